From an optimization exercise on the open Yosys and OpenROAD flow, aimed at small area and few clock cycles; shortcuts taken in it are not production practice.
Only simulation tests tie the RTL to the original design; equivalence was not proved.
Order is by start time. A run may have started before the one above it ended, and the first run may already hold edits.
The series may have gaps, and a smaller design here may also do less where the tests do not look.

==> design/flow/design.v <==
module merlin_fifo
    #(
        parameter C_FIFO_PASSTHROUGH = 0,
        parameter C_FIFO_WIDTH       = 1,
        parameter C_FIFO_DEPTH_X     = 1,
        parameter C_FIFO_DEPTH       = 2**C_FIFO_DEPTH_X
    )
    (
        input  wire                     clk_i,
        input  wire                     reset_i,
        input  wire                     flush_i,
        output wire                     empty_o,
        output reg                      full_o,
        input  wire                     wr_i,
        input  wire  [C_FIFO_WIDTH-1:0] din_i,
        input  wire                     rd_i,
        output wire  [C_FIFO_WIDTH-1:0] dout_o
    );
    reg                    empty_int;
    reg [C_FIFO_DEPTH_X:0] rd_ptr_q;
    reg [C_FIFO_DEPTH_X:0] wr_ptr_q;
    reg [C_FIFO_WIDTH-1:0] mem[C_FIFO_DEPTH-1:0];
    generate if (C_FIFO_PASSTHROUGH) begin
        assign empty_o = (empty_int == 1'b1 ? ~wr_i : empty_int);
        assign dout_o  = (empty_int == 1'b1 ? din_i : mem[rd_ptr_q[C_FIFO_DEPTH_X-1:0]]);
    end else begin
        assign empty_o = empty_int;
        assign dout_o  = mem[rd_ptr_q[C_FIFO_DEPTH_X-1:0]];
    end endgenerate
    always @ (*) begin
        empty_int = 1'b0;
        full_o    = 1'b0;
        if (rd_ptr_q[C_FIFO_DEPTH_X-1:0] == wr_ptr_q[C_FIFO_DEPTH_X-1:0]) begin
            if (rd_ptr_q[C_FIFO_DEPTH_X] == wr_ptr_q[C_FIFO_DEPTH_X]) begin
                empty_int = 1'b1;
            end else begin
                full_o = 1'b1;
            end
        end
    end
    always @ (posedge clk_i or posedge reset_i) begin
        if (reset_i) begin
            rd_ptr_q <= { C_FIFO_DEPTH_X+1 {1'b0} };
            wr_ptr_q <= { C_FIFO_DEPTH_X+1 {1'b0} };
        end else begin
            if (flush_i) begin
                rd_ptr_q <= { C_FIFO_DEPTH_X+1 {1'b0} };
                wr_ptr_q <= { C_FIFO_DEPTH_X+1 {1'b0} };
            end else begin
                if (rd_i) begin
                    rd_ptr_q <= rd_ptr_q + { { C_FIFO_DEPTH_X {1'b0} }, 1'b1 };
                end
                if (wr_i) begin
                    wr_ptr_q <= wr_ptr_q + { { C_FIFO_DEPTH_X {1'b0} }, 1'b1 };
                end
            end
        end
    end
    always @ (posedge clk_i) begin
        if (wr_i) begin
            mem[wr_ptr_q[C_FIFO_DEPTH_X-1:0]] <= din_i;
        end
    end
endmodule
module merlin_pfu32ic
    #(
        parameter C_FIFO_PASSTHROUGH  = 0,
        parameter C_FIFO_DEPTH_X      = 2,     
        parameter C_WORD_RESET_VECTOR = 30'b0
    )
    (
        input  wire                   clk_i,
        input  wire                   reset_i,
        input  wire                   ireqready_i,
        output wire                   ireqvalid_o,
        output wire             [1:0] ireqhpl_o,
        output wire            [31:0] ireqaddr_o,  
        output wire                   irspready_o,
        input  wire                   irspvalid_i,
        input  wire                   irsprerr_i,
        input  wire            [31:0] irspdata_i,
        output wire                   ids_dav_o,       
        input  wire                   ids_ack_i,       
        input  wire             [1:0] ids_ack_size_i,  
        output reg  [2-1:0] ids_sofid_o,     
        output reg             [31:0] ids_ins_o,       
        output wire                   ids_ferr_o,      
        output wire            [31:0] ids_pc_o,        
        input  wire                   exs_pc_wr_i,
        input  wire            [31:0] exs_pc_din_i,
        input  wire             [1:0] exs_hpl_i
    );
    reg                          request_gate;
    reg                          ibus_debt;
    wire                         request;
    wire                         response;
    reg       [C_FIFO_DEPTH_X:0] fifo_level_q;
    reg                          fifo_accepting;
    reg                   [31:0] pc_q;
    reg                   [31:0] request_addr_q;
    reg                          vectoring_q;
    reg                          sofid_q;
    parameter C_FIFO_LINE_WIDTH = 1 + 30;
    parameter C_FERR_LSB        = 30;
    parameter C_FIFO_PC_LSB     =  0;
    wire                         fifo_line_rd;
    wire [C_FIFO_LINE_WIDTH-1:0] fifo_line_din;
    wire [C_FIFO_LINE_WIDTH-1:0] fifo_line_dout;
    genvar                       genvar_i;
    wire                   [1:0] fifo_atom_empty;
    wire                   [1:0] fifo_atom_wr_mask;
    wire                   [1:0] fifo_atom_rd_mask;
    wire                   [1:0] fifo_atom_din_sof;
    wire                  [16:0] fifo_atom_dout[1:0];
    wire                  [15:0] fifo_atom_dout_ins[1:0];
    wire                   [1:0] fifo_atom_dout_sof;
    reg                          atom_base_q;
    reg                          atom_base;
    assign ireqhpl_o   = exs_hpl_i;
    assign ireqvalid_o = fifo_accepting & ~exs_pc_wr_i & (~ibus_debt | response) & request_gate;
    assign ireqaddr_o  = { pc_q[31:2], 2'b0 };
    assign irspready_o = 1'b1;  
    assign ids_dav_o = ~(|fifo_atom_empty);
    always @ (posedge clk_i or posedge reset_i) begin
        if (reset_i) begin
            request_gate <= 1'b0;
        end else begin
            request_gate <= 1'b1;
        end
    end
    assign request  = ireqvalid_o & ireqready_i;
    assign response = irspvalid_i & irspready_o;
    always @ (posedge clk_i or posedge reset_i) begin
        if (reset_i) begin
            ibus_debt <= 1'b0;
        end else begin
            if (request & ~response) begin
                ibus_debt <= 1'b1;
            end else if (~request & response) begin
                ibus_debt <= 1'b0;
            end
        end
    end
    always @ (posedge clk_i or posedge reset_i) begin
        if (reset_i) begin
            fifo_level_q <= { 1'b1, { C_FIFO_DEPTH_X {1'b0} } };
        end else begin
            if (exs_pc_wr_i) begin
                fifo_level_q <= { 1'b1, { C_FIFO_DEPTH_X {1'b0} } };
            end else if (request & ~fifo_line_rd) begin
                fifo_level_q <= fifo_level_q - { { C_FIFO_DEPTH_X {1'b0} }, 1'b1 };
            end else if (~request & fifo_line_rd) begin
                fifo_level_q <= fifo_level_q + { { C_FIFO_DEPTH_X {1'b0} }, 1'b1 };
            end
        end
    end
    always @ (*) begin
        if (|fifo_level_q) begin
            fifo_accepting = 1'b1;
        end else begin
            fifo_accepting = 1'b0;
        end
    end
    always @ (posedge clk_i or posedge reset_i) begin
        if (reset_i) begin
            pc_q <= { C_WORD_RESET_VECTOR, 2'b0 };
        end else begin
            if (exs_pc_wr_i) begin
                pc_q <= exs_pc_din_i;
            end else if (request) begin
                pc_q <= pc_q + 32'd4;
            end
        end
    end
    always @ (posedge clk_i) begin
        if (request) begin
            request_addr_q <= pc_q;
        end
    end
    always @ (posedge clk_i or posedge reset_i) begin
        if (reset_i) begin
            vectoring_q <= 1'b0;
        end else begin
            if (exs_pc_wr_i) begin
                vectoring_q <= 1'b1;
            end else if (request) begin
                vectoring_q <= 1'b0;
            end
        end
    end
    always @ (posedge clk_i or posedge reset_i) begin
        if (reset_i) begin
            sofid_q <= 1'b0;
        end else begin
            if (vectoring_q & request) begin
                sofid_q <= 1'b1;
            end else if (response) begin
                sofid_q <= 1'b0;
            end
        end
    end
    assign fifo_line_rd = ids_ack_i & (atom_base | ids_ack_size_i[1]);
    assign fifo_line_din[   C_FERR_LSB +:  1] = irsprerr_i;
    assign fifo_line_din[C_FIFO_PC_LSB +: 30] = request_addr_q[31:2];
    assign ids_ferr_o    = fifo_line_dout[C_FERR_LSB +: 1];
    assign ids_pc_o      = { fifo_line_dout[C_FIFO_PC_LSB +: 30], atom_base, 1'b0 };
    merlin_fifo
        #(
            .C_FIFO_PASSTHROUGH (C_FIFO_PASSTHROUGH),
            .C_FIFO_WIDTH       (C_FIFO_LINE_WIDTH),
            .C_FIFO_DEPTH_X     (C_FIFO_DEPTH_X)
        ) i_line_merlin_fifo (
            .clk_i              (clk_i),
            .reset_i            (reset_i),
            .flush_i            (exs_pc_wr_i | vectoring_q),
            .empty_o            (),
            .full_o             (),
            .wr_i               (response),
            .din_i              (fifo_line_din),
            .rd_i               (fifo_line_rd),
            .dout_o             (fifo_line_dout)
        );
    assign fifo_atom_wr_mask = { 1'b1, ~sofid_q | (sofid_q & ~request_addr_q[1]) };
    assign fifo_atom_rd_mask = { atom_base | ids_ack_size_i[1], ~atom_base | ids_ack_size_i[1] };
    assign fifo_atom_din_sof = { (sofid_q & request_addr_q[1]), (sofid_q & ~request_addr_q[1]) };
    generate
    for (genvar_i = 0; genvar_i < 2; genvar_i = genvar_i + 1) begin : atom_fifo
        assign fifo_atom_dout_ins[genvar_i] = fifo_atom_dout[genvar_i][15:0];
        assign fifo_atom_dout_sof[genvar_i] = fifo_atom_dout[genvar_i][16];
        merlin_fifo
            #(
                .C_FIFO_PASSTHROUGH (C_FIFO_PASSTHROUGH),
                .C_FIFO_WIDTH       (17),  
                .C_FIFO_DEPTH_X     (C_FIFO_DEPTH_X)
            ) i_atom_merlin_fifo (
                .clk_i              (clk_i),
                .reset_i            (reset_i),
                .flush_i            (exs_pc_wr_i | vectoring_q),
                .empty_o            (fifo_atom_empty[genvar_i]),
                .full_o             (),
                .wr_i               (response & fifo_atom_wr_mask[genvar_i]),
                .din_i              ({ fifo_atom_din_sof[genvar_i], irspdata_i[16*genvar_i +: 16] }),
                .rd_i               (ids_ack_i & fifo_atom_rd_mask[genvar_i]),
                .dout_o             (fifo_atom_dout[genvar_i])
            );
    end
    endgenerate
    always @ (posedge clk_i or posedge reset_i) begin
        if (reset_i) begin
            atom_base_q <= 1'b0;  
        end else if (ids_ack_i) begin
            if (|fifo_atom_dout_sof) begin
                if (~ids_ack_size_i[1]) begin  
                    atom_base_q <= ~fifo_atom_dout_sof[1];
                end else begin  
                    atom_base_q <= fifo_atom_dout_sof[1];
                end
            end else begin
                if (~ids_ack_size_i[1]) begin  
                    atom_base_q <= ~atom_base_q;
                end
            end
        end
    end
    always @ (*) begin
        if (|fifo_atom_dout_sof) begin
            atom_base = fifo_atom_dout_sof[1];
        end else begin
            atom_base = atom_base_q;
        end
    end
    always @ (*) begin
        if (atom_base == 1'b0) begin
            ids_ins_o = { fifo_atom_dout_ins[1], fifo_atom_dout_ins[0] };
        end else begin
            ids_ins_o = { fifo_atom_dout_ins[0], fifo_atom_dout_ins[1] };
        end
        if (|fifo_atom_dout_sof) begin
            ids_sofid_o = 2'b01;
        end else begin
            ids_sofid_o = 2'b00;
        end
    end
endmodule
module merlin_rv32ic_expander
    (
        input  wire [15:0] ins_i,
        output reg         ins_rvc_o,
        output reg         ins_err_o,
        output reg  [31:0] ins_o
    );
    wire [1:0] op;
    wire [2:0] funct3;
    assign op     = ins_i[1:0];
    assign funct3 = ins_i[15:13];
    always @ (*) begin
        ins_rvc_o = 1'b1;
        ins_err_o = 1'b0;
        ins_o     = 32'b0;  
        case (op)
            2'b00 : begin
                case (funct3)
                    3'b000 : begin  
                        if (ins_i[12:2] == 11'b0) begin  
                            ins_err_o = 1'b1;
                        end else if (ins_i[12:5] != 8'b0) begin  
                            ins_o = { 2'b0, ins_i[10:7], ins_i[12:11], ins_i[5], ins_i[6], 2'b0, 5'd2, 3'b000, 2'b01, ins_i[4:2], 7'b0010011 };
                        end else begin
                            ins_err_o = 1'b1;
                        end
                    end
                    3'b010 : begin  
                        ins_o = { 5'b0, ins_i[5], ins_i[12:10], ins_i[6], 2'b0, 2'b01, ins_i[9:7], 3'b010, 2'b01, ins_i[4:2], 7'b0000011 };
                    end
                    3'b110 : begin  
                        ins_o = { 5'b0, ins_i[5], ins_i[12], 2'b01, ins_i[4:2], 2'b01, ins_i[9:7], 3'b010, ins_i[11:10], ins_i[6], 2'b0, 7'b0100011 };
                    end
                    default : begin
                        ins_err_o = 1'b1;
                    end
                endcase
            end
            2'b01 : begin
                case (funct3)
                    3'b000 : begin  
                        if (ins_i[12:2] == 11'b0) begin  
                            ins_o = { 25'b0, 7'b0010011 };  
                        end else if (!(ins_i[12] == 1'b0 && ins_i[6:2] == 5'b0) ) begin  
                            ins_o = { { 7 {ins_i[12]} }, ins_i[6:2], ins_i[11:7], 3'b000, ins_i[11:7], 7'b0010011 };
                        end else begin
                            ins_err_o = 1'b1;
                        end
                    end
                    3'b001 : begin  
                        ins_o = { ins_i[12], ins_i[8], ins_i[10:9], ins_i[6], ins_i[7], ins_i[2], ins_i[11], ins_i[5:3], ins_i[12], { 8 {ins_i[12]} }, 5'd1, 7'b1101111 };
                    end
                    3'b010 : begin  
                        if (ins_i[11:7] != 5'd0) begin
                            ins_o = { { 7 {ins_i[12]} }, ins_i[6:2], 5'd0, 3'b000, ins_i[11:7], 7'b0010011 };
                        end else begin
                            ins_err_o = 1'b1;
                        end
                    end
                    3'b011 : begin  
                        if (!(ins_i[12] == 1'b0 && ins_i[6:2] == 5'b0)) begin
                            if (ins_i[11:7] != 5'd0) begin
                                if (ins_i[11:7] == 5'd2) begin  
                                    ins_o = { { 3 {ins_i[12]} }, ins_i[4], ins_i[3], ins_i[5], ins_i[2], ins_i[6], 4'b0, 5'd2, 3'b000, 5'd2, 7'b0010011 };
                                end else begin  
                                    ins_o = { { 15 {ins_i[12]} }, ins_i[6:2], ins_i[11:7], 7'b0110111 };
                                end
                            end else begin
                                ins_err_o = 1'b1;
                            end
                        end else begin
                            ins_err_o = 1'b1;
                        end
                    end
                    3'b100 : begin  
                        if (ins_i[12:10] == 3'b011) begin  
                            if (ins_i[6:5] == 2'b00) begin  
                                ins_o = { 7'b0100000, 2'b01, ins_i[4:2], 2'b01, ins_i[9:7], 3'b000, 2'b01, ins_i[9:7], 7'b0110011 };
                            end else if (ins_i[6:5] == 2'b01) begin  
                                ins_o = { 7'b0000000, 2'b01, ins_i[4:2], 2'b01, ins_i[9:7], 3'b100, 2'b01, ins_i[9:7], 7'b0110011 };
                            end else if (ins_i[6:5] == 2'b10) begin  
                                ins_o = { 7'b0000000, 2'b01, ins_i[4:2], 2'b01, ins_i[9:7], 3'b110, 2'b01, ins_i[9:7], 7'b0110011 };
                            end else begin  
                                ins_o = { 7'b0000000, 2'b01, ins_i[4:2], 2'b01, ins_i[9:7], 3'b111, 2'b01, ins_i[9:7], 7'b0110011 };
                            end
                        end else begin
                            if (ins_i[11:10] == 2'b10) begin  
                                    ins_o = { { 7 {ins_i[12]} }, ins_i[6:2], 2'b01, ins_i[9:7], 3'b111, 2'b01, ins_i[9:7], 7'b0010011 };
                            end else begin
                                if (ins_i[12] == 1'b0 && ins_i[6:2] == 5'b0) begin
                                    ins_err_o = 1'b1;
                                end else begin
                                    if (ins_i[11:10] == 2'b00) begin  
                                        ins_o = { 7'b0000000, ins_i[6:2], 2'b01, ins_i[9:7], 3'b101, 2'b01, ins_i[9:7], 7'b0010011 };
                                    end else if (ins_i[11:10] == 2'b01) begin  
                                        ins_o = { 7'b0100000, ins_i[6:2], 2'b01, ins_i[9:7], 3'b101, 2'b01, ins_i[9:7], 7'b0010011 };
                                    end else begin
                                        ins_err_o = 1'b1;
                                    end
                                end
                            end
                        end
                    end
                    3'b101 : begin  
                        ins_o = { ins_i[12], ins_i[8], ins_i[10:9], ins_i[6], ins_i[7], ins_i[2], ins_i[11], ins_i[5:3], ins_i[12], { 8 {ins_i[12]} }, 5'd0, 7'b1101111 };
                    end
                    3'b110 : begin  
                        ins_o = { { 4 {ins_i[12]} }, ins_i[6], ins_i[5], ins_i[2], 5'd0, 2'b01, ins_i[9:7], 3'b000, ins_i[11], ins_i[10], ins_i[4], ins_i[3], ins_i[12], 7'b1100011 };
                    end
                    3'b111 : begin  
                        ins_o = { { 4 {ins_i[12]} }, ins_i[6], ins_i[5], ins_i[2], 5'd0, 2'b01, ins_i[9:7], 3'b001, ins_i[11], ins_i[10], ins_i[4], ins_i[3], ins_i[12], 7'b1100011 };
                    end
                    default : begin
                        ins_err_o = 1'b1;
                    end
                endcase
            end
            2'b10 : begin
                case (funct3)
                    3'b000 : begin  
                        if (ins_i[12] == 1'b0 && ins_i[6:2] != 5'b0 && ins_i[11:7] != 5'b0) begin
                            ins_o = { 7'b0, ins_i[6:2], ins_i[11:7], 3'b001, ins_i[11:7], 7'b0010011 };
                        end else begin
                            ins_err_o = 1'b1;
                        end
                    end
                    3'b010 : begin  
                        if (ins_i[11:7] != 5'b0) begin
                            ins_o = { 4'b0, ins_i[3:2], ins_i[12], ins_i[6:4], 2'b0, 5'd2, 3'b010, ins_i[11:7], 7'b0000011 };
                        end else begin
                            ins_err_o = 1'b1;
                        end
                    end
                    3'b110 : begin  
                        ins_o = { 4'b0, ins_i[8:7], ins_i[12], ins_i[6:2], 5'd2, 3'b010, ins_i[11:9], 2'b0, 7'b0100011 };
                    end
                    3'b100 : begin  
                        if (ins_i[6:2] == 5'd0) begin  
                            if (ins_i[11:7] == 5'd0) begin
                                if (ins_i[12] == 1'b1) begin  
                                    ins_o = { 11'b0, 1'b1, 13'b0, 7'b1110011 };
                                end else begin
                                    ins_err_o = 1'b1;
                                end
                            end else begin  
                                if (ins_i[12] == 1'b0) begin  
                                    ins_o = { 12'b0, ins_i[11:7], 3'b000, 5'd0, 7'b1100111 };
                                end else begin  
                                    ins_o = { 12'b0, ins_i[11:7], 3'b000, 5'd1, 7'b1100111 };
                                end
                            end
                        end else begin  
                            if (ins_i[11:7] != 5'd0) begin  
                                if (ins_i[12] == 1'b0) begin  
                                    ins_o = { 7'b0, ins_i[6:2], 5'd0, 3'b000, ins_i[11:7], 7'b0110011 };
                                end else begin  
                                    ins_o = { 7'b0, ins_i[6:2], ins_i[11:7], 3'b000, ins_i[11:7], 7'b0110011 };
                                end
                            end else begin
                                ins_err_o = 1'b1;
                            end
                        end
                    end
                    default : begin
                        ins_err_o = 1'b1;
                    end
                endcase
            end
            default : begin
                ins_rvc_o = 1'b0;
            end
        endcase
    end
endmodule
module merlin_rv32i_decoder
    (
        input  wire              [31:0] ins_i,
        output reg                      ins_err_o,
        output reg                      fencei_o,
        output reg                      wfi_o,
        output reg                      jump_o,
        output reg                      ecall_o,
        output reg                      trap_rtn_o,
        output wire               [1:0] trap_rtn_mode_o,
        output reg     [2-1:0] zone_o,
        output reg                      regd_tgt_o,
        output wire               [4:0] regd_addr_o,
        output reg                      regs1_rd_o,
        output wire               [4:0] regs1_addr_o,
        output reg                      regs2_rd_o,
        output wire               [4:0] regs2_addr_o,
        output reg       [(2**5)-1:0] imm_o,
        output reg                      link_o,
        output reg                      sels1_pc_o,
        output reg                      sel_csr_wr_data_imm_o,
        output reg                      sels2_imm_o,
        output reg                      selcmps2_imm_o,
        output reg    [4-1:0] aluop_o,
        output wire               [2:0] funct3_o,
        output reg                      csr_rd_o,
        output reg                      csr_wr_o,
        output wire              [11:0] csr_addr_o,
        output reg                      conditional_o
    );
    parameter C_IMM_TYPE_UDEF     = 3'd0;  
    parameter C_IMM_TYPE_R        = 3'd0;
    parameter C_IMM_TYPE_I        = 3'd1;
    parameter C_IMM_TYPE_I_ZIMM   = 3'd2;
    parameter C_IMM_TYPE_S        = 3'd3;
    parameter C_IMM_TYPE_SB       = 3'd4;
    parameter C_IMM_TYPE_U        = 3'd5;
    parameter C_IMM_TYPE_UJ       = 3'd6;
    parameter C_IMM_TYPE_MISC_MEM = 3'd7;
    wire [6:0] opcode;
    wire [2:0] funct3;
    wire [6:0] funct7;
    wire [4:0] regd_addr;
    wire [4:0] regs1_addr;
    reg  [2:0] ins_type;
    reg [(2**5)-1:0] sign_imm;
    assign trap_rtn_mode_o = ins_i[29:28];
    assign regd_addr_o     = regd_addr;
    assign regs1_addr_o    = regs1_addr;
    assign regs2_addr_o    = ins_i[24:20];
    assign funct3_o        = funct3;
    assign csr_addr_o      = ins_i[31:20];
    assign opcode     = ins_i[ 6: 0];
    assign funct3     = ins_i[14:12];
    assign funct7     = ins_i[31:25];
    assign regd_addr  = ins_i[11: 7];
    assign regs1_addr = ins_i[19:15];
    always @ (*) begin
        ins_err_o             = 1'b0;
        fencei_o              = 1'b0;
        wfi_o                 = 1'b0;
        jump_o                = 1'b0;
        ecall_o               = 1'b0;
        trap_rtn_o            = 1'b0;
        zone_o                = 2'b00;
        regd_tgt_o            = 1'b0;
        regs1_rd_o            = 1'b0;
        regs2_rd_o            = 1'b0;
        aluop_o               = { 1'b0, 3'b000 };  
        link_o                = 1'b0;
        sels1_pc_o            = 1'b0;
        sels2_imm_o           = 1'b0;
        selcmps2_imm_o        = 1'b0;
        sel_csr_wr_data_imm_o = 1'b0;
        csr_rd_o              = 1'b0;
        csr_wr_o              = 1'b0;
        conditional_o         = 1'b0;
        ins_type              = C_IMM_TYPE_UDEF;
        case (opcode)
            7'b0110111 : begin  
                ins_type    = C_IMM_TYPE_U;
                zone_o      = 2'b01;
                regd_tgt_o  = 1'b1;
                aluop_o     = { 1'b1, 3'b111    };
                sels2_imm_o = 1'b1;
            end
            7'b0010111 : begin  
                ins_type    = C_IMM_TYPE_U;
                zone_o      = 2'b01;
                regd_tgt_o  = 1'b1;
                aluop_o     = { 1'b0, 3'b000 };
                sels1_pc_o  = 1'b1;
                sels2_imm_o = 1'b1;
            end
            7'b1101111 : begin  
                ins_type    = C_IMM_TYPE_UJ;
                jump_o      = 1'b1;
                zone_o      = 2'b01;
                regd_tgt_o  = 1'b1;
                aluop_o     = { 1'b0, 3'b000 };
                link_o      = 1'b1;
                sels1_pc_o  = 1'b1;
                sels2_imm_o = 1'b1;
            end
            7'b1100111 : begin  
                ins_type    = C_IMM_TYPE_I;
                jump_o      = 1'b1;
                zone_o      = 2'b01;
                regd_tgt_o  = 1'b1;
                regs1_rd_o  = 1'b1;
                aluop_o     = { 1'b0, 3'b000 };
                link_o      = 1'b1;
                sels2_imm_o = 1'b1;
                if (funct3 != 3'b0) begin
                    ins_err_o = 1'b1;
                end
            end
            7'b1100011 : begin  
                ins_type      = C_IMM_TYPE_SB;
                jump_o        = 1'b1;
                regs1_rd_o    = 1'b1;
                regs2_rd_o    = 1'b1;
                aluop_o       = { 1'b0, 3'b000 };
                sels1_pc_o    = 1'b1;
                sels2_imm_o   = 1'b1;
                conditional_o = 1'b1;
                if (funct3 != 3'b000 &&
                    funct3 != 3'b001 &&
                    funct3 != 3'b100 &&
                    funct3 != 3'b101 &&
                    funct3 != 3'b110 &&
                    funct3 != 3'b111) begin
                    ins_err_o = 1'b1;
                end
            end
            7'b0000011 : begin  
                ins_type    = C_IMM_TYPE_I;
                zone_o      = 2'b11;
                regd_tgt_o  = 1'b1;
                regs1_rd_o  = 1'b1;
                aluop_o     = { 1'b0, 3'b000 };
                sels2_imm_o = 1'b1;
                if (funct3 != 3'b000 &&
                    funct3 != 3'b001 &&
                    funct3 != 3'b010 &&
                    funct3 != 3'b100 &&
                    funct3 != 3'b101) begin
                    ins_err_o = 1'b1;
                end
            end
            7'b0100011 : begin  
                ins_type    = C_IMM_TYPE_S;
                regs1_rd_o  = 1'b1;
                regs2_rd_o  = 1'b1;
                zone_o      = 2'b10;
                aluop_o     = { 1'b0, 3'b000 };
                sels2_imm_o = 1'b1;
                if (funct3 != 3'b000 &&
                    funct3 != 3'b001 &&
                    funct3 != 3'b010) begin
                    ins_err_o = 1'b1;
                end
            end
            7'b0010011 : begin  
                ins_type    = C_IMM_TYPE_I;
                zone_o      = 2'b01;
                regd_tgt_o  = 1'b1;
                regs1_rd_o  = 1'b1;
                sels2_imm_o = 1'b1;
                case (funct3)
                    3'b000 : begin
                        aluop_o = { 1'b0, 3'b000 };
                    end
                    3'b001 : begin
                        aluop_o = { 1'b0, 3'b001    };
                        if (funct7 != 7'b0000000) begin
                            ins_err_o = 1'b1;
                        end
                    end
                    3'b010 : begin
                        aluop_o        = { 1'b0, 3'b010    };
                        selcmps2_imm_o = 1'b1;
                    end
                    3'b011 : begin
                        aluop_o        = { 1'b0, 3'b011   };
                        selcmps2_imm_o = 1'b1;
                    end
                    3'b100 : begin
                        aluop_o = { 1'b0, 3'b100    };
                    end
                    3'b101 : begin
                        if (funct7 == 7'b0000000) begin
                            aluop_o = { 1'b0, 3'b101 };
                        end else if (funct7 == 7'b0100000) begin
                            aluop_o = { 1'b1, 3'b101 };
                        end else begin
                            ins_err_o = 1'b1;
                        end
                    end
                    3'b110 : begin
                        aluop_o = { 1'b0, 3'b110     };
                    end
                    3'b111 : begin
                        aluop_o = { 1'b0, 3'b111    };
                    end
                    default : begin
                        ins_err_o = 1'b1;
                    end
                endcase
            end
            7'b0110011 : begin  
                ins_type   = C_IMM_TYPE_R;
                zone_o     = 2'b01;
                regd_tgt_o = 1'b1;
                regs1_rd_o = 1'b1;
                regs2_rd_o = 1'b1;
                case (funct3)
                    3'b000 : begin
                        if (funct7 == 7'b0000000) begin
                            aluop_o = { 1'b0, 3'b000 };
                        end else if (funct7 == 7'b0100000) begin
                            aluop_o = { 1'b1, 3'b000 };
                        end else begin
                            ins_err_o = 1'b1;
                        end
                    end
                    3'b001 : begin
                        aluop_o = { 1'b0, 3'b001    };
                        if (funct7 != 7'b0000000) begin
                            ins_err_o = 1'b1;
                        end
                    end
                    3'b010 : begin
                        aluop_o = { 1'b0, 3'b010    };
                        if (funct7 != 7'b0000000) begin
                            ins_err_o = 1'b1;
                        end
                    end
                    3'b011 : begin
                        aluop_o = { 1'b0, 3'b011   };
                        if (funct7 != 7'b0000000) begin
                            ins_err_o = 1'b1;
                        end
                    end
                    3'b100 : begin
                        aluop_o = { 1'b0, 3'b100    };
                        if (funct7 != 7'b0000000) begin
                            ins_err_o = 1'b1;
                        end
                    end
                    3'b101 : begin
                        if (funct7 == 7'b0000000) begin
                            aluop_o = { 1'b0, 3'b101 };
                        end else if (funct7 == 7'b0100000) begin
                            aluop_o = { 1'b1, 3'b101 };
                        end else begin
                            ins_err_o = 1'b1;
                        end
                    end
                    3'b110 : begin
                        aluop_o = { 1'b0, 3'b110     };
                        if (funct7 != 7'b0000000) begin
                            ins_err_o = 1'b1;
                        end
                    end
                    3'b111 : begin
                        aluop_o = { 1'b0, 3'b111    };
                        if (funct7 != 7'b0000000) begin
                            ins_err_o = 1'b1;
                        end
                    end
                    default : begin
                        ins_err_o = 1'b1;
                    end
                endcase
            end
            7'b0001111 : begin  
                ins_type = C_IMM_TYPE_MISC_MEM;
                if (funct3 == 3'b000 && ins_i[31:28] == 4'b0 && regs1_addr == 5'b0 && regd_addr == 5'b0) begin  
                    fencei_o = 1'b1;
                end else if (funct3 == 3'b001 && ins_i[31:15] == 17'b0 && regd_addr == 5'b0) begin  
                    fencei_o = 1'b1;
                end else begin
                    ins_err_o = 1'b1;
                end
            end
            7'b1110011 : begin  
                if (funct3 == 3'b000) begin
                    if (regd_addr == 5'b0) begin
                        if (funct7 == 7'b0001001) begin  
                            ins_err_o = 1'b1;
                        end else if (regs1_addr == 5'b0) begin
                            if (ins_i[31:20] == 12'h000) begin  
                                ecall_o = 1'b1;
                            end else if (ins_i[31:20] == 12'h001) begin  
                            end else if (ins_i[31:30] == 2'b0 && ins_i[27:20] == 8'h02) begin  
                                trap_rtn_o = 1'b1;
                            end else if (ins_i[31:20] == 12'h105) begin
                                wfi_o = 1'b1;
                            end else begin
                                ins_err_o = 1'b1;
                            end
                        end else begin
                            ins_err_o = 1'b1;
                        end
                    end else begin
                        ins_err_o = 1'b1;
                    end
                end else if (funct3 == 3'b001 ||
                             funct3 == 3'b010 ||
                             funct3 == 3'b011) begin  
                    zone_o     = 2'b01;
                    regd_tgt_o = 1'b1;
                    regs1_rd_o = 1'b1;
                    if (regd_addr != 5'b0) begin
                        csr_rd_o = 1'b1;
                    end
                    if (regs1_addr != 5'b0 || funct3 == 3'b001) begin
                        csr_wr_o = 1'b1;
                    end
                end else if (funct3 == 3'b101 ||
                             funct3 == 3'b110 ||
                             funct3 == 3'b111) begin  
                    ins_type              = C_IMM_TYPE_I_ZIMM;
                    zone_o                = 2'b01;
                    regd_tgt_o            = 1'b1;
                    sel_csr_wr_data_imm_o = 1'b1;
                    if (regd_addr != 5'b0) begin
                        csr_rd_o = 1'b1;
                    end
                    if (regs1_addr != 5'b0 || funct3 == 3'b101) begin
                        csr_wr_o = 1'b1;
                    end
                end else begin
                    ins_err_o = 1'b1;
                end
            end
            default : begin
                ins_err_o = 1'b1;
            end
        endcase
    end
    always @ (*) begin
        if (ins_i[31]) begin
            sign_imm = { (2**5) {1'b1} };
        end else begin
            sign_imm = { (2**5) {1'b0} };
        end
        case (ins_type)
            C_IMM_TYPE_I      : imm_o = { sign_imm[(2**5)-1:11], ins_i[30:20] };
            C_IMM_TYPE_I_ZIMM : imm_o = {   { (2**5)-5 {1'b0} }, ins_i[19:15] };
            C_IMM_TYPE_S      : imm_o = { sign_imm[(2**5)-1:11], ins_i[30:25], ins_i[11:7] };
            C_IMM_TYPE_SB     : imm_o = { sign_imm[(2**5)-1:12], ins_i[7],     ins_i[30:25], ins_i[11:8],  1'b0 };
            C_IMM_TYPE_U      : imm_o = { sign_imm[(2**5)-1:31], ins_i[30:12], 12'b0 };
            C_IMM_TYPE_UJ     : imm_o = { sign_imm[(2**5)-1:20], ins_i[19:12], ins_i[20],    ins_i[30:21], 1'b0 };
            default           : imm_o = { (2**5) {1'b0} };  
        endcase
    end
endmodule
module merlin_int_regs
    (
        input  wire                clk_i,
        input  wire                reset_i,
        input  wire                wreg_a_wr_i,
        input  wire          [4:0] wreg_a_addr_i,
        input  wire [(2**5)-1:0] wreg_a_data_i,
        input  wire                wreg_b_wr_i,
        input  wire          [4:0] wreg_b_addr_i,
        input  wire [(2**5)-1:0] wreg_b_data_i,
        input  wire                rreg_a_rd_i,
        input  wire          [4:0] rreg_a_addr_i,
        output reg  [(2**5)-1:0] rreg_a_data_o,
        input  wire                rreg_b_rd_i,
        input  wire          [4:0] rreg_b_addr_i,
        output reg  [(2**5)-1:0] rreg_b_data_o
    );
    reg [(2**5)-1:0] mem[1:31];
    always @ (posedge clk_i) begin
        if (wreg_a_wr_i) begin
            mem[wreg_a_addr_i] <= wreg_a_data_i;
        end
        if (wreg_b_wr_i) begin
            mem[wreg_b_addr_i] <= wreg_b_data_i;
        end
    end
    always @ (*) begin
        if (rreg_a_rd_i && rreg_a_addr_i != 5'b0) begin
            rreg_a_data_o = mem[rreg_a_addr_i];
        end else begin
            rreg_a_data_o = { (2**5) {1'b0} };
        end
        if (rreg_b_rd_i && rreg_b_addr_i != 5'b0) begin
            rreg_b_data_o = mem[rreg_b_addr_i];
        end else begin
            rreg_b_data_o = { (2**5) {1'b0} };
        end
    end
endmodule
module merlin_id_stage
    (
        input  wire                      clk_i,
        input  wire                      reset_i,
        input  wire                      pfu_dav_i,    
        output wire                      pfu_ack_o,    
        output reg                 [1:0] pfu_ack_size_o,  
        input  wire    [2-1:0] pfu_sofid_i,  
        input  wire               [31:0] pfu_ins_i,    
        input  wire                      pfu_ferr_i,   
        input  wire       [(2**5)-1:0] pfu_pc_i,     
        output reg        [(2**5)-1:0] exs_ins_o,
        output reg                       exs_valid_o,
        input  wire                      exs_stall_i,
        output reg     [2-1:0] exs_sofid_o,
        output reg                 [1:0] exs_ins_size_o,
        output reg                       exs_ins_uerr_o,
        output reg                       exs_ins_ferr_o,
        output reg                       exs_fencei_o,
        output reg                       exs_wfi_o,
        output reg                       exs_jump_o,
        output reg                       exs_ecall_o,
        output reg                       exs_trap_rtn_o,
        output reg                 [1:0] exs_trap_rtn_mode_o,
        output reg                       exs_cond_o,
        output reg      [2-1:0] exs_zone_o,
        output reg                       exs_link_o,
        output wire       [(2**5)-1:0] exs_pc_o,
        output reg     [4-1:0] exs_alu_op_o,
        output reg        [(2**5)-1:0] exs_operand_left_o,
        output reg        [(2**5)-1:0] exs_operand_right_o,
        output reg        [(2**5)-1:0] exs_cmp_right_o,
        output wire       [(2**5)-1:0] exs_regs1_data_o,
        output wire       [(2**5)-1:0] exs_regs2_data_o,
        output reg                 [4:0] exs_regd_addr_o,
        output reg                 [2:0] exs_funct3_o,
        output reg                       exs_csr_rd_o,
        output reg                       exs_csr_wr_o,
        output reg                [11:0] exs_csr_addr_o,
        output reg        [(2**5)-1:0] exs_csr_wr_data_o,
        input  wire                      exs_regd_cncl_load_i,
        input  wire                      exs_regd_wr_i,
        input  wire                [4:0] exs_regd_addr_i,
        input  wire       [(2**5)-1:0] exs_regd_data_i,
        input  wire                      lsq_reg_wr_i,
        input  wire                [4:0] lsq_reg_addr_i,
        input  wire       [(2**5)-1:0] lsq_reg_data_i
    );
    wire                     id_stage_en;
    wire                     exs_stall;
    wire                     ins_expanded_valid;
    wire                     rv32ic_ins_uerr;
    wire              [31:0] ins_expanded;
    wire                     ins_uerr_d;
    reg               [31:0] rv32i_ins;
    wire                     rv32i_ins_uerr;
    wire                     fencei_d;
    wire                     wfi_d;
    wire                     jump_d;
    wire                     ecall_d;
    wire                     trap_rtn_d;
    wire               [1:0] trap_rtn_mode_d;
    wire    [2-1:0] zone_d;
    wire                     regd_tgt;
    wire               [4:0] regd_addr_d;
    wire                     regs1_rd_d;
    wire               [4:0] regs1_addr_d;
    wire                     regs2_rd_d;
    wire               [4:0] regs2_addr_d;
    wire      [(2**5)-1:0] imm_d;
    wire                     link_d;
    wire                     sels1_pc_d;
    wire                     sel_csr_wr_data_imm_d;
    wire                     sels2_imm_d;
    wire                     selcmps2_imm_d;
    wire   [4-1:0] alu_op_d;
    wire               [2:0] funct3_d;
    wire                     csr_rd_d;
    wire                     csr_wr_d;
    wire              [11:0] csr_addr_d;
    wire                     conditional_d;
    wire                     s1_lq_fwd_available;
    wire                     s2_lq_fwd_available;
    reg                      ids_stall;
    reg               [31:1] reg_loading_vector_q;
    wire      [(2**5)-1:0] regs1_dout;
    wire      [(2**5)-1:0] regs2_dout;
    reg       [(2**5)-1:0] pc_q;
    reg       [(2**5)-1:0] imm_q;
    reg                      sels1_pc_q;
    reg                      sel_csr_wr_data_imm_q;
    reg                      sels2_imm_q;
    reg                      selcmps2_imm_q;
    reg                      regs1_rd_q;
    reg                [4:0] regs1_addr_q;
    reg                      regs2_rd_q;
    reg                [4:0] regs2_addr_q;
    reg       [(2**5)-1:0] fwd_mux_regs1_data;
    reg       [(2**5)-1:0] fwd_mux_regs2_data;
    assign exs_pc_o         = pc_q;
    assign exs_regs1_data_o = fwd_mux_regs1_data;
    assign exs_regs2_data_o = fwd_mux_regs2_data;
    assign pfu_ack_o    = pfu_dav_i & ~ids_stall & ~exs_stall;
    assign id_stage_en  = pfu_ack_o;
    assign exs_stall    = exs_stall_i & exs_valid_o;
    merlin_rv32ic_expander i_merlin_rv32ic_expander (
            .ins_i     (pfu_ins_i[15:0]),
            .ins_rvc_o (ins_expanded_valid),
            .ins_err_o (rv32ic_ins_uerr),
            .ins_o     (ins_expanded)
        );
    assign ins_uerr_d = rv32i_ins_uerr | (ins_expanded_valid & rv32ic_ins_uerr);
    always @ (*) begin
        if (ins_expanded_valid) begin
            pfu_ack_size_o = 2'b01;
            rv32i_ins      = ins_expanded;
        end else begin
            pfu_ack_size_o = 2'b10;
            rv32i_ins      = pfu_ins_i;
        end
    end
    merlin_rv32i_decoder i_merlin_rv32i_decoder (
            .ins_i                 (rv32i_ins),
            .ins_err_o             (rv32i_ins_uerr),
            .fencei_o              (fencei_d),
            .wfi_o                 (wfi_d),
            .jump_o                (jump_d),
            .ecall_o               (ecall_d),
            .trap_rtn_o            (trap_rtn_d),
            .trap_rtn_mode_o       (trap_rtn_mode_d),
            .zone_o                (zone_d),
            .regd_tgt_o            (regd_tgt),
            .regd_addr_o           (regd_addr_d),
            .regs1_rd_o            (regs1_rd_d),
            .regs1_addr_o          (regs1_addr_d),
            .regs2_rd_o            (regs2_rd_d),
            .regs2_addr_o          (regs2_addr_d),
            .imm_o                 (imm_d),
            .link_o                (link_d),
            .sels1_pc_o            (sels1_pc_d),
            .sel_csr_wr_data_imm_o (sel_csr_wr_data_imm_d),
            .sels2_imm_o           (sels2_imm_d),
            .selcmps2_imm_o        (selcmps2_imm_d),
            .aluop_o               (alu_op_d),
            .funct3_o              (funct3_d),
            .csr_rd_o              (csr_rd_d),
            .csr_wr_o              (csr_wr_d),
            .csr_addr_o            (csr_addr_d),
            .conditional_o         (conditional_d)
        );
    assign s1_lq_fwd_available = (lsq_reg_wr_i && (lsq_reg_addr_i == regs1_addr_d));
    assign s2_lq_fwd_available = (lsq_reg_wr_i && (lsq_reg_addr_i == regs2_addr_d));
    always @ (*) begin
        ids_stall = 1'b0;
        if (pfu_dav_i) begin
            if (regs1_addr_d != 5'b0 && regs1_rd_d &&
                reg_loading_vector_q[regs1_addr_d] && !s1_lq_fwd_available) begin
                ids_stall = 1'b1;
            end
            if (regs2_addr_d != 5'b0 && regs2_rd_d &&
                reg_loading_vector_q[regs2_addr_d] && !s2_lq_fwd_available) begin
                ids_stall = 1'b1;
            end
            if (regd_addr_d != 5'b0 && regd_tgt && reg_loading_vector_q[regd_addr_d]) begin
                ids_stall = 1'b1;
            end
        end
    end
    always @ (posedge clk_i or posedge reset_i) begin
        if (reset_i) begin
            reg_loading_vector_q <= 31'b0;
        end else begin
            if (regd_addr_d != 5'b0 && id_stage_en && zone_d == 2'b11) begin
        if (0) begin                        
        end
                reg_loading_vector_q[regd_addr_d] <= 1'b1;
            end
            if (exs_regd_addr_i != 5'b0 && exs_regd_cncl_load_i) begin
        if (0) begin                        
        end
                reg_loading_vector_q[exs_regd_addr_i] <= 1'b0;
            end
            if (lsq_reg_addr_i != 5'b0 && lsq_reg_wr_i) begin
        if (0) begin                        
        end
                reg_loading_vector_q[lsq_reg_addr_i] <= 1'b0;
            end
        end
    end
    merlin_int_regs i_merlin_int_regs (
            .clk_i         (clk_i),
            .reset_i       (reset_i),
            .wreg_a_wr_i   (exs_regd_wr_i),
            .wreg_a_addr_i (exs_regd_addr_i),
            .wreg_a_data_i (exs_regd_data_i),
            .wreg_b_wr_i   (lsq_reg_wr_i),
            .wreg_b_addr_i (lsq_reg_addr_i),
            .wreg_b_data_i (lsq_reg_data_i),
            .rreg_a_rd_i   (regs1_rd_q),
            .rreg_a_addr_i (regs1_addr_q),
            .rreg_a_data_o (regs1_dout),
            .rreg_b_rd_i   (regs2_rd_q),
            .rreg_b_addr_i (regs2_addr_q),
            .rreg_b_data_o (regs2_dout)
        );
    always @ (posedge clk_i or posedge reset_i) begin
        if (reset_i) begin
            exs_valid_o <= 1'b0;
        end else begin
            if (id_stage_en) begin
                exs_valid_o <= 1'b1;
            end else if (~exs_stall) begin
                exs_valid_o <= 1'b0;
            end
        end
    end
    always @ (posedge clk_i) begin
        if (id_stage_en) begin
            exs_ins_o             <= { { (2**5)-32 {1'b0} }, pfu_ins_i };
            exs_sofid_o           <= pfu_sofid_i;
            exs_fencei_o          <= fencei_d;
            exs_wfi_o             <= wfi_d;
            exs_jump_o            <= jump_d;
            exs_ecall_o           <= ecall_d;
            exs_trap_rtn_o        <= trap_rtn_d;
            exs_trap_rtn_mode_o   <= trap_rtn_mode_d;
            pc_q                  <= pfu_pc_i;
            exs_ins_size_o        <= pfu_ack_size_o;
            exs_ins_uerr_o        <= ins_uerr_d;
            exs_ins_ferr_o        <= pfu_ferr_i;
            exs_zone_o            <= zone_d;
            exs_regd_addr_o       <= regd_addr_d;
            imm_q                 <= imm_d;
            exs_link_o            <= link_d;
            sels1_pc_q            <= sels1_pc_d;
            sel_csr_wr_data_imm_q <= sel_csr_wr_data_imm_d;
            sels2_imm_q           <= sels2_imm_d;
            selcmps2_imm_q        <= selcmps2_imm_d;
            exs_alu_op_o          <= alu_op_d;
            exs_funct3_o          <= funct3_d;
            exs_csr_rd_o          <= csr_rd_d;
            exs_csr_wr_o          <= csr_wr_d;
            exs_csr_addr_o        <= csr_addr_d;
            exs_cond_o            <= conditional_d;
            regs1_rd_q            <= regs1_rd_d;
            regs1_addr_q          <= regs1_addr_d;
            regs2_rd_q            <= regs2_rd_d;
            regs2_addr_q          <= regs2_addr_d;
        end
    end
    always @ (*) begin
        if (regs1_addr_q == 5'b0) begin
            fwd_mux_regs1_data = regs1_dout;
        end else if (exs_regd_wr_i && exs_regd_addr_i == regs1_addr_q) begin
            fwd_mux_regs1_data = exs_regd_data_i;
        end else if (lsq_reg_wr_i && lsq_reg_addr_i == regs1_addr_q) begin
            fwd_mux_regs1_data = lsq_reg_data_i;
        end else begin
            fwd_mux_regs1_data = regs1_dout;
        end
    end
    always @ (*) begin
        if (regs2_addr_q == 5'b0) begin
            fwd_mux_regs2_data = regs2_dout;
        end else if (exs_regd_wr_i && exs_regd_addr_i == regs2_addr_q) begin
            fwd_mux_regs2_data = exs_regd_data_i;
        end else if (lsq_reg_wr_i && lsq_reg_addr_i == regs2_addr_q) begin
            fwd_mux_regs2_data = lsq_reg_data_i;
        end else begin
            fwd_mux_regs2_data = regs2_dout;
        end
    end
    always @ (*) begin
        if (sels1_pc_q) begin
            exs_operand_left_o = pc_q;
        end else begin
            exs_operand_left_o = fwd_mux_regs1_data;
        end
    end
    always @ (*) begin
        if (sels2_imm_q) begin
            exs_operand_right_o = imm_q;
        end else begin
            exs_operand_right_o = fwd_mux_regs2_data;
        end
    end
    always @ (*) begin
        if (selcmps2_imm_q) begin
            exs_cmp_right_o = imm_q;
        end else begin
            exs_cmp_right_o = fwd_mux_regs2_data;
        end
    end
    always @ (*) begin
        if (sel_csr_wr_data_imm_q) begin
            exs_csr_wr_data_o = imm_q;
        end else begin
            exs_csr_wr_data_o = fwd_mux_regs1_data;
        end
    end
endmodule
module merlin_alu
    (
        input  wire                   clk_i,
        input  wire                   stage_en_i,
        input  wire                   reset_i,
        input  wire    [(2**5)-1:0] op_left_i,
        input  wire    [(2**5)-1:0] op_right_i,
        output reg     [(2**5)-1:0] op_result_o,
        input  wire [4-1:0] op_opcode_i,
        input  wire    [(2**5)-1:0] cmp_left_i,
        input  wire    [(2**5)-1:0] cmp_right_i,
        output reg                    cmp_result_o,
        input  wire             [2:0] cmp_opcode_i
    );
    reg  [(2**5)-1:0] op_result_mux_out;
    genvar              genvar_i;
    reg  [(2**5)-1:0] shift_left_array[0:5];
    reg  [(2**5)-1:0] shift_right_array[0:5];
    reg                 cmp_lts;
    reg                 cmp_ltu;
    always @ (posedge clk_i) begin
        if (stage_en_i) begin
            op_result_o <= op_result_mux_out;
        end
    end
    always @ (*) begin
        op_result_mux_out = { (2**5) {1'b0} };  
        case (op_opcode_i)
            { 1'b0, 3'b000 }  : op_result_mux_out = op_left_i + op_right_i;
            { 1'b1, 3'b000 }  : op_result_mux_out = op_left_i - op_right_i;
            { 1'b0, 3'b001    }  : op_result_mux_out = shift_left_array[5];
            { 1'b0, 3'b010    }  : op_result_mux_out = { { (2**5)-1 {1'b0} }, cmp_lts };
            { 1'b0, 3'b011   } : op_result_mux_out = { { (2**5)-1 {1'b0} }, cmp_ltu };
            { 1'b0, 3'b100    }  : op_result_mux_out = op_left_i ^ op_right_i;
            { 1'b0, 3'b101 }  : op_result_mux_out = shift_right_array[5];
            { 1'b1, 3'b101 }  : op_result_mux_out = shift_right_array[5];
            { 1'b0, 3'b110     }   : op_result_mux_out = op_left_i | op_right_i;
            { 1'b0, 3'b111    }  : op_result_mux_out = op_left_i & op_right_i;
            { 1'b1, 3'b111    }  : op_result_mux_out = op_right_i;
            default : begin
            end
        endcase
    end
    always @ (*) begin
        shift_left_array[0]  = op_left_i;
        shift_right_array[0] = op_left_i;
    end
    generate for (genvar_i = 0; genvar_i < 5; genvar_i = genvar_i + 1) begin : shifter
        always @ (*) begin
            if (op_right_i[genvar_i] == 1'b1) begin
                shift_left_array[genvar_i + 1][2**genvar_i - 1:   0] = { 2**genvar_i {1'b0} };
                shift_left_array[genvar_i + 1][(2**5) - 1:2**genvar_i] = shift_left_array[genvar_i][(2**5) - 1 - 2**genvar_i:0];
                if (op_opcode_i == { 1'b1, 3'b101 } && op_left_i[(2**5)-1] == 1'b1) begin
                    shift_right_array[genvar_i + 1][(2**5) - 1:(2**5) - 2**genvar_i] = { 2**genvar_i {1'b1} };
                end else begin
                    shift_right_array[genvar_i + 1][(2**5) - 1:(2**5) - 2**genvar_i] = { 2**genvar_i {1'b0} };
                end
                shift_right_array[genvar_i + 1][(2**5) - 1 - 2**genvar_i:0] = shift_right_array[genvar_i][(2**5) - 1:2**genvar_i];
            end else begin
                shift_left_array[genvar_i + 1] = shift_left_array[genvar_i];
                shift_right_array[genvar_i + 1] = shift_right_array[genvar_i];
            end
        end
    end endgenerate
    always @ (*) begin  
        cmp_lts = $signed(cmp_left_i) < $signed(cmp_right_i);
        cmp_ltu = cmp_left_i < cmp_right_i;
    end
    always @ (posedge clk_i) begin
        if (stage_en_i) begin
            cmp_result_o <= 1'b0;
            case (cmp_opcode_i)
                3'b000  : begin
                    if (cmp_left_i == cmp_right_i) begin
                        cmp_result_o <= 1'b1;
                    end
                end
                3'b001  : begin
                    if (cmp_left_i != cmp_right_i) begin
                        cmp_result_o <= 1'b1;
                    end
                end
                3'b100  : begin
                    cmp_result_o <= cmp_lts;
                end
                3'b101  : begin
                    cmp_result_o <= ~cmp_lts;
                end
                3'b110 : begin
                    cmp_result_o <= cmp_ltu;
                end
                3'b111 : begin
                    cmp_result_o <= ~cmp_ltu;
                end
                default : begin
                end
            endcase
        end
    end
endmodule
module merlin_cs_regs
    #(
        parameter C_WORD_RESET_VECTOR = 30'h0
    )
    (
        input  wire                clk_i,
        input  wire                fclk_i,
        input  wire                reset_i,
        input  wire                access_rd_i,
        input  wire                access_wr_i,
        input  wire         [11:0] access_addr_i,
        output wire                access_badcsr_o,
        output wire                access_badwrite_o,
        output wire                access_badpriv_o,
        output reg  [(2**5)-1:0] access_rd_data_o,
        input  wire                wr_i,  
        input  wire          [1:0] wr_mode_i,
        input  wire         [11:0] wr_addr_i,
        input  wire [(2**5)-1:0] wr_data_i,
        input  wire                ex_valid_i,
        input  wire                irqm_extern_i,
        input  wire                irqm_softw_i,
        input  wire                irqm_timer_i,
        input  wire                irqs_extern_i,
        input  wire                excp_ferr_i,
        input  wire                excp_uerr_i,
        input  wire                excp_maif_i,
        input  wire                excp_mala_i,
        input  wire                excp_masa_i,
        input  wire                excp_ilgl_i,
        input  wire                excp_ecall_i,
        input  wire [(2**5)-1:0] excp_pc_i,
        input  wire [(2**5)-1:0] excp_ins_i,
        output wire                interrupt_o,
        output wire                trap_call_o,        
        output wire [(2**5)-1:0] trap_call_addr_o,   
        output wire [(2**5)-1:0] trap_call_cause_o,  
        output reg  [(2**5)-1:0] trap_call_value_o,  
        input  wire                trap_rtn_i,         
        input  wire          [1:0] trap_rtn_mode_i,    
        output reg  [(2**5)-1:0] trap_rtn_addr_o,    
        output wire          [1:0] mode_o              
    );
    reg                 access_badcsr;
    wire [(2**5)-1:0] mstatus;
    wire [(2**5)-1:0] sstatus;
    wire [(2**5)-1:0] ustatus;
    reg           [1:0] mode_d;
    reg           [1:0] mstatus_mpp_d;
    reg                 mstatus_spp_d;
    reg                 mstatus_mpie_d;
    reg                 mstatus_spie_d;
    reg                 mstatus_upie_d;
    reg                 mstatus_mie_d;
    reg                 mstatus_sie_d;
    reg                 mstatus_uie_d;
    reg           [1:0] mode_q;
    reg           [1:0] mstatus_mpp_q;
    reg                 mstatus_spp_q;
    reg                 mstatus_mpie_q;
    reg                 mstatus_spie_q;
    reg                 mstatus_upie_q;
    reg                 mstatus_mie_q;
    reg                 mstatus_sie_q;
    reg                 mstatus_uie_q;
    wire [(2**5)-1:0] medeleg;
    reg                 medeleg_ecfs_d;
    reg                 medeleg_ecfu_d;
    reg                 medeleg_saf_d;
    reg                 medeleg_sam_d;
    reg                 medeleg_laf_d;
    reg                 medeleg_lam_d;
    reg                 medeleg_ii_d;
    reg                 medeleg_iaf_d;
    reg                 medeleg_iam_d;
    reg                 medeleg_ecfs_q;
    reg                 medeleg_ecfu_q;
    reg                 medeleg_saf_q;
    reg                 medeleg_sam_q;
    reg                 medeleg_laf_q;
    reg                 medeleg_lam_q;
    reg                 medeleg_ii_q;
    reg                 medeleg_iaf_q;
    reg                 medeleg_iam_q;
    wire [(2**5)-1:0] sedeleg;
    reg                 sedeleg_ecfu_d;
    reg                 sedeleg_saf_d;
    reg                 sedeleg_sam_d;
    reg                 sedeleg_laf_d;
    reg                 sedeleg_lam_d;
    reg                 sedeleg_ii_d;
    reg                 sedeleg_iaf_d;
    reg                 sedeleg_iam_d;
    reg                 sedeleg_ecfu_q;
    reg                 sedeleg_saf_q;
    reg                 sedeleg_sam_q;
    reg                 sedeleg_laf_q;
    reg                 sedeleg_lam_q;
    reg                 sedeleg_ii_q;
    reg                 sedeleg_iaf_q;
    reg                 sedeleg_iam_q;
    wire [(2**5)-1:0] mideleg;
    reg                 mideleg_usi_d;
    reg                 mideleg_ssi_d;
    reg                 mideleg_uti_d;
    reg                 mideleg_sti_d;
    reg                 mideleg_uei_d;
    reg                 mideleg_sei_d;
    reg                 mideleg_usi_q;
    reg                 mideleg_ssi_q;
    reg                 mideleg_uti_q;
    reg                 mideleg_sti_q;
    reg                 mideleg_uei_q;
    reg                 mideleg_sei_q;
    wire [(2**5)-1:0] sideleg;
    reg                 sideleg_usi_d;
    reg                 sideleg_uti_d;
    reg                 sideleg_uei_d;
    reg                 sideleg_usi_q;
    reg                 sideleg_uti_q;
    reg                 sideleg_uei_q;
    wire [(2**5)-1:0] mtvec;
    reg  [(2**5)-3:0] mtvec_d;
    reg           [1:0] mtvec_mode_d;
    reg  [(2**5)-3:0] mtvec_q;
    reg           [1:0] mtvec_mode_q;
    wire [(2**5)-1:0] stvec;
    reg  [(2**5)-3:0] stvec_d;
    reg           [1:0] stvec_mode_d;
    reg  [(2**5)-3:0] stvec_q;
    reg           [1:0] stvec_mode_q;
    wire [(2**5)-1:0] utvec;
    reg  [(2**5)-3:0] utvec_d;
    reg           [1:0] utvec_mode_d;
    reg  [(2**5)-3:0] utvec_q;
    reg           [1:0] utvec_mode_q;
    wire [(2**5)-1:0] mie;
    wire [(2**5)-1:0] sie;
    wire [(2**5)-1:0] uie;
    reg                 mie_meie_d;
    reg                 mie_seie_d;
    reg                 mie_ueie_d;
    reg                 mie_mtie_d;
    reg                 mie_stie_d;
    reg                 mie_utie_d;
    reg                 mie_msie_d;
    reg                 mie_ssie_d;
    reg                 mie_usie_d;
    reg                 mie_meie_q;
    reg                 mie_seie_q;
    reg                 mie_ueie_q;
    reg                 mie_mtie_q;
    reg                 mie_stie_q;
    reg                 mie_utie_q;
    reg                 mie_msie_q;
    reg                 mie_ssie_q;
    reg                 mie_usie_q;
    wire [(2**5)-1:0] mip;
    wire [(2**5)-1:0] sip;
    wire [(2**5)-1:0] uip;
    wire                mip_meip;
    wire                mip_mtip;
    wire                mip_msip;
    wire                mip_seip;
    wire                mip_stip;
    wire                mip_ssip;
    wire                mip_ueip;
    wire                mip_utip;
    wire                mip_usip;
    reg                 mip_seip_d;
    reg                 mip_ueip_d;
    reg                 mip_stip_d;
    reg                 mip_utip_d;
    reg                 mip_ssip_d;
    reg                 mip_usip_d;
    reg                 mip_seip_q;
    reg                 mip_ueip_q;
    reg                 mip_stip_q;
    reg                 mip_utip_q;
    reg                 mip_ssip_q;
    reg                 mip_usip_q;
    wire [(2**5)-1:0] mscratch;
    reg  [(2**5)-1:0] mscratch_d;
    reg  [(2**5)-1:0] mscratch_q;
    wire [(2**5)-1:0] sscratch;
    reg  [(2**5)-1:0] sscratch_d;
    reg  [(2**5)-1:0] sscratch_q;
    wire [(2**5)-1:0] uscratch;
    reg  [(2**5)-1:0] uscratch_d;
    reg  [(2**5)-1:0] uscratch_q;
    wire [(2**5)-1:0] mepc;
    reg  [(2**5)-2:0] mepc_d;
    reg  [(2**5)-2:0] mepc_q;
    wire [(2**5)-1:0] sepc;
    reg  [(2**5)-2:0] sepc_d;
    reg  [(2**5)-2:0] sepc_q;
    wire [(2**5)-1:0] uepc;
    reg  [(2**5)-2:0] uepc_d;
    reg  [(2**5)-2:0] uepc_q;
    wire [(2**5)-1:0] mcause;
    reg                 mcause_int_d;
    reg           [3:0] mcause_code_d;
    reg                 mcause_int_q;
    reg           [3:0] mcause_code_q;
    wire [(2**5)-1:0] scause;
    reg                 scause_int_d;
    reg           [3:0] scause_code_d;
    reg                 scause_int_q;
    reg           [3:0] scause_code_q;
    wire [(2**5)-1:0] ucause;
    reg                 ucause_int_d;
    reg           [3:0] ucause_code_d;
    reg                 ucause_int_q;
    reg           [3:0] ucause_code_q;
    wire [(2**5)-1:0] mtval;
    reg  [(2**5)-1:0] mtval_d;
    reg  [(2**5)-1:0] mtval_q;
    wire [(2**5)-1:0] stval;
    reg  [(2**5)-1:0] stval_d;
    reg  [(2**5)-1:0] stval_q;
    wire [(2**5)-1:0] utval;
    reg  [(2**5)-1:0] utval_d;
    reg  [(2**5)-1:0] utval_q;
    reg                 m_int_e_q;
    reg                 m_int_t_q;
    reg                 m_int_s_q;
    reg                 s_int_e_q;
    reg                 s_int_t_q;
    reg                 s_int_s_q;
    reg                 u_int_e_q;
    reg                 u_int_t_q;
    reg                 u_int_s_q;
    reg                 interrupt;
    reg           [3:0] interrupt_cause;
    reg           [1:0] interrupt_mode;
    reg                 exception;
    reg           [3:0] exception_cause;
    reg           [1:0] exception_mode;
    wire          [3:0] trap_call_cause_code;
    wire          [1:0] trap_call_mode;
    reg                 trap_call_vectored;
    reg  [(2**5)-3:0] trap_call_base;
    function read_modify_write1;
        input field_q;
        input field_modifier;
        begin
            read_modify_write1 = field_modifier;
            case (wr_mode_i)
                2'b10 : read_modify_write1 = field_q |  field_modifier;
                2'b11 : read_modify_write1 = field_q & ~field_modifier;
                default : begin
                end
            endcase
        end
    endfunction
    function [1:0] read_modify_write2;
        input [1:0] field_q;
        input [1:0] field_modifier;
        begin
            read_modify_write2 = field_modifier;
            case (wr_mode_i)
                2'b10 : read_modify_write2 = field_q |  field_modifier;
                2'b11 : read_modify_write2 = field_q & ~field_modifier;
                default : begin
                end
            endcase
        end
    endfunction
    function [3:0] read_modify_write4;
        input [3:0] field_q;
        input [3:0] field_modifier;
        begin
            read_modify_write4 = field_modifier;
            case (wr_mode_i)
                2'b10 : read_modify_write4 = field_q |  field_modifier;
                2'b11 : read_modify_write4 = field_q & ~field_modifier;
                default : begin
                end
            endcase
        end
    endfunction
    function [(2**5)-2:0] read_modify_writem1;
        input [(2**5)-2:0] field_q;
        input [(2**5)-2:0] field_modifier;
        begin
            read_modify_writem1 = field_modifier;
            case (wr_mode_i)
                2'b10 : read_modify_writem1 = field_q |  field_modifier;
                2'b11 : read_modify_writem1 = field_q & ~field_modifier;
                default : begin
                end
            endcase
        end
    endfunction
    function [(2**5)-3:0] read_modify_writem2;
        input [(2**5)-3:0] field_q;
        input [(2**5)-3:0] field_modifier;
        begin
            read_modify_writem2 = field_modifier;
            case (wr_mode_i)
                2'b10 : read_modify_writem2 = field_q |  field_modifier;
                2'b11 : read_modify_writem2 = field_q & ~field_modifier;
                default : begin
                end
            endcase
        end
    endfunction
    function [(2**5)-1:0] read_modify_write;
        input [(2**5)-1:0] field_q;
        input [(2**5)-1:0] field_modifier;
        begin
            read_modify_write = field_modifier;
            case (wr_mode_i)
                2'b10 : read_modify_write = field_q |  field_modifier;
                2'b11 : read_modify_write = field_q & ~field_modifier;
                default : begin
                end
            endcase
        end
    endfunction
    assign interrupt_o = interrupt;
    assign mode_o      = mode_q;
    assign access_badcsr_o   = access_badcsr & (access_rd_i | access_wr_i);
    assign access_badwrite_o = (access_addr_i[11:10] == 2'b11 ? access_wr_i
                                                              : 1'b0)
                                                              ;
    assign access_badpriv_o  = (access_addr_i[9:8] > mode_d ? access_rd_i | access_wr_i
                                                            : 1'b0)
                                                            ;
    always @ (*) begin
        access_badcsr    = 1'b0;
        access_rd_data_o = { (2**5) {1'bx} };
        case (access_addr_i)
            12'h000 : access_rd_data_o = ustatus;
            12'h004 : access_rd_data_o = uie;
            12'h005 : access_rd_data_o = utvec;
            12'h040 : access_rd_data_o = uscratch;
            12'h041 : access_rd_data_o = uepc;
            12'h042 : access_rd_data_o = ucause;
            12'h043 : access_rd_data_o = utval;
            12'h044 : access_rd_data_o = uip;
            12'h100 : access_rd_data_o = sstatus;
            12'h102 : access_rd_data_o = sedeleg;
            12'h103 : access_rd_data_o = sideleg;
            12'h104 : access_rd_data_o = sie;
            12'h105 : access_rd_data_o = stvec;
            12'h140 : access_rd_data_o = sscratch;
            12'h141 : access_rd_data_o = sepc;
            12'h142 : access_rd_data_o = scause;
            12'h143 : access_rd_data_o = stval;
            12'h144 : access_rd_data_o = sip;
            12'h300 : access_rd_data_o = mstatus;
            12'h302 : access_rd_data_o = medeleg;
            12'h303 : access_rd_data_o = mideleg;
            12'h304 : access_rd_data_o = mie;
            12'h305 : access_rd_data_o = mtvec;
            12'h340 : access_rd_data_o = mscratch;
            12'h341 : access_rd_data_o = mepc;
            12'h342 : access_rd_data_o = mcause;
            12'h343 : access_rd_data_o = mtval;
            12'h344 : access_rd_data_o = mip;
            default : access_badcsr    = 1'b1;
        endcase
    end
    assign mstatus = {
            1'b0,            
            8'b0,            
            1'b0,            
            1'b0,            
            1'b0,            
            1'b0,            
            1'b0,            
            1'b0,            
            2'b0,            
            2'b0,            
            mstatus_mpp_d,   
            2'b0,            
            mstatus_spp_d,   
            mstatus_mpie_d,  
            1'b0,            
            mstatus_spie_d,  
            mstatus_upie_d,  
            mstatus_mie_d,   
            1'b0,            
            mstatus_sie_d,   
            mstatus_uie_d    
        };
    assign sstatus = {
            1'b0,            
            8'b0,            
            1'b0,            
            1'b0,            
            1'b0,            
            1'b0,            
            1'b0,            
            1'b0,            
            2'b0,            
            2'b0,            
            2'b0,            
            2'b0,            
            mstatus_spp_d,   
            1'b0,            
            1'b0,            
            mstatus_spie_d,  
            mstatus_upie_d,  
            1'b0,            
            1'b0,            
            mstatus_sie_d,   
            mstatus_uie_d    
        };
    assign ustatus = {
            1'b0,            
            8'b0,            
            1'b0,            
            1'b0,            
            1'b0,            
            1'b0,            
            1'b0,            
            1'b0,            
            2'b0,            
            2'b0,            
            2'b0,            
            2'b0,            
            1'b0,            
            1'b0,            
            1'b0,            
            1'b0,            
            mstatus_upie_d,  
            1'b0,            
            1'b0,            
            1'b0,            
            mstatus_uie_d    
        };
    always @ (*) begin
        mode_d         = mode_q;
        mstatus_mpp_d  = mstatus_mpp_q;
        mstatus_spp_d  = mstatus_spp_q;
        mstatus_mpie_d = mstatus_mpie_q;
        mstatus_spie_d = mstatus_spie_q;
        mstatus_upie_d = mstatus_upie_q;
        mstatus_mie_d  = mstatus_mie_q;
        mstatus_sie_d  = mstatus_sie_q;
        mstatus_uie_d  = mstatus_uie_q;
        if (trap_call_o) begin
            mode_d = trap_call_mode;
            case (trap_call_mode)
                2'b11 : begin
                    mstatus_mpp_d  = mode_q;
                    mstatus_mpie_d = mstatus_mie_q;
                    mstatus_mie_d  = 1'b0;
                end
                2'b01 : begin
                    mstatus_spp_d  = |mode_q;  
                    mstatus_spie_d = mstatus_sie_q;
                    mstatus_sie_d  = 1'b0;
                end
                2'b00 : begin
                    mstatus_upie_d = mstatus_uie_q;
                    mstatus_uie_d  = 1'b0;
                end
                default : begin
                end
            endcase
        end else if (trap_rtn_i) begin
            mstatus_mpp_d = 2'b00;
            mstatus_spp_d = 1'b0;
            case (trap_rtn_mode_i)
                2'b11 : begin
                    mode_d         = mstatus_mpp_q;
                    mstatus_mie_d  = mstatus_mpie_q;
                    mstatus_mpie_d = 1'b1;
                end
                2'b01 : begin
                    if (mstatus_spp_q == 1'b0) begin
                        mode_d = 2'b00;
                    end
                    mstatus_sie_d  = mstatus_spie_q;
                    mstatus_spie_d = 1'b1;
                end
                2'b00 : begin
                    mstatus_uie_d  = mstatus_upie_q;
                    mstatus_upie_d = 1'b1;
                end
                default : begin
                end
            endcase
        end else if (wr_i) begin
            case (wr_addr_i)
                12'h300 : begin  
                    mstatus_mpp_d  = read_modify_write2(mstatus_mpp_q,  wr_data_i[12:11]);
                    mstatus_spp_d  = read_modify_write1(mstatus_spp_q,  wr_data_i[8]);
                    mstatus_mpie_d = read_modify_write1(mstatus_mpie_q, wr_data_i[7]);
                    mstatus_spie_d = read_modify_write1(mstatus_spie_q, wr_data_i[5]);
                    mstatus_upie_d = read_modify_write1(mstatus_upie_q, wr_data_i[4]);
                    mstatus_mie_d  = read_modify_write1(mstatus_mie_q,  wr_data_i[3]);
                    mstatus_sie_d  = read_modify_write1(mstatus_sie_q,  wr_data_i[1]);
                    mstatus_uie_d  = read_modify_write1(mstatus_uie_q,  wr_data_i[0]);
                end
                12'h100 : begin  
                    mstatus_spp_d  = read_modify_write1(mstatus_spp_q,  wr_data_i[8]);
                    mstatus_spie_d = read_modify_write1(mstatus_spie_q, wr_data_i[5]);
                    mstatus_upie_d = read_modify_write1(mstatus_upie_q, wr_data_i[4]);
                    mstatus_sie_d  = read_modify_write1(mstatus_sie_q,  wr_data_i[1]);
                    mstatus_uie_d  = read_modify_write1(mstatus_uie_q,  wr_data_i[0]);
                end
                12'h000 : begin  
                    mstatus_upie_d = read_modify_write1(mstatus_upie_q, wr_data_i[4]);
                    mstatus_uie_d  = read_modify_write1(mstatus_uie_q,  wr_data_i[0]);
                end
                default : begin
                end
            endcase
        end
    end
    always @ (posedge clk_i or posedge reset_i) begin
        if (reset_i) begin
            mode_q         <= 2'b11;
            mstatus_mpp_q  <= 2'b0;
            mstatus_spp_q  <= 1'b0;
            mstatus_mpie_q <= 1'b0;
            mstatus_spie_q <= 1'b0;
            mstatus_upie_q <= 1'b0;
            mstatus_mie_q  <= 1'b0;
            mstatus_sie_q  <= 1'b0;
            mstatus_uie_q  <= 1'b0;
        end else begin
            mode_q         <= mode_d;
            mstatus_mpp_q  <= mstatus_mpp_d;
            mstatus_spp_q  <= mstatus_spp_d;
            mstatus_mpie_q <= mstatus_mpie_d;
            mstatus_spie_q <= mstatus_spie_d;
            mstatus_upie_q <= mstatus_upie_d;
            mstatus_mie_q  <= mstatus_mie_d;
            mstatus_sie_q  <= mstatus_sie_d;
            mstatus_uie_q  <= mstatus_uie_d;
        end
    end
    assign medeleg = {
            16'b0,           
            1'b0,            
            1'b0,            
            1'b0,            
            1'b0,            
            1'b0,            
            1'b0,            
            medeleg_ecfs_d,  
            medeleg_ecfu_d,  
            medeleg_saf_d,   
            medeleg_sam_d,   
            medeleg_laf_d,   
            medeleg_lam_d,   
            1'b0,            
            medeleg_ii_d,    
            medeleg_iaf_d,   
            medeleg_iam_d    
        };
    always @ (*) begin
        medeleg_ecfs_d = medeleg_ecfs_q;
        medeleg_ecfu_d = medeleg_ecfu_q;
        medeleg_saf_d  = medeleg_saf_q;
        medeleg_sam_d  = medeleg_sam_q;
        medeleg_laf_d  = medeleg_laf_q;
        medeleg_lam_d  = medeleg_lam_q;
        medeleg_ii_d   = medeleg_ii_q;
        medeleg_iaf_d  = medeleg_iaf_q;
        medeleg_iam_d  = medeleg_iam_q;
        if (wr_i) begin
            if (wr_addr_i == 12'h302) begin
                medeleg_ecfs_d = read_modify_write1(medeleg_ecfs_q, wr_data_i[9]);
                medeleg_ecfu_d = read_modify_write1(medeleg_ecfu_q, wr_data_i[8]);
                medeleg_saf_d  = read_modify_write1(medeleg_saf_q,  wr_data_i[7]);
                medeleg_sam_d  = read_modify_write1(medeleg_sam_q,  wr_data_i[6]);
                medeleg_laf_d  = read_modify_write1(medeleg_laf_q,  wr_data_i[5]);
                medeleg_lam_d  = read_modify_write1(medeleg_lam_q,  wr_data_i[4]);
                medeleg_ii_d   = read_modify_write1(medeleg_ii_q,   wr_data_i[2]);
                medeleg_iaf_d  = read_modify_write1(medeleg_iaf_q,  wr_data_i[1]);
                medeleg_iam_d  = read_modify_write1(medeleg_iam_q,  wr_data_i[0]);
            end
        end
    end
    always @ (posedge clk_i or posedge reset_i) begin
        if (reset_i) begin
            medeleg_ecfs_q <= 1'b0;
            medeleg_ecfu_q <= 1'b0;
            medeleg_saf_q  <= 1'b0;
            medeleg_sam_q  <= 1'b0;
            medeleg_laf_q  <= 1'b0;
            medeleg_lam_q  <= 1'b0;
            medeleg_ii_q   <= 1'b0;
            medeleg_iaf_q  <= 1'b0;
            medeleg_iam_q  <= 1'b0;
        end else begin
            medeleg_ecfs_q <= medeleg_ecfs_d;
            medeleg_ecfu_q <= medeleg_ecfu_d;
            medeleg_saf_q  <= medeleg_saf_d;
            medeleg_sam_q  <= medeleg_sam_d;
            medeleg_laf_q  <= medeleg_laf_d;
            medeleg_lam_q  <= medeleg_lam_d;
            medeleg_ii_q   <= medeleg_ii_d;
            medeleg_iaf_q  <= medeleg_iaf_d;
            medeleg_iam_q  <= medeleg_iam_d;
        end
    end
    assign sedeleg = {
            16'b0,           
            1'b0,            
            1'b0,            
            1'b0,            
            1'b0,            
            1'b0,            
            1'b0,            
            1'b0,            
            sedeleg_ecfu_d,  
            sedeleg_saf_d,   
            sedeleg_sam_d,   
            sedeleg_laf_d,   
            sedeleg_lam_d,   
            1'b0,            
            sedeleg_ii_d,    
            sedeleg_iaf_d,   
            sedeleg_iam_d    
        };
    always @ (*) begin
        sedeleg_ecfu_d = sedeleg_ecfu_q;
        sedeleg_saf_d  = sedeleg_saf_q;
        sedeleg_sam_d  = sedeleg_sam_q;
        sedeleg_laf_d  = sedeleg_laf_q;
        sedeleg_lam_d  = sedeleg_lam_q;
        sedeleg_ii_d   = sedeleg_ii_q;
        sedeleg_iaf_d  = sedeleg_iaf_q;
        sedeleg_iam_d  = sedeleg_iam_q;
        if (wr_i) begin
            if (wr_addr_i == 12'h102) begin
                sedeleg_ecfu_d = read_modify_write1(sedeleg_ecfu_q, wr_data_i[8]);
                sedeleg_saf_d  = read_modify_write1(sedeleg_saf_q,  wr_data_i[7]);
                sedeleg_sam_d  = read_modify_write1(sedeleg_sam_q,  wr_data_i[6]);
                sedeleg_laf_d  = read_modify_write1(sedeleg_laf_q,  wr_data_i[5]);
                sedeleg_lam_d  = read_modify_write1(sedeleg_lam_q,  wr_data_i[4]);
                sedeleg_ii_d   = read_modify_write1(sedeleg_ii_q,   wr_data_i[2]);
                sedeleg_iaf_d  = read_modify_write1(sedeleg_iaf_q,  wr_data_i[1]);
                sedeleg_iam_d  = read_modify_write1(sedeleg_iam_q,  wr_data_i[0]);
            end
        end
    end
    always @ (posedge clk_i or posedge reset_i) begin
        if (reset_i) begin
            sedeleg_ecfu_q <= 1'b0;
            sedeleg_saf_q  <= 1'b0;
            sedeleg_sam_q  <= 1'b0;
            sedeleg_laf_q  <= 1'b0;
            sedeleg_lam_q  <= 1'b0;
            sedeleg_ii_q   <= 1'b0;
            sedeleg_iaf_q  <= 1'b0;
            sedeleg_iam_q  <= 1'b0;
        end else begin
            sedeleg_ecfu_q <= sedeleg_ecfu_d;
            sedeleg_saf_q  <= sedeleg_saf_d;
            sedeleg_sam_q  <= sedeleg_sam_d;
            sedeleg_laf_q  <= sedeleg_laf_d;
            sedeleg_lam_q  <= sedeleg_lam_d;
            sedeleg_ii_q   <= sedeleg_ii_d;
            sedeleg_iaf_q  <= sedeleg_iaf_d;
            sedeleg_iam_q  <= sedeleg_iam_d;
        end
    end
    assign mideleg = {
            20'b0,           
            1'b0,            
            1'b0,            
            mideleg_sei_d,   
            mideleg_uei_d,   
            1'b0,            
            1'b0,            
            mideleg_sti_d,   
            mideleg_uti_d,   
            1'b0,            
            1'b0,            
            mideleg_ssi_d,   
            mideleg_usi_d    
        };
    always @ (*) begin
        mideleg_usi_d = mideleg_usi_q;
        mideleg_ssi_d = mideleg_ssi_q;
        mideleg_uti_d = mideleg_uti_q;
        mideleg_sti_d = mideleg_sti_q;
        mideleg_uei_d = mideleg_uei_q;
        mideleg_sei_d = mideleg_sei_q;
        if (wr_i) begin
            if (wr_addr_i == 12'h303) begin
                mideleg_usi_d = read_modify_write1(mideleg_usi_q, wr_data_i[0]);
                mideleg_ssi_d = read_modify_write1(mideleg_ssi_q, wr_data_i[1]);
                mideleg_uti_d = read_modify_write1(mideleg_uti_q, wr_data_i[4]);
                mideleg_sti_d = read_modify_write1(mideleg_sti_q, wr_data_i[5]);
                mideleg_uei_d = read_modify_write1(mideleg_uei_q, wr_data_i[8]);
                mideleg_sei_d = read_modify_write1(mideleg_sei_q, wr_data_i[9]);
            end
        end
    end
    always @ (posedge clk_i or posedge reset_i) begin
        if (reset_i) begin
            mideleg_usi_q <= 1'b0;
            mideleg_ssi_q <= 1'b0;
            mideleg_uti_q <= 1'b0;
            mideleg_sti_q <= 1'b0;
            mideleg_uei_q <= 1'b0;
            mideleg_sei_q <= 1'b0;
        end else begin
            mideleg_usi_q <= mideleg_usi_d;
            mideleg_ssi_q <= mideleg_ssi_d;
            mideleg_uti_q <= mideleg_uti_d;
            mideleg_sti_q <= mideleg_sti_d;
            mideleg_uei_q <= mideleg_uei_d;
            mideleg_sei_q <= mideleg_sei_d;
        end
    end
    assign sideleg = {
            20'b0,           
            1'b0,            
            1'b0,            
            1'b0,            
            sideleg_uei_d,   
            1'b0,            
            1'b0,            
            1'b0,            
            sideleg_uti_d,   
            1'b0,            
            1'b0,            
            1'b0,            
            sideleg_usi_d    
        };
    always @ (*) begin
        sideleg_usi_d = sideleg_usi_q;
        sideleg_uti_d = sideleg_uti_q;
        sideleg_uei_d = sideleg_uei_q;
        if (wr_i) begin
            if (wr_addr_i == 12'h103) begin
                sideleg_usi_d = read_modify_write1(sideleg_usi_q, wr_data_i[0]);
                sideleg_uti_d = read_modify_write1(sideleg_uti_q, wr_data_i[4]);
                sideleg_uei_d = read_modify_write1(sideleg_uei_q, wr_data_i[8]);
            end
        end
    end
    always @ (posedge clk_i or posedge reset_i) begin
        if (reset_i) begin
            sideleg_usi_q <= 1'b0;
            sideleg_uti_q <= 1'b0;
            sideleg_uei_q <= 1'b0;
        end else begin
            sideleg_usi_q <= sideleg_usi_d;
            sideleg_uti_q <= sideleg_uti_d;
            sideleg_uei_q <= sideleg_uei_d;
        end
    end
    assign mtvec = {
            mtvec_d,         
            mtvec_mode_d     
        };
    always @ (*) begin
        mtvec_d      = mtvec_q;
        mtvec_mode_d = mtvec_mode_q;
        if (wr_i) begin
            if (wr_addr_i == 12'h305) begin
                mtvec_d      = read_modify_writem2(mtvec_q,      wr_data_i[(2**5)-1:2]);
                mtvec_mode_d = read_modify_write2(mtvec_mode_q, wr_data_i[1:0]);
            end
        end
    end
    always @ (posedge clk_i or posedge reset_i) begin
        if (reset_i) begin
            mtvec_q      <= C_WORD_RESET_VECTOR;
            mtvec_mode_q <= 2'd0;
        end else begin
            mtvec_q      <= mtvec_d;
            mtvec_mode_q <= mtvec_mode_d;
        end
    end
    assign stvec = {
            stvec_d,         
            stvec_mode_d     
        };
    always @ (*) begin
        stvec_d      = stvec_q;
        stvec_mode_d = stvec_mode_q;
        if (wr_i) begin
            if (wr_addr_i == 12'h105) begin
                stvec_d      = read_modify_writem2(stvec_q,      wr_data_i[(2**5)-1:2]);
                stvec_mode_d = read_modify_write2(stvec_mode_q, wr_data_i[1:0]);
            end
        end
    end
    always @ (posedge clk_i) begin
        stvec_q      <= stvec_d;
        stvec_mode_q <= stvec_mode_d;
    end
    assign utvec = {
            utvec_d,         
            utvec_mode_d     
        };
    always @ (*) begin
        utvec_d      = utvec_q;
        utvec_mode_d = utvec_mode_q;
        if (wr_i) begin
            if (wr_addr_i == 12'h005) begin
                utvec_d      = read_modify_writem2(utvec_q,      wr_data_i[(2**5)-1:2]);
                utvec_mode_d = read_modify_write2(utvec_mode_q, wr_data_i[1:0]);
            end
        end
    end
    always @ (posedge clk_i) begin
        utvec_q      <= utvec_d;
        utvec_mode_q <= utvec_mode_d;
    end
    assign mie = {
            20'b0,           
            mie_meie_d,      
            1'b0,            
            mie_seie_d,      
            mie_ueie_d,      
            mie_mtie_d,      
            1'b0,            
            mie_stie_d,      
            mie_utie_d,      
            mie_msie_d,      
            1'b0,            
            mie_ssie_d,      
            mie_usie_d       
        };
    assign sie = {
            20'b0,           
            1'b0,            
            1'b0,            
            mie_seie_d,      
            mie_ueie_d,      
            1'b0,            
            1'b0,            
            mie_stie_d,      
            mie_utie_d,      
            1'b0,            
            1'b0,            
            mie_ssie_d,      
            mie_usie_d       
        };
    assign uie = {
            20'b0,           
            1'b0,            
            1'b0,            
            1'b0,            
            mie_ueie_d,      
            1'b0,            
            1'b0,            
            1'b0,            
            mie_utie_d,      
            1'b0,            
            1'b0,            
            1'b0,            
            mie_usie_d       
        };
    always @ (*) begin
        mie_meie_d = mie_meie_q;
        mie_seie_d = mie_seie_q;
        mie_ueie_d = mie_ueie_q;
        mie_mtie_d = mie_mtie_q;
        mie_stie_d = mie_stie_q;
        mie_utie_d = mie_utie_q;
        mie_msie_d = mie_msie_q;
        mie_ssie_d = mie_ssie_q;
        mie_usie_d = mie_usie_q;
        if (wr_i) begin
            case (wr_addr_i)
                12'h304 : begin  
                    mie_meie_d = read_modify_write1(mie_meie_q, wr_data_i[11]);
                    mie_seie_d = read_modify_write1(mie_seie_q, wr_data_i[9]);
                    mie_ueie_d = read_modify_write1(mie_ueie_q, wr_data_i[8]);
                    mie_mtie_d = read_modify_write1(mie_mtie_q, wr_data_i[7]);
                    mie_stie_d = read_modify_write1(mie_stie_q, wr_data_i[5]);
                    mie_utie_d = read_modify_write1(mie_utie_q, wr_data_i[4]);
                    mie_msie_d = read_modify_write1(mie_msie_q, wr_data_i[3]);
                    mie_ssie_d = read_modify_write1(mie_ssie_q, wr_data_i[1]);
                    mie_usie_d = read_modify_write1(mie_usie_q, wr_data_i[0]);
                end
                12'h104 : begin  
                    mie_seie_d = read_modify_write1(mie_seie_q, wr_data_i[9]);
                    mie_ueie_d = read_modify_write1(mie_ueie_q, wr_data_i[8]);
                    mie_stie_d = read_modify_write1(mie_stie_q, wr_data_i[5]);
                    mie_utie_d = read_modify_write1(mie_utie_q, wr_data_i[4]);
                    mie_ssie_d = read_modify_write1(mie_ssie_q, wr_data_i[1]);
                    mie_usie_d = read_modify_write1(mie_usie_q, wr_data_i[0]);
                end
                12'h004 : begin  
                    mie_ueie_d = read_modify_write1(mie_ueie_q, wr_data_i[8]);
                    mie_utie_d = read_modify_write1(mie_utie_q, wr_data_i[4]);
                    mie_usie_d = read_modify_write1(mie_usie_q, wr_data_i[0]);
                end
                default : begin
                end
            endcase
        end
    end
    always @ (posedge clk_i or posedge reset_i) begin
        if (reset_i) begin
            mie_meie_q <= 1'b0;
            mie_seie_q <= 1'b0;
            mie_ueie_q <= 1'b0;
            mie_mtie_q <= 1'b0;
            mie_stie_q <= 1'b0;
            mie_utie_q <= 1'b0;
            mie_msie_q <= 1'b0;
            mie_ssie_q <= 1'b0;
            mie_usie_q <= 1'b0;
        end else begin
            mie_meie_q <= mie_meie_d;
            mie_seie_q <= mie_seie_d;
            mie_ueie_q <= mie_ueie_d;
            mie_mtie_q <= mie_mtie_d;
            mie_stie_q <= mie_stie_d;
            mie_utie_q <= mie_utie_d;
            mie_msie_q <= mie_msie_d;
            mie_ssie_q <= mie_ssie_d;
            mie_usie_q <= mie_usie_d;
        end
    end
    assign mip = {
            20'b0,           
            mip_meip,        
            1'b0,            
            mip_seip,        
            mip_ueip,        
            mip_mtip,        
            1'b0,            
            mip_stip,        
            mip_utip,        
            mip_msip,        
            1'b0,            
            mip_ssip,        
            mip_usip         
        };
    assign sip = {
            20'b0,           
            1'b0,            
            1'b0,            
            mip_seip,        
            mip_ueip,        
            1'b0,            
            1'b0,            
            mip_stip,        
            mip_utip,        
            1'b0,            
            1'b0,            
            mip_ssip,        
            mip_usip         
        };
    assign uip = {
            20'b0,           
            1'b0,            
            1'b0,            
            1'b0,            
            mip_ueip,        
            1'b0,            
            1'b0,            
            1'b0,            
            mip_utip,        
            1'b0,            
            1'b0,            
            1'b0,            
            mip_usip         
        };
    assign mip_meip = (             irqm_extern_i);
    assign mip_mtip = (             irqm_timer_i );
    assign mip_msip = (             irqm_softw_i );
    assign mip_seip = (mip_seip_d | irqs_extern_i);
    assign mip_stip = (mip_stip_d                );
    assign mip_ssip = (mip_ssip_d                );
    assign mip_ueip = (mip_ueip_d                );
    assign mip_utip = (mip_utip_d                );
    assign mip_usip = (mip_usip_d                );
    always @ (*) begin
        mip_seip_d = mip_seip_q;
        mip_ueip_d = mip_ueip_q;
        mip_stip_d = mip_stip_q;
        mip_utip_d = mip_utip_q;
        mip_ssip_d = mip_ssip_q;
        mip_usip_d = mip_usip_q;
        if (wr_i) begin
            case (wr_addr_i)
                12'h344 : begin  
                    mip_seip_d = read_modify_write1(mip_seip_q, wr_data_i[9]);
                    mip_ueip_d = read_modify_write1(mip_ueip_q, wr_data_i[8]);
                    mip_stip_d = read_modify_write1(mip_stip_q, wr_data_i[5]);
                    mip_utip_d = read_modify_write1(mip_utip_q, wr_data_i[4]);
                    mip_ssip_d = read_modify_write1(mip_ssip_q, wr_data_i[1]);
                    mip_usip_d = read_modify_write1(mip_usip_q, wr_data_i[0]);
                end
                12'h144 : begin  
                    mip_ueip_d = read_modify_write1(mip_ueip_q, wr_data_i[8]);
                    mip_utip_d = read_modify_write1(mip_utip_q, wr_data_i[4]);
                    mip_ssip_d = read_modify_write1(mip_ssip_q, wr_data_i[1]);
                    mip_usip_d = read_modify_write1(mip_usip_q, wr_data_i[0]);
                end
                12'h044 : begin  
                    mip_usip_d = read_modify_write1(mip_usip_q, wr_data_i[0]);
                end
                default : begin
                end
            endcase
        end
    end
    always @ (posedge clk_i or posedge reset_i) begin
        if (reset_i) begin
            mip_seip_q <= 1'b0;
            mip_ueip_q <= 1'b0;
            mip_stip_q <= 1'b0;
            mip_utip_q <= 1'b0;
            mip_ssip_q <= 1'b0;
            mip_usip_q <= 1'b0;
        end else begin
            mip_seip_q <= mip_seip_d;
            mip_ueip_q <= mip_ueip_d;
            mip_stip_q <= mip_stip_d;
            mip_utip_q <= mip_utip_d;
            mip_ssip_q <= mip_ssip_d;
            mip_usip_q <= mip_usip_d;
        end
    end
    assign mscratch = mscratch_d;  
    always @ (*) begin
        mscratch_d = mscratch_q;
        if (wr_i) begin
            if (wr_addr_i == 12'h340) begin
                mscratch_d = read_modify_write(mscratch_q, wr_data_i);
            end
        end
    end
    always @ (posedge clk_i) begin
        mscratch_q <= mscratch_d;
    end
    assign sscratch = sscratch_d;  
    always @ (*) begin
        sscratch_d = sscratch_q;
        if (wr_i) begin
            if (wr_addr_i == 12'h140) begin
                sscratch_d = read_modify_write(sscratch_q, wr_data_i);
            end
        end
    end
    always @ (posedge clk_i) begin
        sscratch_q <= sscratch_d;
    end
    assign uscratch = uscratch_d;  
    always @ (*) begin
        uscratch_d = uscratch_q;
        if (wr_i) begin
            if (wr_addr_i == 12'h040) begin
                uscratch_d = read_modify_write(uscratch_q, wr_data_i);
            end
        end
    end
    always @ (posedge clk_i) begin
        uscratch_q <= uscratch_d;
    end
    assign mepc = {
        mepc_d,  
        1'b0
        };
    always @ (*) begin
        mepc_d = mepc_q;
        if (trap_call_o && trap_call_mode == 2'b11) begin
            mepc_d = excp_pc_i[(2**5)-1:1];
        end else if (wr_i) begin
            if (wr_addr_i == 12'h341) begin
                mepc_d = read_modify_writem1(mepc_q, wr_data_i[(2**5)-1:1]);
            end
        end
    end
    always @ (posedge clk_i) begin
        mepc_q <= mepc_d;
    end
    assign sepc = {
        sepc_d,  
        1'b0
        };
    always @ (*) begin
        sepc_d = sepc_q;
        if (trap_call_o && trap_call_mode == 2'b01) begin
            sepc_d = excp_pc_i[(2**5)-1:1];
        end else if (wr_i) begin
            if (wr_addr_i == 12'h141) begin
                sepc_d = read_modify_writem1(sepc_q, wr_data_i[(2**5)-1:1]);
            end
        end
    end
    always @ (posedge clk_i) begin
        sepc_q <= sepc_d;
    end
    assign uepc = {
        uepc_d,  
        1'b0
        };
    always @ (*) begin
        uepc_d = uepc_q;
        if (trap_call_o && trap_call_mode == 2'b00) begin
            uepc_d = excp_pc_i[(2**5)-1:1];
        end else if (wr_i) begin
            if (wr_addr_i == 12'h041) begin
                uepc_d = read_modify_writem1(uepc_q, wr_data_i[(2**5)-1:1]);
            end
        end
    end
    always @ (posedge clk_i) begin
        uepc_q <= uepc_d;
    end
    assign mcause = {
        mcause_int_d,           
        { (2**5)-5 {1'b0} },  
        mcause_code_d           
        };
    always @ (*) begin
        mcause_int_d  = mcause_int_q;
        mcause_code_d = mcause_code_q;
        if (trap_call_o && trap_call_mode == 2'b11) begin
            mcause_int_d  = interrupt;
            mcause_code_d = trap_call_cause_code;
        end else if (wr_i) begin
            if (wr_addr_i == 12'h342) begin
                mcause_int_d  = read_modify_write1(mcause_int_q,  wr_data_i[(2**5)-1]);
                mcause_code_d = read_modify_write4(mcause_code_q, wr_data_i[3:0]);
            end
        end
    end
    always @ (posedge clk_i) begin
        mcause_int_q  <= mcause_int_d;
        mcause_code_q <= mcause_code_d;
    end
    assign scause = {
        scause_int_d,           
        { (2**5)-5 {1'b0} },  
        scause_code_d           
        };
    always @ (*) begin
        scause_int_d  = scause_int_q;
        scause_code_d = scause_code_q;
        if (trap_call_o && trap_call_mode == 2'b01) begin
            scause_int_d  = interrupt;
            scause_code_d = trap_call_cause_code;
        end else if (wr_i) begin
            if (wr_addr_i == 12'h142) begin
                scause_int_d  = read_modify_write1(scause_int_q,  wr_data_i[(2**5)-1]);
                scause_code_d = read_modify_write4(scause_code_q, wr_data_i[3:0]);
            end
        end
    end
    always @ (posedge clk_i) begin
        scause_int_q  <= scause_int_d;
        scause_code_q <= scause_code_d;
    end
    assign ucause = {
        ucause_int_d,           
        { (2**5)-5 {1'b0} },  
        ucause_code_d           
        };
    always @ (*) begin
        ucause_int_d  = ucause_int_q;
        ucause_code_d = ucause_code_q;
        if (trap_call_o && trap_call_mode == 2'b00) begin
            ucause_int_d  = interrupt;
            ucause_code_d = trap_call_cause_code;
        end else if (wr_i) begin
            if (wr_addr_i == 12'h042) begin
                ucause_int_d  = read_modify_write1(ucause_int_q,  wr_data_i[(2**5)-1]);
                ucause_code_d = read_modify_write4(ucause_code_q, wr_data_i[3:0]);
            end
        end
    end
    always @ (posedge clk_i) begin
        ucause_int_q  <= ucause_int_d;
        ucause_code_q <= ucause_code_d;
    end
    assign mtval = mtval_d;  
    always @ (*) begin
        mtval_d = mtval_q;
        if (trap_call_o && trap_call_mode == 2'b11) begin
            mtval_d = trap_call_value_o;
        end else if (wr_i) begin
            if (wr_addr_i == 12'h343) begin
                mtval_d = read_modify_write(mtval_q, wr_data_i);
            end
        end
    end
    always @ (posedge clk_i) begin
        mtval_q <= mtval_d;
    end
    assign stval = stval_d;  
    always @ (*) begin
        stval_d = stval_q;
        if (trap_call_o && trap_call_mode == 2'b01) begin
            stval_d = trap_call_value_o;
        end else if (wr_i) begin
            if (wr_addr_i == 12'h143) begin
                stval_d = read_modify_write(stval_q, wr_data_i);
            end
        end
    end
    always @ (posedge clk_i) begin
        stval_q <= stval_d;
    end
    assign utval = utval_d;  
    always @ (*) begin
        utval_d = utval_q;
        if (trap_call_o && trap_call_mode == 2'b00) begin
            utval_d = trap_call_value_o;
        end else if (wr_i) begin
            if (wr_addr_i == 12'h043) begin
                utval_d = read_modify_write(utval_q, wr_data_i);
            end
        end
    end
    always @ (posedge clk_i) begin
        utval_q <= utval_d;
    end
    always @ (posedge fclk_i or posedge reset_i) begin
        if (reset_i) begin
            m_int_e_q <= 1'b0;
            m_int_t_q <= 1'b0;
            m_int_s_q <= 1'b0;
            s_int_e_q <= 1'b0;
            s_int_t_q <= 1'b0;
            s_int_s_q <= 1'b0;
            u_int_e_q <= 1'b0;
            u_int_t_q <= 1'b0;
            u_int_s_q <= 1'b0;
        end else begin
            m_int_e_q <= mip_meip & mie_meie_q;
            m_int_t_q <= mip_mtip & mie_mtie_q;
            m_int_s_q <= mip_msip & mie_msie_q;
            s_int_e_q <= mip_seip & mie_seie_q;
            s_int_t_q <= mip_stip & mie_stie_q;
            s_int_s_q <= mip_ssip & mie_ssie_q;
            u_int_e_q <= mip_ueip & mie_ueie_q;
            u_int_t_q <= mip_utip & mie_utie_q;
            u_int_s_q <= mip_usip & mie_usie_q;
        end
    end
    always @ (*) begin
        interrupt       = 1'b0;
        interrupt_cause = 4'bx;
        interrupt_mode  = 2'b11;
        case (mode_q)
            2'b11 : begin
                interrupt = (mstatus_mie_q & (m_int_e_q | m_int_t_q | m_int_s_q));
                if (m_int_e_q) begin           
                    interrupt_cause = { 2'b10, 2'b11 };
                    interrupt_mode  = 2'b11;
                end else if (m_int_s_q) begin  
                    interrupt_cause = { 2'b00, 2'b11 };
                    interrupt_mode  = 2'b11;
                end else begin               
                    interrupt_cause = { 2'b01, 2'b11 };
                    interrupt_mode  = 2'b11;
                end
            end
            2'b01 : begin
                interrupt = (                (m_int_e_q | m_int_t_q | m_int_s_q)) |
                            (mstatus_sie_q & (s_int_e_q | s_int_t_q | s_int_s_q)) ;
                if (m_int_e_q) begin           
                    interrupt_cause = { 2'b10, 2'b11 };
                    interrupt_mode  = 2'b11;
                end else if (m_int_s_q) begin  
                    interrupt_cause = { 2'b00, 2'b11 };
                    interrupt_mode  = 2'b11;
                end else if (m_int_t_q) begin  
                    interrupt_cause = { 2'b01, 2'b11 };
                    interrupt_mode  = 2'b11;
                end else if (s_int_e_q) begin  
                    interrupt_cause = { 2'b10, 2'b01 };
                    interrupt_mode  = (mideleg_sei_q ? 2'b01
                                                     : 2'b11)
                                                     ;
                end else if (s_int_s_q) begin  
                    interrupt_cause = { 2'b00, 2'b01 };
                    interrupt_mode  = (mideleg_ssi_q ? 2'b01
                                                     : 2'b11)
                                                     ;
                end else begin               
                    interrupt_cause = { 2'b01, 2'b01 };
                    interrupt_mode  = (mideleg_sti_q ? 2'b01
                                                     : 2'b11)
                                                     ;
                end
            end
            2'b00 : begin
                interrupt = (                (m_int_e_q | m_int_t_q | m_int_s_q)) |
                            (                (s_int_e_q | s_int_t_q | s_int_s_q)) |
                            (mstatus_uie_q & (u_int_e_q | u_int_t_q | u_int_s_q)) ;
                if (m_int_e_q) begin           
                    interrupt_cause = { 2'b10, 2'b11 };
                    interrupt_mode  = 2'b11;
                end else if (m_int_s_q) begin  
                    interrupt_cause = { 2'b00, 2'b11 };
                    interrupt_mode  = 2'b11;
                end else if (m_int_t_q) begin  
                    interrupt_cause = { 2'b01, 2'b11 };
                    interrupt_mode  = 2'b11;
                end else if (s_int_e_q) begin  
                    interrupt_cause = { 2'b10, 2'b01 };
                    interrupt_mode  = (mideleg_sei_q ? 2'b01
                                                     : 2'b11)
                                                     ;
                end else if (s_int_s_q) begin  
                    interrupt_cause = { 2'b00, 2'b01 };
                    interrupt_mode  = (mideleg_ssi_q ? 2'b01
                                                     : 2'b11)
                                                     ;
                end else if (s_int_t_q) begin  
                    interrupt_cause = { 2'b01, 2'b01 };
                    interrupt_mode  = (mideleg_sti_q ? 2'b01
                                                     : 2'b11)
                                                     ;
                end else if (u_int_e_q) begin  
                    interrupt_cause = { 2'b10, 2'b00 };
                    interrupt_mode  = (mideleg_uei_q ? (sideleg_uei_q ? 2'b00
                                                                      : 2'b01)
                                                     : 2'b11)
                                                     ;
                end else if (u_int_s_q) begin  
                    interrupt_cause = { 2'b00, 2'b00 };
                    interrupt_mode  = (mideleg_usi_q ? (sideleg_usi_q ? 2'b00
                                                                      : 2'b01)
                                                     : 2'b11)
                                                     ;
                end else begin               
                    interrupt_cause = { 2'b01, 2'b00 };
                    interrupt_mode  = (mideleg_uti_q ? (sideleg_uti_q ? 2'b00
                                                                      : 2'b01)
                                                     : 2'b11)
                                                     ;
                end
            end
            default : begin
            end
        endcase
    end
    always @ (*) begin
        exception       = 1'b0;
        exception_cause = 4'bx;
        exception_mode  = 2'b11;
        case (mode_q)
            2'b11 : begin
                if (excp_ferr_i) begin
                    exception       = 1'b1;
                    exception_cause = { 4'd01 };
                    exception_mode  = 2'b11;
                end else if (excp_uerr_i) begin
                    exception       = 1'b1;
                    exception_cause = { 4'd02 };
                    exception_mode  = 2'b11;
                end else if (excp_ilgl_i) begin
                    exception       = 1'b1;
                    exception_cause = { 4'd02 };
                    exception_mode  = 2'b11;
                end else if (excp_maif_i) begin
                    exception       = 1'b1;
                    exception_cause = { 4'd00 };
                    exception_mode  = 2'b11;
                end else if (excp_mala_i) begin
                    exception       = 1'b1;
                    exception_cause = { 4'd04 };
                    exception_mode  = 2'b11;
                end else if (excp_masa_i) begin
                    exception       = 1'b1;
                    exception_cause = { 4'd06 };
                    exception_mode  = 2'b11;
                end else if (excp_ecall_i) begin
                    exception       = 1'b1;
                    exception_cause = { 4'd11 };
                    exception_mode  = 2'b11;
                end
            end
            2'b01 : begin
                if (excp_ferr_i) begin
                    exception       = 1'b1;
                    exception_cause = { 4'd01 };
                    exception_mode  = (medeleg_iaf_q ? 2'b01
                                                     : 2'b11)
                                                     ;
                end else if (excp_uerr_i) begin
                    exception       = 1'b1;
                    exception_cause = { 4'd02 };
                    exception_mode  = (medeleg_ii_q ? 2'b01
                                                    : 2'b11)
                                                    ;
                end else if (excp_ilgl_i) begin
                    exception       = 1'b1;
                    exception_cause = { 4'd02 };
                    exception_mode  = (medeleg_ii_q ? 2'b01
                                                    : 2'b11)
                                                    ;
                end else if (excp_maif_i) begin
                    exception       = 1'b1;
                    exception_cause = { 4'd00 };
                    exception_mode  = (medeleg_iam_q ? 2'b01
                                                     : 2'b11)
                                                     ;
                end else if (excp_mala_i) begin
                    exception       = 1'b1;
                    exception_cause = { 4'd04 };
                    exception_mode  = (medeleg_lam_q ? 2'b01
                                                     : 2'b11)
                                                     ;
                end else if (excp_masa_i) begin
                    exception       = 1'b1;
                    exception_cause = { 4'd06 };
                    exception_mode  = (medeleg_sam_q ? 2'b01
                                                     : 2'b11)
                                                     ;
                end else if (excp_ecall_i) begin
                    exception       = 1'b1;
                    exception_cause = { 4'd09 };
                    exception_mode  = (medeleg_ecfs_q ? 2'b01
                                                      : 2'b11)
                                                      ;
                end
            end
            2'b00 : begin
                if (excp_ferr_i) begin
                    exception       = 1'b1;
                    exception_cause = { 4'd01 };
                    exception_mode  = (medeleg_iaf_q ? (sedeleg_iaf_q ? 2'b00
                                                                      : 2'b01)
                                                     : 2'b11)
                                                     ;
                end else if (excp_uerr_i) begin
                    exception       = 1'b1;
                    exception_cause = { 4'd02 };
                    exception_mode  = (medeleg_ii_q ? (sedeleg_ii_q ? 2'b00
                                                                    : 2'b01)
                                                    : 2'b11)
                                                    ;
                end else if (excp_ilgl_i) begin
                    exception       = 1'b1;
                    exception_cause = { 4'd02 };
                    exception_mode  = (medeleg_ii_q ? (sedeleg_ii_q ? 2'b00
                                                                    : 2'b01)
                                                    : 2'b11)
                                                    ;
                end else if (excp_maif_i) begin
                    exception       = 1'b1;
                    exception_cause = { 4'd00 };
                    exception_mode  = (medeleg_iam_q ? (sedeleg_iam_q ? 2'b00
                                                                      : 2'b01)
                                                     : 2'b11)
                                                     ;
                end else if (excp_mala_i) begin
                    exception       = 1'b1;
                    exception_cause = { 4'd04 };
                    exception_mode  = (medeleg_lam_q ? (sedeleg_lam_q ? 2'b00
                                                                      : 2'b01)
                                                     : 2'b11)
                                                     ;
                end else if (excp_masa_i) begin
                    exception       = 1'b1;
                    exception_cause = { 4'd06 };
                    exception_mode  = (medeleg_sam_q ? (sedeleg_sam_q ? 2'b00
                                                                      : 2'b01)
                                                     : 2'b11)
                                                     ;
                end else if (excp_ecall_i) begin
                    exception       = 1'b1;
                    exception_cause = { 4'd08 };
                    exception_mode  = (medeleg_ecfu_q ? (sedeleg_ecfu_q ? 2'b00
                                                                        : 2'b01)
                                                      : 2'b11)
                                                      ;
                end
            end
            default : begin
            end
        endcase
    end
    assign trap_call_o       = ex_valid_i & (interrupt | exception);
    assign trap_call_cause_o = { interrupt, { (2**5)-5 {1'b0} }, trap_call_cause_code };
    assign trap_call_addr_o  = (trap_call_vectored ? { trap_call_base[(2**5)-3:4], interrupt_cause, 2'b0 }
                                                   : { trap_call_base,                                2'b0 })
                                                   ;
    assign trap_call_cause_code = (interrupt ? interrupt_cause
                                             : exception_cause)
                                             ;
    assign trap_call_mode       = (interrupt ? interrupt_mode
                                             : exception_mode)
                                             ;
    always @ (*) begin
        if (interrupt) begin  
            trap_call_value_o = { (2**5) {1'b0} };
        end else if (excp_maif_i | excp_mala_i | excp_masa_i) begin
            trap_call_value_o = excp_pc_i;
        end else if (excp_uerr_i | excp_ilgl_i) begin
            trap_call_value_o = excp_ins_i;
        end else begin
            trap_call_value_o = { (2**5) {1'b0} };
        end
    end
    always @ (*) begin
        trap_call_vectored  = 1'b0;
        trap_call_base = { (2**5)-2 {1'bx} };
        case (trap_call_mode)
            2'b11 : begin
                trap_call_base = mtvec_q;
                if (mtvec_mode_q == 2'd1) begin
                    trap_call_vectored = interrupt;
                end
            end
            2'b01 : begin
                trap_call_base = stvec_q;
                if (stvec_mode_q == 2'd1) begin
                    trap_call_vectored = interrupt;
                end
            end
            2'b00 : begin
                trap_call_base = utvec_q;
                if (utvec_mode_q == 2'd1) begin
                    trap_call_vectored = interrupt;
                end
            end
            default : begin
            end
        endcase
    end
    always @ (*) begin
        trap_rtn_addr_o = { (2**5) {1'bx} };
        case (trap_rtn_mode_i)
            2'b11    : trap_rtn_addr_o = { mepc_q, 1'b0 };
            2'b01 : trap_rtn_addr_o = { sepc_q, 1'b0 };
            2'b00       : trap_rtn_addr_o = { uepc_q, 1'b0 };
            default : begin
            end
        endcase
    end
endmodule
module merlin_ex_stage
    #(
        parameter C_WORD_RESET_VECTOR = 30'h0
    )
    (
        input  wire                     clk_i,
        input  wire                     fclk_i,
        input  wire                     reset_i,
        output wire                     sleeping_o,
        input  wire                     irqm_extern_i,
        input  wire                     irqm_softw_i,
        input  wire                     irqm_timer_i,
        input  wire                     irqs_extern_i,
        output wire               [1:0] pfu_hpl_o,
        output wire                     pfu_jump_o,
        output reg       [(2**5)-1:0] pfu_jump_addr_o,
        input  wire      [(2**5)-1:0] ids_ins_i,
        input  wire                     ids_valid_i,
        output wire                     ids_stall_o,
        input  wire   [2-1:0] ids_sofid_i,
        input  wire               [1:0] ids_ins_size_i,
        input  wire                     ids_ins_uerr_i,
        input  wire                     ids_ins_ferr_i,
        input  wire                     ids_fencei_i,
        input  wire                     ids_wfi_i,
        input  wire                     ids_jump_i,
        input  wire                     ids_ecall_i,
        input  wire                     ids_trap_rtn_i,
        input  wire               [1:0] ids_trap_rtn_mode_i,
        input  wire                     ids_cond_i,
        input  wire    [2-1:0] ids_zone_i,
        input  wire                     ids_link_i,
        input  wire      [(2**5)-1:0] ids_pc_i,
        input  wire   [4-1:0] ids_alu_op_i,
        input  wire      [(2**5)-1:0] ids_operand_left_i,
        input  wire      [(2**5)-1:0] ids_operand_right_i,
        input  wire      [(2**5)-1:0] ids_cmp_right_i,
        input  wire      [(2**5)-1:0] ids_regs1_data_i,
        input  wire      [(2**5)-1:0] ids_regs2_data_i,
        input  wire               [4:0] ids_regd_addr_i,
        input  wire               [2:0] ids_funct3_i,
        input  wire                     ids_csr_rd_i,
        input  wire                     ids_csr_wr_i,
        input  wire              [11:0] ids_csr_addr_i,
        input  wire      [(2**5)-1:0] ids_csr_wr_data_i,
        output wire                     ids_regd_cncl_load_o,
        output wire                     ids_regd_wr_o,
        output wire               [4:0] ids_regd_addr_o,
        output reg       [(2**5)-1:0] ids_regd_data_o,
        input  wire                     lsq_full_i,
        input  wire                     lsq_empty_i,
        output wire                     lsq_lq_wr_o,
        output wire                     lsq_sq_wr_o,
        output wire               [1:0] lsq_hpl_o,
        output wire               [2:0] lsq_funct3_o,
        output wire               [4:0] lsq_regd_addr_o,
        output wire      [(2**5)-1:0] lsq_regs2_data_o,
        output wire      [(2**5)-1:0] lsq_addr_o,
        output wire                     mit_en_o,
        output wire                     mit_commit_o,
        output wire      [(2**5)-1:0] mit_pc_o,
        output wire      [(2**5)-1:0] mit_ins_o,
        output wire      [(2**5)-1:0] mit_regs2_data_o,
        output wire      [(2**5)-1:0] mit_alu_dout_o,
        output wire               [1:0] mit_mode_o,
        output wire                     mit_trap_o,
        output wire      [(2**5)-1:0] mit_trap_cause_o,
        output wire      [(2**5)-1:0] mit_trap_entry_addr_o,
        output wire      [(2**5)-1:0] mit_trap_rtn_addr_o
    );
    wire                   jump;
    wire                   csr_wr;
    wire             [1:0] csr_wr_mode;
    wire                   csr_trap_rtn;
    wire                   excp_ecall;
    wire                   excp_ferr;
    wire                   excp_uerr;
    wire                   excp_maif;
    reg                    excp_mala;
    reg                    excp_masa;
    wire                   excp_ilgl;
    wire                   ex_valid;
    wire                   execute_commit;
    reg  [2-1:0] sofid_q;
    reg                    sofid_run;
    reg     [(2**5)-1:0] ids_ins_q;
    reg                    ids_valid_q;
    reg                    ids_ins_uerr_q;
    reg                    ids_ins_ferr_q;
    reg                    ids_fencei_q;
    reg                    ids_wfi_q;
    reg                    ids_jump_q;
    reg                    ids_ecall_q;
    reg                    ids_trap_rtn_q;
    reg              [1:0] ids_trap_rtn_mode_q;
    reg                    ids_cond_q;
    reg                    lq_wr_q;
    reg                    sq_wr_q;
    reg                    regd_wr_q;
    reg                    ids_csr_rd_q;
    reg                    ids_csr_wr_q;
    reg             [11:0] ids_csr_addr_q;
    reg     [(2**5)-1:0] ids_csr_wr_data_q;
    reg                    ids_link_q;
    reg     [(2**5)-1:0] ids_pc_q;
    reg     [(2**5)-1:0] pc_inc_q;
    reg     [(2**5)-1:0] ids_regs2_data_q;
    reg              [4:0] ids_regd_addr_q;
    reg              [2:0] funct3_q;
    reg     [(2**5)-1:0] csr_rd_data_q;
    reg                    csr_badpriv_q;
    reg                    csr_badwrite_q;
    reg                    csr_badcsr_q;
    reg                    wfi_latch_q;
    wire                   ex_stage_en;
    reg                    exs_stall;
    reg     [(2**5)-1:0] alu_pcinc_mux_out;
    wire    [(2**5)-1:0] alu_data_out;
    wire                   alu_cmp_out;
    wire    [(2**5)-1:0] csr_rd_data_d;
    wire                   csr_badcsr_d;
    wire                   csr_badwrite_d;
    wire                   csr_badpriv_d;
    wire                   csr_interrupt;
    wire                   csr_jump_to_trap;
    wire    [(2**5)-1:0] csr_trap_entry_addr;
    wire    [(2**5)-1:0] csr_trap_rtn_addr;
    wire             [1:0] csr_mode;
    wire    [(2**5)-1:0] csr_trap_cause;
    assign pfu_hpl_o        = csr_mode;
    assign ids_stall_o      = exs_stall;
    assign ids_regd_addr_o  = ids_regd_addr_q;
    assign lsq_hpl_o        = csr_mode;
    assign lsq_funct3_o     = funct3_q;
    assign lsq_regd_addr_o  = ids_regd_addr_q;
    assign lsq_regs2_data_o = ids_regs2_data_q;
    assign lsq_addr_o       = alu_data_out;
    assign mit_en_o              = ex_stage_en;
    assign mit_commit_o          = execute_commit;
    assign mit_pc_o              = ids_pc_q;
    assign mit_ins_o             = ids_ins_q;
    assign mit_regs2_data_o      = ids_regs2_data_q;
    assign mit_alu_dout_o        = alu_data_out;
    assign mit_mode_o            = csr_mode;
    assign mit_trap_o            = csr_jump_to_trap;
    assign mit_trap_cause_o      = csr_trap_cause;
    assign mit_trap_entry_addr_o = csr_trap_entry_addr;
    assign mit_trap_rtn_addr_o   = csr_trap_rtn_addr;
    assign jump = (execute_commit & (ids_jump_q | ids_trap_rtn_q | ids_fencei_q)) | csr_jump_to_trap;
    always @ (*) begin
        if (csr_jump_to_trap) begin
            pfu_jump_addr_o = csr_trap_entry_addr;
        end else if (ids_trap_rtn_q) begin
            pfu_jump_addr_o = csr_trap_rtn_addr;
        end else if (ids_fencei_q) begin
            pfu_jump_addr_o = pc_inc_q;
        end else begin
            pfu_jump_addr_o = { alu_data_out[(2**5)-1:1], 1'b0 };
        end
    end
    assign pfu_jump_o = ex_stage_en & jump;
    assign ids_regd_cncl_load_o = ex_stage_en & ~execute_commit & ids_valid_q & lq_wr_q;
    assign ids_regd_wr_o        = ex_stage_en &  execute_commit & regd_wr_q;
    assign lsq_lq_wr_o = ex_stage_en & execute_commit & lq_wr_q;
    assign lsq_sq_wr_o = ex_stage_en & execute_commit & sq_wr_q;
    assign csr_wr       = ex_stage_en & execute_commit & ids_csr_wr_q;
    assign csr_wr_mode  = funct3_q[1:0];
    assign csr_trap_rtn = execute_commit & ids_trap_rtn_q;
    assign excp_ecall = ids_ecall_q;
    assign excp_ferr  = ids_ins_ferr_q;
    assign excp_uerr  = ids_ins_uerr_q;
    assign excp_maif  = 1'b0;
    assign excp_ilgl = (ids_trap_rtn_mode_q > csr_mode ? ids_trap_rtn_q : 1'b0) |  
                       (csr_badcsr_q | csr_badpriv_q | csr_badwrite_q);            
    always @ (*) begin
        excp_mala = 1'b0;
        excp_masa = 1'b0;
        if (funct3_q == 3'b001 && alu_data_out[0] != 1'b0) begin
            excp_mala = lq_wr_q;
            excp_masa = sq_wr_q;
        end else if (funct3_q == 3'b010 && alu_data_out[1:0] != 2'b00) begin
            excp_mala = lq_wr_q;
            excp_masa = sq_wr_q;
        end
    end
    assign ex_valid       = ids_valid_q & sofid_run;
    assign execute_commit = ex_valid & (alu_cmp_out | ~ids_cond_q) & ~csr_jump_to_trap;
    always @ (posedge clk_i or posedge reset_i) begin
        if (reset_i) begin
            sofid_q <= 2'b00;
        end else begin
            if (ex_stage_en) begin
                if (jump) begin
                    sofid_q <= 2'b01;
                end else if (ids_valid_i && ids_sofid_i == sofid_q) begin
                    sofid_q <= 2'b00;
                end
            end
        end
    end
    always @ (*) begin
        if (sofid_q == 2'b00) begin
            sofid_run = 1'b1;
        end else begin
            sofid_run = 1'b0;
        end
    end
    always @ (posedge clk_i or posedge reset_i) begin
        if (reset_i) begin
            ids_valid_q <= 1'b0;
        end else begin
            if (ex_stage_en) begin
                ids_ins_q           <= ids_ins_i;
                ids_valid_q         <= ids_valid_i;
                ids_ins_uerr_q      <= ids_ins_uerr_i;
                ids_ins_ferr_q      <= ids_ins_ferr_i;
                ids_fencei_q        <= ids_fencei_i;
                ids_wfi_q           <= ids_wfi_i;
                ids_jump_q          <= ids_jump_i;
                ids_ecall_q         <= ids_ecall_i;
                ids_trap_rtn_q      <= ids_trap_rtn_i;
                ids_trap_rtn_mode_q <= ids_trap_rtn_mode_i;
                ids_cond_q          <= ids_cond_i;
                lq_wr_q   <= 1'b0;
                sq_wr_q   <= 1'b0;
                regd_wr_q <= 1'b0;
                case (ids_zone_i)
                    2'b11   : lq_wr_q   <= 1'b1;
                    2'b10  : sq_wr_q   <= 1'b1;
                    2'b01 : regd_wr_q <= 1'b1;
                    default : begin
                    end
                endcase
                ids_csr_rd_q      <= ids_csr_rd_i;
                ids_csr_wr_q      <= ids_csr_wr_i;
                ids_csr_addr_q    <= ids_csr_addr_i;
                ids_csr_wr_data_q <= ids_csr_wr_data_i;
                ids_link_q        <= ids_link_i;
                ids_pc_q          <= ids_pc_i;
                pc_inc_q          <= ids_pc_i + { { (2**5)-3 {1'b0} }, ids_ins_size_i, 1'b0 };
                ids_regs2_data_q  <= ids_regs2_data_i;
                ids_regd_addr_q   <= ids_regd_addr_i;
                funct3_q          <= ids_funct3_i;
                csr_rd_data_q     <= csr_rd_data_d;
                csr_badpriv_q     <= csr_badpriv_d;
                csr_badwrite_q    <= csr_badwrite_d;
                csr_badcsr_q      <= csr_badcsr_d;
            end
        end
    end
    assign sleeping_o = wfi_latch_q;
    always @ (posedge fclk_i or posedge reset_i) begin
        if (reset_i) begin
            wfi_latch_q <= 1'b0;
        end else begin
            if (csr_interrupt) begin
                wfi_latch_q <= 1'b0;
            end else if (ex_stage_en) begin
                if (execute_commit & ids_wfi_q) begin
                    wfi_latch_q <= 1'b1;
                end
            end
        end
    end
    assign ex_stage_en = ~exs_stall;
    always @ (*) begin
        exs_stall = wfi_latch_q;
        if (execute_commit) begin
            if ( ( lsq_full_i & (lq_wr_q | sq_wr_q)) |
                 (~lsq_empty_i & ids_fencei_q) ) begin
                exs_stall = 1'b1;
            end
        end
    end
    always @ (*) begin
        if (ids_csr_rd_q) begin
            ids_regd_data_o = csr_rd_data_q;
        end else begin
            ids_regd_data_o = alu_pcinc_mux_out;
        end
    end
    always @ (*) begin
        if (ids_link_q) begin
            alu_pcinc_mux_out = pc_inc_q;
        end else begin
            alu_pcinc_mux_out = alu_data_out;
        end
    end
    merlin_alu i_merlin_alu (
            .clk_i        (clk_i),
            .stage_en_i   (ex_stage_en),
            .reset_i      (reset_i),
            .op_left_i    (ids_operand_left_i),
            .op_right_i   (ids_operand_right_i),
            .op_result_o  (alu_data_out),
            .op_opcode_i  (ids_alu_op_i),
            .cmp_left_i   (ids_regs1_data_i),
            .cmp_right_i  (ids_cmp_right_i),
            .cmp_result_o (alu_cmp_out),
            .cmp_opcode_i (ids_funct3_i)
        );
    merlin_cs_regs
        #(
            .C_WORD_RESET_VECTOR (C_WORD_RESET_VECTOR)
        ) i_merlin_cs_regs (
            .clk_i             (clk_i),
            .fclk_i            (fclk_i),
            .reset_i           (reset_i),
            .access_rd_i       (ids_csr_rd_i),
            .access_wr_i       (ids_csr_wr_i),
            .access_addr_i     (ids_csr_addr_i),
            .access_badcsr_o   (csr_badcsr_d),
            .access_badwrite_o (csr_badwrite_d),
            .access_badpriv_o  (csr_badpriv_d),
            .access_rd_data_o  (csr_rd_data_d),
            .wr_i              (csr_wr),
            .wr_mode_i         (csr_wr_mode),
            .wr_addr_i         (ids_csr_addr_q),
            .wr_data_i         (ids_csr_wr_data_q),
            .ex_valid_i        (ex_valid & ~wfi_latch_q),  
            .irqm_extern_i     (irqm_extern_i),
            .irqm_softw_i      (irqm_softw_i),
            .irqm_timer_i      (irqm_timer_i),
            .irqs_extern_i     (irqs_extern_i),
            .excp_ferr_i       (excp_ferr),
            .excp_uerr_i       (excp_uerr),
            .excp_maif_i       (excp_maif),
            .excp_mala_i       (excp_mala),
            .excp_masa_i       (excp_masa),
            .excp_ilgl_i       (excp_ilgl),
            .excp_ecall_i      (excp_ecall),
            .excp_pc_i         (ids_pc_q),
            .excp_ins_i        (ids_ins_q),
            .interrupt_o       (csr_interrupt),
            .trap_call_o       (csr_jump_to_trap),     
            .trap_call_addr_o  (csr_trap_entry_addr),  
            .trap_call_cause_o (csr_trap_cause),       
            .trap_call_value_o (),                     
            .trap_rtn_i        (csr_trap_rtn),         
            .trap_rtn_mode_i   (ids_trap_rtn_mode_q),  
            .trap_rtn_addr_o   (csr_trap_rtn_addr),    
            .mode_o            (csr_mode)
        );
endmodule
module merlin_lsqueue
    #(
        parameter C_FIFO_PASSTHROUGH = 0,
        parameter C_FIFO_DEPTH_X     = 2
    )
    (
        input  wire                clk_i,
        input  wire                reset_i,
        output wire                lsq_reg_wr_o,
        output wire          [4:0] lsq_reg_addr_o,
        output reg  [(2**5)-1:0] lsq_reg_data_o,
        output wire                exs_full_o,
        output wire                exs_empty_o,
        input  wire                exs_lq_wr_i,
        input  wire                exs_sq_wr_i,
        input  wire          [1:0] exs_hpl_i,
        input  wire          [2:0] exs_funct3_i,
        input  wire          [4:0] exs_regd_addr_i,
        input  wire [(2**5)-1:0] exs_regs2_data_i,
        input  wire [(2**5)-1:0] exs_addr_i,
        output wire                plic_int_laf_o,      
        output wire                plic_int_saf_o,      
        output wire [(2**5)-1:0] plic_int_rspdata_o,  
        input  wire                dreqready_i,
        output wire                dreqvalid_o,
        output wire          [1:0] dreqsize_o,
        output wire                dreqwrite_o,
        output wire          [1:0] dreqhpl_o,
        output wire [(2**5)-1:0] dreqaddr_o,
        output wire [(2**5)-1:0] dreqdata_o,
        output wire                drspready_o,
        input  wire                drspvalid_i,
        input  wire                drsprerr_i,
        input  wire                drspwerr_i,
        input  wire [(2**5)-1:0] drspdata_i
    );
    wire                             request;
    reg               [(2**5)-1:0] exs_regs2_data_justified;
    parameter C_REQ_FIFO_WIDTH = (2**5) + (2**5) + 3 + 2 + 1;
    wire                             req_fifo_wr;
    reg       [C_REQ_FIFO_WIDTH-1:0] req_fifo_wr_data;
    wire      [C_REQ_FIFO_WIDTH-1:0] req_fifo_rd_data;
    wire                             req_fifo_empty;
    wire              [(2**5)-1:0] req_fifo_rd_data_addr;
    wire              [(2**5)-1:0] req_fifo_rd_data_data;
    wire                       [4:0] req_fifo_rd_data_regd;
    wire                       [2:0] req_fifo_rd_data_funct3;
    wire                       [1:0] req_fifo_rd_data_hpl;
    wire                             req_fifo_rd_data_wr;
    parameter C_RSP_CTRL_FIFO_WIDTH = 5-3 + 5 + 3;
    wire            [5-4:0] req_ctrl_fifo_rd_data_alignment;
    wire                       [2:0] req_ctrl_fifo_rd_data_funct3;
    wire                             rsp_ctrl_fifo_empty;
    wire                             rsp_ctrl_fifo_full;
    wire [C_RSP_CTRL_FIFO_WIDTH-1:0] req_ctrl_fifo_wr_data;
    wire [C_RSP_CTRL_FIFO_WIDTH-1:0] req_ctrl_fifo_rd_data;
    wire                             rsp_data_fifo_empty;
    wire                             rsp_data_fifo_full;
    wire              [(2**5)-1:0] rsp_data_fifo_wr_data;
    wire              [(2**5)-1:0] rsp_data_fifo_rd_data;
    reg               [(2**5)-1:0] rsp_data_justified;
    assign request = dreqvalid_o & dreqready_i;
    assign lsq_reg_wr_o = ~rsp_data_fifo_empty;
    assign exs_empty_o = rsp_ctrl_fifo_empty & req_fifo_empty;
    assign plic_int_laf_o     = drspready_o & drsprerr_i;
    assign plic_int_saf_o     = drspready_o & drspwerr_i;
    assign plic_int_rspdata_o = drspdata_i;
    assign dreqvalid_o  = ~req_fifo_empty & ~rsp_ctrl_fifo_full;
    assign dreqsize_o   =  req_fifo_rd_data_funct3[1:0];
    assign dreqwrite_o  =  req_fifo_rd_data_wr;
    assign dreqhpl_o    =  req_fifo_rd_data_hpl;
    assign dreqaddr_o   =  req_fifo_rd_data_addr;
    assign dreqdata_o   =  req_fifo_rd_data_data;
    assign drspready_o = drspvalid_i & (~rsp_data_fifo_full | drspwerr_i);
    always @ (*) begin
        case (exs_funct3_i)
            3'b000  : exs_regs2_data_justified = { exs_regs2_data_i[ 7:0],
                                                   exs_regs2_data_i[ 7:0],
                                                   exs_regs2_data_i[ 7:0],
                                                   exs_regs2_data_i[ 7:0] };
            3'b001  : exs_regs2_data_justified = { exs_regs2_data_i[15:0],
                                                   exs_regs2_data_i[15:0] };
            default : exs_regs2_data_justified = exs_regs2_data_i;
        endcase
    end
    assign req_fifo_wr = exs_lq_wr_i | exs_sq_wr_i;
    always @ (*) begin
        if (exs_lq_wr_i) begin
            req_fifo_wr_data = { exs_addr_i,
                                 { (2**5)-5 {1'b0} }, exs_regd_addr_i,
                                 exs_funct3_i,
                                 exs_hpl_i,
                                 exs_sq_wr_i };
        end else begin
            req_fifo_wr_data = { exs_addr_i,
                                 exs_regs2_data_justified,
                                 exs_funct3_i,
                                 exs_hpl_i,
                                 exs_sq_wr_i };
        end
    end
    assign req_fifo_rd_data_addr   = req_fifo_rd_data[(2**5) + 3 + 2 + 1 +: (2**5)];
    assign req_fifo_rd_data_data   = req_fifo_rd_data[           3 + 2 + 1 +: (2**5)];
    assign req_fifo_rd_data_regd   = req_fifo_rd_data[           3 + 2 + 1 +:        5];
    assign req_fifo_rd_data_funct3 = req_fifo_rd_data[               2 + 1 +:        3];
    assign req_fifo_rd_data_hpl    = req_fifo_rd_data[                   1 +:        2];
    assign req_fifo_rd_data_wr     = req_fifo_rd_data[0];
    merlin_fifo
        #(
            .C_FIFO_PASSTHROUGH (C_FIFO_PASSTHROUGH),
            .C_FIFO_WIDTH       (C_REQ_FIFO_WIDTH),
            .C_FIFO_DEPTH_X     (C_FIFO_DEPTH_X)
        ) i_req_merlin_fifo (
            .clk_i              (clk_i),
            .reset_i            (reset_i),
            .flush_i            (1'b0),
            .empty_o            (req_fifo_empty),
            .full_o             (exs_full_o),
            .wr_i               (req_fifo_wr),
            .din_i              (req_fifo_wr_data),
            .rd_i               (request),
            .dout_o             (req_fifo_rd_data)
        );
    assign req_ctrl_fifo_wr_data = { req_fifo_rd_data_addr[5-4:0], req_fifo_rd_data_regd, req_fifo_rd_data_funct3 };
    assign req_ctrl_fifo_rd_data_alignment = req_ctrl_fifo_rd_data[8 +: 5-3];
    assign lsq_reg_addr_o                  = req_ctrl_fifo_rd_data[3 +: 5];
    assign req_ctrl_fifo_rd_data_funct3    = req_ctrl_fifo_rd_data[0 +: 3];
    merlin_fifo
        #(
            .C_FIFO_PASSTHROUGH (C_FIFO_PASSTHROUGH),
            .C_FIFO_WIDTH       (C_RSP_CTRL_FIFO_WIDTH),
            .C_FIFO_DEPTH_X     (C_FIFO_DEPTH_X)
        ) i_rsp_ctrl_merlin_fifo (
            .clk_i              (clk_i),
            .reset_i            (reset_i),
            .flush_i            (1'b0),
            .empty_o            (rsp_ctrl_fifo_empty),
            .full_o             (rsp_ctrl_fifo_full),
            .wr_i               (request & ~req_fifo_rd_data_wr),
            .din_i              (req_ctrl_fifo_wr_data),  
            .rd_i               (lsq_reg_wr_o),
            .dout_o             (req_ctrl_fifo_rd_data)
        );
    assign rsp_data_fifo_wr_data = (drsprerr_i ? { (2**5) {1'b0} } : drspdata_i);  
    merlin_fifo
        #(
            .C_FIFO_PASSTHROUGH (C_FIFO_PASSTHROUGH),
            .C_FIFO_WIDTH       ((2**5)),
            .C_FIFO_DEPTH_X     (C_FIFO_DEPTH_X)
        ) i_rsp_data_merlin_fifo (
            .clk_i              (clk_i),
            .reset_i            (reset_i),
            .flush_i            (1'b0),
            .empty_o            (rsp_data_fifo_empty),
            .full_o             (rsp_data_fifo_full),
            .wr_i               (drspready_o & ~drspwerr_i),
            .din_i              (rsp_data_fifo_wr_data),
            .rd_i               (lsq_reg_wr_o),
            .dout_o             (rsp_data_fifo_rd_data)
        );
    always @ (*) begin
        case (req_ctrl_fifo_rd_data_funct3)
            3'b000 : begin  
                if (rsp_data_justified[7]) begin
                    lsq_reg_data_o = { { (2**5)-8 {1'b1} }, rsp_data_justified[7:0] };
                end else begin
                    lsq_reg_data_o = { { (2**5)-8 {1'b0} }, rsp_data_justified[7:0] };
                end
            end
            3'b001 : begin  
                if (rsp_data_justified[15]) begin
                    lsq_reg_data_o = { { (2**5)-16 {1'b1} }, rsp_data_justified[15:0] };
                end else begin
                    lsq_reg_data_o = { { (2**5)-16 {1'b0} }, rsp_data_justified[15:0] };
                end
            end
            3'b010 : begin  
                if ((2**5) == 64) begin  
                    if (rsp_data_justified[31]) begin
                        lsq_reg_data_o = { { (2**5)-32 {1'b1} }, rsp_data_justified[31:0] };
                    end else begin
                        lsq_reg_data_o = { { (2**5)-32 {1'b0} }, rsp_data_justified[31:0] };
                    end
                end else begin  
                    lsq_reg_data_o = rsp_data_justified;
                end
            end
            3'b011 : begin  
                lsq_reg_data_o = rsp_data_justified;
            end
            3'b100 : begin  
                lsq_reg_data_o = { { (2**5)-8 {1'b0} }, rsp_data_justified[7:0] };
            end
            3'b101 : begin  
                lsq_reg_data_o = { { (2**5)-16 {1'b0} }, rsp_data_justified[15:0] };
            end
            3'b110 : begin  
                if ((2**5) == 64) begin  
                    lsq_reg_data_o = { { (2**5)-32 {1'b0} }, rsp_data_justified[31:0] };
                end else begin  
                    lsq_reg_data_o = rsp_data_justified;
                end
            end
            default : begin
                lsq_reg_data_o = rsp_data_justified;
            end
        endcase
    end
    always @ (*) begin
        case (req_ctrl_fifo_rd_data_alignment)
            2'b01   : rsp_data_justified = {  8'b0, rsp_data_fifo_rd_data[(2**5)-1: 8] };
            2'b10   : rsp_data_justified = { 16'b0, rsp_data_fifo_rd_data[(2**5)-1:16] };
            2'b11   : rsp_data_justified = { 24'b0, rsp_data_fifo_rd_data[(2**5)-1:24] };
            default : rsp_data_justified = rsp_data_fifo_rd_data;
        endcase
    end
    initial begin
        if (0) begin                        
        end
    end
endmodule
module merlin
    #(
        parameter C_WORD_RESET_VECTOR = 30'h0
    )
    (
        input  wire                  clk_i,
        input  wire                  reset_i,
        output wire                  sleeping_o,
        input  wire                  irqm_extern_i,
        input  wire                  irqm_softw_i,
        input  wire                  irqm_timer_i,
        input  wire                  irqs_extern_i,
        input  wire                  ireqready_i,
        output wire                  ireqvalid_o,
        output wire            [1:0] ireqhpl_o,
        output wire   [(2**5)-1:0] ireqaddr_o,
        output wire                  irspready_o,
        input  wire                  irspvalid_i,
        input  wire                  irsprerr_i,
        input  wire   [(2**5)-1:0] irspdata_i,
        input  wire                  dreqready_i,
        output wire                  dreqvalid_o,
        output wire            [1:0] dreqsize_o,
        output wire                  dreqwrite_o,
        output wire            [1:0] dreqhpl_o,
        output wire           [31:0] dreqaddr_o,
        output wire           [31:0] dreqdata_o,
        output wire                  drspready_o,
        input  wire                  drspvalid_i,
        input  wire                  drsprerr_i,
        input  wire                  drspwerr_i,
        input  wire           [31:0] drspdata_i,
        output wire                  mit_en_o,
        output wire                  mit_commit_o,
        output wire   [(2**5)-1:0] mit_pc_o,
        output wire   [(2**5)-1:0] mit_ins_o,
        output wire   [(2**5)-1:0] mit_regs2_data_o,
        output wire   [(2**5)-1:0] mit_alu_dout_o,
        output wire            [1:0] mit_mode_o,
        output wire                  mit_trap_o,
        output wire   [(2**5)-1:0] mit_trap_cause_o,
        output wire   [(2**5)-1:0] mit_trap_entry_addr_o,
        output wire   [(2**5)-1:0] mit_trap_rtn_addr_o
    );
    wire                     pfu_ids_dav;
    wire   [2-1:0] pfu_ids_sofid;
    wire              [31:0] pfu_ids_ins;
    wire                     pfu_ids_ferr;
    wire      [(2**5)-1:0] pfu_ids_pc;
    wire                     ids_pfu_ack;
    wire               [1:0] ids_pfu_ack_size;
    wire      [(2**5)-1:0] ids_exs_ins;
    wire                     ids_exs_valid;
    wire   [2-1:0] ids_exs_sofid;
    wire               [1:0] ids_exs_ins_size;
    wire                     ids_exs_ins_uerr;
    wire                     ids_exs_ins_ferr;
    wire                     ids_exs_fencei;
    wire                     ids_exs_wfi;
    wire                     ids_exs_jump;
    wire                     ids_exs_ecall;
    wire                     ids_exs_trap_rtn;
    wire               [1:0] ids_exs_trap_rtn_mode;
    wire                     ids_exs_cond;
    wire    [2-1:0] ids_exs_zone;
    wire                     ids_exs_link;
    wire      [(2**5)-1:0] ids_exs_pc;
    wire   [4-1:0] ids_exs_alu_op;
    wire      [(2**5)-1:0] ids_exs_operand_left;
    wire      [(2**5)-1:0] ids_exs_operand_right;
    wire      [(2**5)-1:0] ids_exs_cmp_right;
    wire      [(2**5)-1:0] ids_exs_regs1_data;
    wire      [(2**5)-1:0] ids_exs_regs2_data;
    wire               [4:0] ids_exs_regd_addr;
    wire               [2:0] ids_exs_funct3;
    wire                     ids_exs_csr_rd;
    wire                     ids_exs_csr_wr;
    wire              [11:0] ids_exs_csr_addr;
    wire      [(2**5)-1:0] ids_exs_csr_wr_data;
    wire               [1:0] exs_pfu_hpl;
    wire                     exs_pfu_jump;
    wire      [(2**5)-1:0] exs_pfu_jump_addr;
    wire                     exs_ids_stall;
    wire                     exs_ids_regd_cncl_load;
    wire                     exs_ids_regd_wr;
    wire               [4:0] exs_ids_regd_addr;
    wire      [(2**5)-1:0] exs_ids_regd_data;
    wire                     exs_lsq_lq_wr;
    wire                     exs_lsq_sq_wr;
    wire               [1:0] exs_lsq_hpl;
    wire               [2:0] exs_lsq_funct3;
    wire               [4:0] exs_lsq_regd_addr;
    wire      [(2**5)-1:0] exs_lsq_regs2_data;
    wire      [(2**5)-1:0] exs_lsq_addr;
    wire                     lsq_ids_reg_wr;
    wire               [4:0] lsq_ids_reg_addr;
    wire      [(2**5)-1:0] lsq_ids_reg_data;
    wire                     lsq_exs_full;
    wire                     lsq_exs_empty;
    merlin_pfu32ic
        #(
            .C_FIFO_PASSTHROUGH  (0),
            .C_FIFO_DEPTH_X      (2),  
            .C_WORD_RESET_VECTOR (C_WORD_RESET_VECTOR)
        ) i_merlin_pfu32ic (
            .clk_i           (clk_i),
            .reset_i         (reset_i),
            .ireqready_i     (ireqready_i),
            .ireqvalid_o     (ireqvalid_o),
            .ireqhpl_o       (ireqhpl_o),  
            .ireqaddr_o      (ireqaddr_o),
            .irspready_o     (irspready_o),
            .irspvalid_i     (irspvalid_i),
            .irsprerr_i      (irsprerr_i),
            .irspdata_i      (irspdata_i),
            .ids_dav_o       (pfu_ids_dav),       
            .ids_ack_i       (ids_pfu_ack),       
            .ids_ack_size_i  (ids_pfu_ack_size),  
            .ids_sofid_o     (pfu_ids_sofid),     
            .ids_ins_o       (pfu_ids_ins),       
            .ids_ferr_o      (pfu_ids_ferr),      
            .ids_pc_o        (pfu_ids_pc),        
            .exs_pc_wr_i     (exs_pfu_jump),
            .exs_pc_din_i    (exs_pfu_jump_addr),
            .exs_hpl_i       (exs_pfu_hpl)
        );
    merlin_id_stage i_merlin_id_stage (
            .clk_i                (clk_i),
            .reset_i              (reset_i),
            .pfu_dav_i            (pfu_ids_dav),       
            .pfu_ack_o            (ids_pfu_ack),       
            .pfu_ack_size_o       (ids_pfu_ack_size),  
            .pfu_sofid_i          (pfu_ids_sofid),     
            .pfu_ins_i            (pfu_ids_ins),       
            .pfu_ferr_i           (pfu_ids_ferr),      
            .pfu_pc_i             (pfu_ids_pc),        
            .exs_ins_o            (ids_exs_ins),
            .exs_valid_o          (ids_exs_valid),
            .exs_stall_i          (exs_ids_stall),
            .exs_sofid_o          (ids_exs_sofid),
            .exs_ins_size_o       (ids_exs_ins_size),
            .exs_ins_uerr_o       (ids_exs_ins_uerr),
            .exs_ins_ferr_o       (ids_exs_ins_ferr),
            .exs_fencei_o         (ids_exs_fencei),
            .exs_wfi_o            (ids_exs_wfi),
            .exs_jump_o           (ids_exs_jump),
            .exs_ecall_o          (ids_exs_ecall),
            .exs_trap_rtn_o       (ids_exs_trap_rtn),
            .exs_trap_rtn_mode_o  (ids_exs_trap_rtn_mode),
            .exs_cond_o           (ids_exs_cond),
            .exs_zone_o           (ids_exs_zone),
            .exs_link_o           (ids_exs_link),
            .exs_pc_o             (ids_exs_pc),
            .exs_alu_op_o         (ids_exs_alu_op),
            .exs_operand_left_o   (ids_exs_operand_left),
            .exs_operand_right_o  (ids_exs_operand_right),
            .exs_cmp_right_o      (ids_exs_cmp_right),
            .exs_regs1_data_o     (ids_exs_regs1_data),
            .exs_regs2_data_o     (ids_exs_regs2_data),
            .exs_regd_addr_o      (ids_exs_regd_addr),
            .exs_funct3_o         (ids_exs_funct3),
            .exs_csr_rd_o         (ids_exs_csr_rd),
            .exs_csr_wr_o         (ids_exs_csr_wr),
            .exs_csr_addr_o       (ids_exs_csr_addr),
            .exs_csr_wr_data_o    (ids_exs_csr_wr_data),
            .exs_regd_cncl_load_i (exs_ids_regd_cncl_load),
            .exs_regd_wr_i        (exs_ids_regd_wr),
            .exs_regd_addr_i      (exs_ids_regd_addr),
            .exs_regd_data_i      (exs_ids_regd_data),
            .lsq_reg_wr_i         (lsq_ids_reg_wr),
            .lsq_reg_addr_i       (lsq_ids_reg_addr),
            .lsq_reg_data_i       (lsq_ids_reg_data)
        );
    merlin_ex_stage
        #(
            .C_WORD_RESET_VECTOR   (C_WORD_RESET_VECTOR)
        ) i_merlin_ex_stage (
            .clk_i                 (clk_i),
            .fclk_i                (clk_i),
            .reset_i               (reset_i),
            .sleeping_o            (sleeping_o),
            .irqm_extern_i         (irqm_extern_i),
            .irqm_softw_i          (irqm_softw_i),
            .irqm_timer_i          (irqm_timer_i),
            .irqs_extern_i         (irqs_extern_i),
            .pfu_hpl_o             (exs_pfu_hpl),
            .pfu_jump_o            (exs_pfu_jump),
            .pfu_jump_addr_o       (exs_pfu_jump_addr),
            .ids_ins_i             (ids_exs_ins),
            .ids_valid_i           (ids_exs_valid),
            .ids_stall_o           (exs_ids_stall),
            .ids_sofid_i           (ids_exs_sofid),
            .ids_ins_size_i        (ids_exs_ins_size),
            .ids_ins_uerr_i        (ids_exs_ins_uerr),
            .ids_ins_ferr_i        (ids_exs_ins_ferr),
            .ids_fencei_i          (ids_exs_fencei),
            .ids_wfi_i             (ids_exs_wfi),
            .ids_jump_i            (ids_exs_jump),
            .ids_ecall_i           (ids_exs_ecall),
            .ids_trap_rtn_i        (ids_exs_trap_rtn),
            .ids_trap_rtn_mode_i   (ids_exs_trap_rtn_mode),
            .ids_cond_i            (ids_exs_cond),
            .ids_zone_i            (ids_exs_zone),
            .ids_link_i            (ids_exs_link),
            .ids_pc_i              (ids_exs_pc),
            .ids_alu_op_i          (ids_exs_alu_op),
            .ids_operand_left_i    (ids_exs_operand_left),
            .ids_operand_right_i   (ids_exs_operand_right),
            .ids_cmp_right_i       (ids_exs_cmp_right),
            .ids_regs1_data_i      (ids_exs_regs1_data),
            .ids_regs2_data_i      (ids_exs_regs2_data),
            .ids_regd_addr_i       (ids_exs_regd_addr),
            .ids_funct3_i          (ids_exs_funct3),
            .ids_csr_rd_i          (ids_exs_csr_rd),
            .ids_csr_wr_i          (ids_exs_csr_wr),
            .ids_csr_addr_i        (ids_exs_csr_addr),
            .ids_csr_wr_data_i     (ids_exs_csr_wr_data),
            .ids_regd_cncl_load_o  (exs_ids_regd_cncl_load),
            .ids_regd_wr_o         (exs_ids_regd_wr),
            .ids_regd_addr_o       (exs_ids_regd_addr),
            .ids_regd_data_o       (exs_ids_regd_data),
            .lsq_full_i            (lsq_exs_full),
            .lsq_empty_i           (lsq_exs_empty),
            .lsq_lq_wr_o           (exs_lsq_lq_wr),
            .lsq_sq_wr_o           (exs_lsq_sq_wr),
            .lsq_hpl_o             (exs_lsq_hpl),
            .lsq_funct3_o          (exs_lsq_funct3),
            .lsq_regd_addr_o       (exs_lsq_regd_addr),
            .lsq_regs2_data_o      (exs_lsq_regs2_data),
            .lsq_addr_o            (exs_lsq_addr),
            .mit_en_o              (mit_en_o),
            .mit_commit_o          (mit_commit_o),
            .mit_pc_o              (mit_pc_o),
            .mit_ins_o             (mit_ins_o),
            .mit_regs2_data_o      (mit_regs2_data_o),
            .mit_alu_dout_o        (mit_alu_dout_o),
            .mit_mode_o            (mit_mode_o),
            .mit_trap_o            (mit_trap_o),
            .mit_trap_cause_o      (mit_trap_cause_o),
            .mit_trap_entry_addr_o (mit_trap_entry_addr_o),
            .mit_trap_rtn_addr_o   (mit_trap_rtn_addr_o)
        );
    merlin_lsqueue
        #(
            .C_FIFO_PASSTHROUGH (0),
            .C_FIFO_DEPTH_X     (2)
        ) i_merlin_lsqueue (
            .clk_i              (clk_i),
            .reset_i            (reset_i),
            .lsq_reg_wr_o       (lsq_ids_reg_wr),
            .lsq_reg_addr_o     (lsq_ids_reg_addr),
            .lsq_reg_data_o     (lsq_ids_reg_data),
            .exs_full_o         (lsq_exs_full),
            .exs_empty_o        (lsq_exs_empty),
            .exs_lq_wr_i        (exs_lsq_lq_wr),
            .exs_sq_wr_i        (exs_lsq_sq_wr),
            .exs_hpl_i          (exs_lsq_hpl),
            .exs_funct3_i       (exs_lsq_funct3),
            .exs_regd_addr_i    (exs_lsq_regd_addr),
            .exs_regs2_data_i   (exs_lsq_regs2_data),
            .exs_addr_i         (exs_lsq_addr),
            .plic_int_laf_o     (),  
            .plic_int_saf_o     (),  
            .plic_int_rspdata_o (),  
            .dreqready_i        (dreqready_i),
            .dreqvalid_o        (dreqvalid_o),
            .dreqsize_o         (dreqsize_o),
            .dreqwrite_o        (dreqwrite_o),
            .dreqhpl_o          (dreqhpl_o),
            .dreqaddr_o         (dreqaddr_o),
            .dreqdata_o         (dreqdata_o),
            .drspready_o        (drspready_o),
            .drspvalid_i        (drspvalid_i),
            .drsprerr_i         (drsprerr_i),
            .drspwerr_i         (drspwerr_i),
            .drspdata_i         (drspdata_i)
        );
endmodule
==> design/flow/run.sh <==
#!/bin/bash
# synth_recipe.tcl (not shown) runs the flow's synth.tcl, then flattens the netlist and writes it again
# the make line also repeats each setting of config.mk as NAME=value (left out here)
make -C /OpenROAD-flow-scripts/flow DESIGN_CONFIG=/design/flow/config.mk WORK_HOME=/design/flow/orfs CLKGATE_MAP_FILE= SYNTH_SCRIPT=/design/flow/synth_recipe.tcl finish
==> design/flow/config.mk <==
export PLATFORM = sky130hd
export DESIGN_NAME = merlin
export DESIGN_NICKNAME = merlin
export VERILOG_FILES = /design/flow/design.v
export SDC_FILE = /design/flow/constraint.sdc
export NUM_CORES = 4
export LEC_CHECK = 0
export CAP_MARGIN = 20
export CORE_MARGIN = 2
export CORE_UTILIZATION = 40
export SLEW_MARGIN = 20
==> design/flow/constraint.sdc <==
create_clock -name core_clock -period 15.0 [get_ports {clk_i}]
set_input_delay 3.0000 -clock core_clock [delete_from_list [all_inputs] [get_ports {clk_i}]]
set_output_delay 3.0000 -clock core_clock [all_outputs]
set_load 0.01 [all_outputs]
==> flow_summary.ini, run 1 <==
[logic_synthesis]
synth_commonest_cells = edfxtp_1, o21ai_0, nand2_1
ys_warn_count = 16
synthesis.area_um2 = 147000
netlist_instances = 12988
synth_seq_cells = 2712
synthArstFlopShare_pct = 7.41
synth_cell_type_count = 120
synth_edf_count = 2137
yosysTopAreaCellShare_pct = 43.6
yosysTopAreaCell = edfxtp_1
ys.flop_type = edfxtp_1
yosysSeqAreaShare_pct = 52.1
synthTopCellsByArea = edfxtp_1, mux4_2, o21ai_0, dfxtp_1, nand2_1
avgSynthCellArea_um2 = 11.3
yosysMostFrequentCell = edfxtp_1

[clocking]
cts_max_path_buffers = 4
clock-sinks = 2712
cts_resized = 0
cts-root-buf = clkbuf_16
cts.clk_slew.worst_paths_ns = 0.07
cts_max_level = 5
cts_tree = done
postCtsHoldBufs = 0
postCtsSetupBuffers = 0
insertion_delay_ns = 0.99
cts_buffers = 308

[run]
max_cap_viol_count = 0

[timing]
drv_slew = 0
relSlewSlack_pct = 18.1
finalClockSkew_ns = 0.0869
finalCritPeriodShare_pct = 70.0
postLayoutSetupSlackWorst_ns = 4.50
setup_viol = 0
fmax_mhz = 95.2
hold_viol = 0
period_needed_ns = 10.50
fin_tns_setup_ns = 0
rsz0062_at_grt = no
worst_slew_pin_slew_ns = 1.19

[routing]
viasPerCell = 6.52
drc = 0
wl_per_cell_um = 34.2
dr.pass1.iters = 7
finalWirelength_um = 614000
drt_iter0_drc = 19753
ant_nets = 0
vias = 116832

[setup_path]
path_max_fanout = 81
arrival_ns = 11.06
path_class = register to register
cpLargestDelayFamily = buffers and inverters
critPathLaunchType = register
cpPeakStageDelay_ns = 0.93
timing.critical_path.required_ns = 15.56
slowest_stage = dfrtp_1
end_kind = register
crit_chain = mux4_2 > o21ba_1 > buf_4 > inv_4 > mux2i_2 > and4_1 > o31ai_1 > a2bb2oi_2 > nand3_4 > inv_2 > ha_1 > a311oi_1 > o211a_1 > a221oi_2 > and2_1 > mux4_2 > mux2_2 > o2111ai_1 > and2_2 > nand3_2 > inv_6 > buf_4
crit_buf_inv = 5

[grt]
first_global_vias = 107587
antenna_found_initial = 49
grt-ovfl-total = 0
grt_util_met2_pct = 44.4
grtUsageMet1_pct = 43.9
grt_start_max_net_pins = 151
met3_usage_pct = 10.2
track_usage_pct = 31.9
grt.busiest_layer = met2
grt_pass1_wl_um = 846000

[finish]
drive_above_1_share_pct = 15.6
syn2layout_area_growth_pct = 12.8
nNetsFinal = 13136
fill_cells = 33288
final_area_um2 = 166000

[run_status]
status = complete, no violations

[placement]
port_buffers = 379
dp_hpwl_um = 414000
post-place-ws_ns = 4.64
gp_congestion = 1.00
placed_area_um2 = 156000

[floorplan]
initial_core_util_pct = 40.2
pin_count = 414
coreArea_um2 = 366000
fp.dieH_um = 611
rows = 222
dieArea_um2 = 373000
chipWidth_um = 611

[worst_hold_path]
hp-start = i_merlin_id_stage.exs_regd_addr_o[3]
min_path_type = register to register
placed cells by master (no fill, tap or decap), types with 94 or more instances in the layout:
cell type and n:
mux2i_1 431, nand3_1 243, a211oi_1 97, a21oi_1 450, nor3_1 141, ha_1 207, o22ai_1 112, mux4_2 791
a22oi_1 154, o21ai_0 1994, buf_4 418, nand2_1 1722, nor2b_1 94, inv_1 231, xnor2_1 142, nor2_1 632
o211ai_1 124, clkdlybuf4s50_1 379, clkbuf_16 311, dfrtp_1 194, dfxtp_1 364, edfxtp_1 2137
worst reg2reg max path, cell delays in order (launching register included):
cell and delay (ns):
dfrtp_1 0.93, mux4_2 0.47, o21ba_1 0.19, buf_4 0.27
inv_4 0.65, mux2i_2 0.84, and4_1 0.57, o31ai_1 0.23
a2bb2oi_2 0.24, nand3_4 0.30, inv_2 0.25, ha_1 0.26
a311oi_1 0.07, o211a_1 0.17, a221oi_2 0.32, and2_1 0.56
mux4_2 0.40, mux2_2 0.27, o2111ai_1 0.33, and2_2 0.25
nand3_2 0.61, inv_6 0.87, buf_4 1.01
registers in the layout, indices dropped and copies added (netlist names), 40 cells and up, named ones only:
| signal | cells |
|---|---|
| i_merlin_id_stage.i_merlin_int_regs.mem | 992 |
| i_merlin_lsqueue.i_rsp_data_merlin_fifo.mem | 128 |
| i_merlin_lsqueue.i_rsp_ctrl_merlin_fifo.mem | 40 |
| i_merlin_lsqueue.i_req_merlin_fifo.mem | 280 |
| i_merlin_pfu32ic.atom_fifo.i_atom_merlin_fifo.mem | 136 |
| i_merlin_pfu32ic.i_line_merlin_fifo.mem | 124 |
path summary, 6_finish.rpt:
check,end,slack [ns],cells past startpoint
worst min-delay path,i_merlin_ex_stage.ids_regd_addr_q[3],0.41,0
max in group asynchronous,i_merlin_lsqueue.i_req_merlin_fifo.rd_ptr_q[0],10.12,4
worst max register to register,i_merlin_id_stage.pc_q[25],4.50,22
worst min register to register,i_merlin_ex_stage.ids_regd_addr_q[3],0.41,0
min in group asynchronous,i_merlin_ex_stage.i_merlin_cs_regs.mtvec_q[22],2.77,2
worst max-delay path,i_merlin_id_stage.pc_q[25],4.50,22
layout make-up:
type	count	area, µm²	share of cell area (%)
Antenna cell	10	25.0	0.0151
Sequential cell	2712	76700	46.2
Tap cell	4816	6030	3.63
Clock buffer	395	8210	4.94
Multi-Input combinational cell	8765	65300	39.3
Timing Repair Buffer	808	7150	4.30
Inverter	254	970	0.584
Clock inverter	166	1770	1.06
through the flow:
step / util [%] / instances / hold WS (ns)
5_1_grt: 45.4 / 17918 / 0.422
2_1_floorplan: - / 13021 / 0.400
4_1_cts: 45.4 / 17913 / 0.412
3_3_place_gp: 42.6 / 17352 / 0.401
3_5_place_dp: 42.6 / 17352 / 0.405
6_report: 45.4 / 17926 / 0.410
layer usage:
layer / routed length, µm / up-vias
met1: 236000 / 57731
met4: 41000 / 26
li1: - / 48753
met2: 250000 / 8685
met5: 227 / -
met3: 87300 / 1637
kinds of logic (layout without fill, tap and decap cells):
kind of cell,Yosys count,count (layout),synth area share [%]
adders and majority gates,210,210,1.80
DFF,2712,2712,52.1
buffers and inverters,1544,1623,4.49
AOI/OAI and AO/OA,3664,3664,14.7
other,2,45,0.00510
muxes,1322,1322,15.9
xor gates and xnor gates,195,195,1.17
and+or+nand+nor,3339,3339,9.94
Testbench counts, summed over its fixed seeds: cycles 207,325.
Power of run 1 is not shown: the default activity estimate is doubtful for this run.
==> inputs of run 2 (changes only) <==
--- a/design/flow/design.v
+++ b/design/flow/design.v
@@ -98,10 +98,10 @@
     reg                          fifo_accepting;
     reg                   [31:0] pc_q;
-    reg                   [31:0] request_addr_q;
+    reg                          request_addr1_q;
     reg                          vectoring_q;
     reg                          sofid_q;
-    parameter C_FIFO_LINE_WIDTH = 1 + 30;
-    parameter C_FERR_LSB        = 30;
-    parameter C_FIFO_PC_LSB     =  0;
+    parameter C_FIFO_LINE_WIDTH = 1;
+    parameter C_FERR_LSB        = 0;
+    wire                  [29:0] line_head_addr;
     wire                         fifo_line_rd;
     wire [C_FIFO_LINE_WIDTH-1:0] fifo_line_din;
@@ -175,5 +175,5 @@
     always @ (posedge clk_i) begin
         if (request) begin
-            request_addr_q <= pc_q;
+            request_addr1_q <= pc_q[1];
         end
     end
@@ -202,7 +202,7 @@
     assign fifo_line_rd = ids_ack_i & (atom_base | ids_ack_size_i[1]);
     assign fifo_line_din[   C_FERR_LSB +:  1] = irsprerr_i;
-    assign fifo_line_din[C_FIFO_PC_LSB +: 30] = request_addr_q[31:2];
+    assign line_head_addr = pc_q[31:2] - { { 30-C_FIFO_DEPTH_X-1 {1'b0} }, ({ 1'b1, { C_FIFO_DEPTH_X {1'b0} } } - fifo_level_q) };
     assign ids_ferr_o    = fifo_line_dout[C_FERR_LSB +: 1];
-    assign ids_pc_o      = { fifo_line_dout[C_FIFO_PC_LSB +: 30], atom_base, 1'b0 };
+    assign ids_pc_o      = { line_head_addr, atom_base, 1'b0 };
     merlin_fifo
         #(
@@ -221,7 +221,7 @@
             .dout_o             (fifo_line_dout)
         );
-    assign fifo_atom_wr_mask = { 1'b1, ~sofid_q | (sofid_q & ~request_addr_q[1]) };
+    assign fifo_atom_wr_mask = { 1'b1, ~sofid_q | (sofid_q & ~request_addr1_q) };
     assign fifo_atom_rd_mask = { atom_base | ids_ack_size_i[1], ~atom_base | ids_ack_size_i[1] };
-    assign fifo_atom_din_sof = { (sofid_q & request_addr_q[1]), (sofid_q & ~request_addr_q[1]) };
+    assign fifo_atom_din_sof = { (sofid_q & request_addr1_q), (sofid_q & ~request_addr1_q) };
     generate
     for (genvar_i = 0; genvar_i < 2; genvar_i = genvar_i + 1) begin : atom_fifo
@@ -771,4 +771,6 @@
                     regd_tgt_o = 1'b1;
                     regs1_rd_o = 1'b1;
+                    aluop_o     = { 1'b0, 3'b000 };
+                    sels2_imm_o = 1'b1;
                     if (regd_addr != 5'b0) begin
                         csr_rd_o = 1'b1;
@@ -784,4 +786,6 @@
                     regd_tgt_o            = 1'b1;
                     sel_csr_wr_data_imm_o = 1'b1;
+                    aluop_o               = { 1'b1, 3'b111    };
+                    sels2_imm_o           = 1'b1;
                     if (regd_addr != 5'b0) begin
                         csr_rd_o = 1'b1;
@@ -1170,10 +1174,17 @@
         input  wire             [2:0] cmp_opcode_i
     );
+    wire                op_sub;
+    wire [(2**5)-1:0] adder_out;
+    wire                shift_left;
+    wire                shift_arith;
+    reg  [(2**5)-1:0] shift_in;
+    wire [(2**5)-1:0] shift_out_r;
+    reg  [(2**5)-1:0] shift_out;
+    wire   [(2**5):0] cmp_diff;
+    wire                cmp_eq;
+    wire                cmp_ltu;
+    wire                cmp_lts;
     reg  [(2**5)-1:0] op_result_mux_out;
-    genvar              genvar_i;
-    reg  [(2**5)-1:0] shift_left_array[0:5];
-    reg  [(2**5)-1:0] shift_right_array[0:5];
-    reg                 cmp_lts;
-    reg                 cmp_ltu;
+    integer             i;
     always @ (posedge clk_i) begin
         if (stage_en_i) begin
@@ -1181,15 +1192,30 @@
         end
     end
+    assign op_sub    = (op_opcode_i == { 1'b1, 3'b000 });
+    assign adder_out = op_left_i + (op_right_i ^ { (2**5) {op_sub} }) + { { (2**5)-1 {1'b0} }, op_sub };
+    assign shift_left  = (op_opcode_i == { 1'b0, 3'b001    });
+    assign shift_arith = (op_opcode_i == { 1'b1, 3'b101 }) & op_left_i[(2**5)-1];
+    always @ (*) begin
+        for (i = 0; i < (2**5); i = i + 1) begin
+            shift_in[i] = shift_left ? op_left_i[(2**5)-1-i] : op_left_i[i];
+        end
+    end
+    assign shift_out_r = $signed({ shift_arith, shift_in }) >>> op_right_i[5-1:0];
+    always @ (*) begin
+        for (i = 0; i < (2**5); i = i + 1) begin
+            shift_out[i] = shift_left ? shift_out_r[(2**5)-1-i] : shift_out_r[i];
+        end
+    end
     always @ (*) begin
         op_result_mux_out = { (2**5) {1'b0} };  
         case (op_opcode_i)
-            { 1'b0, 3'b000 }  : op_result_mux_out = op_left_i + op_right_i;
-            { 1'b1, 3'b000 }  : op_result_mux_out = op_left_i - op_right_i;
-            { 1'b0, 3'b001    }  : op_result_mux_out = shift_left_array[5];
+            { 1'b0, 3'b000 }  : op_result_mux_out = adder_out;
+            { 1'b1, 3'b000 }  : op_result_mux_out = adder_out;
+            { 1'b0, 3'b001    }  : op_result_mux_out = shift_out;
             { 1'b0, 3'b010    }  : op_result_mux_out = { { (2**5)-1 {1'b0} }, cmp_lts };
             { 1'b0, 3'b011   } : op_result_mux_out = { { (2**5)-1 {1'b0} }, cmp_ltu };
             { 1'b0, 3'b100    }  : op_result_mux_out = op_left_i ^ op_right_i;
-            { 1'b0, 3'b101 }  : op_result_mux_out = shift_right_array[5];
-            { 1'b1, 3'b101 }  : op_result_mux_out = shift_right_array[5];
+            { 1'b0, 3'b101 }  : op_result_mux_out = shift_out;
+            { 1'b1, 3'b101 }  : op_result_mux_out = shift_out;
             { 1'b0, 3'b110     }   : op_result_mux_out = op_left_i | op_right_i;
             { 1'b0, 3'b111    }  : op_result_mux_out = op_left_i & op_right_i;
@@ -1199,55 +1225,18 @@
         endcase
     end
-    always @ (*) begin
-        shift_left_array[0]  = op_left_i;
-        shift_right_array[0] = op_left_i;
-    end
-    generate for (genvar_i = 0; genvar_i < 5; genvar_i = genvar_i + 1) begin : shifter
-        always @ (*) begin
-            if (op_right_i[genvar_i] == 1'b1) begin
-                shift_left_array[genvar_i + 1][2**genvar_i - 1:   0] = { 2**genvar_i {1'b0} };
-                shift_left_array[genvar_i + 1][(2**5) - 1:2**genvar_i] = shift_left_array[genvar_i][(2**5) - 1 - 2**genvar_i:0];
-                if (op_opcode_i == { 1'b1, 3'b101 } && op_left_i[(2**5)-1] == 1'b1) begin
-                    shift_right_array[genvar_i + 1][(2**5) - 1:(2**5) - 2**genvar_i] = { 2**genvar_i {1'b1} };
-                end else begin
-                    shift_right_array[genvar_i + 1][(2**5) - 1:(2**5) - 2**genvar_i] = { 2**genvar_i {1'b0} };
-                end
-                shift_right_array[genvar_i + 1][(2**5) - 1 - 2**genvar_i:0] = shift_right_array[genvar_i][(2**5) - 1:2**genvar_i];
-            end else begin
-                shift_left_array[genvar_i + 1] = shift_left_array[genvar_i];
-                shift_right_array[genvar_i + 1] = shift_right_array[genvar_i];
-            end
-        end
-    end endgenerate
-    always @ (*) begin  
-        cmp_lts = $signed(cmp_left_i) < $signed(cmp_right_i);
-        cmp_ltu = cmp_left_i < cmp_right_i;
-    end
+    assign cmp_diff = { 1'b0, cmp_left_i } - { 1'b0, cmp_right_i };
+    assign cmp_ltu  = cmp_diff[(2**5)];
+    assign cmp_lts  = (cmp_left_i[(2**5)-1] ^ cmp_right_i[(2**5)-1]) ? cmp_left_i[(2**5)-1] : cmp_ltu;
+    assign cmp_eq   = (cmp_left_i == cmp_right_i);
     always @ (posedge clk_i) begin
         if (stage_en_i) begin
             cmp_result_o <= 1'b0;
             case (cmp_opcode_i)
-                3'b000  : begin
-                    if (cmp_left_i == cmp_right_i) begin
-                        cmp_result_o <= 1'b1;
-                    end
-                end
-                3'b001  : begin
-                    if (cmp_left_i != cmp_right_i) begin
-                        cmp_result_o <= 1'b1;
-                    end
-                end
-                3'b100  : begin
-                    cmp_result_o <= cmp_lts;
-                end
-                3'b101  : begin
-                    cmp_result_o <= ~cmp_lts;
-                end
-                3'b110 : begin
-                    cmp_result_o <= cmp_ltu;
-                end
-                3'b111 : begin
-                    cmp_result_o <= ~cmp_ltu;
-                end
+                3'b000  : cmp_result_o <= cmp_eq;
+                3'b001  : cmp_result_o <= ~cmp_eq;
+                3'b100  : cmp_result_o <= cmp_lts;
+                3'b101  : cmp_result_o <= ~cmp_lts;
+                3'b110 : cmp_result_o <= cmp_ltu;
+                3'b111 : cmp_result_o <= ~cmp_ltu;
                 default : begin
                 end
@@ -1264,4 +1253,5 @@
         input  wire                fclk_i,
         input  wire                reset_i,
+        input  wire                rd_sample_i,  
         input  wire                access_rd_i,
         input  wire                access_wr_i,
@@ -1300,4 +1290,8 @@
     );
     reg                 access_badcsr;
+    reg           [3:0] irq_lines_q;
+    reg  [(2**5)-1:0] csr_raw;
+    reg  [(2**5)-1:0] csr_lines;
+    reg  [(2**5)-1:0] csr_rmw;
     wire [(2**5)-1:0] mstatus;
     wire [(2**5)-1:0] sstatus;
@@ -1582,40 +1576,61 @@
                                                               : 1'b0)
                                                               ;
-    assign access_badpriv_o  = (access_addr_i[9:8] > mode_d ? access_rd_i | access_wr_i
+    assign access_badpriv_o  = (access_addr_i[9:8] > mode_q ? access_rd_i | access_wr_i
                                                             : 1'b0)
                                                             ;
+    always @ (posedge clk_i or posedge reset_i) begin
+        if (reset_i) begin
+            irq_lines_q <= 4'b0;
+        end else if (rd_sample_i) begin
+            irq_lines_q <= { irqm_extern_i, irqs_extern_i, irqm_timer_i, irqm_softw_i };
+        end
+    end
     always @ (*) begin
-        access_badcsr    = 1'b0;
-        access_rd_data_o = { (2**5) {1'bx} };
+        access_badcsr = 1'b0;
+        csr_raw       = { (2**5) {1'b0} };
+        csr_lines     = { (2**5) {1'b0} };
         case (access_addr_i)
-            12'h000 : access_rd_data_o = ustatus;
-            12'h004 : access_rd_data_o = uie;
-            12'h005 : access_rd_data_o = utvec;
-            12'h040 : access_rd_data_o = uscratch;
-            12'h041 : access_rd_data_o = uepc;
-            12'h042 : access_rd_data_o = ucause;
-            12'h043 : access_rd_data_o = utval;
-            12'h044 : access_rd_data_o = uip;
-            12'h100 : access_rd_data_o = sstatus;
-            12'h102 : access_rd_data_o = sedeleg;
-            12'h103 : access_rd_data_o = sideleg;
-            12'h104 : access_rd_data_o = sie;
-            12'h105 : access_rd_data_o = stvec;
-            12'h140 : access_rd_data_o = sscratch;
-            12'h141 : access_rd_data_o = sepc;
-            12'h142 : access_rd_data_o = scause;
-            12'h143 : access_rd_data_o = stval;
-            12'h144 : access_rd_data_o = sip;
-            12'h300 : access_rd_data_o = mstatus;
-            12'h302 : access_rd_data_o = medeleg;
-            12'h303 : access_rd_data_o = mideleg;
-            12'h304 : access_rd_data_o = mie;
-            12'h305 : access_rd_data_o = mtvec;
-            12'h340 : access_rd_data_o = mscratch;
-            12'h341 : access_rd_data_o = mepc;
-            12'h342 : access_rd_data_o = mcause;
-            12'h343 : access_rd_data_o = mtval;
-            12'h344 : access_rd_data_o = mip;
-            default : access_badcsr    = 1'b1;
+            12'h000 : csr_raw = ustatus;
+            12'h004 : csr_raw = uie;
+            12'h005 : csr_raw = utvec;
+            12'h040 : csr_raw = uscratch;
+            12'h041 : csr_raw = uepc;
+            12'h042 : csr_raw = ucause;
+            12'h043 : csr_raw = utval;
+            12'h044 : csr_raw = uip;
+            12'h100 : csr_raw = sstatus;
+            12'h102 : csr_raw = sedeleg;
+            12'h103 : csr_raw = sideleg;
+            12'h104 : csr_raw = sie;
+            12'h105 : csr_raw = stvec;
+            12'h140 : csr_raw = sscratch;
+            12'h141 : csr_raw = sepc;
+            12'h142 : csr_raw = scause;
+            12'h143 : csr_raw = stval;
+            12'h144 : begin
+                csr_raw   = sip;
+                csr_lines = { { (2**5)-10 {1'b0} }, irq_lines_q[2], 9'b0 };
+            end
+            12'h300 : csr_raw = mstatus;
+            12'h302 : csr_raw = medeleg;
+            12'h303 : csr_raw = mideleg;
+            12'h304 : csr_raw = mie;
+            12'h305 : csr_raw = mtvec;
+            12'h340 : csr_raw = mscratch;
+            12'h341 : csr_raw = mepc;
+            12'h342 : csr_raw = mcause;
+            12'h343 : csr_raw = mtval;
+            12'h344 : begin
+                csr_raw   = mip;
+                csr_lines = { { (2**5)-12 {1'b0} }, irq_lines_q[3], 1'b0, irq_lines_q[2], 1'b0,
+                              irq_lines_q[1], 3'b0, irq_lines_q[0], 3'b0 };
+            end
+            default : access_badcsr = 1'b1;
+        endcase
+        access_rd_data_o = csr_raw | csr_lines;
+        case (wr_mode_i)
+            2'b10   : csr_rmw = csr_raw |  wr_data_i;
+            2'b11   : csr_rmw = csr_raw & ~wr_data_i;
+            default : csr_rmw = wr_data_i;
         endcase
     end
@@ -1631,15 +1646,15 @@
             2'b0,            
             2'b0,            
-            mstatus_mpp_d,   
+            mstatus_mpp_q,   
             2'b0,            
-            mstatus_spp_d,   
-            mstatus_mpie_d,  
+            mstatus_spp_q,   
+            mstatus_mpie_q,  
             1'b0,            
-            mstatus_spie_d,  
-            mstatus_upie_d,  
-            mstatus_mie_d,   
+            mstatus_spie_q,  
+            mstatus_upie_q,  
+            mstatus_mie_q,   
             1'b0,            
-            mstatus_sie_d,   
-            mstatus_uie_d    
+            mstatus_sie_q,   
+            mstatus_uie_q    
         };
     assign sstatus = {
@@ -1656,13 +1671,13 @@
             2'b0,            
             2'b0,            
-            mstatus_spp_d,   
+            mstatus_spp_q,   
             1'b0,            
             1'b0,            
-            mstatus_spie_d,  
-            mstatus_upie_d,  
+            mstatus_spie_q,  
+            mstatus_upie_q,  
             1'b0,            
             1'b0,            
-            mstatus_sie_d,   
-            mstatus_uie_d    
+            mstatus_sie_q,   
+            mstatus_uie_q    
         };
     assign ustatus = {
@@ -1683,9 +1698,9 @@
             1'b0,            
             1'b0,            
-            mstatus_upie_d,  
+            mstatus_upie_q,  
             1'b0,            
             1'b0,            
             1'b0,            
-            mstatus_uie_d    
+            mstatus_uie_q    
         };
     always @ (*) begin
@@ -1745,23 +1760,23 @@
             case (wr_addr_i)
                 12'h300 : begin  
-                    mstatus_mpp_d  = read_modify_write2(mstatus_mpp_q,  wr_data_i[12:11]);
-                    mstatus_spp_d  = read_modify_write1(mstatus_spp_q,  wr_data_i[8]);
-                    mstatus_mpie_d = read_modify_write1(mstatus_mpie_q, wr_data_i[7]);
-                    mstatus_spie_d = read_modify_write1(mstatus_spie_q, wr_data_i[5]);
-                    mstatus_upie_d = read_modify_write1(mstatus_upie_q, wr_data_i[4]);
-                    mstatus_mie_d  = read_modify_write1(mstatus_mie_q,  wr_data_i[3]);
-                    mstatus_sie_d  = read_modify_write1(mstatus_sie_q,  wr_data_i[1]);
-                    mstatus_uie_d  = read_modify_write1(mstatus_uie_q,  wr_data_i[0]);
+                    mstatus_mpp_d  = csr_rmw[12:11];
+                    mstatus_spp_d  = csr_rmw[8];
+                    mstatus_mpie_d = csr_rmw[7];
+                    mstatus_spie_d = csr_rmw[5];
+                    mstatus_upie_d = csr_rmw[4];
+                    mstatus_mie_d  = csr_rmw[3];
+                    mstatus_sie_d  = csr_rmw[1];
+                    mstatus_uie_d  = csr_rmw[0];
                 end
                 12'h100 : begin  
-                    mstatus_spp_d  = read_modify_write1(mstatus_spp_q,  wr_data_i[8]);
-                    mstatus_spie_d = read_modify_write1(mstatus_spie_q, wr_data_i[5]);
-                    mstatus_upie_d = read_modify_write1(mstatus_upie_q, wr_data_i[4]);
-                    mstatus_sie_d  = read_modify_write1(mstatus_sie_q,  wr_data_i[1]);
-                    mstatus_uie_d  = read_modify_write1(mstatus_uie_q,  wr_data_i[0]);
+                    mstatus_spp_d  = csr_rmw[8];
+                    mstatus_spie_d = csr_rmw[5];
+                    mstatus_upie_d = csr_rmw[4];
+                    mstatus_sie_d  = csr_rmw[1];
+                    mstatus_uie_d  = csr_rmw[0];
                 end
                 12'h000 : begin  
-                    mstatus_upie_d = read_modify_write1(mstatus_upie_q, wr_data_i[4]);
-                    mstatus_uie_d  = read_modify_write1(mstatus_uie_q,  wr_data_i[0]);
+                    mstatus_upie_d = csr_rmw[4];
+                    mstatus_uie_d  = csr_rmw[0];
                 end
                 default : begin
@@ -1801,14 +1816,14 @@
             1'b0,            
             1'b0,            
-            medeleg_ecfs_d,  
-            medeleg_ecfu_d,  
-            medeleg_saf_d,   
-            medeleg_sam_d,   
-            medeleg_laf_d,   
-            medeleg_lam_d,   
-            1'b0,            
-            medeleg_ii_d,    
-            medeleg_iaf_d,   
-            medeleg_iam_d    
+            medeleg_ecfs_q,  
+            medeleg_ecfu_q,  
+            medeleg_saf_q,   
+            medeleg_sam_q,   
+            medeleg_laf_q,   
+            medeleg_lam_q,   
+            1'b0,            
+            medeleg_ii_q,    
+            medeleg_iaf_q,   
+            medeleg_iam_q    
         };
     always @ (*) begin
@@ -1824,13 +1839,13 @@
         if (wr_i) begin
             if (wr_addr_i == 12'h302) begin
-                medeleg_ecfs_d = read_modify_write1(medeleg_ecfs_q, wr_data_i[9]);
-                medeleg_ecfu_d = read_modify_write1(medeleg_ecfu_q, wr_data_i[8]);
-                medeleg_saf_d  = read_modify_write1(medeleg_saf_q,  wr_data_i[7]);
-                medeleg_sam_d  = read_modify_write1(medeleg_sam_q,  wr_data_i[6]);
-                medeleg_laf_d  = read_modify_write1(medeleg_laf_q,  wr_data_i[5]);
-                medeleg_lam_d  = read_modify_write1(medeleg_lam_q,  wr_data_i[4]);
-                medeleg_ii_d   = read_modify_write1(medeleg_ii_q,   wr_data_i[2]);
-                medeleg_iaf_d  = read_modify_write1(medeleg_iaf_q,  wr_data_i[1]);
-                medeleg_iam_d  = read_modify_write1(medeleg_iam_q,  wr_data_i[0]);
+                medeleg_ecfs_d = csr_rmw[9];
+                medeleg_ecfu_d = csr_rmw[8];
+                medeleg_saf_d  = csr_rmw[7];
+                medeleg_sam_d  = csr_rmw[6];
+                medeleg_laf_d  = csr_rmw[5];
+                medeleg_lam_d  = csr_rmw[4];
+                medeleg_ii_d   = csr_rmw[2];
+                medeleg_iaf_d  = csr_rmw[1];
+                medeleg_iam_d  = csr_rmw[0];
             end
         end
@@ -1868,13 +1883,13 @@
             1'b0,            
             1'b0,            
-            sedeleg_ecfu_d,  
-            sedeleg_saf_d,   
-            sedeleg_sam_d,   
-            sedeleg_laf_d,   
-            sedeleg_lam_d,   
-            1'b0,            
-            sedeleg_ii_d,    
-            sedeleg_iaf_d,   
-            sedeleg_iam_d    
+            sedeleg_ecfu_q,  
+            sedeleg_saf_q,   
+            sedeleg_sam_q,   
+            sedeleg_laf_q,   
+            sedeleg_lam_q,   
+            1'b0,            
+            sedeleg_ii_q,    
+            sedeleg_iaf_q,   
+            sedeleg_iam_q    
         };
     always @ (*) begin
@@ -1889,12 +1904,12 @@
         if (wr_i) begin
             if (wr_addr_i == 12'h102) begin
-                sedeleg_ecfu_d = read_modify_write1(sedeleg_ecfu_q, wr_data_i[8]);
-                sedeleg_saf_d  = read_modify_write1(sedeleg_saf_q,  wr_data_i[7]);
-                sedeleg_sam_d  = read_modify_write1(sedeleg_sam_q,  wr_data_i[6]);
-                sedeleg_laf_d  = read_modify_write1(sedeleg_laf_q,  wr_data_i[5]);
-                sedeleg_lam_d  = read_modify_write1(sedeleg_lam_q,  wr_data_i[4]);
-                sedeleg_ii_d   = read_modify_write1(sedeleg_ii_q,   wr_data_i[2]);
-                sedeleg_iaf_d  = read_modify_write1(sedeleg_iaf_q,  wr_data_i[1]);
-                sedeleg_iam_d  = read_modify_write1(sedeleg_iam_q,  wr_data_i[0]);
+                sedeleg_ecfu_d = csr_rmw[8];
+                sedeleg_saf_d  = csr_rmw[7];
+                sedeleg_sam_d  = csr_rmw[6];
+                sedeleg_laf_d  = csr_rmw[5];
+                sedeleg_lam_d  = csr_rmw[4];
+                sedeleg_ii_d   = csr_rmw[2];
+                sedeleg_iaf_d  = csr_rmw[1];
+                sedeleg_iam_d  = csr_rmw[0];
             end
         end
@@ -1925,14 +1940,14 @@
             1'b0,            
             1'b0,            
-            mideleg_sei_d,   
-            mideleg_uei_d,   
+            mideleg_sei_q,   
+            mideleg_uei_q,   
             1'b0,            
             1'b0,            
-            mideleg_sti_d,   
-            mideleg_uti_d,   
+            mideleg_sti_q,   
+            mideleg_uti_q,   
             1'b0,            
             1'b0,            
-            mideleg_ssi_d,   
-            mideleg_usi_d    
+            mideleg_ssi_q,   
+            mideleg_usi_q    
         };
     always @ (*) begin
@@ -1945,10 +1960,10 @@
         if (wr_i) begin
             if (wr_addr_i == 12'h303) begin
-                mideleg_usi_d = read_modify_write1(mideleg_usi_q, wr_data_i[0]);
-                mideleg_ssi_d = read_modify_write1(mideleg_ssi_q, wr_data_i[1]);
-                mideleg_uti_d = read_modify_write1(mideleg_uti_q, wr_data_i[4]);
-                mideleg_sti_d = read_modify_write1(mideleg_sti_q, wr_data_i[5]);
-                mideleg_uei_d = read_modify_write1(mideleg_uei_q, wr_data_i[8]);
-                mideleg_sei_d = read_modify_write1(mideleg_sei_q, wr_data_i[9]);
+                mideleg_usi_d = csr_rmw[0];
+                mideleg_ssi_d = csr_rmw[1];
+                mideleg_uti_d = csr_rmw[4];
+                mideleg_sti_d = csr_rmw[5];
+                mideleg_uei_d = csr_rmw[8];
+                mideleg_sei_d = csr_rmw[9];
             end
         end
@@ -1976,13 +1991,13 @@
             1'b0,            
             1'b0,            
-            sideleg_uei_d,   
+            sideleg_uei_q,   
             1'b0,            
             1'b0,            
             1'b0,            
-            sideleg_uti_d,   
+            sideleg_uti_q,   
             1'b0,            
             1'b0,            
             1'b0,            
-            sideleg_usi_d    
+            sideleg_usi_q    
         };
     always @ (*) begin
@@ -1992,7 +2007,7 @@
         if (wr_i) begin
             if (wr_addr_i == 12'h103) begin
-                sideleg_usi_d = read_modify_write1(sideleg_usi_q, wr_data_i[0]);
-                sideleg_uti_d = read_modify_write1(sideleg_uti_q, wr_data_i[4]);
-                sideleg_uei_d = read_modify_write1(sideleg_uei_q, wr_data_i[8]);
+                sideleg_usi_d = csr_rmw[0];
+                sideleg_uti_d = csr_rmw[4];
+                sideleg_uei_d = csr_rmw[8];
             end
         end
@@ -2010,6 +2025,6 @@
     end
     assign mtvec = {
-            mtvec_d,         
-            mtvec_mode_d     
+            mtvec_q,         
+            mtvec_mode_q     
         };
     always @ (*) begin
@@ -2018,6 +2033,6 @@
         if (wr_i) begin
             if (wr_addr_i == 12'h305) begin
-                mtvec_d      = read_modify_writem2(mtvec_q,      wr_data_i[(2**5)-1:2]);
-                mtvec_mode_d = read_modify_write2(mtvec_mode_q, wr_data_i[1:0]);
+                mtvec_d      = csr_rmw[(2**5)-1:2];
+                mtvec_mode_d = csr_rmw[1:0];
             end
         end
@@ -2033,6 +2048,6 @@
     end
     assign stvec = {
-            stvec_d,         
-            stvec_mode_d     
+            stvec_q,         
+            stvec_mode_q     
         };
     always @ (*) begin
@@ -2041,6 +2056,6 @@
         if (wr_i) begin
             if (wr_addr_i == 12'h105) begin
-                stvec_d      = read_modify_writem2(stvec_q,      wr_data_i[(2**5)-1:2]);
-                stvec_mode_d = read_modify_write2(stvec_mode_q, wr_data_i[1:0]);
+                stvec_d      = csr_rmw[(2**5)-1:2];
+                stvec_mode_d = csr_rmw[1:0];
             end
         end
@@ -2051,6 +2066,6 @@
     end
     assign utvec = {
-            utvec_d,         
-            utvec_mode_d     
+            utvec_q,         
+            utvec_mode_q     
         };
     always @ (*) begin
@@ -2059,6 +2074,6 @@
         if (wr_i) begin
             if (wr_addr_i == 12'h005) begin
-                utvec_d      = read_modify_writem2(utvec_q,      wr_data_i[(2**5)-1:2]);
-                utvec_mode_d = read_modify_write2(utvec_mode_q, wr_data_i[1:0]);
+                utvec_d      = csr_rmw[(2**5)-1:2];
+                utvec_mode_d = csr_rmw[1:0];
             end
         end
@@ -2070,16 +2085,16 @@
     assign mie = {
             20'b0,           
-            mie_meie_d,      
+            mie_meie_q,      
             1'b0,            
-            mie_seie_d,      
-            mie_ueie_d,      
-            mie_mtie_d,      
-            1'b0,            
-            mie_stie_d,      
-            mie_utie_d,      
-            mie_msie_d,      
+            mie_seie_q,      
+            mie_ueie_q,      
+            mie_mtie_q,      
+            1'b0,            
+            mie_stie_q,      
+            mie_utie_q,      
+            mie_msie_q,      
             1'b0,            
-            mie_ssie_d,      
-            mie_usie_d       
+            mie_ssie_q,      
+            mie_usie_q       
         };
     assign sie = {
@@ -2087,14 +2102,14 @@
             1'b0,            
             1'b0,            
-            mie_seie_d,      
-            mie_ueie_d,      
+            mie_seie_q,      
+            mie_ueie_q,      
             1'b0,            
             1'b0,            
-            mie_stie_d,      
-            mie_utie_d,      
+            mie_stie_q,      
+            mie_utie_q,      
             1'b0,            
             1'b0,            
-            mie_ssie_d,      
-            mie_usie_d       
+            mie_ssie_q,      
+            mie_usie_q       
         };
     assign uie = {
@@ -2103,13 +2118,13 @@
             1'b0,            
             1'b0,            
-            mie_ueie_d,      
+            mie_ueie_q,      
             1'b0,            
             1'b0,            
             1'b0,            
-            mie_utie_d,      
+            mie_utie_q,      
             1'b0,            
             1'b0,            
             1'b0,            
-            mie_usie_d       
+            mie_usie_q       
         };
     always @ (*) begin
@@ -2126,26 +2141,26 @@
             case (wr_addr_i)
                 12'h304 : begin  
-                    mie_meie_d = read_modify_write1(mie_meie_q, wr_data_i[11]);
-                    mie_seie_d = read_modify_write1(mie_seie_q, wr_data_i[9]);
-                    mie_ueie_d = read_modify_write1(mie_ueie_q, wr_data_i[8]);
-                    mie_mtie_d = read_modify_write1(mie_mtie_q, wr_data_i[7]);
-                    mie_stie_d = read_modify_write1(mie_stie_q, wr_data_i[5]);
-                    mie_utie_d = read_modify_write1(mie_utie_q, wr_data_i[4]);
-                    mie_msie_d = read_modify_write1(mie_msie_q, wr_data_i[3]);
-                    mie_ssie_d = read_modify_write1(mie_ssie_q, wr_data_i[1]);
-                    mie_usie_d = read_modify_write1(mie_usie_q, wr_data_i[0]);
+                    mie_meie_d = csr_rmw[11];
+                    mie_seie_d = csr_rmw[9];
+                    mie_ueie_d = csr_rmw[8];
+                    mie_mtie_d = csr_rmw[7];
+                    mie_stie_d = csr_rmw[5];
+                    mie_utie_d = csr_rmw[4];
+                    mie_msie_d = csr_rmw[3];
+                    mie_ssie_d = csr_rmw[1];
+                    mie_usie_d = csr_rmw[0];
                 end
                 12'h104 : begin  
-                    mie_seie_d = read_modify_write1(mie_seie_q, wr_data_i[9]);
-                    mie_ueie_d = read_modify_write1(mie_ueie_q, wr_data_i[8]);
-                    mie_stie_d = read_modify_write1(mie_stie_q, wr_data_i[5]);
-                    mie_utie_d = read_modify_write1(mie_utie_q, wr_data_i[4]);
-                    mie_ssie_d = read_modify_write1(mie_ssie_q, wr_data_i[1]);
-                    mie_usie_d = read_modify_write1(mie_usie_q, wr_data_i[0]);
+                    mie_seie_d = csr_rmw[9];
+                    mie_ueie_d = csr_rmw[8];
+                    mie_stie_d = csr_rmw[5];
+                    mie_utie_d = csr_rmw[4];
+                    mie_ssie_d = csr_rmw[1];
+                    mie_usie_d = csr_rmw[0];
                 end
                 12'h004 : begin  
-                    mie_ueie_d = read_modify_write1(mie_ueie_q, wr_data_i[8]);
-                    mie_utie_d = read_modify_write1(mie_utie_q, wr_data_i[4]);
-                    mie_usie_d = read_modify_write1(mie_usie_q, wr_data_i[0]);
+                    mie_ueie_d = csr_rmw[8];
+                    mie_utie_d = csr_rmw[4];
+                    mie_usie_d = csr_rmw[0];
                 end
                 default : begin
@@ -2179,16 +2194,16 @@
     assign mip = {
             20'b0,           
-            mip_meip,        
             1'b0,            
-            mip_seip,        
-            mip_ueip,        
-            mip_mtip,        
-            1'b0,            
-            mip_stip,        
-            mip_utip,        
-            mip_msip,        
             1'b0,            
-            mip_ssip,        
-            mip_usip         
+            mip_seip_q,        
+            mip_ueip_q,        
+            1'b0,            
+            1'b0,            
+            mip_stip_q,        
+            mip_utip_q,        
+            1'b0,            
+            1'b0,            
+            mip_ssip_q,        
+            mip_usip_q         
         };
     assign sip = {
@@ -2196,14 +2211,14 @@
             1'b0,            
             1'b0,            
-            mip_seip,        
-            mip_ueip,        
+            mip_seip_q,        
+            mip_ueip_q,        
             1'b0,            
             1'b0,            
-            mip_stip,        
-            mip_utip,        
+            mip_stip_q,        
+            mip_utip_q,        
             1'b0,            
             1'b0,            
-            mip_ssip,        
-            mip_usip         
+            mip_ssip_q,        
+            mip_usip_q         
         };
     assign uip = {
@@ -2212,13 +2227,13 @@
             1'b0,            
             1'b0,            
-            mip_ueip,        
+            mip_ueip_q,        
             1'b0,            
             1'b0,            
             1'b0,            
-            mip_utip,        
+            mip_utip_q,        
             1'b0,            
             1'b0,            
             1'b0,            
-            mip_usip         
+            mip_usip_q         
         };
     assign mip_meip = (             irqm_extern_i);
@@ -2241,19 +2256,19 @@
             case (wr_addr_i)
                 12'h344 : begin  
-                    mip_seip_d = read_modify_write1(mip_seip_q, wr_data_i[9]);
-                    mip_ueip_d = read_modify_write1(mip_ueip_q, wr_data_i[8]);
-                    mip_stip_d = read_modify_write1(mip_stip_q, wr_data_i[5]);
-                    mip_utip_d = read_modify_write1(mip_utip_q, wr_data_i[4]);
-                    mip_ssip_d = read_modify_write1(mip_ssip_q, wr_data_i[1]);
-                    mip_usip_d = read_modify_write1(mip_usip_q, wr_data_i[0]);
+                    mip_seip_d = csr_rmw[9];
+                    mip_ueip_d = csr_rmw[8];
+                    mip_stip_d = csr_rmw[5];
+                    mip_utip_d = csr_rmw[4];
+                    mip_ssip_d = csr_rmw[1];
+                    mip_usip_d = csr_rmw[0];
                 end
                 12'h144 : begin  
-                    mip_ueip_d = read_modify_write1(mip_ueip_q, wr_data_i[8]);
-                    mip_utip_d = read_modify_write1(mip_utip_q, wr_data_i[4]);
-                    mip_ssip_d = read_modify_write1(mip_ssip_q, wr_data_i[1]);
-                    mip_usip_d = read_modify_write1(mip_usip_q, wr_data_i[0]);
+                    mip_ueip_d = csr_rmw[8];
+                    mip_utip_d = csr_rmw[4];
+                    mip_ssip_d = csr_rmw[1];
+                    mip_usip_d = csr_rmw[0];
                 end
                 12'h044 : begin  
-                    mip_usip_d = read_modify_write1(mip_usip_q, wr_data_i[0]);
+                    mip_usip_d = csr_rmw[0];
                 end
                 default : begin
@@ -2279,10 +2294,10 @@
         end
     end
-    assign mscratch = mscratch_d;  
+    assign mscratch = mscratch_q;  
     always @ (*) begin
         mscratch_d = mscratch_q;
         if (wr_i) begin
             if (wr_addr_i == 12'h340) begin
-                mscratch_d = read_modify_write(mscratch_q, wr_data_i);
+                mscratch_d = csr_rmw;
             end
         end
@@ -2291,10 +2306,10 @@
         mscratch_q <= mscratch_d;
     end
-    assign sscratch = sscratch_d;  
+    assign sscratch = sscratch_q;  
     always @ (*) begin
         sscratch_d = sscratch_q;
         if (wr_i) begin
             if (wr_addr_i == 12'h140) begin
-                sscratch_d = read_modify_write(sscratch_q, wr_data_i);
+                sscratch_d = csr_rmw;
             end
         end
@@ -2303,10 +2318,10 @@
         sscratch_q <= sscratch_d;
     end
-    assign uscratch = uscratch_d;  
+    assign uscratch = uscratch_q;  
     always @ (*) begin
         uscratch_d = uscratch_q;
         if (wr_i) begin
             if (wr_addr_i == 12'h040) begin
-                uscratch_d = read_modify_write(uscratch_q, wr_data_i);
+                uscratch_d = csr_rmw;
             end
         end
@@ -2316,5 +2331,5 @@
     end
     assign mepc = {
-        mepc_d,  
+        mepc_q,  
         1'b0
         };
@@ -2325,5 +2340,5 @@
         end else if (wr_i) begin
             if (wr_addr_i == 12'h341) begin
-                mepc_d = read_modify_writem1(mepc_q, wr_data_i[(2**5)-1:1]);
+                mepc_d = csr_rmw[(2**5)-1:1];
             end
         end
@@ -2333,5 +2348,5 @@
     end
     assign sepc = {
-        sepc_d,  
+        sepc_q,  
         1'b0
         };
@@ -2342,5 +2357,5 @@
         end else if (wr_i) begin
             if (wr_addr_i == 12'h141) begin
-                sepc_d = read_modify_writem1(sepc_q, wr_data_i[(2**5)-1:1]);
+                sepc_d = csr_rmw[(2**5)-1:1];
             end
         end
@@ -2350,5 +2365,5 @@
     end
     assign uepc = {
-        uepc_d,  
+        uepc_q,  
         1'b0
         };
@@ -2359,5 +2374,5 @@
         end else if (wr_i) begin
             if (wr_addr_i == 12'h041) begin
-                uepc_d = read_modify_writem1(uepc_q, wr_data_i[(2**5)-1:1]);
+                uepc_d = csr_rmw[(2**5)-1:1];
             end
         end
@@ -2367,7 +2382,7 @@
     end
     assign mcause = {
-        mcause_int_d,           
+        mcause_int_q,           
         { (2**5)-5 {1'b0} },  
-        mcause_code_d           
+        mcause_code_q           
         };
     always @ (*) begin
@@ -2379,6 +2394,6 @@
         end else if (wr_i) begin
             if (wr_addr_i == 12'h342) begin
-                mcause_int_d  = read_modify_write1(mcause_int_q,  wr_data_i[(2**5)-1]);
-                mcause_code_d = read_modify_write4(mcause_code_q, wr_data_i[3:0]);
+                mcause_int_d  = csr_rmw[(2**5)-1];
+                mcause_code_d = csr_rmw[3:0];
             end
         end
@@ -2389,7 +2404,7 @@
     end
     assign scause = {
-        scause_int_d,           
+        scause_int_q,           
         { (2**5)-5 {1'b0} },  
-        scause_code_d           
+        scause_code_q           
         };
     always @ (*) begin
@@ -2401,6 +2416,6 @@
         end else if (wr_i) begin
             if (wr_addr_i == 12'h142) begin
-                scause_int_d  = read_modify_write1(scause_int_q,  wr_data_i[(2**5)-1]);
-                scause_code_d = read_modify_write4(scause_code_q, wr_data_i[3:0]);
+                scause_int_d  = csr_rmw[(2**5)-1];
+                scause_code_d = csr_rmw[3:0];
             end
         end
@@ -2411,7 +2426,7 @@
     end
     assign ucause = {
-        ucause_int_d,           
+        ucause_int_q,           
         { (2**5)-5 {1'b0} },  
-        ucause_code_d           
+        ucause_code_q           
         };
     always @ (*) begin
@@ -2423,6 +2438,6 @@
         end else if (wr_i) begin
             if (wr_addr_i == 12'h042) begin
-                ucause_int_d  = read_modify_write1(ucause_int_q,  wr_data_i[(2**5)-1]);
-                ucause_code_d = read_modify_write4(ucause_code_q, wr_data_i[3:0]);
+                ucause_int_d  = csr_rmw[(2**5)-1];
+                ucause_code_d = csr_rmw[3:0];
             end
         end
@@ -2432,5 +2447,5 @@
         ucause_code_q <= ucause_code_d;
     end
-    assign mtval = mtval_d;  
+    assign mtval = mtval_q;  
     always @ (*) begin
         mtval_d = mtval_q;
@@ -2439,5 +2454,5 @@
         end else if (wr_i) begin
             if (wr_addr_i == 12'h343) begin
-                mtval_d = read_modify_write(mtval_q, wr_data_i);
+                mtval_d = csr_rmw;
             end
         end
@@ -2446,5 +2461,5 @@
         mtval_q <= mtval_d;
     end
-    assign stval = stval_d;  
+    assign stval = stval_q;  
     always @ (*) begin
         stval_d = stval_q;
@@ -2453,5 +2468,5 @@
         end else if (wr_i) begin
             if (wr_addr_i == 12'h143) begin
-                stval_d = read_modify_write(stval_q, wr_data_i);
+                stval_d = csr_rmw;
             end
         end
@@ -2460,5 +2475,5 @@
         stval_q <= stval_d;
     end
-    assign utval = utval_d;  
+    assign utval = utval_q;  
     always @ (*) begin
         utval_d = utval_q;
@@ -2467,5 +2482,5 @@
         end else if (wr_i) begin
             if (wr_addr_i == 12'h043) begin
-                utval_d = read_modify_write(utval_q, wr_data_i);
+                utval_d = csr_rmw;
             end
         end
@@ -2894,15 +2909,11 @@
     reg                    ids_csr_wr_q;
     reg             [11:0] ids_csr_addr_q;
-    reg     [(2**5)-1:0] ids_csr_wr_data_q;
     reg                    ids_link_q;
     reg     [(2**5)-1:0] ids_pc_q;
-    reg     [(2**5)-1:0] pc_inc_q;
+    reg                    ins_size32_q;
+    wire    [(2**5)-1:0] pc_inc_q;
     reg     [(2**5)-1:0] ids_regs2_data_q;
     reg              [4:0] ids_regd_addr_q;
     reg              [2:0] funct3_q;
-    reg     [(2**5)-1:0] csr_rd_data_q;
-    reg                    csr_badpriv_q;
-    reg                    csr_badwrite_q;
-    reg                    csr_badcsr_q;
     reg                    wfi_latch_q;
     wire                   ex_stage_en;
@@ -2940,4 +2951,5 @@
     assign mit_trap_entry_addr_o = csr_trap_entry_addr;
     assign mit_trap_rtn_addr_o   = csr_trap_rtn_addr;
+    assign pc_inc_q = ids_pc_q + { { (2**5)-3 {1'b0} }, ins_size32_q, ~ins_size32_q, 1'b0 };
     assign jump = (execute_commit & (ids_jump_q | ids_trap_rtn_q | ids_fencei_q)) | csr_jump_to_trap;
     always @ (*) begin
@@ -2965,5 +2977,5 @@
     assign excp_maif  = 1'b0;
     assign excp_ilgl = (ids_trap_rtn_mode_q > csr_mode ? ids_trap_rtn_q : 1'b0) |  
-                       (csr_badcsr_q | csr_badpriv_q | csr_badwrite_q);            
+                       (csr_badcsr_d | csr_badpriv_d | csr_badwrite_d);            
     always @ (*) begin
         excp_mala = 1'b0;
@@ -3028,15 +3040,10 @@
                 ids_csr_wr_q      <= ids_csr_wr_i;
                 ids_csr_addr_q    <= ids_csr_addr_i;
-                ids_csr_wr_data_q <= ids_csr_wr_data_i;
                 ids_link_q        <= ids_link_i;
                 ids_pc_q          <= ids_pc_i;
-                pc_inc_q          <= ids_pc_i + { { (2**5)-3 {1'b0} }, ids_ins_size_i, 1'b0 };
+                ins_size32_q      <= ids_ins_size_i[1];
                 ids_regs2_data_q  <= ids_regs2_data_i;
                 ids_regd_addr_q   <= ids_regd_addr_i;
                 funct3_q          <= ids_funct3_i;
-                csr_rd_data_q     <= csr_rd_data_d;
-                csr_badpriv_q     <= csr_badpriv_d;
-                csr_badwrite_q    <= csr_badwrite_d;
-                csr_badcsr_q      <= csr_badcsr_d;
             end
         end
@@ -3068,5 +3075,5 @@
     always @ (*) begin
         if (ids_csr_rd_q) begin
-            ids_regd_data_o = csr_rd_data_q;
+            ids_regd_data_o = csr_rd_data_d;
         end else begin
             ids_regd_data_o = alu_pcinc_mux_out;
@@ -3100,7 +3107,8 @@
             .fclk_i            (fclk_i),
             .reset_i           (reset_i),
-            .access_rd_i       (ids_csr_rd_i),
-            .access_wr_i       (ids_csr_wr_i),
-            .access_addr_i     (ids_csr_addr_i),
+            .rd_sample_i       (ex_stage_en),
+            .access_rd_i       (ids_csr_rd_q),
+            .access_wr_i       (ids_csr_wr_q),
+            .access_addr_i     (ids_csr_addr_q),
             .access_badcsr_o   (csr_badcsr_d),
             .access_badwrite_o (csr_badwrite_d),
@@ -3110,5 +3118,5 @@
             .wr_mode_i         (csr_wr_mode),
             .wr_addr_i         (ids_csr_addr_q),
-            .wr_data_i         (ids_csr_wr_data_q),
+            .wr_data_i         (alu_data_out),  
             .ex_valid_i        (ex_valid & ~wfi_latch_q),  
             .irqm_extern_i     (irqm_extern_i),
@@ -3280,20 +3288,21 @@
         );
     assign rsp_data_fifo_wr_data = (drsprerr_i ? { (2**5) {1'b0} } : drspdata_i);  
-    merlin_fifo
-        #(
-            .C_FIFO_PASSTHROUGH (C_FIFO_PASSTHROUGH),
-            .C_FIFO_WIDTH       ((2**5)),
-            .C_FIFO_DEPTH_X     (C_FIFO_DEPTH_X)
-        ) i_rsp_data_merlin_fifo (
-            .clk_i              (clk_i),
-            .reset_i            (reset_i),
-            .flush_i            (1'b0),
-            .empty_o            (rsp_data_fifo_empty),
-            .full_o             (rsp_data_fifo_full),
-            .wr_i               (drspready_o & ~drspwerr_i),
-            .din_i              (rsp_data_fifo_wr_data),
-            .rd_i               (lsq_reg_wr_o),
-            .dout_o             (rsp_data_fifo_rd_data)
-        );
+    reg                rsp_data_valid_q;
+    reg [(2**5)-1:0] rsp_data_q;
+    assign rsp_data_fifo_empty   = ~rsp_data_valid_q;
+    assign rsp_data_fifo_full    = 1'b0;
+    assign rsp_data_fifo_rd_data = rsp_data_q;
+    always @ (posedge clk_i or posedge reset_i) begin
+        if (reset_i) begin
+            rsp_data_valid_q <= 1'b0;
+        end else begin
+            rsp_data_valid_q <= drspvalid_i & ~drspwerr_i;
+        end
+    end
+    always @ (posedge clk_i) begin
+        if (drspvalid_i & ~drspwerr_i) begin
+            rsp_data_q <= rsp_data_fifo_wr_data;
+        end
+    end
     always @ (*) begin
         case (req_ctrl_fifo_rd_data_funct3)
==> run 2 against run 1 <==
Critical path depth is 7 lower. Register-to-register slack gained 0.65 ns. Via count shrank 6.5%. Cell count decreased by 7.6%. Non-clock buffer count down 14. Clock skew increased by 0.018 ns. Design area shrank 7.9%. First-iteration DRC count is 9.4% lower. Count of clock-buffer cells in the layout is 40 lower. Routed wire length up 3.6%. Hold slack got worse by 0.019 ns. Core utilization is 0.16 points higher.
==> flow_summary.ini, run 2 <==
[run_status]
status = complete, no violations

[logic_synthesis]
synthTopCellsByArea = edfxtp_1, mux4_2, a21oi_1, nor2_1, dfrtp_1
yosysSeqAreaShare_pct = 51.9
yosysTopAreaCell = edfxtp_1
yosysMostFrequentCell = edfxtp_1
synth_edf_count = 2156
ys_warn_count = 13
synth_cell_type_count = 112
yosysTopAreaCellShare_pct = 48.1
netlist_instances = 11875
synth_seq_cells = 2366
avgSynthCellArea_um2 = 11.3
ys.flop_type = edfxtp_1
synthArstFlopShare_pct = 8.45
synthesis.area_um2 = 135000
synth_commonest_cells = edfxtp_1, nor2_1, nand2_1

[floorplan]
initial_core_util_pct = 40.1
rows = 213
dieArea_um2 = 342000
coreArea_um2 = 336000
chipWidth_um = 584
fp.dieH_um = 584
pin_count = 414

[setup_path]
r2r_cells = 22
r2r_setup_slack_ns = 5.15
path_class = register to output pin
path_max_fanout = 39
critPathLaunchType = register
end_kind = output pin
timing.critical_path.required_ns = 12.00
arrival_ns = 7.82

[finish]
drive_above_1_share_pct = 16.5
fill_cells = 30354
top_register = i_merlin_id_stage.i_merlin_int_regs.mem
top_regs = i_merlin_id_stage.i_merlin_int_regs.mem x992, i_merlin_lsqueue.i_req_merlin_fifo.mem x280, i_merlin_pfu32ic.atom_fifo.i_atom_merlin_fifo.mem x136
layout_commonest_cell = edfxtp_1
largest_reg_flops = 992
seq_area_um2 = 70000
multi_input_area_um2 = 60100
syn2layout_area_growth_pct = 13.6
fin_util_pct = 45.6
layout_common_cells = edfxtp_1, nor2_1, a21oi_1
nNetsFinal = 12076

[clocking]
cts_buffers = 280
cts_max_level = 5
postCtsSetupBuffers = 0
cts.clk_slew.worst_paths_ns = 0.06
postCtsHoldBufs = 0
cts_resized = 0
cts_max_path_buffers = 4
insertion_delay_ns = 1.00
clock-sinks = 2366
cts-root-buf = clkbuf_16
cts_tree = done

[worst_hold_path]
min_path_type = register to register
hp-start = i_merlin_id_stage.exs_regd_addr_o[4]
worstHoldEndpoint = i_merlin_ex_stage.ids_regd_addr_q[4]
min_path_cells = 0

[routing]
finalWirelength_um = 636000
dr.pass1.iters = 10
wl_per_cell_um = 38.4
drc = 0
drt_iter0_drc = 17892
vias = 109196
viasPerCell = 6.60
ant_nets = 0

[timing]
hold_viol = 0
finalCritPeriodShare_pct = 72.1
finalClockSkew_ns = 0.105
period_needed_ns = 10.82
setup_viol = 0
fmax_mhz = 92.4
relSlewSlack_pct = 7.40
drv_slew = 0
worst_slew_pin_slew_ns = 1.38
rsz0062_at_grt = no
fin_tns_setup_ns = 0

[placement]
port_buffers = 379
dp_hpwl_um = 442000
gp_congestion = 1.03

[run]
max_cap_viol_count = 0

[grt]
first_global_vias = 102459
grt_pass1_wl_um = 856000
antenna_found_initial = 64
grt-ovfl-total = 0
track_usage_pct = 36.3
grt_start_max_net_pins = 119
## run 2: cells by family after synthesis
group / after synthesis / synth area share [%]
AOI/OAI and AO/OA: 2845 / 12.7
xor gates and xnor gates: 196 / 1.27
adders and majority gates: 207 / 1.94
buffers and inverters: 1420 / 4.55
DFF: 2366 / 51.9
muxes: 1262 / 16.1
other: 2 / 0.00557
and+or+nand+nor: 3577 / 11.6
## run 2: worst max-delay path by stage
| stage | start | end | cells past startpoint |
|---|---|---|---|
| 6_report | i_merlin_ex_stage.ids_csr_addr_q[9] | mit_trap_entry_addr_o[3] | 15 |
| 5_1_grt | i_merlin_ex_stage.ids_csr_addr_q[9] | mit_trap_entry_addr_o[2] | 16 |
| 4_1_cts | i_merlin_ex_stage.ids_csr_addr_q[8] | mit_trap_entry_addr_o[2] | 17 |
| 3_5_place_dp | register | register | 23 |
| 3_3_place_gp | register | i_merlin_id_stage.reg_loading_vector_q[23] | 28 |
| 2_1_floorplan | i_merlin_ex_stage.ids_csr_addr_q[8] | i_merlin_ex_stage.funct3_q[0] | 14 |
## run 2: metal layers
layer	vias up	track usage, %	wire, µm
li1	44448	-	-
met1	54656	47.1	232000
met2	8279	53.6	275000
met3	1791	9.48	78800
met4	22	23.7	49600
met5	-	0	149
## run 2: critical path: stages, from the launching register on
cell             delay (ns)
edfxtp_1               0.33
buf_4                  0.57
buf_4                  0.56
nor2_1                 0.14
o21ai_0                0.25
a31oi_1                0.21
or4_1                  0.63
o21ai_1                0.97
a311oi_1               0.44
o31ai_4                0.33
buf_4                  0.46
and2_1                 0.20
a211oi_1               0.05
o21bai_1               0.55
mux2i_1                0.51
clkdlybuf4s50_1        0.63
## run 2: layout make-up
cell class	count	area share, %
tap	4515	3.69
antenna	23	0.0376
inverter	229	0.568
clock inverter	152	1.21
multi-input combinational	8122	39.3
timing repair buffer	794	4.58
sequential	2366	45.7
clock buffer	355	4.90
## run 2: stage by stage
stage	instance area (µm²)	hold slack, ns	worst slack, ns	std cells
3_5_place_dp	144000	0.405	5.33	16023
4_1_cts	153000	0.416	4.39	16530
3_3_place_gp	144000	0.403	5.30	16020
6_report	153000	0.391	4.18	16556
5_1_grt	153000	0.417	4.17	16534
2_1_floorplan	135000	0.400	4.23	11908
Testbench counts for the RTL of run 2, summed over its fixed seeds: cycles 207,325.
Power of run 2 is not shown: the default activity estimate is doubtful for this run.
==> inputs of run 3 (changes only) <==
--- a/design/flow/config.mk
+++ b/design/flow/config.mk
@@ -6,6 +6,6 @@
 export NUM_CORES = 4
 export LEC_CHECK = 0
-export CAP_MARGIN = 20
+export CAP_MARGIN = 10
 export CORE_MARGIN = 2
-export CORE_UTILIZATION = 40
-export SLEW_MARGIN = 20
+export CORE_UTILIZATION = 60
+export SLEW_MARGIN = 10
==> run 3 against run 2 <==
Now fails the layout checks on capacitance limit. Non-clock buffer count fell by 42. Sequential cell count did not move. Routed wire length fell by 8.0%. First-iteration DRC count rose by 24%. Cell count fell by 9.8%. Hold slack improved by 0.025 ns. Global-route usage rose by 14 points. Fmax rose by 2.7%. Sequential share of layout area rose by 1.1 points. Register-to-register slack got worse by 0.35 ns. Highest routed layer unchanged.
==> flow_summary.ini, run 3 <==
[clocking]
cts_max_level = 4
cts_buffers = 239
cts_resized = 0
insertion_delay_ns = 0.97
postCtsHoldBufs = 0
cts_tree = done
cts_max_path_buffers = 3
postCtsSetupBuffers = 0
cts.clk_slew.worst_paths_ns = 0.06
cts-root-buf = clkbuf_16
clock-sinks = 2366

[run_status]
violatedChecks = capacitance limit
status = failed layout checks

[logic_synthesis]
yosysTopAreaCellShare_pct = 48.1
synthArstFlopShare_pct = 8.45
yosysSeqAreaShare_pct = 51.9
yosysTopAreaCell = edfxtp_1
ys_warn_count = 13
avgSynthCellArea_um2 = 11.3
yosysMostFrequentCell = edfxtp_1
synth_edf_count = 2156
synth_seq_cells = 2366
synthesis.area_um2 = 135000
synthTopCellsByArea = edfxtp_1, mux4_2, a21oi_1, nor2_1, dfrtp_1
ys.flop_type = edfxtp_1
synth_commonest_cells = edfxtp_1, nor2_1, nand2_1
netlist_instances = 11875
synth_cell_type_count = 112

[timing]
period_needed_ns = 10.53
relSlewSlack_pct = 0.407
fmax_mhz = 95.0
hold_viol = 0
rsz0062_at_grt = no
finalCritPeriodShare_pct = 70.2
worst_slew_pin_slew_ns = 1.48
finalClockSkew_ns = 0.110
drv_slew = 0
fin_tns_setup_ns = 0
setup_viol = 0

[setup_path]
critPathLaunchType = register
path_class = register to output pin
cpPeakStageDelay_ns = 0.90
end_kind = output pin
crit_buf_inv = 4
path_max_fanout = 45
crit_chain = buf_4 > nor4bb_1 > buf_4 > nand2_1 > a211oi_1 > a311o_1 > o21ai_1 > a311oi_1 > o31ai_4 > buf_4 > and2_1 > o31ai_1 > o21bai_1 > mux2i_1 > clkdlybuf4s50_1
timing.critical_path.required_ns = 12.00
crit_path_start = i_merlin_ex_stage.ids_csr_addr_q[0]
arrival_ns = 7.53
cpLargestDelayFamily = compound AO/OA/AOI/OAI gates
slowest_stage = nor4bb_1
cp_common_cell = buf_4

[finish]
top_regs = i_merlin_id_stage.i_merlin_int_regs.mem x992, i_merlin_lsqueue.i_req_merlin_fifo.mem x280, i_merlin_pfu32ic.atom_fifo.i_atom_merlin_fifo.mem x136
layout_commonest_cell = edfxtp_1
syn2layout_area_growth_pct = 10.8
layout_common_cells = edfxtp_1, nor2_1, a21oi_1
largest_reg_flops = 992
drive_above_1_share_pct = 15.5
top_register = i_merlin_id_stage.i_merlin_int_regs.mem
nNetsFinal = 11993

[routing]
vias = 112759
ant_nets = 0
wl_per_cell_um = 39.2
drt_iter0_drc = 22181
viasPerCell = 7.55
dr.pass1.iters = 13
drc = 0
finalWirelength_um = 585000

[floorplan]
dieArea_um2 = 228000
chipWidth_um = 478
initial_core_util_pct = 60.5
pin_count = 414
fp.dieH_um = 478
rows = 173
coreArea_um2 = 223000

[run]
max_cap_viol_count = 1

[grt]
grt_pass1_wl_um = 810000
grt-ovfl-total = 0
antenna_found_initial = 42
track_usage_pct = 50.3
grt_start_max_net_pins = 185
first_global_vias = 107864

[placement]
dp_hpwl_um = 396000
gp_congestion = 1.05
port_buffers = 379

[worst_hold_path]
hp-start = i_merlin_id_stage.exs_ins_o[28]
min_path_type = register to register
## run 3: cell counts after synthesis
Identical to the previous run, type by type.
## run 3: logic make-up after synthesis
| family | synth area share [%] |
|---|---|
| fa+ha+maj | 1.94 |
| other cells | 0.00557 |
| flops | 51.9 |
| mux | 16.1 |
| buf+inv | 4.55 |
| compound gates | 12.7 |
| xor+xnor | 1.27 |
| simple gates | 11.6 |
## run 3: worst paths after layout
kind                                                            endpoint  slack, ns  cells after the start
min in group asynchronous  i_merlin_ex_stage.i_merlin_cs_regs.mie_usie_q       2.85                      2
hold reg to reg                          i_merlin_ex_stage.ids_ins_q[28]       0.42                      0
setup reg to reg                        i_merlin_pfu32ic.fifo_level_q[2]       4.80                     26
max in group asynchronous      i_merlin_id_stage.reg_loading_vector_q[3]      10.63                      3
hold / removal                           i_merlin_ex_stage.ids_ins_q[28]       0.42                      0
setup / recovery                                mit_trap_entry_addr_o[3]       4.47                     15
## run 3: final cells by class
class	count	area [µm²]
fill	15450	73400
sequential	2366	70000
multi-input combinational	8122	60000
timing repair buffer	752	6670
clock buffer	315	6480
tap	2975	3720
clock inverter	139	1530
inverter	229	870
antenna	33	82.6
## run 3: stage by stage
step | instances | hold slack [ns] | setup slack (ns) | utilization [%] | instance area, µm²
after detailed placement | 14444 | 0.405 | 5.10 | 63.4 | 141000
after floorplan | 11908 | 0.400 | 4.23 | - | 135000
after global placement | 14444 | 0.403 | 5.08 | 63.4 | 141000
after global routing | 14900 | 0.420 | 4.25 | 67.0 | 149000
final | 14931 | 0.416 | 4.47 | 67.0 | 149000
after CTS | 14898 | 0.416 | 4.65 | 67.0 | 149000
## run 3: layer usage
metal / global-route usage, % / up-vias / share of wire, % / wire length (µm)
met2: 72.0 / 11332 / 42 / 245000
met1: 61.1 / 53935 / 32 / 185000
li1: - / 44237 / - / -
met3: 18.9 / 3225 / 16 / 93500
met4: 39.9 / 30 / 10 / 61300
met5: 0.756 / - / 0.095 / 558
## run 3: worst register-to-register path, cell delays in order (launching register included)
cell	delay, ns
dfrtp_1	0.37
buf_4	0.37
mux4_2	0.61
o21ba_2	0.24
buf_4	0.29
inv_4	0.65
mux2i_1	0.87
o211ai_1	0.48
a221oi_1	0.53
o221ai_1	0.25
a221oi_2	0.57
ha_1	0.35
inv_1	0.13
nand4_1	0.32
nand2_1	0.42
a311oi_1	0.42
mux4_2	0.28
mux2_2	0.17
o22ai_2	0.13
nor3_4	0.72
nand2_1	0.57
ha_1	0.44
fa_1	0.45
xnor2_1	0.14
nor2_1	0.12
xnor2_1	0.14
nand2_1	0.07
Power of run 3 is not shown: the default activity estimate is doubtful for this run.

## port drivers added, routing unchanged
The results above use ideal ports. As a check the final layouts listed here were re-extracted and re-timed, cells and wires unchanged.
Step 1 assumes that a clkbuf_16 drives the clock port and a buf_2 every other input.
Step 2 adds t to the input delays and takes it off the output delays; t is the mean of the earliest and latest rising clock arrival at the registers after step 1. Input paths then give back, and output paths get back, about the clock's delay inside the block.
Slacks: ideal ports / drivers / drivers and shift; pairs: ideal ports / drivers.
run | shift t [ns] | setup slack, ns | pins driven straight from the clock port
run 1 | 1.054 | 4.497 / 4.497 / 4.497 | 1
run 2 | 1.048 | 4.182 / 4.078 / 5.126 | 1
run 3 | 1.027 | 4.469 / 4.358 / 4.799 | 1
